This design comes from an exercise in tuning for small area on the open sky130 flow, not from production work. Function was checked by simulation only, so behaviour that the tests miss may differ from the original. Order is by start time. A run may have started before the one above it ended, and the first run may already hold edits. Some runs may be left out. An edit can pass the tests and still lose a function that they never use. The clock cells of runs 11 to 16 come from the design's own scripts or RTL, not from TritonCTS. The flow treats the clock pin as an ideal source. Dropping or thinning the clock tree relies on that and would not hold on a real chip. Power and IR drop assume default switching activity.

### design/flow/config.mk
export PLATFORM = sky130hd
export DESIGN_NAME = spimaster_top
export DESIGN_NICKNAME = spimaster_top
export VERILOG_FILES = /design/flow/design.v
export SDC_FILE = /design/flow/constraint.sdc
export NUM_CORES = 4
export LEC_CHECK = 0
export CAP_MARGIN = 20
export CORE_MARGIN = 2
export CORE_UTILIZATION = 40
export SLEW_MARGIN = 20
### design/flow/constraint.sdc
create_clock -name core_clock -period 10.0 [get_ports {clk}]
set_input_delay 2.0000 -clock core_clock [delete_from_list [all_inputs] [get_ports {clk}]]
set_output_delay 2.0000 -clock core_clock [all_outputs]
set_load 0.01 [all_outputs]
### design/flow/design.v
module spimaster (
    input wire clk,
    input wire rst_n,
    input wire start,
    input wire [15:0] data_in,
    input wire [7:0] clk_div,
    output reg busy,
    output reg spi_cs_n,
    output reg spi_sclk,
    output reg spi_mosi
);
    localparam IDLE       = 2'b00;
    localparam TRANSFER   = 2'b01;
    localparam FINISH     = 2'b10;
    reg [1:0] state;
    reg [1:0] next_state;
    reg [15:0] shift_reg;
    reg [4:0] bit_count;       
    reg [7:0] clk_count;
    reg sclk_enable;
    reg sclk_internal;
    reg sclk_prev;             
    always @(posedge clk or negedge rst_n) begin
        if (!rst_n) begin
            clk_count <= 8'h0;
            sclk_internal <= 1'b0;
        end else if (sclk_enable) begin
            if (clk_count >= clk_div) begin
                clk_count <= 8'h0;
                sclk_internal <= ~sclk_internal;
            end else begin
                clk_count <= clk_count + 1'b1;
            end
        end else begin
            clk_count <= 8'h0;
            sclk_internal <= 1'b0;
        end
    end
    always @(posedge clk or negedge rst_n) begin
        if (!rst_n) begin
            state <= IDLE;
        end else begin
            state <= next_state;
        end
    end
    always @(*) begin
        next_state = state;
        case (state)
            IDLE: begin
                if (start) begin
                    next_state = TRANSFER;
                end
            end
            TRANSFER: begin
                if (bit_count == 5'd16 && sclk_internal == 1'b0 && clk_count == 8'h0) begin
                    next_state = FINISH;
                end
            end
            FINISH: begin
                next_state = IDLE;
            end
            default: begin
                next_state = IDLE;
            end
        endcase
    end
    always @(posedge clk or negedge rst_n) begin
        if (!rst_n) begin
            shift_reg <= 16'h0;
            bit_count <= 5'd0;
            busy <= 1'b0;
            spi_cs_n <= 1'b1;
            spi_sclk <= 1'b0;
            spi_mosi <= 1'b0;
            sclk_enable <= 1'b0;
            sclk_prev <= 1'b0;
        end else begin
            sclk_prev <= sclk_internal;
            case (state)
                IDLE: begin
                    busy <= 1'b0;
                    spi_cs_n <= 1'b1;
                    spi_sclk <= 1'b0;
                    spi_mosi <= 1'b0;
                    sclk_enable <= 1'b0;
                    bit_count <= 5'd0;
                    sclk_prev <= 1'b0;
                    if (start) begin
                        shift_reg <= data_in;
                        busy <= 1'b1;
                        spi_cs_n <= 1'b0;   
                    end
                end
                TRANSFER: begin
                    busy <= 1'b1;
                    spi_cs_n <= 1'b0;
                    sclk_enable <= 1'b1;
                    spi_sclk <= sclk_internal;
                    if (bit_count == 5'd0) begin
                        spi_mosi <= shift_reg[15];
                        shift_reg <= {shift_reg[14:0], 1'b0};
                        bit_count <= bit_count + 1'b1;
                    end
                    else if (sclk_prev == 1'b1 && sclk_internal == 1'b0) begin
                        if (bit_count < 5'd16) begin
                            spi_mosi <= shift_reg[15];
                            shift_reg <= {shift_reg[14:0], 1'b0};
                            bit_count <= bit_count + 1'b1;
                        end
                    end
                end
                FINISH: begin
                    busy <= 1'b0;
                    spi_cs_n <= 1'b1;   
                    spi_sclk <= 1'b0;
                    spi_mosi <= 1'b0;
                    sclk_enable <= 1'b0;
                    bit_count <= 5'd0;
                end
                default: begin
                    busy <= 1'b0;
                    spi_cs_n <= 1'b1;
                    spi_sclk <= 1'b0;
                    spi_mosi <= 1'b0;
                    sclk_enable <= 1'b0;
                    bit_count <= 5'd0;
                end
            endcase
        end
    end
endmodule
module spimaster_top (
    input wire clk,               
    input wire rst_btn,           
    input wire [1:0] mode_sw,     
    input wire start_btn,         
    input wire [3:0] clk_div_sw,  
    input wire [7:0] data_sw,     
    output wire led_busy,         
    output wire [1:0] led_mode,   
    output wire spi_cs_n,         
    output wire spi_sclk,         
    output wire spi_mosi          
);
    reg [19:0] debounce_counter;
    reg start_btn_sync, start_btn_prev;
    reg rst_btn_sync;
    wire start_pulse;
    wire rst_n;
    reg spi_start;
    reg [15:0] spi_data;
    wire spi_busy;
    reg [15:0] pattern_data;
    reg [23:0] auto_counter;      
    reg [11:0] ramp_value;        
    reg [7:0] sine_index;         
    always @(posedge clk) begin
        rst_btn_sync <= rst_btn;
    end
    assign rst_n = rst_btn_sync;
    always @(posedge clk or negedge rst_n) begin
        if (!rst_n) begin
            start_btn_sync <= 1'b0;
            start_btn_prev <= 1'b0;
            debounce_counter <= 20'd0;
        end else begin
            start_btn_prev <= start_btn_sync;
            if (start_btn != start_btn_sync) begin
                if (debounce_counter < 20'd999999) begin   
                    debounce_counter <= debounce_counter + 1'b1;
                end else begin
                    start_btn_sync <= start_btn;
                    debounce_counter <= 20'd0;
                end
            end else begin
                debounce_counter <= 20'd0;
            end
        end
    end
    assign start_pulse = (start_btn_sync && !start_btn_prev);
    always @(posedge clk or negedge rst_n) begin
        if (!rst_n) begin
            auto_counter <= 24'd0;
        end else if (mode_sw != 2'b00) begin   
            if (auto_counter >= 24'd8388607) begin   
                auto_counter <= 24'd0;
            end else begin
                auto_counter <= auto_counter + 1'b1;
            end
        end else begin
            auto_counter <= 24'd0;
        end
    end
    always @(posedge clk or negedge rst_n) begin
        if (!rst_n) begin
            ramp_value <= 12'd0;
        end else if (mode_sw == 2'b10 && auto_counter == 24'd0 && !spi_busy) begin
            ramp_value <= ramp_value + 12'd64;   
        end
    end
    always @(posedge clk or negedge rst_n) begin
        if (!rst_n) begin
            sine_index <= 8'd0;
        end else if (mode_sw == 2'b11 && auto_counter == 24'd0 && !spi_busy) begin
            sine_index <= sine_index + 8'd4;   
        end
    end
    function [11:0] sine_lookup;
        input [7:0] index;
        reg [5:0] table_index;
        begin
            table_index = index[7:2];   
            case (table_index)
                6'd0:  sine_lookup = 12'd2048;   
                6'd1:  sine_lookup = 12'd2448;
                6'd2:  sine_lookup = 12'd2831;
                6'd3:  sine_lookup = 12'd3185;
                6'd4:  sine_lookup = 12'd3495;
                6'd5:  sine_lookup = 12'd3750;
                6'd6:  sine_lookup = 12'd3939;
                6'd7:  sine_lookup = 12'd4056;
                6'd8:  sine_lookup = 12'd4095;   
                6'd9:  sine_lookup = 12'd4056;
                6'd10: sine_lookup = 12'd3939;
                6'd11: sine_lookup = 12'd3750;
                6'd12: sine_lookup = 12'd3495;
                6'd13: sine_lookup = 12'd3185;
                6'd14: sine_lookup = 12'd2831;
                6'd15: sine_lookup = 12'd2448;
                6'd16: sine_lookup = 12'd2048;   
                6'd17: sine_lookup = 12'd1648;
                6'd18: sine_lookup = 12'd1265;
                6'd19: sine_lookup = 12'd911;
                6'd20: sine_lookup = 12'd601;
                6'd21: sine_lookup = 12'd346;
                6'd22: sine_lookup = 12'd157;
                6'd23: sine_lookup = 12'd40;
                6'd24: sine_lookup = 12'd0;      
                6'd25: sine_lookup = 12'd40;
                6'd26: sine_lookup = 12'd157;
                6'd27: sine_lookup = 12'd346;
                6'd28: sine_lookup = 12'd601;
                6'd29: sine_lookup = 12'd911;
                6'd30: sine_lookup = 12'd1265;
                6'd31: sine_lookup = 12'd1648;
                default: sine_lookup = 12'd2048;   
            endcase
        end
    endfunction
    always @(*) begin
        case (mode_sw)
            2'b00: begin
                pattern_data = {8'h30, data_sw};   
            end
            2'b01: begin
                case (auto_counter[23:21])
                    3'd0: pattern_data = 16'h3000;   
                    3'd1: pattern_data = 16'h37FF;   
                    3'd2: pattern_data = 16'h3FFF;   
                    3'd3: pattern_data = 16'h3AAA;   
                    3'd4: pattern_data = 16'h3555;   
                    3'd5: pattern_data = 16'h3F0F;   
                    3'd6: pattern_data = 16'h30F0;   
                    3'd7: pattern_data = 16'h3FFF;   
                endcase
            end
            2'b10: begin
                pattern_data = {4'h3, ramp_value};   
            end
            2'b11: begin
                pattern_data = {4'h3, sine_lookup(sine_index)};
            end
            default: begin
                pattern_data = 16'h0000;
            end
        endcase
    end
    localparam CTRL_IDLE = 2'b00;
    localparam CTRL_START = 2'b01;
    localparam CTRL_WAIT = 2'b10;
    reg [1:0] ctrl_state;
    always @(posedge clk or negedge rst_n) begin
        if (!rst_n) begin
            ctrl_state <= CTRL_IDLE;
            spi_start <= 1'b0;
            spi_data <= 16'h0000;
        end else begin
            case (ctrl_state)
                CTRL_IDLE: begin
                    spi_start <= 1'b0;
                    if ((mode_sw == 2'b00 && start_pulse) ||
                        (mode_sw != 2'b00 && auto_counter == 24'd0 && !spi_busy)) begin
                        spi_data <= pattern_data;
                        ctrl_state <= CTRL_START;
                    end
                end
                CTRL_START: begin
                    spi_start <= 1'b1;
                    ctrl_state <= CTRL_WAIT;
                end
                CTRL_WAIT: begin
                    spi_start <= 1'b0;
                    if (!spi_busy) begin
                        ctrl_state <= CTRL_IDLE;
                    end
                end
                default: begin
                    ctrl_state <= CTRL_IDLE;
                    spi_start <= 1'b0;
                end
            endcase
        end
    end
    spimaster spi_inst (
        .clk(clk),
        .rst_n(rst_n),
        .start(spi_start),
        .data_in(spi_data),
        .clk_div({4'b0000, clk_div_sw}),   
        .busy(spi_busy),
        .spi_cs_n(spi_cs_n),
        .spi_sclk(spi_sclk),
        .spi_mosi(spi_mosi)
    );
    assign led_busy = spi_busy;
    assign led_mode = mode_sw;
endmodule
### design/flow/run.sh
#!/bin/bash
# synth_recipe.tcl (not shown) runs the flow's synth.tcl, then flattens the netlist and writes it again
# the make line also repeats each setting of config.mk as NAME=value (left out here)
make -C /OpenROAD-flow-scripts/flow DESIGN_CONFIG=/design/flow/config.mk WORK_HOME=/design/flow/orfs CLKGATE_MAP_FILE= SYNTH_SCRIPT=/design/flow/synth_recipe.tcl finish
==> reports/qor.csv, run 1 <==
metric,value,unit
status,finished clean,
critical-path-slowest-cell,sky130_fd_sc_hd__clkdlybuf4s50_1,
cts_buffers,17,
slew_headroom,29.6,%
grt_antenna_before_repair,0,
vias_in_the_first_global_route,4445,
port_bufs,22,
remaining_drc_errors,0,
post_synthesis_sequential_element_count,113,
drt_pre_antenna_iters,5,
synth-warning-count,2,
wl_per_cell,14.6,um
slowest_delay,870,ps
synth_enable_flop_cells,0,
track_usage,16.5,%
synthTopCellsByCount,"sky130_fd_sc_hd__dfrtp_1, sky130_fd_sc_hd__nor2_1, sky130_fd_sc_hd__nand2_1",
finish.net_count,706,
r2r_cells,4,
final.fill_count,1419,
cts_hold_buf,0,
largest_register_ff_count,24,
drive_above_1_share,8.86,%
drt.antenna.violating_nets,0,
cts.repair_timing.setup_buffer_count,0,
clock_sinks,113,
report.final.setup_viol,0,
chipWidth,129,um
path_max_fanout,17,
worstPathCellList,clkdlybuf4s50_1 > clkdlybuf4s50_1,
routed_via_density,5.28,
synthCells,649,
critical_path.reg2reg.startpoint,spi_inst.state[1],
total_instance_count_after_detailed_placement,855,
diodes,0,
unrepaired_setup_endpoints_after_global_routing,no,
final_cell_count_no_fill,888,
die-area,16700,um^2
postSynth.topFlopCell,sky130_fd_sc_hd__dfrtp_1,
timing_worst_setup_path_type,primary input to output pin,
dr_total_vias,4686,
p_leak,3.19,nW
cts_tree,done,
fin_crit,5540,ps
synth.cell_area,6270,um^2
clock.fmax,181,MHz
flow.area_growth_from_synthesis,16.2,%
dpl.hpwl,8720,um
pin_count_of_the_biggest_net_entering_global_routing,79,
rr_endpoint,spi_inst.shift_reg[15],
cts.root.buffer_cell,sky130_fd_sc_hd__clkbuf_16,
core.rowCount,45,
number_of_gates_resized_after_cts,0,
clock_latency_of_the_later_clocked_register_in_the_worst_skew_pair,410,ps
clk_pin_slew_worst_paths,50,ps
finClkSkew,6.57,ps
crit_arrival,3540,ps
synth_top_area_cell,sky130_fd_sc_hd__dfrtp_1,
critical_path.endpoint_type,output pin,
cp_data_required_time,8000,ps
synth.lib_cells_used.distinct,79,
cts-root-to-sink-buffers,2,
cap_violations,0,
initial_core_utilization,41.1,%
register_area_share_after_synthesis,45.0,%
critical_path.n_buffers_inverters,2,
gp_routability_congestion,0.869,
synthMostInstantiatedCell,sky130_fd_sc_hd__dfrtp_1,
hold_class,register to asynchronous set/reset pin,
startpoint_type,primary input,
drt_first_iter_violations,385,
grt_overflow,0,
dieHeight,129,um
post_synth_main_area_contributors,"sky130_fd_sc_hd__dfrtp_1, sky130_fd_sc_hd__nor2_1, sky130_fd_sc_hd__ha_1, sky130_fd_sc_hd__xor2_1, sky130_fd_sc_hd__xnor2_1",
drv_slew,0,
crit_family,buffers and inverters,
grt_pass1_wl,21800,um
synthArstFlopShare,99.1,%
per_instance_average_area_after_synthesis,9.66,um^2
min_period_over_period,55.4,%
detail_route.wirelength,12900,um
crit_path_frequent_cell,sky130_fd_sc_hd__clkdlybuf4s50_1,
cell_pwr_density,211,nW/um^2
setup_tns_final,0,ps
minimum_hold_slack,207,ps
worst_pin_slew,1060,ps
hold_viol_final,0,
irDropWorstVdd,148,uV
core,15300,um^2
clock_tree.htree_level_count,4,
layout.core_utilization,47.7,%
num_io_pins,23,
yosys.area.top_type_share,44.3,%
r2r_slack,6960,ps
-- layer usage --
metal | part of all wire [%] | routed length (um) | vias to the layer above | global-route usage [%]
met4 | 1.3 | 173 | 0 | 6.46
met1 | 49 | 6340 | 2277 | 23.2
met5 | 0 | 0 | - | 0
met3 | 3.9 | 501 | 15 | 4.46
li1 | - | - | 2296 | -
met2 | 46 | 5930 | 98 | 24.4
-- cells by family after synthesis --
kind of cell / after synthesis / synth area share [%]
AND/OR/NAND/NOR: 254 / 21.6
AO/OA/AOI/OAI: 121 / 13.6
flip-flops: 113 / 45.0
buffers and inverters: 68 / 4.63
multiplexers: 12 / 2.37
adder cells (fa/ha/maj): 25 / 4.99
XOR/XNOR: 55 / 7.68
other: 1 / 0.0598
-- power breakdown --
group / switching (mW) / internal (mW) / leakage (nW)
Clock: 0.212 / 0.413 / 0.296
Combinational: 0.163 / 0.134 / 1.47
Sequential: 0.0751 / 0.539 / 1.42
-- worst reg2reg max path, stage by stage, from the launching register on --
cell,delay [ps]
sky130_fd_sc_hd__dfrtp_1,410
sky130_fd_sc_hd__nand2b_1,600
sky130_fd_sc_hd__clkinv_1,640
sky130_fd_sc_hd__a21oi_2,1010
sky130_fd_sc_hd__o32ai_1,210
-- worst max-delay path by stage --
| stage | from | end | slack (ps) | cells after the start |
|---|---|---|---|---|
| 2_1_floorplan | mode_sw[0] | led_mode[0] | 5880 | 1 |
| 5_1_grt | mode_sw[0] | led_mode[0] | 4380 | 2 |
| 3_5_place_dp | mode_sw[0] | led_mode[0] | 4470 | 2 |
| 6_report | mode_sw[0] | led_mode[0] | 4460 | 2 |
| 4_1_cts | mode_sw[0] | led_mode[0] | 4460 | 2 |
| 3_3_place_gp | mode_sw[0] | led_mode[0] | 4520 | 2 |
-- area by class of cell --
| cell class | instances | area [um^2] | share of cell area, % |
|---|---|---|---|
| flip-flops and latches | 113 | 2830 | 38.8 |
| clock buffers | 21 | 470 | 6.46 |
| multi-input cells | 470 | 3160 | 43.4 |
| repair buffers | 26 | 270 | 3.71 |
| inverters | 36 | 135 | 1.85 |
| clock inverters | 11 | 153 | 2.10 |
| well taps | 211 | 264 | 3.62 |
-- metrics by stage --
stage / power [mW] / cell area (um^2) / setup WS, ps
2_1_floorplan: 0.836 / 6280 / 5880
3_3_place_gp: 0.903 / 6630 / 4520
3_5_place_dp: 0.917 / 6630 / 4470
4_1_cts: 1.55 / 7260 / 4460
5_1_grt: 1.62 / 7290 / 4380
6_report: 1.54 / 7290 / 4460
-- placed cells by master, fill, tap and decap left out, types with 4 or more instances in the layout --
cell type / instances
sky130_fd_sc_hd__nor2_1: 87
sky130_fd_sc_hd__a21oi_1: 21
sky130_fd_sc_hd__o2bb2ai_1: 4
sky130_fd_sc_hd__nor2b_1: 7
sky130_fd_sc_hd__a31oi_1: 14
sky130_fd_sc_hd__nand2b_1: 13
sky130_fd_sc_hd__a211oi_1: 5
sky130_fd_sc_hd__nor4_4: 5
sky130_fd_sc_hd__nor3_1: 9
sky130_fd_sc_hd__nor4_1: 5
sky130_fd_sc_hd__a21o_1: 8
sky130_fd_sc_hd__o21ai_0: 19
sky130_fd_sc_hd__dfrtp_1: 110
sky130_fd_sc_hd__clkdlybuf4s50_1: 22
sky130_fd_sc_hd__a211o_1: 4
sky130_fd_sc_hd__nand3_1: 23
sky130_fd_sc_hd__and2_1: 5
sky130_fd_sc_hd__clkbuf_16: 17
sky130_fd_sc_hd__nand2_1: 54
sky130_fd_sc_hd__nand4_1: 16
sky130_fd_sc_hd__ha_1: 25
sky130_fd_sc_hd__a32o_1: 5
sky130_fd_sc_hd__and3_1: 9
sky130_fd_sc_hd__xor2_1: 30
sky130_fd_sc_hd__mux2i_1: 7
sky130_fd_sc_hd__xnor2_1: 25
sky130_fd_sc_hd__o211ai_1: 4
sky130_fd_sc_hd__inv_1: 34
==> run 2, diff against run 1 <==
==> design/flow/design.v (replaced) <==
module spimaster (
    input  wire        clk,
    input  wire        rst_n,
    input  wire        start,
    input  wire        load,
    input  wire [11:0] data_in,
    input  wire [3:0]  clk_div,
    output wire        busy,
    output wire        spi_cs_n,
    output reg         spi_sclk,
    output reg         spi_mosi
);
    localparam [4:0] P_IDLE = 5'd0;
    localparam [4:0] P_T0 = 5'd1;
    localparam [4:0] P_T1A = 5'd2;
    localparam [4:0] P_T1B = 5'd3;
    localparam [4:0] P_T2 = 5'd4;
    localparam [4:0] P_T3 = 5'd5;
    localparam [4:0] P_T4 = 5'd6;
    localparam [4:0] P_T5 = 5'd7;
    localparam [4:0] P_T6 = 5'd8;
    localparam [4:0] P_T7 = 5'd9;
    localparam [4:0] P_T8 = 5'd10;
    localparam [4:0] P_T9 = 5'd11;
    localparam [4:0] P_T10 = 5'd12;
    localparam [4:0] P_T11 = 5'd13;
    localparam [4:0] P_T12 = 5'd14;
    localparam [4:0] P_T13 = 5'd15;
    localparam [4:0] P_T14 = 5'd16;
    localparam [4:0] P_T15 = 5'd17;
    localparam [4:0] P_T16 = 5'd18;
    localparam [4:0] P_FIN = 5'd19;
    reg  [4:0]  P;
    reg  [3:0]  cnt;
    reg  [11:0] sr;
    wire zc   = (cnt == 4'd0);
    wire fall = zc & spi_sclk;
    always @(posedge clk or negedge rst_n) begin
        if (!rst_n) begin
            P <= P_IDLE;
        end else begin
            case (P)
            P_IDLE: if (start) P <= P_T0;
            P_T0:   P <= P_T1A;
            P_T1A:  P <= P_T1B;
            P_T1B: if (fall) P <= P_T2;
            P_T2: if (fall) P <= P_T3;
            P_T3: if (fall) P <= P_T4;
            P_T4: if (fall) P <= P_T5;
            P_T5: if (fall) P <= P_T6;
            P_T6: if (fall) P <= P_T7;
            P_T7: if (fall) P <= P_T8;
            P_T8: if (fall) P <= P_T9;
            P_T9: if (fall) P <= P_T10;
            P_T10: if (fall) P <= P_T11;
            P_T11: if (fall) P <= P_T12;
            P_T12: if (fall) P <= P_T13;
            P_T13: if (fall) P <= P_T14;
            P_T14: if (fall) P <= P_T15;
            P_T15: if (fall) P <= P_T16;
            P_T16: if (fall) P <= P_FIN;
            default: P <= P_IDLE;
            endcase
        end
    end
    assign busy     = (P != P_IDLE);
    assign spi_cs_n = ~busy;
    always @(posedge clk)
        cnt <= ((P == P_T0) || (cnt >= clk_div)) ? 4'd0 : cnt + 4'd1;
    always @(posedge clk or negedge rst_n) begin
        if (!rst_n) begin
            spi_sclk <= 1'b0;
            spi_mosi <= 1'b0;
        end else begin
            spi_sclk <= ((P == P_T1B) | (P == P_T2) | (P == P_T3) | (P == P_T4) | (P == P_T5) | (P == P_T6) | (P == P_T7) | (P == P_T8) | (P == P_T9) | (P == P_T10) | (P == P_T11) | (P == P_T12) | (P == P_T13) | (P == P_T14) | (P == P_T15) | (P == P_T16)) & (spi_sclk ^ zc);
            if (((P == P_IDLE) | (P == P_T0) | (P == P_FIN)))
                spi_mosi <= 1'b0;
            else if (fall && ((P == P_T2) | (P == P_T3) | (P == P_T4) | (P == P_T5) | (P == P_T6) | (P == P_T7) | (P == P_T8) | (P == P_T9) | (P == P_T10) | (P == P_T11) | (P == P_T12) | (P == P_T13) | (P == P_T14) | (P == P_T15)))
                spi_mosi <= ((P == P_T2) | (P == P_T3)) | sr[11];
        end
    end
    always @(posedge clk) begin
        if (load && ((P == P_IDLE) | (P == P_T16) | (P == P_FIN)))
            sr <= data_in;
        else if (fall && ((P == P_T4) | (P == P_T5) | (P == P_T6) | (P == P_T7) | (P == P_T8) | (P == P_T9) | (P == P_T10) | (P == P_T11) | (P == P_T12) | (P == P_T13) | (P == P_T14) | (P == P_T15)))
            sr <= {sr[10:0], 1'b0};
    end
endmodule
module spimaster_top (
    input  wire       clk,
    input  wire       rst_btn,
    input  wire [1:0] mode_sw,
    input  wire       start_btn,
    input  wire [3:0] clk_div_sw,
    input  wire [7:0] data_sw,
    output wire       led_busy,
    output wire [1:0] led_mode,
    output wire       spi_cs_n,
    output wire       spi_sclk,
    output wire       spi_mosi
);
    reg rst_btn_sync;
    always @(posedge clk) rst_btn_sync <= rst_btn;
    wire rst_n = rst_btn_sync;
    localparam [20-1:0] DINV = 20'd699050;
    localparam [20-1:0] DEND = 20'd801525;
    reg  [20-1:0] deb_q;
    reg             start_btn_sync;
    reg             start_pulse;
    wire [20-1:0] deb_s   = deb_q ^ DINV;
    wire            differ  = start_btn ^ start_btn_sync;
    wire            deb_end = (deb_s == DEND);
    wire            accept  = differ & deb_end;
    wire            deb_clr = ~rst_n | ~differ | deb_end;
    wire [20-1:0] deb_nx  = {deb_s[20-2:0], ~(deb_s[19] ^ deb_s[16])};
    always @(posedge clk) begin
        deb_q          <= deb_clr ? DINV : (deb_nx ^ DINV);
        start_btn_sync <= rst_n & (start_btn_sync ^ accept);
        start_pulse    <= rst_n & accept & start_btn;
    end
    localparam [23-1:0] AINV = 23'd2796202;
    reg  [23-1:0] auto_q;
    wire [23-1:0] auto_s  = auto_q ^ AINV;
    wire            auto_lo = (auto_s[23-2:0] == {(23-1){1'b0}});
    wire            auto_z  = auto_lo & ~auto_s[23-1];
    wire            auto_clr = ~rst_n | (mode_sw == 2'b00);
    wire [23-1:0] auto_nx = {auto_s[23-2:0], auto_s[22] ^ auto_s[17] ^ auto_lo};
    always @(posedge clk)
        auto_q <= auto_clr ? AINV : (auto_nx ^ AINV);
    wire spi_busy;
    wire auto_go = auto_z & ~spi_busy;
    reg [5:0] ramp;
    reg [5:0] sidx;
    always @(posedge clk or negedge rst_n) begin
        if (!rst_n) begin
            ramp <= 6'd0;
            sidx <= 6'd0;
        end else begin
            if (mode_sw == 2'b10 && auto_go) ramp <= ramp + 6'd1;
            if (mode_sw == 2'b11 && auto_go) sidx <= sidx + 6'd1;
        end
    end
    reg [11:0] sine;
    always @(*) begin
        case (sidx)
            6'd0:  sine = 12'd2048;
            6'd1:  sine = 12'd2448;
            6'd2:  sine = 12'd2831;
            6'd3:  sine = 12'd3185;
            6'd4:  sine = 12'd3495;
            6'd5:  sine = 12'd3750;
            6'd6:  sine = 12'd3939;
            6'd7:  sine = 12'd4056;
            6'd8:  sine = 12'd4095;
            6'd9:  sine = 12'd4056;
            6'd10: sine = 12'd3939;
            6'd11: sine = 12'd3750;
            6'd12: sine = 12'd3495;
            6'd13: sine = 12'd3185;
            6'd14: sine = 12'd2831;
            6'd15: sine = 12'd2448;
            6'd16: sine = 12'd2048;
            6'd17: sine = 12'd1648;
            6'd18: sine = 12'd1265;
            6'd19: sine = 12'd911;
            6'd20: sine = 12'd601;
            6'd21: sine = 12'd346;
            6'd22: sine = 12'd157;
            6'd23: sine = 12'd40;
            6'd24: sine = 12'd0;
            6'd25: sine = 12'd40;
            6'd26: sine = 12'd157;
            6'd27: sine = 12'd346;
            6'd28: sine = 12'd601;
            6'd29: sine = 12'd911;
            6'd30: sine = 12'd1265;
            6'd31: sine = 12'd1648;
            default: sine = 12'd2048;
        endcase
    end
    reg [11:0] pattern;
    always @(*) begin
        case (mode_sw)
            2'b00:   pattern = {4'h0, data_sw};
            2'b01:   pattern = 12'h000;
            2'b10:   pattern = {ramp, 6'd0};
            default: pattern = sine;
        endcase
    end
    reg [1:0] ctrl;
    wire trig = (ctrl == 2'b00) &
                ((mode_sw == 2'b00) ? start_pulse : auto_go);
    always @(posedge clk or negedge rst_n) begin
        if (!rst_n)
            ctrl <= 2'b00;
        else case (ctrl)
            2'b00:   if (trig) ctrl <= 2'b01;
            2'b01:   ctrl <= 2'b11;
            default: ctrl <= spi_busy ? 2'b10 : 2'b00;
        endcase
    end
    spimaster spi_inst (
        .clk(clk),
        .rst_n(rst_n),
        .start(ctrl == 2'b11),
        .load(trig),
        .data_in(pattern),
        .clk_div(clk_div_sw),
        .busy(spi_busy),
        .spi_cs_n(spi_cs_n),
        .spi_sclk(spi_sclk),
        .spi_mosi(spi_mosi)
    );
    assign led_busy = spi_busy;
    assign led_mode = mode_sw;
endmodule
==> run 2 against run 1 <==
Compared with the run above: routed wire length down 38%; final cell count down 36%; non-clock buffer count down 2; critical endpoint is now led_mode[1]; area after synthesis down 36%; largest cell class unchanged; via count down 36%.
==> reports/qor.csv, run 2 <==
metric,value,unit,change
diodes,0,,unchanged
power_report.internal_total,601,uW,was 1.09 mW
share_comb_of_total_power,24.0,%,was 19.3%
critical_path.endpoint_type,output pin,,unchanged
grt_pass1_wl,13900,um,"was 21,800 um"
cts.root.buffer_cell,sky130_fd_sc_hd__clkbuf_8,,was sky130_fd_sc_hd__clkbuf_16
worst_pin_slew,924,ps,was 1060 ps
crit_arrival,3260,ps,was 3540 ps
synth_enable_flop_cells,12,,was 0
track_usage,15.8,%,was 16.5%
cp_data_required_time,8000,ps,about the same
synth-warning-count,2,,unchanged
switching_power,277,uW,was 450 uW
synth.cell_area,4000,um^2,was 6270 um^2
unrepaired_setup_endpoints_after_global_routing,no,,unchanged
clock.fmax,190,MHz,was 181 MHz
flow.area_growth_from_synthesis,12.1,%,was 16.2%
irDropWorstVdd,101,uV,was 148 uV
post_synth_main_area_contributors,"sky130_fd_sc_hd__dfxtp_1, sky130_fd_sc_hd__dfrtp_1, sky130_fd_sc_hd__edfxtp_1, sky130_fd_sc_hd__ha_1, sky130_fd_sc_hd__nand2_1",,"was sky130_fd_sc_hd__dfrtp_1, sky130_fd_sc_hd__nor2_1, sky130_fd_sc_hd__ha_1, sky130_fd_sc_hd__xor2_1, sky130_fd_sc_hd__xnor2_1"
power.total,878,uW,was 1.54 mW
placedInstanceArea,4290,um^2,was 6630 um^2
register_name_with_the_most_flops,auto_q,,
die-area,10800,um^2,"was 16,700 um^2"
finish.net_count,468,,was 706
per_instance_average_area_after_synthesis,9.47,um^2,was 9.66 um^2
rr_endpoint,spi_inst.sr[0],,was spi_inst.shift_reg[15]
grt_overflow,0,,unchanged
startpoint_type,primary input,,unchanged
grt_antenna_before_repair,0,,unchanged
critical-path-slowest-cell,sky130_fd_sc_hd__clkdlybuf4s50_1,,unchanged
dr_total_vias,3003,,"was 4,686"
seq_power_share,49.2,%,was 40.0%
pre_cts_ws,4720,ps,was 4470 ps
synthMostInstantiatedCell,sky130_fd_sc_hd__nand2_1,,was sky130_fd_sc_hd__dfrtp_1
finClkSkew,5.05,ps,was 6.57 ps
startpoint,mode_sw[1],,was mode_sw[0]
gp_routability_congestion,0.881,,was 0.869
path_max_fanout,10,,was 17
detail_route.wirelength,8030,um,"was 12,900 um"
critical_path.n_buffers_inverters,2,,unchanged
cts_tree,done,,unchanged
pin_count_of_the_biggest_net_entering_global_routing,32,,was 79
minimum_hold_slack,224,ps,was 207 ps
drive_above_1_share,7.97,%,was 8.86%
core,9730,um^2,"was 15,300 um^2"
port_bufs,22,,unchanged
slowest_delay,660,ps,was 870 ps
drt_first_iter_violations,260,,was 385
setup_tns_final,0,ps,unchanged
register_area_share_after_synthesis,47.2,%,was 45.0%
worst_slack,4740,ps,was 4460 ps
r2r_cells,5,,was 4
post_synthesis_sequential_element_count,83,,was 113
num_io_pins,23,,unchanged
crit_path_frequent_cell,sky130_fd_sc_hd__clkdlybuf4s50_1,,unchanged
synth_top_area_cell,sky130_fd_sc_hd__dfxtp_1,,was sky130_fd_sc_hd__dfrtp_1
cell_pwr_density,196,nW/um^2,was 211 nW/um^2
largest_register_ff_count,23,,was 24
r2r_slack,6810,ps,was 6960 ps
wl_per_cell,14.0,um,was 14.6 um
initial_core_utilization,41.1,%,about the same
clock_latency_of_the_later_clocked_register_in_the_worst_skew_pair,350,ps,was 410 ps
clock_sinks,83,,was 113
synthArstFlopShare,25.3,%,was 99.1%
fin_crit,5260,ps,was 5540 ps
hold_class,register to asynchronous set/reset pin,,unchanged
vias_in_the_first_global_route,2914,,"was 4,445"
yosys.area.top_type_share,25.0,%,was 44.3%
synthTopCellsByCount,"sky130_fd_sc_hd__nand2_1, sky130_fd_sc_hd__dfxtp_1, sky130_fd_sc_hd__nor2_1",,"was sky130_fd_sc_hd__dfrtp_1, sky130_fd_sc_hd__nor2_1, sky130_fd_sc_hd__nand2_1"
final.fill_count,984,,"was 1,419"
p_leak,1.79,nW,was 3.19 nW
remaining_drc_errors,0,,unchanged
report.final.setup_viol,0,,unchanged
number_of_gates_resized_after_cts,0,,unchanged
pwr-share-clk,26.7,%,was 40.7%
core.rowCount,36,,was 45
cts-root-to-sink-buffers,2,,unchanged
layout.area.seq,1890,um^2,was 2830 um^2
clk_pin_slew_worst_paths,80,ps,was 50 ps
worstPathCellList,clkdlybuf4s50_1 > clkdlybuf4s50_1,,unchanged
crit_family,buffers and inverters,,unchanged
cts.repair_timing.setup_buffer_count,0,,unchanged
design_area,4480,um^2,was 7290 um^2
cts_buffers,9,,was 17
timing_worst_setup_path_type,primary input to output pin,,unchanged
drt.antenna.violating_nets,0,,unchanged
status,finished clean,,unchanged
most_frequent_cells_in_the_layout,"sky130_fd_sc_hd__nand2_1, sky130_fd_sc_hd__dfxtp_1, sky130_fd_sc_hd__nor2_1",,"was sky130_fd_sc_hd__dfrtp_1, sky130_fd_sc_hd__nor2_1, sky130_fd_sc_hd__nand2_1"
min_period_over_period,52.6,%,was 55.4%
hold_viol_final,0,,unchanged
slew_headroom,38.4,%,was 29.6%
postSynth.topFlopCell,sky130_fd_sc_hd__dfxtp_1,,was sky130_fd_sc_hd__dfrtp_1
drv_slew,0,,unchanged
most_common_cell_after_layout_fill_and_taps_aside,sky130_fd_sc_hd__nand2_1,,was sky130_fd_sc_hd__dfrtp_1
dpl.hpwl,5780,um,was 8720 um
sw_frac_of_total,31.6,%,was 29.3%
multi_input_area,1910,um^2,was 3160 um^2
synth.lib_cells_used.distinct,54,,was 79
critical_path.reg2reg.startpoint,spi_inst.P[3],,was spi_inst.state[1]
clock_tree.htree_level_count,3,,was 4
synthCells,422,,was 649
drt_pre_antenna_iters,4,,was 5
cap_violations,0,,unchanged
chipWidth,104,um,was 129 um
dieHeight,104,um,was 129 um
cts_hold_buf,0,,unchanged
routed_via_density,5.25,,was 5.28
## run 2: cell types whose count changed in the layout (fill, tap and decap cells not counted), sizes merged, moves of 9 or more
cell,delta
edfxtp,+12
inv,-13
xor2,-26
dfrtp,-90
dfxtp,+49
xnor2,-12
nand3,-12
nor2,-41
clkbuf,-10
and3,-9
## run 2: cell families (layout without fill, tap and decap cells)
kind of cell	Yosys count	after routing	share of synthesized area [%]
flip-flops	83	83	47.2
AO/OA/AOI/OAI	78	78	13.4
adder cells (fa/ha/maj)	17	17	5.32
XOR/XNOR	17	17	3.73
multiplexers	20	20	5.89
buffers and inverters	46	63	4.95
AND/OR/NAND/NOR	161	161	19.5
## run 2: worst max-delay path by stage
| stage | to | cells after the start |
|---|---|---|
| after detailed placement | led_mode[1] | 2 |
| after floorplan | led_mode[0] | 1 |
| after global placement | led_mode[1] | 2 |
| after global routing | led_mode[0] | 2 |
| final | led_mode[1] | 2 |
| after CTS | led_mode[1] | 2 |
## run 2: per-layer routing
| layer | routed length (um) | vias to the layer above | track usage [%] |
|---|---|---|---|
| li1 | - | 1505 | - |
| met2 | 3700 | 68 | 24.1 |
| met1 | 3790 | 1422 | 21.7 |
| met3 | 439 | 8 | 4.89 |
| met4 | 99 | 0 | 4.73 |
| met5 | 0 | - | 0 |
## run 2: layout make-up
cell class	instances	share of cell area (%)
clock buffers	11	3.16
clock inverters	5	1.15
inverters	23	1.93
multi-input cells	293	42.7
flip-flops and latches	83	42.1
well taps	133	3.72
repair buffers	24	5.25
## run 2: through the flow
step	utilization [%]	instances
floorplan	-	422
global placement	44.1	556
detailed placement	44.1	556
CTS	46.0	572
global route	46.0	572
finish	46.0	572
## run 2: power groups by stage
| stage | clock network [mW] | registers (mW) | logic (mW) |
|---|---|---|---|
| 2_1_floorplan | 0 | 0.413 | 0.178 |
| 3_3_place_gp | 0 | 0.438 | 0.207 |
| 3_5_place_dp | 0 | 0.439 | 0.212 |
| 4_1_cts | 0.244 | 0.432 | 0.213 |
| 5_1_grt | 0.258 | 0.440 | 0.241 |
| 6_report | 0.235 | 0.432 | 0.211 |
==> run 3, diff against run 2 <==
--- a/design/flow/config.mk
+++ b/design/flow/config.mk
@@ -7,5 +7,9 @@
 export LEC_CHECK = 0
 export CAP_MARGIN = 20
 export CORE_MARGIN = 2
-export CORE_UTILIZATION = 40
+export CORE_UTILIZATION = 70
+export CTS_BUF_LIST = sky130_fd_sc_hd__clkbuf_4 sky130_fd_sc_hd__clkbuf_8
+export CTS_CLUSTER_DIAMETER = 60
+export CTS_CLUSTER_SIZE = 20
+export PLACE_DENSITY = 0.8
 export SLEW_MARGIN = 20
==> run 3 against run 2 <==
Compared with the run above: clock power rose by 6%; worst setup slack got worse by 4.9 ps; largest cell class unchanged; flip-flop and latch count did not move; critical endpoint unchanged; sequential power barely moved; die area fell by 41%; routed wire length rose by 3.2%; power rose by 2.3%; clock-buffer cell count fell by 2; via count rose by 3.6%.
==> reports/qor.csv, run 3 <==
metric,value,unit,change
drt_pre_antenna_iters,6,,was 4
placedInstanceArea,4210,um^2,was 4290 um^2
startpoint_type,primary input,,unchanged
register_name_with_the_most_flops,auto_q,,unchanged
pin_count_of_the_biggest_net_entering_global_routing,32,,unchanged
rr_endpoint,spi_inst.sr[9],,was spi_inst.sr[0]
power.total,898,uW,was 878 uW
grt_pass1_wl,13500,um,"was 13,900 um"
grt_overflow,0,,unchanged
clock_latency_of_the_later_clocked_register_in_the_worst_skew_pair,350,ps,about the same
cts.repair_timing.setup_buffer_count,0,,unchanged
cts_buffers,9,,unchanged
track_usage,27.8,%,was 15.8%
clock.fmax,190,MHz,about the same
synth.cell_area,4000,um^2,unchanged
cts_hold_buf,0,,unchanged
most_frequent_cells_in_the_layout,"sky130_fd_sc_hd__nand2_1, sky130_fd_sc_hd__dfxtp_1, sky130_fd_sc_hd__nor2_1",,unchanged
core,5510,um^2,was 9730 um^2
post_synth_main_area_contributors,"sky130_fd_sc_hd__dfxtp_1, sky130_fd_sc_hd__dfrtp_1, sky130_fd_sc_hd__edfxtp_1, sky130_fd_sc_hd__ha_1, sky130_fd_sc_hd__nand2_1",,unchanged
irDropWorstVdd,176,uV,was 101 uV
detail_route.wirelength,8280,um,was 8030 um
clk_pin_slew_worst_paths,90,ps,was 80 ps
synthArstFlopShare,25.3,%,unchanged
hold_class,register to asynchronous set/reset pin,,unchanged
drt.antenna.violating_nets,0,,unchanged
num_io_pins,23,,unchanged
core.rowCount,27,,was 36
minimum_hold_slack,261,ps,was 224 ps
per_instance_average_area_after_synthesis,9.47,um^2,unchanged
synth_enable_flop_cells,12,,unchanged
postSynth.topFlopCell,sky130_fd_sc_hd__dfxtp_1,,unchanged
crit_family,buffers and inverters,,unchanged
routed_via_density,6.09,,was 5.25
worstPathCellList,clkdlybuf4s50_1 > clkdlybuf4s50_1,,unchanged
vias_in_the_first_global_route,2871,,"was 2,914"
pre_cts_ws,4740,ps,was 4720 ps
port_bufs,22,,unchanged
diodes,0,,unchanged
cp_data_required_time,8000,ps,about the same
critical_path.n_buffers_inverters,2,,unchanged
cell_pwr_density,203,nW/um^2,was 196 nW/um^2
finClkSkew,12.1,ps,was 5.05 ps
gp_routability_congestion,0.911,,was 0.881
remaining_drc_errors,0,,unchanged
chipWidth,79.6,um,was 104 um
final_cell_count_no_fill,511,,was 572
synthTopCellsByCount,"sky130_fd_sc_hd__nand2_1, sky130_fd_sc_hd__dfxtp_1, sky130_fd_sc_hd__nor2_1",,unchanged
dpl.hpwl,5670,um,was 5780 um
worst_pin_slew,931,ps,was 924 ps
worst_slack,4730,ps,was 4740 ps
report.final.setup_viol,0,,unchanged
fin_crit,5270,ps,was 5260 ps
total_instance_count_after_detailed_placement,495,,was 556
drive_above_1_share,8.20,%,was 7.97%
critical-path-slowest-cell,sky130_fd_sc_hd__clkdlybuf4s50_1,,unchanged
drt_first_iter_violations,454,,was 260
path_max_fanout,10,,unchanged
cts_tree,done,,unchanged
setup_tns_final,0,ps,unchanged
register_area_share_after_synthesis,47.2,%,unchanged
r2r_cells,5,,unchanged
critical_path.reg2reg.startpoint,spi_inst.P[1],,was spi_inst.P[3]
synthCells,422,,unchanged
initial_core_utilization,72.6,%,was 41.1%
most_common_cell_after_layout_fill_and_taps_aside,sky130_fd_sc_hd__nand2_1,,unchanged
flow.area_growth_from_synthesis,10.6,%,was 12.1%
clock_tree.htree_level_count,3,,unchanged
clock_sinks,83,,unchanged
unrepaired_setup_endpoints_after_global_routing,no,,unchanged
largest_register_ff_count,23,,unchanged
slowest_delay,660,ps,about the same
design_area,4420,um^2,was 4480 um^2
wl_per_cell,16.2,um,was 14.0 um
drv_slew,0,,unchanged
crit_path_frequent_cell,sky130_fd_sc_hd__clkdlybuf4s50_1,,unchanged
slew_headroom,37.9,%,was 38.4%
synth-warning-count,2,,unchanged
cts.root.buffer_cell,sky130_fd_sc_hd__clkbuf_8,,unchanged
yosys.area.top_type_share,25.0,%,unchanged
r2r_slack,6780,ps,was 6810 ps
critical_path.endpoint_type,output pin,,unchanged
synth_top_area_cell,sky130_fd_sc_hd__dfxtp_1,,unchanged
min_period_over_period,52.7,%,was 52.6%
post_synthesis_sequential_element_count,83,,unchanged
dr_total_vias,3112,,"was 3,003"
grt_antenna_before_repair,0,,unchanged
synthMostInstantiatedCell,sky130_fd_sc_hd__nand2_1,,unchanged
timing_worst_setup_path_type,primary input to output pin,,unchanged
synth.lib_cells_used.distinct,54,,unchanged
hold_viol_final,0,,unchanged
finish.net_count,468,,unchanged
number_of_gates_resized_after_cts,0,,unchanged
dieHeight,79.6,um,was 104 um
crit_arrival,3270,ps,was 3260 ps
layout.core_utilization,80.2,%,was 46.0%
p_leak,1.79,nW,about the same
cts-root-to-sink-buffers,2,,unchanged
cap_violations,0,,unchanged
status,finished clean,,unchanged
die-area,6330,um^2,"was 10,800 um^2"
run 3: cell count changes in the layout (fill, tap and decap cells not counted), sizes merged:
cell / before / now
clkinv: 3 / 2
clkbuf: 11 / 9
inv: 24 / 27
run 3: worst max path at each step:
stage                    start           to  slack [ps]  cells past startpoint
floorplan           mode_sw[0]  led_mode[0]        5880                      1
global placement    mode_sw[1]  led_mode[1]        4760                      2
detailed placement  mode_sw[1]  led_mode[1]        4740                      2
CTS                 mode_sw[0]  led_mode[0]        4730                      2
global route        mode_sw[1]  led_mode[1]        4640                      2
finish              mode_sw[1]  led_mode[1]        4730                      2
run 3: where the power goes:
part           switching [mW]  internal (mW)  leakage [nW]
Combinational           0.118         0.0984         0.913
Clock                   0.129          0.120         0.108
Sequential             0.0516          0.382         0.774
run 3: kinds of logic (layout without fill, tap and decap cells):
kind of cell	count (synthesis)	count (layout)	share of synthesized area, %
buf+inv	46	63	4.95
simple gates	161	161	19.5
compound gates	78	78	13.4
flops	83	83	47.2
xor+xnor	17	17	3.73
fa+ha+maj	17	17	5.32
mux	20	20	5.89
run 3: layout make-up:
| type | instances | area, um^2 |
|---|---|---|
| multi-input combinational | 293 | 1910 |
| clock buffer | 9 | 124 |
| inverter | 23 | 86.3 |
| sequential | 83 | 1890 |
| timing repair buffer | 24 | 235 |
| clock inverter | 7 | 83.8 |
| tap | 72 | 90.1 |
| fill | 354 | 1090 |
run 3: layer usage:
metal  GRT usage (%)  vias up  share of wire, %
li1                -     1505                 -
met1            38.0     1480                46
met2            45.2      109                47
met3            5.32       18               5.1
met4            7.76        0               1.7
met5               0        -                 0
==> run 4, diff against run 3 <==
==> design/flow/flow/run.sh (new file) <==
#!/bin/bash
# Own layout flow: the standard layout (standard.sh) with these changes:
#  - clock tree: large sink clusters and no dummy loads (flow/cts_args.txt).
# Each tool's output is in orfs/logs/; make's own output in standard_make.log.
set -euo pipefail
W=$(pwd)
export MY_ABC_SCRIPT="$W/flow/area.abc"
export CTS_ARGS="$(cat "$W/flow/cts_args.txt")"
if [[ -f "$W/flow/port_args.txt" ]]; then
  export BUFFER_PORTS_ARGS="$(cat "$W/flow/port_args.txt")"
fi
bash standard.sh SYNTH_SCRIPT="$W/flow/area_synth.tcl" finish > "$W/standard_make.log" 2>&1
==> design/flow/flow/area.abc (new file) <==
strash
&get -n
&deepsyn -I 4 -J 50
&put
dch -f
amap
topo
==> design/flow/flow/area_synth.tcl (new file) <==
# synth_recipe.tcl, with ABC run on flow/area.abc (no delay target) instead of
# the script and -D ORFS's synth.tcl passes it.
proc abc {args} {
  set new {}
  set skip 0
  foreach a $args {
    if {$skip} { set skip 0; continue }
    if {$a eq "-script" || $a eq "-D"} { set skip 1; continue }
    lappend new $a
  }
  yosys abc -script $::env(MY_ABC_SCRIPT) {*}$new
}
source [file join [file dirname [file normalize [info script]]] .. synth_recipe.tcl]
==> design/flow/flow/cts_args.txt (new file) <==
-sink_clustering_enable -repair_clock_nets -dont_use_dummy_load -sink_clustering_size 100 -sink_clustering_max_diameter 500 -buf_list {sky130_fd_sc_hd__clkbuf_8 sky130_fd_sc_hd__clkbuf_16}
==> design/flow/standard.sh (new file) <==
#!/bin/bash
# synth_recipe.tcl (not shown) runs the flow's synth.tcl, then flattens the netlist and writes it again
# the make line also repeats each setting of config.mk as NAME=value (left out here)
make -C /OpenROAD-flow-scripts/flow DESIGN_CONFIG=/design/flow/config.mk WORK_HOME=/design/flow/orfs CLKGATE_MAP_FILE= SYNTH_SCRIPT=/design/flow/synth_recipe.tcl "${@:-finish}"
==> design/flow/config.mk (replaced) <==
export PLATFORM = sky130hd
export DESIGN_NAME = spimaster_top
export DESIGN_NICKNAME = spimaster_top
export VERILOG_FILES = /design/flow/design.v
export SDC_FILE = /design/flow/constraint.sdc
export NUM_CORES = 4
export LEC_CHECK = 0
export CAP_MARGIN = 20
export CORE_MARGIN = 2
export CORE_UTILIZATION = 40
export SLEW_MARGIN = 20
removed: design/flow/run.sh
==> run 4 against run 3 <==
Compared with the run above: still clean; die area grew 56%; worst setup slack gained 140 ps; power grew 2.0%; area after synthesis shrank 9.2%; clock skew grew 22 ps; design area shrank 7.2%; final cell count grew 7.0%.
==> reports/qor.csv, run 4 <==
metric,value,unit,change
status,finished clean,,unchanged
finish.net_count,475,,was 468
synthMostInstantiatedCell,sky130_fd_sc_hd__nor2_1,,was sky130_fd_sc_hd__nand2_1
hold_class,register to asynchronous set/reset pin,,unchanged
slew_headroom,52.1,%,was 37.9%
crit_arrival,3130,ps,was 3270 ps
grt_pass1_wl,13000,um,"was 13,500 um"
unrepaired_setup_endpoints_after_global_routing,no,,unchanged
chipWidth,99.3,um,was 79.6 um
synthCells,409,,was 422
clock_latency_of_the_later_clocked_register_in_the_worst_skew_pair,350,ps,about the same
num_io_pins,23,,unchanged
irDropWorstVdd,115,uV,was 176 uV
worst_pin_slew,716,ps,was 931 ps
slowest_delay,570,ps,was 660 ps
vias_in_the_first_global_route,2821,,"was 2,871"
clock_sinks,83,,unchanged
yosys.area.top_type_share,27.6,%,was 25.0%
per_instance_average_area_after_synthesis,8.87,um^2,was 9.47 um^2
cts_hold_buf,0,,unchanged
clk_pin_slew_worst_paths,80,ps,was 90 ps
cts.root.buffer_cell,sky130_fd_sc_hd__clkbuf_8,,unchanged
cts.repair_timing.setup_buffer_count,0,,unchanged
most_frequent_cells_in_the_layout,"sky130_fd_sc_hd__nor2_1, sky130_fd_sc_hd__dfxtp_1, sky130_fd_sc_hd__clkinv_1",,"was sky130_fd_sc_hd__nand2_1, sky130_fd_sc_hd__dfxtp_1, sky130_fd_sc_hd__nor2_1"
dr_total_vias,2884,,"was 3,112"
cts_tree,done,,unchanged
synthSimpleGateAreaFrac,22.7,%,was 19.5%
synthTopCellsByCount,"sky130_fd_sc_hd__nor2_1, sky130_fd_sc_hd__dfxtp_1, sky130_fd_sc_hd__clkinv_1",,"was sky130_fd_sc_hd__nand2_1, sky130_fd_sc_hd__dfxtp_1, sky130_fd_sc_hd__nor2_1"
cap_violations,0,,unchanged
total_instance_count_after_detailed_placement,538,,was 495
setup_tns_final,0,ps,unchanged
remaining_drc_errors,0,,unchanged
combinational_family_with_the_most_area_after_synthesis,simple AND/OR/NAND/NOR gates,,unchanged
r2r_cells,12,,was 5
startpoint_type,primary input,,unchanged
cts_buffers,9,,unchanged
p_leak,1.55,nW,was 1.79 nW
synth.lib_cells_used.distinct,41,,was 54
cell_pwr_density,223,nW/um^2,was 203 nW/um^2
synth_top_area_cell,sky130_fd_sc_hd__dfxtp_1,,unchanged
drive_above_1_share,2.28,%,was 8.20%
post_synth_main_area_contributors,"sky130_fd_sc_hd__dfxtp_1, sky130_fd_sc_hd__dfrtp_1, sky130_fd_sc_hd__edfxtp_1, sky130_fd_sc_hd__nor2_1, sky130_fd_sc_hd__ha_1",,"was sky130_fd_sc_hd__dfxtp_1, sky130_fd_sc_hd__dfrtp_1, sky130_fd_sc_hd__edfxtp_1, sky130_fd_sc_hd__ha_1, sky130_fd_sc_hd__nand2_1"
pin_count_of_the_biggest_net_entering_global_routing,36,,was 32
core,8760,um^2,was 5510 um^2
fin_crit,5130,ps,was 5270 ps
critical_path.endpoint_type,output pin,,unchanged
rr_endpoint,spi_inst.sr[3],,was spi_inst.sr[9]
postSynth.topFlopCell,sky130_fd_sc_hd__dfxtp_1,,unchanged
r2r_slack,5960,ps,was 6780 ps
initial_core_utilization,41.4,%,was 72.6%
drt.antenna.violating_nets,0,,unchanged
synthMuxAreaShare,0,%,was 5.89%
gp_routability_congestion,0.897,,was 0.911
dieHeight,99.3,um,was 79.6 um
post_synthesis_sequential_element_count,83,,unchanged
grt_overflow,0,,unchanged
drv_slew,0,,unchanged
synth-warning-count,2,,unchanged
routed_via_density,5.27,,was 6.09
number_of_gates_resized_after_cts,0,,unchanged
core.rowCount,34,,was 27
path_max_fanout,6,,was 10
synth-xor-area-share,0,%,was 3.73%
clock_tree.htree_level_count,3,,unchanged
report.final.setup_viol,0,,unchanged
largest_register_ff_count,23,,unchanged
register_name_with_the_most_flops,auto_q,,unchanged
crit_family,buffers and inverters,,unchanged
synth_enable_flop_cells,12,,unchanged
detail_route.wirelength,7590,um,was 8280 um
cts-root-to-sink-buffers,2,,unchanged
synthArstFlopShare,25.3,%,unchanged
port_bufs,22,,unchanged
hold_viol_final,0,,unchanged
final_cell_count_no_fill,547,,was 511
diodes,0,,unchanged
dpl.hpwl,5730,um,was 5670 um
synth.cell_area,3630,um^2,was 4000 um^2
die-area,9850,um^2,was 6330 um^2
drt_pre_antenna_iters,4,,was 6
worstPathCellList,clkdlybuf4s50_1 > clkdlybuf4s50_1,,unchanged
wl_per_cell,13.9,um,was 16.2 um
critical_path.reg2reg.startpoint,spi_inst.P[3],,was spi_inst.P[1]
worst_slack,4870,ps,was 4730 ps
flow.area_growth_from_synthesis,13.0,%,was 10.6%
layout.core_utilization,46.8,%,was 80.2%
clock.fmax,195,MHz,was 190 MHz
most_common_cell_after_layout_fill_and_taps_aside,sky130_fd_sc_hd__nor2_1,,was sky130_fd_sc_hd__nand2_1
synthesized_area_fraction_occupied_by_ao_oa_aoi_and_oai_cells,14.2,%,was 13.4%
register_area_share_after_synthesis,52.0,%,was 47.2%
min_period_over_period,51.3,%,was 52.7%
critical-path-slowest-cell,sky130_fd_sc_hd__clkdlybuf4s50_1,,unchanged
power.total,916,uW,was 898 uW
cp_data_required_time,8000,ps,about the same
critical_path.n_buffers_inverters,2,,unchanged
finClkSkew,34.6,ps,was 12.1 ps
crit_path_frequent_cell,sky130_fd_sc_hd__clkdlybuf4s50_1,,unchanged
drt_first_iter_violations,89,,was 454
track_usage,16.4,%,was 27.8%
final.fill_count,842,,was 354
grt_antenna_before_repair,0,,unchanged
pre_cts_ws,4870,ps,was 4740 ps
timing_worst_setup_path_type,primary input to output pin,,unchanged
adder_and_majority_gate_portion_of_the_synthesized_area,5.86,%,was 5.32%
[run 4: cell count changes in the layout (fill, tap and decap cells not counted), sizes merged, moves of 9 or more]
cell / previous run / this run
clkinv: 2 / 47
inv: 27 / 0
mux2: 10 / 0
mux2i: 10 / 0
nand2: 53 / 36
nand2b: 10 / 1
nor2: 46 / 85
xnor2: 13 / 0
[run 4: final cells by class]
| type | count | area (um^2) | share of cell area [%] |
|---|---|---|---|
| inverter | 47 | 176 | 4.30 |
| clock buffer | 9 | 124 | 3.02 |
| sequential | 83 | 1890 | 46.0 |
| tap | 108 | 135 | 3.29 |
| timing repair buffer | 23 | 228 | 5.55 |
| multi-input combinational | 277 | 1550 | 37.8 |
[run 4: through the flow]
stage | instance area (um^2) | hold slack, ps
3_5_place_dp | 3980 | 270
2_1_floorplan | 3630 | 353
4_1_cts | 4100 | 293
6_report | 4100 | 277
5_1_grt | 4100 | 346
3_3_place_gp | 3980 | 271
[run 4: logic make-up after synthesis]
| kind of cell | count (synthesis) |
|---|---|
| buffers and inverters | 49 |
| AO/OA/AOI/OAI | 76 |
| AND/OR/NAND/NOR | 184 |
| flip-flops | 83 |
| adder cells (fa/ha/maj) | 17 |
[run 4: worst max-delay path by stage]
| stage | start | depth (start not counted) | slack, ps | to |
|---|---|---|---|---|
| 5_1_grt | mode_sw[1] | 2 | 4850 | led_mode[1] |
| 3_5_place_dp | mode_sw[1] | 2 | 4870 | led_mode[1] |
| 6_report | mode_sw[1] | 2 | 4870 | led_mode[1] |
| 3_3_place_gp | mode_sw[1] | 2 | 4890 | led_mode[1] |
| 4_1_cts | mode_sw[1] | 2 | 4870 | led_mode[1] |
| 2_1_floorplan | mode_sw[0] | 1 | 5880 | led_mode[0] |
[run 4: routing by layer]
| metal | GRT usage [%] | wire, um |
|---|---|---|
| met5 | 0 | 0 |
| met4 | 5.90 | 96 |
| met3 | 3.23 | 276 |
| met2 | 26.3 | 3500 |
| met1 | 22.2 | 3710 |
[run 4: power breakdown]
group          internal, mW  switching (mW)
clock network        0.0806           0.100
registers             0.389          0.0492
logic                 0.115           0.182
total                 0.584           0.332
==> run 5, diff against run 4 <==
==> design/flow/flow/port_args.txt (new file) <==
-buffer_cell sky130_fd_sc_hd__buf_1
==> run 5 against run 4 <==
Compared with the run above: die area unchanged; utilization is 1.6 points lower; still clean on timing, DRC and antenna; final cell count stayed put; global-route usage is 0.16 points higher; critical endpoint unchanged; worst setup slack improved by 770 ps; design area fell by 3.4%.
==> reports/qor.csv, run 5 <==
metric,value,unit,change
status,finished clean,,unchanged
clock_sinks,83,,unchanged
p_leak,1.49,nW,was 1.55 nW
dr_total_vias,2940,,"was 2,884"
cts_buffers,9,,unchanged
flow.area_growth_from_synthesis,9.20,%,was 13.0%
design_area,3960,um^2,was 4100 um^2
dieHeight,99.3,um,unchanged
synthesized_area_fraction_occupied_by_ao_oa_aoi_and_oai_cells,14.2,%,unchanged
finish.net_count,475,,unchanged
cts-root-to-sink-buffers,2,,unchanged
report.final.setup_viol,0,,unchanged
cts.root.buffer_cell,sky130_fd_sc_hd__clkbuf_8,,unchanged
drive_above_1_share,2.28,%,unchanged
largest_register_ff_count,23,,unchanged
synth_top_area_cell,sky130_fd_sc_hd__dfxtp_1,,unchanged
synthMostInstantiatedCell,sky130_fd_sc_hd__nor2_1,,unchanged
gp_routability_congestion,0.908,,was 0.897
cap_violations,0,,unchanged
slowest_delay,180,ps,was 570 ps
remaining_drc_errors,0,,unchanged
routed_via_density,5.37,,was 5.27
postSynth.topFlopCell,sky130_fd_sc_hd__dfxtp_1,,unchanged
wl_per_cell,13.9,um,about the same
clock.fmax,229,MHz,was 195 MHz
die-area,9850,um^2,unchanged
most_common_cell_after_layout_fill_and_taps_aside,sky130_fd_sc_hd__nor2_1,,unchanged
dpl.hpwl,5890,um,was 5730 um
yosys.area.top_type_share,27.6,%,unchanged
grt_pass1_wl,13100,um,"was 13,000 um"
post_synth_main_area_contributors,"sky130_fd_sc_hd__dfxtp_1, sky130_fd_sc_hd__dfrtp_1, sky130_fd_sc_hd__edfxtp_1, sky130_fd_sc_hd__nor2_1, sky130_fd_sc_hd__ha_1",,unchanged
chipWidth,99.3,um,unchanged
setup_tns_final,0,ps,unchanged
register_name_with_the_most_flops,auto_q,,unchanged
min_period_over_period,43.6,%,was 51.3%
clock_latency_of_the_later_clocked_register_in_the_worst_skew_pair,350,ps,about the same
initial_core_utilization,41.4,%,unchanged
worst_slack,5640,ps,was 4870 ps
num_io_pins,23,,unchanged
grt.busiest_layer,met2,,unchanged
diodes,0,,unchanged
per_instance_average_area_after_synthesis,8.87,um^2,unchanged
critical_path.endpoint_type,output pin,,unchanged
worst_pin_slew,677,ps,was 716 ps
crit_path_frequent_cell,sky130_fd_sc_hd__buf_1,,was sky130_fd_sc_hd__clkdlybuf4s50_1
track_usage,16.6,%,was 16.4%
most_frequent_cells_in_the_layout,"sky130_fd_sc_hd__nor2_1, sky130_fd_sc_hd__dfxtp_1, sky130_fd_sc_hd__clkinv_1",,unchanged
clock_tree.htree_level_count,3,,unchanged
cts_hold_buf,0,,unchanged
placedInstanceArea,3840,um^2,was 3980 um^2
grt_antenna_before_repair,0,,unchanged
core,8760,um^2,unchanged
slew_headroom,54.7,%,was 52.1%
synthTopCellsByCount,"sky130_fd_sc_hd__nor2_1, sky130_fd_sc_hd__dfxtp_1, sky130_fd_sc_hd__clkinv_1",,unchanged
startpoint_type,primary input,,unchanged
path_max_fanout,6,,unchanged
worstPathCellList,buf_1 > buf_1,,was clkdlybuf4s50_1 > clkdlybuf4s50_1
layout.core_utilization,45.2,%,was 46.8%
synthCells,409,,unchanged
hold_viol_final,0,,unchanged
grt.met3_usage,3.37,%,was 3.23%
groute.layer.met1.usage,22.7,%,was 22.2%
irDropWorstVdd,90.3,uV,was 115 uV
pre_cts_ws,5640,ps,was 4870 ps
cell_pwr_density,228,nW/um^2,was 223 nW/um^2
finClkSkew,26.6,ps,was 34.6 ps
synth-warning-count,2,,unchanged
synth.cell_area,3630,um^2,unchanged
synth_enable_flop_cells,12,,unchanged
synthMuxAreaShare,0,%,unchanged
critical-path-slowest-cell,sky130_fd_sc_hd__buf_1,,was sky130_fd_sc_hd__clkdlybuf4s50_1
drt_first_iter_violations,110,,was 89
fin_crit,4360,ps,was 5130 ps
synthSimpleGateAreaFrac,22.7,%,unchanged
number_of_gates_resized_after_cts,0,,unchanged
detail_route.wirelength,7600,um,was 7590 um
register_area_share_after_synthesis,52.0,%,unchanged
drv_slew,0,,unchanged
adder_and_majority_gate_portion_of_the_synthesized_area,5.86,%,unchanged
vias_in_the_first_global_route,2829,,"was 2,821"
cts_tree,done,,unchanged
m2_gr_usage,26.5,%,was 26.3%
pin_count_of_the_biggest_net_entering_global_routing,36,,unchanged
synthArstFlopShare,25.3,%,unchanged
port_bufs,22,,unchanged
drt_pre_antenna_iters,4,,unchanged
grt_overflow,0,,unchanged
unrepaired_setup_endpoints_after_global_routing,no,,unchanged
hold_class,register to asynchronous set/reset pin,,unchanged
post_synthesis_sequential_element_count,83,,unchanged
cp_data_required_time,8000,ps,about the same
crit_arrival,2360,ps,was 3130 ps
core.rowCount,34,,unchanged
crit_family,buffers and inverters,,unchanged
synth.lib_cells_used.distinct,41,,unchanged
drt.antenna.violating_nets,0,,unchanged
synth-xor-area-share,0,%,unchanged
cts.repair_timing.setup_buffer_count,0,,unchanged
clk_pin_slew_worst_paths,70,ps,was 80 ps
combinational_family_with_the_most_area_after_synthesis,simple AND/OR/NAND/NOR gates,,unchanged
critical_path.n_buffers_inverters,2,,unchanged
timing_worst_setup_path_type,primary input to output pin,,unchanged
==> run 5: worst paths after layout <==
path | startpoint | to | slack, ps | cells after the start
worst min-delay path | rst_btn_sync | spi_inst.P[2] | 260 | 1
worst min register to register | rst_btn_sync | spi_inst.P[2] | 260 | 1
worst max-delay path | mode_sw[1] | led_mode[1] | 5640 | 2
min in group core_clock | deb_q[10] | deb_q[11] | 380 | 1
max in group asynchronous | rst_btn_sync | sidx[4] | 9430 | 1
worst max register to register | spi_inst.P[3] | spi_inst.sr[4] | 5960 | 12
==> run 5: final cells by class <==
| class | instances | area (um^2) |
|---|---|---|
| clock buffer | 9 | 124 |
| fill | 889 | 4800 |
| inverter | 47 | 176 |
| multi-input combinational | 277 | 1550 |
| sequential | 83 | 1890 |
| tap | 108 | 135 |
| timing repair buffer | 23 | 90.1 |
==> run 5: per-stage QoR <==
step	instances	hold WS, ps	power [mW]
after global placement	538	258	0.731
after floorplan	409	353	0.650
after global routing	547	325	0.979
after CTS	547	273	0.912
final	547	258	0.905
after detailed placement	538	264	0.731
==> run 5: cell families (layout without fill, tap and decap cells) <==
logic type,after synthesis,after routing
and+or+nand+nor,184,184
adders and majority gates,17,17
DFF,83,83
AOI/OAI and AO/OA,76,76
buffers and inverters,49,79
==> run 5: per-layer routing <==
metal | vias up | part of all wire, %
met5 | - | 0
met4 | 0 | 1.6
met3 | 12 | 3.8
met2 | 59 | 47
met1 | 1393 | 47
li1 | 1476 | -
==> run 5: power breakdown <==
| group | internal, mW | leakage, nW | total [mW] | switching (mW) |
|---|---|---|---|---|
| clock network | 0.0805 | 0.0647 | 0.180 | 0.0994 |
| registers | 0.389 | 0.756 | 0.437 | 0.0488 |
| logic | 0.105 | 0.671 | 0.288 | 0.182 |
| total | 0.574 | 1.49 | 0.905 | 0.330 |
==> run 6, diff against run 5 <==
==> design/flow/flow/cts_args.txt (replaced) <==
-repair_clock_nets -dont_use_dummy_load -buf_list {sky130_fd_sc_hd__clkbuf_4 sky130_fd_sc_hd__clkbuf_8 sky130_fd_sc_hd__clkbuf_16}
==> run 6 against run 5 <==
Compared with the run above: non-clock buffer count unchanged; synthesized cell count unchanged; routed wire length unchanged; critical path depth unchanged; first-iteration DRC count unchanged; largest cell class unchanged.
==> reports/qor.csv, run 6 <==
metric,value,unit,change
grt_pass1_wl,13100,um,unchanged
cts_tree,done,,unchanged
worstPathCellList,buf_1 > buf_1,,unchanged
r2r_slack,5960,ps,about the same
dr_total_vias,2940,,unchanged
clock_sinks,83,,unchanged
p_leak,1.49,nW,unchanged
report.final.setup_viol,0,,unchanged
flow.area_growth_from_synthesis,9.20,%,unchanged
synth.lib_cells_used.distinct,41,,unchanged
path_max_fanout,6,,unchanged
drv_slew,0,,unchanged
minimum_hold_slack,258,ps,unchanged
timing_worst_setup_path_type,primary input to output pin,,unchanged
synth_enable_flop_cells,12,,unchanged
synth-warning-count,2,,unchanged
min_period_over_period,43.6,%,unchanged
pin_count_of_the_biggest_net_entering_global_routing,36,,unchanged
most_common_cell_after_layout_fill_and_taps_aside,sky130_fd_sc_hd__nor2_1,,unchanged
die-area,9850,um^2,unchanged
post_synthesis_sequential_element_count,83,,unchanged
core.rowCount,34,,unchanged
register_area_share_after_synthesis,52.0,%,unchanged
post_synth_main_area_contributors,"sky130_fd_sc_hd__dfxtp_1, sky130_fd_sc_hd__dfrtp_1, sky130_fd_sc_hd__edfxtp_1, sky130_fd_sc_hd__nor2_1, sky130_fd_sc_hd__ha_1",,unchanged
diodes,0,,unchanged
cap_violations,0,,unchanged
gp_routability_congestion,0.908,,unchanged
grt_overflow,0,,unchanged
remaining_drc_errors,0,,unchanged
fin_crit,4360,ps,unchanged
detail_route.wirelength,7600,um,unchanged
synthMostInstantiatedCell,sky130_fd_sc_hd__nor2_1,,unchanged
finish.net_count,475,,unchanged
status,finished clean,,unchanged
synth_top_area_cell,sky130_fd_sc_hd__dfxtp_1,,unchanged
crit_family,buffers and inverters,,unchanged
startpoint_type,primary input,,unchanged
hold_viol_final,0,,unchanged
synthCells,409,,unchanged
crit_path_frequent_cell,sky130_fd_sc_hd__buf_1,,unchanged
core,8760,um^2,unchanged
rr_endpoint,spi_inst.sr[4],,unchanged
hold_class,register to asynchronous set/reset pin,,unchanged
chipWidth,99.3,um,unchanged
cts-root-to-sink-buffers,2,,unchanged
layout.core_utilization,45.2,%,unchanged
clock_latency_of_the_later_clocked_register_in_the_worst_skew_pair,350,ps,about the same
number_of_gates_resized_after_cts,0,,unchanged
clock_tree.htree_level_count,3,,unchanged
wl_met1,3600,um,unchanged
largest_register_ff_count,23,,unchanged
vias_in_the_first_global_route,2829,,unchanged
synthArstFlopShare,25.3,%,unchanged
dieHeight,99.3,um,unchanged
synthTopCellsByCount,"sky130_fd_sc_hd__nor2_1, sky130_fd_sc_hd__dfxtp_1, sky130_fd_sc_hd__clkinv_1",,unchanged
drt_pre_antenna_iters,4,,unchanged
final_cell_count_no_fill,547,,unchanged
cts_buffers,9,,unchanged
route.met2.wl,3590,um,unchanged
slew_headroom,54.7,%,unchanged
port_bufs,22,,unchanged
initial_core_utilization,41.4,%,unchanged
slowest_delay,180,ps,about the same
cell_pwr_density,228,nW/um^2,unchanged
cts.repair_timing.setup_buffer_count,0,,unchanged
drt.antenna.violating_nets,0,,unchanged
setup_tns_final,0,ps,unchanged
drive_above_1_share,2.28,%,unchanged
yosys.area.top_type_share,27.6,%,unchanged
clk_pin_slew_worst_paths,70,ps,about the same
track_usage,16.6,%,unchanged
critical_path.reg2reg.startpoint,spi_inst.P[3],,unchanged
irDropWorstVdd,90.3,uV,unchanged
critical_path.endpoint_type,output pin,,unchanged
worst_pin_slew,677,ps,unchanged
route.met3.wl,289,um,unchanged
wl_per_cell,13.9,um,unchanged
per_instance_average_area_after_synthesis,8.87,um^2,unchanged
critical_path.n_buffers_inverters,2,,unchanged
synth.cell_area,3630,um^2,unchanged
r2r_cells,12,,unchanged
register_name_with_the_most_flops,auto_q,,unchanged
unrepaired_setup_endpoints_after_global_routing,no,,unchanged
cp_data_required_time,8000,ps,about the same
most_frequent_cells_in_the_layout,"sky130_fd_sc_hd__nor2_1, sky130_fd_sc_hd__dfxtp_1, sky130_fd_sc_hd__clkinv_1",,unchanged
finClkSkew,26.6,ps,unchanged
postSynth.topFlopCell,sky130_fd_sc_hd__dfxtp_1,,unchanged
dpl.hpwl,5890,um,unchanged
clock.fmax,229,MHz,unchanged
route.top_layer_used,met4,,unchanged
num_io_pins,23,,unchanged
critical-path-slowest-cell,sky130_fd_sc_hd__buf_1,,unchanged
cts_hold_buf,0,,unchanged
grt_antenna_before_repair,0,,unchanged
routed_via_density,5.37,,unchanged
cts.root.buffer_cell,sky130_fd_sc_hd__clkbuf_8,,unchanged
total_instance_count_after_detailed_placement,538,,unchanged
crit_arrival,2360,ps,about the same
drt_first_iter_violations,110,,unchanged
-- run 6: cell type report --
type,instances,area (um^2)
tap,108,135
multi-input combinational,277,1550
inverter,47,176
sequential,83,1890
clock buffer,9,124
timing repair buffer,23,90.1
fill,889,4800
-- run 6: per-stage QoR --
stage	setup WS [ps]	total power [mW]	instance area (um^2)
floorplan	5880	0.650	3630
global placement	5650	0.731	3840
detailed placement	5640	0.731	3840
CTS	5640	0.912	3960
global route	5540	0.979	3960
finish	5640	0.905	3960
-- run 6: metal layers --
| layer | vias to the layer above | GRT usage, % |
|---|---|---|
| li1 | 1476 | - |
| met1 | 1393 | 22.7 |
| met2 | 59 | 26.5 |
| met3 | 12 | 3.37 |
| met4 | 0 | 5.37 |
| met5 | - | 0 |
-- run 6: logic make-up after synthesis --
group,Yosys count,synth area share (%)
AOI/OAI and AO/OA,76,14.2
DFF,83,52.0
adders and majority gates,17,5.86
and+or+nand+nor,184,22.7
buffers and inverters,49,5.27
-- run 6: power by group --
group / internal (mW) / switching [mW] / leakage [nW]
logic: 0.105 / 0.182 / 0.671
registers: 0.389 / 0.0488 / 0.756
clock network: 0.0805 / 0.0994 / 0.0647
-- run 6: worst max-delay path by stage --
stage,startpoint,end,slack [ps],cells after the start
detailed placement,mode_sw[1],led_mode[1],5640,2
global route,spi_inst.P[3],spi_inst.sr[4],5540,12
floorplan,mode_sw[0],led_mode[0],5880,1
CTS,mode_sw[1],led_mode[1],5640,2
global placement,mode_sw[1],led_mode[1],5650,2
finish,mode_sw[1],led_mode[1],5640,2
-- run 6: worst register-to-register path, stage by stage, from the launching register on --
cell                       delay, ps
sky130_fd_sc_hd__dfrtp_1         440
sky130_fd_sc_hd__or3_1           420
sky130_fd_sc_hd__nor2_1          160
sky130_fd_sc_hd__clkinv_1        110
sky130_fd_sc_hd__nor2_1          250
sky130_fd_sc_hd__clkinv_1        200
sky130_fd_sc_hd__or4_1           650
sky130_fd_sc_hd__o21ai_0         270
sky130_fd_sc_hd__nand3_1         480
sky130_fd_sc_hd__clkinv_1        330
sky130_fd_sc_hd__o21ai_0         180
sky130_fd_sc_hd__o22ai_1         140
sky130_fd_sc_hd__o21ai_0         130
==> run 7, diff against run 6 <==
==> design/flow/flow/cts_args.txt (replaced) <==
-sink_clustering_enable -repair_clock_nets -dont_use_dummy_load -sink_clustering_size 100 -sink_clustering_max_diameter 500 -buf_list {sky130_fd_sc_hd__clkbuf_16}
==> run 7 against run 6 <==
Compared with the run above: utilization is 1.2 points higher; routed wire length is 2.2% higher; die area stayed put; via count is 0.37% lower; still clean; critical path type unchanged; synthesized cell count stayed put; clock-buffer cell count stayed put; first-iteration DRC count is 25% higher; largest power group unchanged; worst hold slack better by 5.7 ps; sequential power hardly changed; area after synthesis stayed put.
==> reports/qor.csv, run 7 <==
metric,value,unit,change
status,finished clean,,unchanged
synthTopCellsByCount,"sky130_fd_sc_hd__nor2_1, sky130_fd_sc_hd__dfxtp_1, sky130_fd_sc_hd__clkinv_1",,unchanged
cts_tree,done,,unchanged
number_of_gates_resized_after_cts,0,,unchanged
diodes,0,,unchanged
yosys.area.top_type_share,27.6,%,unchanged
final.fill_count,875,,was 889
grt_antenna_before_repair,0,,unchanged
synthMostInstantiatedCell,sky130_fd_sc_hd__nor2_1,,unchanged
most_frequent_cells_in_the_layout,"sky130_fd_sc_hd__nor2_1, sky130_fd_sc_hd__dfxtp_1, sky130_fd_sc_hd__clkinv_1",,unchanged
most_common_cell_after_layout_fill_and_taps_aside,sky130_fd_sc_hd__nor2_1,,unchanged
chipWidth,99.3,um,unchanged
power_report.internal_total,652,uW,was 574 uW
num_io_pins,23,,unchanged
clock_latency_of_the_later_clocked_register_in_the_worst_skew_pair,340,ps,was 350 ps
vias_in_the_first_global_route,2841,,"was 2,829"
synth-warning-count,2,,unchanged
critical_path.n_buffers_inverters,2,,unchanged
pin_count_of_the_biggest_net_entering_global_routing,36,,unchanged
clock_tree.htree_level_count,3,,unchanged
setup_tns_final,0,ps,unchanged
pwr-share-clk,27.1,%,was 19.9%
finClkSkew,22.8,ps,was 26.6 ps
track_usage,16.6,%,unchanged
synth_enable_flop_cells,12,,unchanged
flow.area_growth_from_synthesis,12.0,%,was 9.20%
register_name_with_the_most_flops,auto_q,,unchanged
grt_overflow,0,,unchanged
critical-path-slowest-cell,sky130_fd_sc_hd__buf_1,,unchanged
drive_above_1_share,2.28,%,unchanged
critical_path.endpoint_type,output pin,,unchanged
cts.repair_timing.setup_buffer_count,0,,unchanged
drt_first_iter_violations,138,,was 110
drv_slew,0,,unchanged
drt.antenna.violating_nets,0,,unchanged
initial_core_utilization,41.4,%,unchanged
hold_class,register to asynchronous set/reset pin,,unchanged
dieHeight,99.3,um,unchanged
port_bufs,22,,unchanged
worstPathCellList,buf_1 > buf_1,,unchanged
total_instance_count_after_detailed_placement,538,,unchanged
path_max_fanout,6,,unchanged
crit_arrival,2360,ps,about the same
cts_buffers,9,,unchanged
multi_input_area,1550,um^2,unchanged
dr_total_vias,2929,,"was 2,940"
final_cell_count_no_fill,547,,unchanged
clock.fmax,229,MHz,about the same
grt_pass1_wl,13200,um,"was 13,100 um"
detail_route.wirelength,7770,um,was 7600 um
synth.lib_cells_used.distinct,41,,unchanged
sw_frac_of_total,34.6,%,was 36.5%
synthCells,409,,unchanged
core.rowCount,34,,unchanged
largest_register_ff_count,23,,unchanged
slew_headroom,54.7,%,about the same
per_instance_average_area_after_synthesis,8.87,um^2,unchanged
seq_power_share,44.0,%,was 48.3%
irDropWorstVdd,108,uV,was 90.3 uV
core,8760,um^2,unchanged
unrepaired_setup_endpoints_after_global_routing,no,,unchanged
gp_routability_congestion,0.908,,unchanged
worst_pin_slew,676,ps,was 677 ps
report.final.setup_viol,0,,unchanged
clock_sinks,83,,unchanged
crit_family,buffers and inverters,,unchanged
cts_hold_buf,0,,unchanged
timing_worst_setup_path_type,primary input to output pin,,unchanged
synthArstFlopShare,25.3,%,unchanged
hold_viol_final,0,,unchanged
cts-root-to-sink-buffers,2,,unchanged
die-area,9850,um^2,unchanged
post_synth_main_area_contributors,"sky130_fd_sc_hd__dfxtp_1, sky130_fd_sc_hd__dfrtp_1, sky130_fd_sc_hd__edfxtp_1, sky130_fd_sc_hd__nor2_1, sky130_fd_sc_hd__ha_1",,unchanged
slowest_delay,180,ps,about the same
remaining_drc_errors,0,,unchanged
synth_top_area_cell,sky130_fd_sc_hd__dfxtp_1,,unchanged
cts.root.buffer_cell,sky130_fd_sc_hd__clkbuf_16,,was sky130_fd_sc_hd__clkbuf_8
startpoint_type,primary input,,unchanged
min_period_over_period,43.6,%,about the same
r2r_slack,6010,ps,was 5960 ps
routed_via_density,5.35,,was 5.37
switching_power,345,uW,was 330 uW
wl_per_cell,14.2,um,was 13.9 um
register_area_share_after_synthesis,52.0,%,unchanged
dpl.hpwl,5890,um,unchanged
clk_pin_slew_worst_paths,60,ps,was 70 ps
fin_crit,4360,ps,about the same
share_comb_of_total_power,29.0,%,was 31.8%
postSynth.topFlopCell,sky130_fd_sc_hd__dfxtp_1,,unchanged
p_leak,1.54,nW,was 1.49 nW
synth.cell_area,3630,um^2,unchanged
layout.area.seq,1890,um^2,unchanged
crit_path_frequent_cell,sky130_fd_sc_hd__buf_1,,unchanged
cell_pwr_density,245,nW/um^2,was 228 nW/um^2
post_synthesis_sequential_element_count,83,,unchanged
cp_data_required_time,8000,ps,about the same
drt_pre_antenna_iters,4,,unchanged
finish.net_count,475,,unchanged
cap_violations,0,,unchanged
## run 7: changes by cell type in the layout (fill, tap and decap cells not counted)
| cell | delta |
|---|---|
| sky130_fd_sc_hd__clkbuf_8 | -9 |
| sky130_fd_sc_hd__clkbuf_16 | +9 |
## run 7: logic make-up (layout without fill, tap and decap cells)
group	count (synthesis)	in the layout	share of synthesized area [%]
fa+ha+maj	17	17	5.86
compound gates	76	76	14.2
flops	83	83	52.0
simple gates	184	184	22.7
buf+inv	49	79	5.27
## run 7: power by group through the flow
stage | Clock (mW) | Sequential [mW] | Combinational, mW
global route | 0.287 | 0.447 | 0.334
global placement | 0 | 0.442 | 0.289
floorplan | 0 | 0.434 | 0.217
finish | 0.270 | 0.438 | 0.289
CTS | 0.275 | 0.437 | 0.288
detailed placement | 0 | 0.444 | 0.287
## run 7: area by class of cell
cell class,count,area share (%)
Tap cell,108,3.32
Inverter,47,4.34
Clock buffer,9,5.54
Multi-Input combinational cell,277,38.2
Timing Repair Buffer,23,2.22
Sequential cell,83,46.4
## run 7: stage by stage
| step | worst slack, ps | cell area (um^2) | power (mW) | utilization [%] | hold slack [ps] |
|---|---|---|---|---|---|
| 6_report | 5640 | 4070 | 0.997 | 46.4 | 264 |
| 4_1_cts | 5640 | 4070 | 1.00 | 46.4 | 270 |
| 3_5_place_dp | 5640 | 3840 | 0.731 | 43.8 | 264 |
| 5_1_grt | 5570 | 4070 | 1.07 | 46.4 | 323 |
| 3_3_place_gp | 5650 | 3840 | 0.731 | 43.8 | 258 |
| 2_1_floorplan | 5880 | 3630 | 0.650 | - | 353 |
## run 7: path summary, 6_finish.rpt
| path | endpoint | cells after the start | startpoint |
|---|---|---|---|
| hold / removal | sidx[5] | 1 | rst_btn_sync |
| setup / recovery | led_mode[1] | 2 | mode_sw[1] |
| hold reg to reg | sidx[5] | 1 | rst_btn_sync |
| min in group core_clock | deb_q[11] | 1 | deb_q[10] |
| setup reg to reg | spi_inst.sr[4] | 12 | spi_inst.P[3] |
| max in group asynchronous | sidx[0] | 1 | rst_btn_sync |
## run 7: routing by layer
| metal | vias up | part of all wire, % | track usage, % |
|---|---|---|---|
| met2 | 43 | 47 | 27.0 |
| met4 | 0 | 1.2 | 4.43 |
| met5 | - | 0 | 0 |
| met3 | 11 | 3.0 | 3.37 |
| met1 | 1399 | 48 | 22.6 |
| li1 | 1476 | - | - |
==> run 8, diff against run 7 <==
--- a/design/flow/design.v
+++ b/design/flow/design.v
@@ -140,44 +140,188 @@
             if (mode_sw == 2'b11 && auto_go) sidx <= sidx + 6'd1;
         end
     end
-    reg [11:0] sine;
-    always @(*) begin
-        case (sidx)
-            6'd0:  sine = 12'd2048;
-            6'd1:  sine = 12'd2448;
-            6'd2:  sine = 12'd2831;
-            6'd3:  sine = 12'd3185;
-            6'd4:  sine = 12'd3495;
-            6'd5:  sine = 12'd3750;
-            6'd6:  sine = 12'd3939;
-            6'd7:  sine = 12'd4056;
-            6'd8:  sine = 12'd4095;
-            6'd9:  sine = 12'd4056;
-            6'd10: sine = 12'd3939;
-            6'd11: sine = 12'd3750;
-            6'd12: sine = 12'd3495;
-            6'd13: sine = 12'd3185;
-            6'd14: sine = 12'd2831;
-            6'd15: sine = 12'd2448;
-            6'd16: sine = 12'd2048;
-            6'd17: sine = 12'd1648;
-            6'd18: sine = 12'd1265;
-            6'd19: sine = 12'd911;
-            6'd20: sine = 12'd601;
-            6'd21: sine = 12'd346;
-            6'd22: sine = 12'd157;
-            6'd23: sine = 12'd40;
-            6'd24: sine = 12'd0;
-            6'd25: sine = 12'd40;
-            6'd26: sine = 12'd157;
-            6'd27: sine = 12'd346;
-            6'd28: sine = 12'd601;
-            6'd29: sine = 12'd911;
-            6'd30: sine = 12'd1265;
-            6'd31: sine = 12'd1648;
-            default: sine = 12'd2048;
-        endcase
-    end
+    wire [11:0] sine;
+    assign sine[0] = (sidx == 6'd2)
+        | (sidx == 6'd3)
+        | (sidx == 6'd4)
+        | (sidx == 6'd6)
+        | (sidx == 6'd8)
+        | (sidx == 6'd10)
+        | (sidx == 6'd12)
+        | (sidx == 6'd13)
+        | (sidx == 6'd14)
+        | (sidx == 6'd18)
+        | (sidx == 6'd19)
+        | (sidx == 6'd20)
+        | (sidx == 6'd22)
+        | (sidx == 6'd26)
+        | (sidx == 6'd28)
+        | (sidx == 6'd29)
+        | (sidx == 6'd30);
+    assign sine[1] = (sidx == 6'd2)
+        | (sidx == 6'd4)
+        | (sidx == 6'd5)
+        | (sidx == 6'd6)
+        | (sidx == 6'd8)
+        | (sidx == 6'd10)
+        | (sidx == 6'd11)
+        | (sidx == 6'd12)
+        | (sidx == 6'd14)
+        | (sidx == 6'd19)
+        | (sidx == 6'd21)
+        | (sidx == 6'd27)
+        | (sidx == 6'd29);
+    assign sine[2] = (sidx == 6'd2)
+        | (sidx == 6'd4)
+        | (sidx == 6'd5)
+        | (sidx == 6'd8)
+        | (sidx == 6'd11)
+        | (sidx == 6'd12)
+        | (sidx == 6'd14)
+        | (sidx == 6'd19)
+        | (sidx == 6'd22)
+        | (sidx == 6'd26)
+        | (sidx == 6'd29);
+    assign sine[3] = (sidx == 6'd2)
+        | (sidx == 6'd7)
+        | (sidx == 6'd8)
+        | (sidx == 6'd9)
+        | (sidx == 6'd14)
+        | (sidx == 6'd19)
+        | (sidx == 6'd20)
+        | (sidx == 6'd21)
+        | (sidx == 6'd22)
+        | (sidx == 6'd23)
+        | (sidx == 6'd25)
+        | (sidx == 6'd26)
+        | (sidx == 6'd27)
+        | (sidx == 6'd28)
+        | (sidx == 6'd29);
+    assign sine[4] = (sidx == 6'd1)
+        | (sidx == 6'd3)
+        | (sidx == 6'd7)
+        | (sidx == 6'd8)
+        | (sidx == 6'd9)
+        | (sidx == 6'd13)
+        | (sidx == 6'd15)
+        | (sidx == 6'd17)
+        | (sidx == 6'd18)
+        | (sidx == 6'd20)
+        | (sidx == 6'd21)
+        | (sidx == 6'd22)
+        | (sidx == 6'd26)
+        | (sidx == 6'd27)
+        | (sidx == 6'd28)
+        | (sidx == 6'd30)
+        | (sidx == 6'd31);
+    assign sine[5] = (sidx == 6'd3)
+        | (sidx == 6'd4)
+        | (sidx == 6'd5)
+        | (sidx == 6'd6)
+        | (sidx == 6'd8)
+        | (sidx == 6'd10)
+        | (sidx == 6'd11)
+        | (sidx == 6'd12)
+        | (sidx == 6'd13)
+        | (sidx == 6'd17)
+        | (sidx == 6'd18)
+        | (sidx == 6'd23)
+        | (sidx == 6'd25)
+        | (sidx == 6'd30)
+        | (sidx == 6'd31);
+    assign sine[6] = (sidx == 6'd3)
+        | (sidx == 6'd6)
+        | (sidx == 6'd7)
+        | (sidx == 6'd8)
+        | (sidx == 6'd9)
+        | (sidx == 6'd10)
+        | (sidx == 6'd13)
+        | (sidx == 6'd17)
+        | (sidx == 6'd18)
+        | (sidx == 6'd20)
+        | (sidx == 6'd21)
+        | (sidx == 6'd27)
+        | (sidx == 6'd28)
+        | (sidx == 6'd30)
+        | (sidx == 6'd31);
+    assign sine[7] = (sidx == 6'd1)
+        | (sidx == 6'd4)
+        | (sidx == 6'd5)
+        | (sidx == 6'd7)
+        | (sidx == 6'd8)
+        | (sidx == 6'd9)
+        | (sidx == 6'd11)
+        | (sidx == 6'd12)
+        | (sidx == 6'd15)
+        | (sidx == 6'd18)
+        | (sidx == 6'd19)
+        | (sidx == 6'd22)
+        | (sidx == 6'd26)
+        | (sidx == 6'd29)
+        | (sidx == 6'd30);
+    assign sine[8] = (sidx == 6'd1)
+        | (sidx == 6'd2)
+        | (sidx == 6'd4)
+        | (sidx == 6'd6)
+        | (sidx == 6'd7)
+        | (sidx == 6'd8)
+        | (sidx == 6'd9)
+        | (sidx == 6'd10)
+        | (sidx == 6'd12)
+        | (sidx == 6'd14)
+        | (sidx == 6'd15)
+        | (sidx == 6'd19)
+        | (sidx == 6'd21)
+        | (sidx == 6'd27)
+        | (sidx == 6'd29);
+    assign sine[9] = (sidx == 6'd2)
+        | (sidx == 6'd5)
+        | (sidx == 6'd6)
+        | (sidx == 6'd7)
+        | (sidx == 6'd8)
+        | (sidx == 6'd9)
+        | (sidx == 6'd10)
+        | (sidx == 6'd11)
+        | (sidx == 6'd14)
+        | (sidx == 6'd17)
+        | (sidx == 6'd19)
+        | (sidx == 6'd20)
+        | (sidx == 6'd28)
+        | (sidx == 6'd29)
+        | (sidx == 6'd31);
+    assign sine[10] = (sidx == 6'd3)
+        | (sidx == 6'd4)
+        | (sidx == 6'd5)
+        | (sidx == 6'd6)
+        | (sidx == 6'd7)
+        | (sidx == 6'd8)
+        | (sidx == 6'd9)
+        | (sidx == 6'd10)
+        | (sidx == 6'd11)
+        | (sidx == 6'd12)
+        | (sidx == 6'd13)
+        | (sidx == 6'd17)
+        | (sidx == 6'd18)
+        | (sidx == 6'd30)
+        | (sidx == 6'd31);
+    assign sine[11] = sidx[5]
+        | (sidx == 6'd0)
+        | (sidx == 6'd1)
+        | (sidx == 6'd2)
+        | (sidx == 6'd3)
+        | (sidx == 6'd4)
+        | (sidx == 6'd5)
+        | (sidx == 6'd6)
+        | (sidx == 6'd7)
+        | (sidx == 6'd8)
+        | (sidx == 6'd9)
+        | (sidx == 6'd10)
+        | (sidx == 6'd11)
+        | (sidx == 6'd12)
+        | (sidx == 6'd13)
+        | (sidx == 6'd14)
+        | (sidx == 6'd15)
+        | (sidx == 6'd16);
     reg [11:0] pattern;
     always @(*) begin
         case (mode_sw)
==> design/flow/flow/cts_args.txt (replaced) <==
-sink_clustering_enable -repair_clock_nets -dont_use_dummy_load -sink_clustering_size 100 -sink_clustering_max_diameter 500 -buf_list {sky130_fd_sc_hd__clkbuf_8 sky130_fd_sc_hd__clkbuf_16}
==> run 8 against run 7 <==
Compared with the run above: still clean; worst setup slack worse by 140 ps; sequential power about the same; final cell count is 6.2% lower; register-to-register slack better by 110 ps; design area fell by 6.7%; synthesized cell count is 7.8% lower; global-route usage fell by 2.0 points; routed wire length is 19% lower; sequential share of layout area increased by 3.3 points; utilization decreased by 0.69 points; critical path type unchanged; largest power group unchanged; highest routed layer unchanged.
==> reports/qor.csv, run 8 <==
metric,value,unit,change
clock_tree.htree_level_count,3,,unchanged
hold_viol_final,0,,unchanged
dpl.hpwl,4700,um,was 5890 um
synthCells,377,,was 409
crit_family,buffers and inverters,,unchanged
gp_routability_congestion,0.836,,was 0.908
critical_path.endpoint_type,output pin,,unchanged
register_name_with_the_most_flops,auto_q,,unchanged
synthTopCellsByCount,"sky130_fd_sc_hd__nor2_1, sky130_fd_sc_hd__clkinv_1, sky130_fd_sc_hd__dfxtp_1",,"was sky130_fd_sc_hd__nor2_1, sky130_fd_sc_hd__dfxtp_1, sky130_fd_sc_hd__clkinv_1"
most_frequent_cells_in_the_layout,"sky130_fd_sc_hd__nor2_1, sky130_fd_sc_hd__clkinv_1, sky130_fd_sc_hd__dfxtp_1",,"was sky130_fd_sc_hd__nor2_1, sky130_fd_sc_hd__dfxtp_1, sky130_fd_sc_hd__clkinv_1"
r2r_cells,15,,was 12
core,8300,um^2,was 8760 um^2
register_area_share_after_synthesis,54.6,%,was 52.0%
die-area,9400,um^2,was 9850 um^2
yosys.area.top_type_share,29.0,%,was 27.6%
pre_cts_ws,5490,ps,was 5640 ps
routed_via_density,4.97,,was 5.35
rr_endpoint,spi_inst.sr[4],,unchanged
minimum_hold_slack,220,ps,was 264 ps
timing_worst_setup_path_type,primary input to output pin,,unchanged
finClkSkew,21.1,ps,was 22.8 ps
detail_route.wirelength,6270,um,was 7770 um
track_usage,14.6,%,was 16.6%
synth.cell_area,3450,um^2,was 3630 um^2
clock.fmax,222,MHz,was 229 MHz
post_synth_main_area_contributors,"sky130_fd_sc_hd__dfxtp_1, sky130_fd_sc_hd__dfrtp_1, sky130_fd_sc_hd__edfxtp_1, sky130_fd_sc_hd__nor2_1, sky130_fd_sc_hd__clkinv_1",,"was sky130_fd_sc_hd__dfxtp_1, sky130_fd_sc_hd__dfrtp_1, sky130_fd_sc_hd__edfxtp_1, sky130_fd_sc_hd__nor2_1, sky130_fd_sc_hd__ha_1"
setup_tns_final,0,ps,unchanged
crit_arrival,2500,ps,was 2360 ps
largest_register_ff_count,23,,unchanged
fin_crit,4500,ps,was 4360 ps
path_max_fanout,7,,was 6
worst_pin_slew,715,ps,was 676 ps
clk_pin_slew_worst_paths,80,ps,was 60 ps
flow.area_growth_from_synthesis,9.78,%,was 12.0%
wl_per_cell,12.2,um,was 14.2 um
cap_violations,0,,unchanged
cts.root.buffer_cell,sky130_fd_sc_hd__clkbuf_8,,was sky130_fd_sc_hd__clkbuf_16
design_area,3790,um^2,was 4070 um^2
final_cell_count_no_fill,513,,was 547
synth_enable_flop_cells,12,,unchanged
slew_headroom,52.1,%,was 54.7%
cts_hold_buf,0,,unchanged
startpoint_type,primary input,,unchanged
layout.core_utilization,45.7,%,was 46.4%
total_instance_count_after_detailed_placement,504,,was 538
report.final.setup_viol,0,,unchanged
cell_pwr_density,220,nW/um^2,was 245 nW/um^2
p_leak,1.40,nW,was 1.54 nW
initial_core_utilization,41.6,%,was 41.4%
worst_slack,5500,ps,was 5640 ps
hold_class,register to asynchronous set/reset pin,,unchanged
crit_path_frequent_cell,sky130_fd_sc_hd__buf_1,,unchanged
postSynth.topFlopCell,sky130_fd_sc_hd__dfxtp_1,,unchanged
cts-root-to-sink-buffers,2,,unchanged
clock_sinks,83,,unchanged
core.rowCount,33,,was 34
critical_path.reg2reg.startpoint,spi_inst.P[3],,unchanged
remaining_drc_errors,0,,unchanged
cts.repair_timing.setup_buffer_count,0,,unchanged
unrepaired_setup_endpoints_after_global_routing,no,,unchanged
chipWidth,96.9,um,was 99.3 um
synthArstFlopShare,25.3,%,unchanged
vias_in_the_first_global_route,2469,,"was 2,841"
grt_overflow,0,,unchanged
status,finished clean,,unchanged
most_common_cell_after_layout_fill_and_taps_aside,sky130_fd_sc_hd__nor2_1,,unchanged
pin_count_of_the_biggest_net_entering_global_routing,26,,was 36
drt_pre_antenna_iters,4,,unchanged
drv_slew,0,,unchanged
synth.lib_cells_used.distinct,39,,was 41
finish.net_count,439,,was 475
dr_total_vias,2551,,"was 2,929"
slowest_delay,310,ps,was 180 ps
cp_data_required_time,8000,ps,about the same
grt_pass1_wl,11100,um,"was 13,200 um"
power.total,836,uW,was 997 uW
diodes,0,,unchanged
worstPathCellList,buf_1 > buf_1,,unchanged
drt.antenna.violating_nets,0,,unchanged
critical-path-slowest-cell,sky130_fd_sc_hd__buf_1,,unchanged
synth-warning-count,2,,unchanged
port_bufs,22,,unchanged
r2r_slack,6120,ps,was 6010 ps
clock_latency_of_the_later_clocked_register_in_the_worst_skew_pair,340,ps,about the same
cts_tree,done,,unchanged
critical_path.n_buffers_inverters,2,,unchanged
cts_buffers,9,,unchanged
dieHeight,96.9,um,was 99.3 um
synthMostInstantiatedCell,sky130_fd_sc_hd__nor2_1,,unchanged
min_period_over_period,45.0,%,was 43.6%
synth_top_area_cell,sky130_fd_sc_hd__dfxtp_1,,unchanged
drt_first_iter_violations,112,,was 138
post_synthesis_sequential_element_count,83,,unchanged
placedInstanceArea,3670,um^2,was 3840 um^2
number_of_gates_resized_after_cts,0,,unchanged
per_instance_average_area_after_synthesis,9.16,um^2,was 8.87 um^2
drive_above_1_share,2.70,%,was 2.28%
grt_antenna_before_repair,0,,unchanged
num_io_pins,23,,unchanged
irDropWorstVdd,89.6,uV,was 108 uV
[run 8: cell count changes in the layout (fill, tap and decap cells not counted), moves of 5 or more]
cell / change
sky130_fd_sc_hd__clkinv_1: +8
sky130_fd_sc_hd__nand2_1: -6
sky130_fd_sc_hd__o32a_1: -5
sky130_fd_sc_hd__o21ai_0: -6
sky130_fd_sc_hd__a22oi_1: +8
sky130_fd_sc_hd__clkbuf_8: +9
sky130_fd_sc_hd__or2_0: +11
sky130_fd_sc_hd__nor2_1: -16
sky130_fd_sc_hd__nand3_1: -15
sky130_fd_sc_hd__ha_1: -5
sky130_fd_sc_hd__clkbuf_16: -9
[run 8: layout make-up]
| class | instances | area (um^2) |
|---|---|---|
| timing repair buffer | 24 | 97.6 |
| fill | 803 | 4510 |
| multi-input combinational | 237 | 1350 |
| inverter | 55 | 206 |
| clock buffer | 9 | 124 |
| tap | 105 | 131 |
| sequential | 83 | 1890 |
[run 8: worst max path at each step]
stage               startpoint           to  slack [ps]  cells past startpoint
floorplan           mode_sw[0]  led_mode[0]        5880                      1
CTS                 mode_sw[0]  led_mode[0]        5490                      2
detailed placement  mode_sw[0]  led_mode[0]        5490                      2
global route        mode_sw[0]  led_mode[0]        5450                      2
finish              mode_sw[0]  led_mode[0]        5500                      2
global placement    mode_sw[0]  led_mode[0]        5490                      2
[run 8: power breakdown]
group	switching [mW]	internal (mW)	leakage, nW
combinational	0.132	0.0850	0.582
sequential	0.0421	0.396	0.751
clock	0.101	0.0805	0.0647
[run 8: metal layers]
metal,track usage (%),up-vias,part of all wire [%]
met2,22.8,33,45
met5,0,-,0
met4,7.80,0,2.2
met1,19.0,1154,50
met3,2.89,12,2.8
li1,-,1352,-
[run 8: kinds of logic (layout without fill, tap and decap cells)]
kind of cell    Yosys count  in the layout  share of synthesized area (%)
simple gates            154            154                           20.5
fa+ha+maj                12             12                           4.35
compound gates           70             70                           13.9
buf+inv                  57             88                           6.41
flops                    83             83                           54.6
xor+xnor                  1              1                          0.254
==> run 9, diff against run 8 <==
==> design/flow/flow/area.abc (replaced) <==
strash
&get -n
&deepsyn -I 20 -J 100
&put
dch -f
amap
topo
==> run 9 against run 8 <==
Compared with the run above: global-route usage grew 0.46 points; worst hold slack lost 10 ps; sequential share of layout area grew 1.1 points; largest power group unchanged; flip-flop and latch count is the same.
==> reports/qor.csv, run 9 <==
metric,value,unit,change
num_io_pins,23,,unchanged
critical_path.reg2reg.startpoint,spi_inst.P[3],,unchanged
rr_endpoint,spi_inst.sr[10],,was spi_inst.sr[4]
synthArstFlopShare,25.3,%,unchanged
chipWidth,95.7,um,was 96.9 um
post_synth_main_area_contributors,"sky130_fd_sc_hd__dfxtp_1, sky130_fd_sc_hd__dfrtp_1, sky130_fd_sc_hd__edfxtp_1, sky130_fd_sc_hd__nor2_1, sky130_fd_sc_hd__clkinv_1",,unchanged
core.rowCount,33,,unchanged
wl_per_cell,12.1,um,was 12.2 um
cp_data_required_time,8000,ps,about the same
drv_slew,0,,unchanged
clock_latency_of_the_later_clocked_register_in_the_worst_skew_pair,340,ps,about the same
drt_pre_antenna_iters,4,,unchanged
drt_first_iter_violations,80,,was 112
r2r_cells,15,,unchanged
startpoint_type,primary input,,unchanged
crit_path_frequent_cell,sky130_fd_sc_hd__buf_1,,unchanged
pin_count_of_the_biggest_net_entering_global_routing,25,,was 26
clock.fmax,225,MHz,was 222 MHz
cts-root-to-sink-buffers,2,,unchanged
slowest_delay,220,ps,was 310 ps
share_comb_of_total_power,29.0,%,was 25.9%
grt_antenna_before_repair,0,,unchanged
drive_above_1_share,3.04,%,was 2.70%
synth-warning-count,2,,unchanged
final_cell_count_no_fill,500,,was 513
layout.area.seq,1890,um^2,unchanged
hold_viol_final,0,,unchanged
hold_class,register to asynchronous set/reset pin,,unchanged
grt_overflow,0,,unchanged
cts_hold_buf,0,,unchanged
slew_headroom,47.6,%,was 52.1%
irDropWorstVdd,85.5,uV,was 89.6 uV
unrepaired_setup_endpoints_after_global_routing,no,,unchanged
register_name_with_the_most_flops,auto_q,,unchanged
core,8180,um^2,was 8300 um^2
critical-path-slowest-cell,sky130_fd_sc_hd__buf_1,,unchanged
dr_total_vias,2488,,"was 2,551"
timing_worst_setup_path_type,primary input to output pin,,unchanged
cts.root.buffer_cell,sky130_fd_sc_hd__clkbuf_8,,unchanged
grt_pass1_wl,10400,um,"was 11,100 um"
track_usage,15.0,%,was 14.6%
seq_power_share,49.9,%,was 52.4%
worst_slack,5560,ps,was 5500 ps
critical_path.n_buffers_inverters,2,,unchanged
drt.antenna.violating_nets,0,,unchanged
critical_path.endpoint_type,output pin,,unchanged
worstPathCellList,buf_1 > buf_1,,unchanged
dpl.hpwl,4510,um,was 4700 um
cts_buffers,9,,unchanged
diodes,0,,unchanged
postSynth.topFlopCell,sky130_fd_sc_hd__dfxtp_1,,unchanged
status,finished clean,,unchanged
pwr-share-clk,21.1,%,was 21.7%
min_period_over_period,44.4,%,was 45.0%
finClkSkew,14.4,ps,was 21.1 ps
final.fill_count,800,,was 803
routed_via_density,4.98,,was 4.97
synth.cell_area,3360,um^2,was 3450 um^2
vias_in_the_first_global_route,2368,,"was 2,469"
cts_tree,done,,unchanged
crit_arrival,2440,ps,was 2500 ps
cts.repair_timing.setup_buffer_count,0,,unchanged
die-area,9160,um^2,was 9400 um^2
power_report.internal_total,564,uW,was 561 uW
p_leak,1.38,nW,was 1.40 nW
port_bufs,22,,unchanged
synthMostInstantiatedCell,sky130_fd_sc_hd__nor2_1,,unchanged
pre_cts_ws,5570,ps,was 5490 ps
cap_violations,0,,unchanged
synthCells,363,,was 377
synth.lib_cells_used.distinct,32,,was 39
number_of_gates_resized_after_cts,0,,unchanged
setup_tns_final,0,ps,unchanged
dieHeight,95.7,um,was 96.9 um
yosys.area.top_type_share,29.8,%,was 29.0%
synth_top_area_cell,sky130_fd_sc_hd__dfxtp_1,,unchanged
report.final.setup_viol,0,,unchanged
register_area_share_after_synthesis,56.1,%,was 54.6%
largest_register_ff_count,23,,unchanged
initial_core_utilization,41.2,%,was 41.6%
post_synthesis_sequential_element_count,83,,unchanged
gp_routability_congestion,0.867,,was 0.836
crit_family,buffers and inverters,,unchanged
detail_route.wirelength,6050,um,was 6270 um
total_instance_count_after_detailed_placement,491,,was 504
finish.net_count,426,,was 439
worst_pin_slew,783,ps,was 715 ps
remaining_drc_errors,0,,unchanged
most_frequent_cells_in_the_layout,"sky130_fd_sc_hd__nor2_1, sky130_fd_sc_hd__dfxtp_1, sky130_fd_sc_hd__clkinv_1",,"was sky130_fd_sc_hd__nor2_1, sky130_fd_sc_hd__clkinv_1, sky130_fd_sc_hd__dfxtp_1"
clk_pin_slew_worst_paths,70,ps,was 80 ps
most_common_cell_after_layout_fill_and_taps_aside,sky130_fd_sc_hd__nor2_1,,unchanged
per_instance_average_area_after_synthesis,9.27,um^2,was 9.16 um^2
switching_power,292,uW,was 275 uW
sw_frac_of_total,34.1,%,was 32.9%
cell_pwr_density,231,nW/um^2,was 220 nW/um^2
flow.area_growth_from_synthesis,10.3,%,was 9.78%
clock_tree.htree_level_count,3,,unchanged
multi_input_area,1290,um^2,was 1350 um^2
synth_enable_flop_cells,12,,unchanged
clock_sinks,83,,unchanged
path_max_fanout,5,,was 7
r2r_slack,5770,ps,was 6120 ps
fin_crit,4440,ps,was 4500 ps
synthTopCellsByCount,"sky130_fd_sc_hd__nor2_1, sky130_fd_sc_hd__dfxtp_1, sky130_fd_sc_hd__clkinv_1",,"was sky130_fd_sc_hd__nor2_1, sky130_fd_sc_hd__clkinv_1, sky130_fd_sc_hd__dfxtp_1"
[run 9: cell types whose count changed in the layout (fill, tap and decap cells not counted), moves of 3 or more]
cell	delta
sky130_fd_sc_hd__nor2_1	+4
sky130_fd_sc_hd__o21ai_0	+11
sky130_fd_sc_hd__o221ai_1	+7
sky130_fd_sc_hd__nand2_1	-3
sky130_fd_sc_hd__o21a_1	-4
sky130_fd_sc_hd__clkinv_1	-9
[run 9: layer usage]
layer  track usage, %  up-vias  share of wire, %
met2             22.6       44                45
met5                0        -                 0
li1                 -     1312                 -
met4             8.93        0               2.3
met1             19.7     1120                49
met3             3.45       12               3.9
[run 9: layout make-up]
class / instances / share of cell area (%)
well taps: 105 / 3.54
clock buffers: 9 / 3.34
multi-input cells: 232 / 34.8
flip-flops and latches: 83 / 50.9
repair buffers: 25 / 2.83
inverters: 46 / 4.65
[run 9: through the flow]
stage	utilization [%]	hold slack, ps	area [um^2]	power (mW)
floorplan	-	289	3360	0.618
global placement	43.9	224	3590	0.679
detailed placement	43.9	225	3590	0.683
CTS	45.4	228	3710	0.867
global route	45.4	269	3710	0.928
finish	45.4	210	3710	0.856
[run 9: power by group through the flow]
| stage | registers (mW) | logic (mW) | clock network (mW) |
|---|---|---|---|
| 6_report | 0.427 | 0.249 | 0.180 |
| 5_1_grt | 0.435 | 0.290 | 0.204 |
| 4_1_cts | 0.427 | 0.250 | 0.190 |
| 3_5_place_dp | 0.435 | 0.249 | 0 |
| 3_3_place_gp | 0.433 | 0.246 | 0 |
| 2_1_floorplan | 0.429 | 0.189 | 0 |
[run 9: cells by family (layout without fill, tap and decap cells)]
logic type      Yosys count  in the layout  synth area share [%]
buf+inv                  48             80                  5.58
simple gates            147            147                  19.7
flops                    83             83                  56.1
fa+ha+maj                12             12                  4.46
compound gates           73             73                  14.2
[run 9: how the worst max path moves through the flow]
stage	endpoint	cells past startpoint	startpoint
floorplan	led_mode[0]	1	mode_sw[0]
global placement	led_mode[1]	2	mode_sw[1]
detailed placement	led_mode[1]	2	mode_sw[1]
CTS	led_mode[1]	2	mode_sw[1]
global route	spi_inst.sr[7]	15	spi_inst.P[3]
finish	led_mode[1]	2	mode_sw[1]
==> run 10, diff against run 9 <==
==> design/flow/flow/run.sh (replaced) <==
#!/bin/bash
# Own layout flow: the standard layout (standard.sh) with these changes:
#  - synthesis: no adder cells (ADDER_MAP_FILE empty), so ABC also maps the
#    adders and comparators;
#  - clock tree: no dummy loads (flow/cts_args.txt);
#  - port buffers: sky130_fd_sc_hd__buf_1 (flow/port_args.txt).
# Each tool's output is in orfs/logs/; make's own output in standard_make.log.
set -euo pipefail
W=$(pwd)
export MY_ABC_SCRIPT="$W/flow/area.abc"
export CTS_ARGS="$(cat "$W/flow/cts_args.txt")"
if [[ -f "$W/flow/port_args.txt" ]]; then
  export BUFFER_PORTS_ARGS="$(cat "$W/flow/port_args.txt")"
fi
bash standard.sh SYNTH_SCRIPT="$W/flow/area_synth.tcl" ADDER_MAP_FILE= finish > "$W/standard_make.log" 2>&1
==> run 10 against run 9 <==
Compared with the run above: maximum frequency shrank 6.6%; critical path depth is 6 higher; synthesized cell count fell by 3.3%; flip-flop and latch count did not move; sequential share of layout area grew 3.1 points; sequential power barely moved; final cell count fell by 3.4%; combinational power is 28% lower; clock-buffer cell count did not move; routed wire length rose by 4.1%; die area decreased by 5.5%; power is 7.8% lower; largest cell class unchanged.
==> reports/qor.csv, run 10 <==
metric,value,unit,change
groute.layer.met1.usage,20.0,%,was 19.7%
grt_pass1_wl,11000,um,"was 10,400 um"
yosys.area.top_type_share,31.6,%,was 29.8%
critical-path-slowest-cell,sky130_fd_sc_hd__nor2_1,,was sky130_fd_sc_hd__buf_1
drt_first_iter_violations,110,,was 80
cts_hold_buf,0,,unchanged
r2r_slack,6180,ps,was 5770 ps
register_name_with_the_most_flops,auto_q,,unchanged
drt_pre_antenna_iters,5,,was 4
clock_tree.htree_level_count,3,,unchanged
irDropWorstVdd,89.4,uV,was 85.5 uV
slew_headroom,44.7,%,was 47.6%
power_report.internal_total,536,uW,was 564 uW
synth_top_area_cell,sky130_fd_sc_hd__dfxtp_1,,unchanged
synth.lib_cells_used.distinct,34,,was 32
cts.repair_timing.setup_buffer_count,0,,unchanged
critical_path.endpoint_type,register,,was output pin
drive_above_1_share,2.62,%,was 3.04%
grt.busiest_layer,met2,,unchanged
rr_endpoint,spi_inst.sr[7],,was spi_inst.sr[10]
dpl.hpwl,4770,um,was 4510 um
synth.cell_area,3170,um^2,was 3360 um^2
unrepaired_setup_endpoints_after_global_routing,no,,unchanged
cell_pwr_density,226,nW/um^2,was 231 nW/um^2
synthCells,351,,was 363
clock_sinks,83,,unchanged
placedInstanceArea,3370,um^2,was 3590 um^2
timing_worst_setup_path_type,primary input to register,,was primary input to output pin
pin_count_of_the_biggest_net_entering_global_routing,24,,was 25
combinational_family_with_the_most_area_after_synthesis,simple AND/OR/NAND/NOR gates,,unchanged
core.rowCount,32,,was 33
clk_pin_slew_worst_paths,80,ps,was 70 ps
slowest_delay,670,ps,was 220 ps
detail_route.wirelength,6300,um,was 6050 um
share_comb_of_total_power,22.9,%,was 29.0%
critical_path.reg2reg.startpoint,auto_q[10],,was spi_inst.P[3]
cts_buffers,9,,unchanged
chipWidth,93.0,um,was 95.7 um
worstPathCellList,buf_1 > nor2_1 > o32ai_1 > nor2_1 > clkinv_1 > a31oi_1 > o21ai_0 > o32a_1,,was buf_1 > buf_1
cts.root.buffer_cell,sky130_fd_sc_hd__clkbuf_8,,unchanged
die-area,8660,um^2,was 9160 um^2
diodes,0,,unchanged
status,finished clean,,unchanged
per_instance_average_area_after_synthesis,9.04,um^2,was 9.27 um^2
clock_latency_of_the_later_clocked_register_in_the_worst_skew_pair,340,ps,about the same
cts_tree,done,,unchanged
cts-root-to-sink-buffers,2,,unchanged
crit_arrival,4840,ps,was 2440 ps
post_synthesis_sequential_element_count,83,,unchanged
grt.met3_usage,5.00,%,was 3.45%
cap_violations,0,,unchanged
drt.antenna.violating_nets,0,,unchanged
synthesized_area_fraction_occupied_by_ao_oa_aoi_and_oai_cells,14.2,%,about the same
r2r_cells,12,,was 15
finClkSkew,23.2,ps,was 14.4 ps
setup_tns_final,0,ps,unchanged
layout.core_utilization,45.5,%,was 45.4%
most_common_cell_after_layout_fill_and_taps_aside,sky130_fd_sc_hd__nor2_1,,unchanged
grt_overflow,0,,unchanged
synthTopCellsByCount,"sky130_fd_sc_hd__nor2_1, sky130_fd_sc_hd__dfxtp_1, sky130_fd_sc_hd__nand2_1",,"was sky130_fd_sc_hd__nor2_1, sky130_fd_sc_hd__dfxtp_1, sky130_fd_sc_hd__clkinv_1"
hold_viol_final,0,,unchanged
synth_enable_flop_cells,12,,unchanged
routed_via_density,5.14,,was 4.98
dr_total_vias,2482,,"was 2,488"
number_of_gates_resized_after_cts,0,,unchanged
core,7690,um^2,was 8180 um^2
final.fill_count,785,,was 800
design_area,3500,um^2,was 3710 um^2
drv_slew,0,,unchanged
postSynth.topFlopCell,sky130_fd_sc_hd__dfxtp_1,,unchanged
crit_path_frequent_cell,sky130_fd_sc_hd__nor2_1,,was sky130_fd_sc_hd__buf_1
vias_in_the_first_global_route,2465,,"was 2,368"
pwr-share-clk,22.7,%,was 21.1%
grt_antenna_before_repair,0,,unchanged
gp_routability_congestion,0.867,,unchanged
cp_data_required_time,10090,ps,was 8000 ps
seq_power_share,54.5,%,was 49.9%
pre_cts_ws,4900,ps,was 5570 ps
sw_frac_of_total,32.1,%,was 34.1%
hold_class,register to asynchronous set/reset pin,,unchanged
startpoint_type,primary input,,unchanged
register_area_share_after_synthesis,59.5,%,was 56.1%
m2_gr_usage,26.6,%,was 22.6%
flow.area_growth_from_synthesis,10.3,%,about the same
clock.fmax,211,MHz,was 225 MHz
wl_per_cell,13.0,um,was 12.1 um
synthMostInstantiatedCell,sky130_fd_sc_hd__nor2_1,,unchanged
remaining_drc_errors,0,,unchanged
dieHeight,93.0,um,was 95.7 um
largest_register_ff_count,23,,unchanged
worst_pin_slew,826,ps,was 783 ps
synthSimpleGateAreaFrac,21.2,%,was 19.7%
min_period_over_period,47.5,%,was 44.4%
report.final.setup_viol,0,,unchanged
track_usage,16.3,%,was 15.0%
port_bufs,22,,unchanged
switching_power,253,uW,was 292 uW
post_synth_main_area_contributors,"sky130_fd_sc_hd__dfxtp_1, sky130_fd_sc_hd__dfrtp_1, sky130_fd_sc_hd__edfxtp_1, sky130_fd_sc_hd__nor2_1, sky130_fd_sc_hd__nand2_1",,"was sky130_fd_sc_hd__dfxtp_1, sky130_fd_sc_hd__dfrtp_1, sky130_fd_sc_hd__edfxtp_1, sky130_fd_sc_hd__nor2_1, sky130_fd_sc_hd__clkinv_1"
path_max_fanout,13,,was 5
adder_and_majority_gate_portion_of_the_synthesized_area,0,%,was 4.46%
most_frequent_cells_in_the_layout,"sky130_fd_sc_hd__nor2_1, sky130_fd_sc_hd__dfxtp_1, sky130_fd_sc_hd__nand2_1",,"was sky130_fd_sc_hd__nor2_1, sky130_fd_sc_hd__dfxtp_1, sky130_fd_sc_hd__clkinv_1"
num_io_pins,23,,unchanged
synth-warning-count,2,,unchanged
synth-xor-area-share,0,%,unchanged
initial_core_utilization,41.3,%,was 41.2%
synthMuxAreaShare,0,%,unchanged
fin_crit,4750,ps,was 4440 ps
synthArstFlopShare,25.3,%,unchanged
minimum_hold_slack,197,ps,was 210 ps
finish.net_count,400,,was 426
p_leak,1.29,nW,was 1.38 nW
worst_slack,5250,ps,was 5560 ps
-- run 10: cell count changes after synthesis, sizes merged, moves of 6 or more --
| cell | previous run | this run |
|---|---|---|
| o21ai | 26 | 15 |
| a21oi | 8 | 23 |
| clkinv | 46 | 39 |
| or2 | 12 | 4 |
| a22oi | 9 | 1 |
| o221ai | 8 | 2 |
| ha | 12 | 0 |
| nand2 | 27 | 41 |
-- run 10: final cells by class --
| cell class | count | area, um^2 | share of cell area (%) |
|---|---|---|---|
| Timing Repair Buffer | 23 | 90.1 | 2.58 |
| Sequential cell | 83 | 1890 | 53.9 |
| Multi-Input combinational cell | 227 | 1120 | 32.1 |
| Tap cell | 102 | 128 | 3.65 |
| Clock buffer | 9 | 124 | 3.54 |
| Inverter | 39 | 146 | 4.18 |
-- run 10: power groups by stage --
stage / sequential [mW] / combinational [mW] / clock, mW
2_1_floorplan: 0.429 / 0.136 / 0
3_3_place_gp: 0.436 / 0.177 / 0
3_5_place_dp: 0.437 / 0.181 / 0
4_1_cts: 0.430 / 0.182 / 0.188
5_1_grt: 0.437 / 0.209 / 0.202
6_report: 0.430 / 0.180 / 0.179
-- run 10: kinds of logic (layout without fill, tap and decap cells) --
kind of cell | count (synthesis) | in the layout
buffers and inverters | 41 | 71
flip-flops | 83 | 83
AO/OA/AOI/OAI | 71 | 71
AND/OR/NAND/NOR | 156 | 156
-- run 10: routing by layer --
layer | vias to the layer above | wire length, um
met5 | - | 0
met4 | 0 | 144
met3 | 14 | 270
met2 | 49 | 2970
met1 | 1153 | 2920
li1 | 1266 | -
-- run 10: worst max-delay path, delay by kind of cell --
family | cells | cell delay, ps
buffers and inverters | 2 | 550
AO/OA/AOI/OAI | 4 | 1000
AND/OR/NAND/NOR | 2 | 1290
-- run 10: how the worst max path moves through the flow --
stage | start | to
2_1_floorplan | mode_sw[1] | spi_inst.sr[7]
3_3_place_gp | mode_sw[1] | spi_inst.sr[7]
3_5_place_dp | mode_sw[1] | spi_inst.sr[7]
4_1_cts | mode_sw[1] | spi_inst.sr[7]
5_1_grt | mode_sw[1] | spi_inst.sr[1]
6_report | mode_sw[1] | spi_inst.sr[7]
-- run 10: per-stage QoR --
step                power [mW]  instances
floorplan                0.565        351
global placement         0.613        474
detailed placement       0.618        474
CTS                      0.799        483
global route             0.847        483
finish                   0.789        483
==> run 11, diff against run 10 <==
--- a/design/flow/design.v
+++ b/design/flow/design.v
@@ -65,8 +65,12 @@
     end
     assign busy     = (P != P_IDLE);
     assign spi_cs_n = ~busy;
+    wire [3:0] gt_b = cnt & ~clk_div;
+    wire [3:0] eq_b = ~(cnt ^ clk_div);
+    wire cnt_ge = gt_b[3] | (eq_b[3] & (gt_b[2] | (eq_b[2] & (gt_b[1] | (eq_b[1] & (gt_b[0] | eq_b[0]))))));
+    wire [3:0] cnt_t = {&cnt[2:0], &cnt[1:0], cnt[0], 1'b1};
     always @(posedge clk)
-        cnt <= ((P == P_T0) || (cnt >= clk_div)) ? 4'd0 : cnt + 4'd1;
+        cnt <= ((P == P_T0) || cnt_ge) ? 4'd0 : cnt ^ cnt_t;
     always @(posedge clk or negedge rst_n) begin
         if (!rst_n) begin
             spi_sclk <= 1'b0;
@@ -131,13 +135,15 @@
     wire auto_go = auto_z & ~spi_busy;
     reg [5:0] ramp;
     reg [5:0] sidx;
-    always @(posedge clk or negedge rst_n) begin
+    wire [5:0] ramp_t = {&ramp[4:0], &ramp[3:0], &ramp[2:0], &ramp[1:0], ramp[0], 1'b1};
+    wire [5:0] sidx_t = {&sidx[4:0], &sidx[3:0], &sidx[2:0], &sidx[1:0], sidx[0], 1'b1};
+    always @(posedge clk) begin
         if (!rst_n) begin
             ramp <= 6'd0;
             sidx <= 6'd0;
         end else begin
-            if (mode_sw == 2'b10 && auto_go) ramp <= ramp + 6'd1;
-            if (mode_sw == 2'b11 && auto_go) sidx <= sidx + 6'd1;
+            if (mode_sw == 2'b10 && auto_go) ramp <= ramp ^ ramp_t;
+            if (mode_sw == 2'b11 && auto_go) sidx <= sidx ^ sidx_t;
         end
     end
     wire [11:0] sine;
@@ -334,7 +340,7 @@
     reg [1:0] ctrl;
     wire trig = (ctrl == 2'b00) &
                 ((mode_sw == 2'b00) ? start_pulse : auto_go);
-    always @(posedge clk or negedge rst_n) begin
+    always @(posedge clk) begin
         if (!rst_n)
             ctrl <= 2'b00;
         else case (ctrl)
==> design/flow/flow/run.sh (replaced) <==
#!/bin/bash
# Own layout flow: the standard layout (standard.sh) with these changes:
#  - clock tree: built by flow/pre_cts.tcl (the clock port drives a few
#    clkbuf_8, each feeding a group of nearby flip-flops) in place of
#    TritonCTS; the rest of ORFS's CTS step (legalisation, timing repair)
#    runs unchanged;
#  - port buffers: sky130_fd_sc_hd__buf_1 (flow/port_args.txt).
# Each tool's output is in orfs/logs/; make's own output in standard_make.log.
set -euo pipefail
W=$(pwd)
export MY_ABC_SCRIPT="$W/flow/area.abc"
export PRE_CTS_TCL="$W/flow/pre_cts.tcl"
export BUFFER_PORTS_ARGS="$(cat "$W/flow/port_args.txt")"
bash standard.sh SYNTH_SCRIPT="$W/flow/area_synth.tcl" ADDER_MAP_FILE= finish > "$W/standard_make.log" 2>&1
==> design/flow/flow/area.abc (replaced) <==
strash
&get -n
&deepsyn -I 4 -J 50
&dch -f
&nf -a -R 1000 -C 32 -F 8 -A 8
&put
topo
==> design/flow/flow/pre_cts.tcl (new file) <==
# PRE_CTS hook: build the clock tree by hand and make the CTS call in ORFS's
# cts.tcl a no-op; the rest of cts.tcl (legalisation, timing repair) runs as
# usual. The clock port drives one root buffer (clkbuf_4), which drives K
# leaf buffers (clkbuf_8), one per group of about 14 flip-flops; the groups
# come from recursive bisection of the flip-flops' positions, and each leaf
# buffer starts at its group's centroid, the root at the leaves' centroid.

proc manual_cts_bisect {pts k} {
  if {$k <= 1} { return [list $pts] }
  set xs [lsort -integer -index 1 $pts]
  set ys [lsort -integer -index 2 $pts]
  set w [expr {[lindex $xs end 1] - [lindex $xs 0 1]}]
  set h [expr {[lindex $ys end 2] - [lindex $ys 0 2]}]
  set s [expr {$w >= $h ? $xs : $ys}]
  set k1 [expr {$k / 2}]
  set k2 [expr {$k - $k1}]
  set n [llength $s]
  set m [expr {($n * $k1) / $k}]
  return [concat [manual_cts_bisect [lrange $s 0 [expr {$m - 1}]] $k1] \
                 [manual_cts_bisect [lrange $s $m end] $k2]]
}

proc manual_cts {rootmaster bufmaster per_buf} {
  set block [ord::get_db_block]
  set clknet [$block findNet clk]
  set sinks {}
  foreach it [$clknet getITerms] {
    if {[$it isInputSignal]} {
      set bb [[$it getInst] getBBox]
      lappend sinks [list $it [expr {([$bb xMin] + [$bb xMax]) / 2}] [expr {([$bb yMin] + [$bb yMax]) / 2}]]
    }
  }
  set n [llength $sinks]
  set k [expr {($n + $per_buf - 1) / $per_buf}]
  if {$k > 4 * 64} { error "manual_cts: too many sinks" }
  set master [[ord::get_db] findMaster $bufmaster]
  # root buffer: the clock port drives only this one cell
  set root [odb::dbInst_create $block [[ord::get_db] findMaster $rootmaster] "clkbuf_manual_root"]
  set rootnet [odb::dbNet_create $block "clknet_manual_root"]
  $rootnet setSigType CLOCK
  [$root findITerm A] connect $clknet
  [$root findITerm X] connect $rootnet
  set rx 0
  set ry 0
  set gi 0
  foreach grp [manual_cts_bisect $sinks $k] {
    set sx 0
    set sy 0
    foreach s $grp {
      incr sx [lindex $s 1]
      incr sy [lindex $s 2]
    }
    set inst [odb::dbInst_create $block $master "clkbuf_manual_$gi"]
    set net [odb::dbNet_create $block "clknet_manual_$gi"]
    $net setSigType CLOCK
    set cx [expr {$sx / [llength $grp]}]
    set cy [expr {$sy / [llength $grp]}]
    incr rx $cx
    incr ry $cy
    $inst setLocation $cx $cy
    $inst setPlacementStatus PLACED
    [$inst findITerm A] connect $rootnet
    [$inst findITerm X] connect $net
    foreach s $grp {
      set it [lindex $s 0]
      $it disconnect
      $it connect $net
    }
    puts "manual_cts: clkbuf_manual_$gi drives [llength $grp] clock pins"
    incr gi
  }
  $root setLocation [expr {$rx / $gi}] [expr {$ry / $gi}]
  $root setPlacementStatus PLACED
}

manual_cts sky130_fd_sc_hd__clkbuf_4 sky130_fd_sc_hd__clkbuf_8 14
proc clock_tree_synthesis {args} { puts "clock_tree_synthesis skipped: clock tree built by pre_cts.tcl" }
set_propagated_clock [all_clocks]
removed: design/flow/flow/cts_args.txt
==> run 11 against run 10 <==
Compared with the run above: critical path type is now primary input to output pin; critical endpoint is now led_mode[1]; clock skew shrank 8.6 ps; critical path depth down 6; die area is 0.87% lower; utilization shrank 0.72 points; clock power shrank 14%.
==> reports/qor.csv, run 11 <==
metric,value,unit,change
per_instance_average_area_after_synthesis,9.47,um^2,was 9.04 um^2
r2r_cells,13,,was 12
critical-path-slowest-cell,sky130_fd_sc_hd__buf_1,,was sky130_fd_sc_hd__nor2_1
yosys.area.top_type_share,40.8,%,was 31.6%
multi_input_area,1280,um^2,was 1120 um^2
wl_per_cell,13.2,um,was 13.0 um
setup_tns_final,0,ps,unchanged
report.final.setup_viol,0,,unchanged
port_bufs,22,,unchanged
crit_arrival,2440,ps,was 4840 ps
placedInstanceArea,3350,um^2,was 3370 um^2
num_io_pins,23,,unchanged
layout.area.seq,1820,um^2,was 1890 um^2
status,finished clean,,unchanged
critical_path.n_buffers_inverters,2,,unchanged
synth_top_area_cell,sky130_fd_sc_hd__dfxtp_1,,unchanged
clock_latency_of_the_later_clocked_register_in_the_worst_skew_pair,400,ps,was 340 ps
drt_first_iter_violations,109,,was 110
grt_pass1_wl,10300,um,"was 11,000 um"
synthTopCellsByCount,"sky130_fd_sc_hd__dfxtp_1, sky130_fd_sc_hd__nand2_1, sky130_fd_sc_hd__nor2_1",,"was sky130_fd_sc_hd__nor2_1, sky130_fd_sc_hd__dfxtp_1, sky130_fd_sc_hd__nand2_1"
synth.cell_area,3140,um^2,was 3170 um^2
total_instance_count_after_detailed_placement,456,,was 474
final.fill_count,793,,was 785
cts_hold_buf,0,,unchanged
clock.fmax,225,MHz,was 211 MHz
initial_core_utilization,40.9,%,was 41.3%
synthMostInstantiatedCell,sky130_fd_sc_hd__dfxtp_1,,was sky130_fd_sc_hd__nor2_1
cap_violations,0,,unchanged
irDropWorstVdd,75.0,uV,was 89.4 uV
dieHeight,92.6,um,was 93.0 um
synth_enable_flop_cells,12,,unchanged
crit_path_frequent_cell,sky130_fd_sc_hd__buf_1,,was sky130_fd_sc_hd__nor2_1
dr_total_vias,2448,,"was 2,482"
post_synthesis_sequential_element_count,83,,unchanged
most_frequent_cells_in_the_layout,"sky130_fd_sc_hd__dfxtp_1, sky130_fd_sc_hd__nand2_1, sky130_fd_sc_hd__nor2_1",,"was sky130_fd_sc_hd__nor2_1, sky130_fd_sc_hd__dfxtp_1, sky130_fd_sc_hd__nand2_1"
seq_power_share,60.6,%,was 54.5%
drt.antenna.violating_nets,0,,unchanged
critical_path_depth,2,,was 8
final_cell_count_no_fill,463,,was 483
synthCells,332,,was 351
finish.net_count,380,,was 400
slowest_delay,250,ps,was 670 ps
cell_pwr_density,197,nW/um^2,was 226 nW/um^2
sw_frac_of_total,28.4,%,was 32.1%
clk_pin_slew_worst_paths,90,ps,was 80 ps
core,7690,um^2,unchanged
grt_antenna_before_repair,0,,unchanged
groute.layer.met1.usage,20.9,%,was 20.0%
dpl.hpwl,4380,um,was 4770 um
remaining_drc_errors,0,,unchanged
switching_power,192,uW,was 253 uW
core.rowCount,32,,unchanged
synthArstFlopShare,8.43,%,was 25.3%
routed_via_density,5.29,,was 5.14
grt.met3_usage,1.46,%,was 5.00%
fin_crit,4440,ps,was 4750 ps
slew_headroom,39.0,%,was 44.7%
startpoint_type,primary input,,unchanged
most_common_cell_after_layout_fill_and_taps_aside,sky130_fd_sc_hd__dfxtp_1,,was sky130_fd_sc_hd__nor2_1
worst_pin_slew,913,ps,was 826 ps
vias_in_the_first_global_route,2237,,"was 2,465"
grt.busiest_layer,met2,,unchanged
post_synth_main_area_contributors,"sky130_fd_sc_hd__dfxtp_1, sky130_fd_sc_hd__edfxtp_1, sky130_fd_sc_hd__nand2_1, sky130_fd_sc_hd__nor2_1, sky130_fd_sc_hd__dfrtp_1",,"was sky130_fd_sc_hd__dfxtp_1, sky130_fd_sc_hd__dfrtp_1, sky130_fd_sc_hd__edfxtp_1, sky130_fd_sc_hd__nor2_1, sky130_fd_sc_hd__nand2_1"
synth.lib_cells_used.distinct,40,,was 34
postSynth.topFlopCell,sky130_fd_sc_hd__dfxtp_1,,unchanged
drive_above_1_share,2.49,%,was 2.62%
chipWidth,92.6,um,was 93.0 um
diodes,0,,unchanged
drv_slew,0,,unchanged
synth-warning-count,2,,unchanged
register_name_with_the_most_flops,auto_q,,unchanged
grt_overflow,0,,unchanged
hold_class,register to asynchronous set/reset pin,,unchanged
m2_gr_usage,22.6,%,was 26.6%
cp_data_required_time,8000,ps,"was 10,090 ps"
finClkSkew,14.5,ps,was 23.2 ps
detail_route.wirelength,6130,um,was 6300 um
pwr-share-clk,22.7,%,about the same
largest_register_ff_count,23,,unchanged
number_of_gates_resized_after_cts,0,,unchanged
share_comb_of_total_power,16.7,%,was 22.9%
min_period_over_period,44.4,%,was 47.5%
design_area,3440,um^2,was 3500 um^2
gp_routability_congestion,0.939,,was 0.867
track_usage,14.1,%,was 16.3%
crit_family,buffers and inverters,,was simple AND/OR/NAND/NOR gates
cts.repair_timing.setup_buffer_count,0,,unchanged
register_area_share_after_synthesis,57.8,%,was 59.5%
power_report.internal_total,486,uW,was 536 uW
die-area,8580,um^2,was 8660 um^2
p_leak,1.24,nW,was 1.29 nW
flow.area_growth_from_synthesis,9.55,%,was 10.3%
drt_pre_antenna_iters,5,,unchanged
critical_path.endpoint_type,output pin,,was register
path_max_fanout,8,,was 13
timing_worst_setup_path_type,primary input to output pin,,was primary input to register
worstPathCellList,buf_1 > buf_1,,was buf_1 > nor2_1 > o32ai_1 > nor2_1 > clkinv_1 > a31oi_1 > o21ai_0 > o32a_1
hold_viol_final,0,,unchanged
unrepaired_setup_endpoints_after_global_routing,no,,unchanged
pin_count_of_the_biggest_net_entering_global_routing,28,,was 24
==> run 11: cell types whose count changed in the layout (fill, tap and decap cells not counted), moves of 5 or more <==
cell and change:
sky130_fd_sc_hd__dfxtp_1 +14, sky130_fd_sc_hd__nor2_1 -28, sky130_fd_sc_hd__and3_1 +5, sky130_fd_sc_hd__nand2_1 +17, sky130_fd_sc_hd__dfrtp_1 -14, sky130_fd_sc_hd__a222oi_1 +5, sky130_fd_sc_hd__nor3b_1 +9, sky130_fd_sc_hd__clkinv_1 -31
sky130_fd_sc_hd__a21oi_1 -5, sky130_fd_sc_hd__o22ai_1 -6
==> run 11: worst paths after layout <==
kind	slack (ps)	end	startpoint
setup / recovery	5560	led_mode[1]	mode_sw[1]
hold reg to reg	370	spi_inst.spi_mosi	rst_btn_sync
max in group asynchronous	9080	spi_inst.P[0]	rst_btn_sync
hold / removal	370	spi_inst.spi_mosi	rst_btn_sync
setup reg to reg	5870	spi_inst.sr[6]	spi_inst.P[4]
min in group core_clock	380	auto_q[17]	auto_q[16]
==> run 11: layout make-up <==
cell class                      count  share of cell area (%)
Inverter                            8                   0.872
Multi-Input combinational cell    239                    37.2
Buffer                              7                    2.62
Timing Repair Buffer               24                    2.83
Tap cell                          102                    3.71
Sequential cell                    83                    52.8
==> run 11: logic make-up (layout without fill, tap and decap cells) <==
group	after synthesis	in the layout	synth area share (%)
flip-flops	83	83	57.8
AND/OR/NAND/NOR	169	169	25.2
XOR/XNOR	7	7	1.95
multiplexers	2	2	0.637
AO/OA/AOI/OAI	61	61	13.0
buffers and inverters	10	39	1.43
==> run 11: layer usage <==
layer	routed length [um]	up-vias
li1	-	1237
met3	310	14
met4	137	0
met5	0	-
met2	2660	56
met1	3020	1141
==> run 11: power groups by stage <==
stage               Sequential (mW)  Combinational, mW  Clock [mW]
detailed placement            0.418              0.114           0
global placement              0.418              0.113           0
CTS                           0.411              0.115       0.161
global route                  0.417              0.130       0.174
finish                        0.411              0.113       0.154
floorplan                     0.412             0.0869           0
==> run 11: metrics by stage <==
stage	setup WS [ps]	total power, mW	utilization (%)	hold WS (ps)
floorplan	5880	0.499	-	216
global placement	5570	0.531	43.6	362
detailed placement	5500	0.532	43.6	366
CTS	5560	0.687	44.8	381
global route	5470	0.721	44.8	396
finish	5560	0.678	44.8	366
==> run 12, diff against run 11 <==
==> design/flow/flow/area.abc (replaced) <==
strash
&get -n
&deepsyn -I 20 -J 100
&dch -f
&nf -a -R 1000 -C 32 -F 8 -A 8
&put
topo
==> run 12 against run 11 <==
Compared with the run above: still clean; first-iteration DRC count is 45% higher; clock power about the same; synthesized cell count increased by 2.4%; final cell count increased by 1.9%.
==> reports/qor.csv, run 12 <==
metric,value,unit,change
status,finished clean,,unchanged
clk_pin_slew_worst_paths,90,ps,about the same
per_instance_average_area_after_synthesis,9.24,um^2,was 9.47 um^2
clock.fmax,218,MHz,was 225 MHz
largest_register_ff_count,23,,unchanged
hold_class,register to asynchronous set/reset pin,,unchanged
cell_pwr_density,196,nW/um^2,was 197 nW/um^2
critical-path-slowest-cell,sky130_fd_sc_hd__or2_0,,was sky130_fd_sc_hd__buf_1
hold_viol_final,0,,unchanged
cp_data_required_time,10170,ps,was 8000 ps
post_synthesis_sequential_element_count,83,,unchanged
core,7650,um^2,was 7690 um^2
clock_latency_of_the_later_clocked_register_in_the_worst_skew_pair,410,ps,was 400 ps
synth.lib_cells_used.distinct,40,,unchanged
chipWidth,92.6,um,about the same
wl_per_cell,12.6,um,was 13.2 um
synth_top_area_cell,sky130_fd_sc_hd__dfxtp_1,,unchanged
finClkSkew,17.2,ps,was 14.5 ps
slew_headroom,44.5,%,was 39.0%
die-area,8580,um^2,about the same
startpoint,mode_sw[0],,was mode_sw[1]
detail_route.wirelength,5970,um,was 6130 um
most_frequent_cells_in_the_layout,"sky130_fd_sc_hd__dfxtp_1, sky130_fd_sc_hd__nand2_1, sky130_fd_sc_hd__nor2_1",,unchanged
total_instance_count_after_detailed_placement,465,,was 456
adder_and_majority_gate_portion_of_the_synthesized_area,0.637,%,was 0%
drv_slew,0,,unchanged
path_max_fanout,14,,was 8
timing_worst_setup_path_type,primary input to register,,was primary input to output pin
synthMuxAreaShare,0.637,%,about the same
remaining_drc_errors,0,,unchanged
final.fill_count,751,,was 793
synth_enable_flop_cells,12,,unchanged
track_usage,13.9,%,was 14.1%
drive_above_1_share,2.70,%,was 2.49%
dpl.hpwl,4280,um,was 4380 um
routed_via_density,5.08,,was 5.29
gp_routability_congestion,0.953,,was 0.939
irDropWorstVdd,124,uV,was 75.0 uV
cts_hold_buf,0,,unchanged
critical_path.reg2reg.startpoint,spi_inst.P[4],,unchanged
synth-xor-area-share,2.23,%,was 1.95%
synthSimpleGateAreaFrac,24.1,%,was 25.2%
synthTopCellsByCount,"sky130_fd_sc_hd__dfxtp_1, sky130_fd_sc_hd__nand2_1, sky130_fd_sc_hd__nor2_1",,unchanged
num_io_pins,23,,unchanged
slowest_delay,620,ps,was 250 ps
worstPathCellList,buf_1 > nor2_1 > mux2i_1 > or2_0 > clkinv_1 > nand4b_1 > or2_0 > nor2_1 > mux2i_1 > xor2_1 > a221o_1,,was buf_1 > buf_1
worst_slack,5400,ps,was 5560 ps
synthMostInstantiatedCell,sky130_fd_sc_hd__dfxtp_1,,unchanged
synthesized_area_fraction_occupied_by_ao_oa_aoi_and_oai_cells,12.5,%,was 13.0%
postSynth.topFlopCell,sky130_fd_sc_hd__dfxtp_1,,unchanged
vias_in_the_first_global_route,2210,,"was 2,237"
register_area_share_after_synthesis,57.8,%,about the same
grt_overflow,0,,unchanged
fin_crit,4600,ps,was 4440 ps
flow.area_growth_from_synthesis,9.80,%,was 9.55%
diodes,0,,unchanged
initial_core_utilization,41.1,%,was 40.9%
unrepaired_setup_endpoints_after_global_routing,no,,unchanged
cap_violations,0,,unchanged
synth.cell_area,3140,um^2,about the same
register_name_with_the_most_flops,auto_q,,unchanged
synthArstFlopShare,8.43,%,unchanged
critical_path.endpoint_type,register,,was output pin
finish.net_count,389,,was 380
final_cell_count_no_fill,472,,was 463
minimum_hold_slack,196,ps,was 366 ps
p_leak,1.26,nW,was 1.24 nW
port_bufs,22,,unchanged
setup_tns_final,0,ps,unchanged
min_period_over_period,46.0,%,was 44.4%
number_of_gates_resized_after_cts,0,,unchanged
pin_count_of_the_biggest_net_entering_global_routing,27,,was 28
synthCells,340,,was 332
core.rowCount,32,,unchanged
post_synth_main_area_contributors,"sky130_fd_sc_hd__dfxtp_1, sky130_fd_sc_hd__edfxtp_1, sky130_fd_sc_hd__nand2_1, sky130_fd_sc_hd__nor2_1, sky130_fd_sc_hd__dfrtp_1",,unchanged
combinational_family_with_the_most_area_after_synthesis,simple AND/OR/NAND/NOR gates,,unchanged
cts.repair_timing.setup_buffer_count,0,,unchanged
startpoint_type,primary input,,unchanged
worst_pin_slew,831,ps,was 913 ps
pre_cts_ws,4970,ps,was 5500 ps
crit_arrival,4770,ps,was 2440 ps
most_common_cell_after_layout_fill_and_taps_aside,sky130_fd_sc_hd__dfxtp_1,,unchanged
grt_pass1_wl,10200,um,"was 10,300 um"
drt_first_iter_violations,158,,was 109
drt.antenna.violating_nets,0,,unchanged
grt_antenna_before_repair,0,,unchanged
synth-warning-count,2,,unchanged
dr_total_vias,2399,,"was 2,448"
dieHeight,92.6,um,about the same
drt_pre_antenna_iters,5,,unchanged
yosys.area.top_type_share,40.8,%,about the same
report.final.setup_viol,0,,unchanged
run 12: worst paths after layout:
kind | cells after the start | slack, ps | end
worst max-delay path | 11 | 5400 | spi_inst.sr[9]
worst min-delay path | 1 | 200 | spi_inst.P[0]
worst max register to register | 12 | 5600 | spi_inst.sr[9]
worst min register to register | 1 | 200 | spi_inst.P[0]
max in group asynchronous | 1 | 9600 | spi_inst.spi_mosi
min in group core_clock | 1 | 380 | auto_q[1]
run 12: final cells by class:
type	instances	area, um^2	area share [%]
timing repair buffer	25	105	3.05
sequential	83	1820	52.7
multi-input combinational	242	1260	36.5
inverter	13	48.8	1.42
buffer	7	90.1	2.61
tap	102	128	3.70
run 12: worst max-delay path, delay by kind of cell:
| family | cells | cell delay [ps] |
|---|---|---|
| buffers and inverters | 2 | 380 |
| AOI/OAI and AO/OA | 1 | 260 |
| muxes | 2 | 540 |
| and+or+nand+nor | 5 | 1500 |
| xor gates and xnor gates | 1 | 100 |
run 12: logic make-up (layout without fill, tap and decap cells):
| kind of cell | after synthesis | after routing |
|---|---|---|
| adder cells (fa/ha/maj) | 2 | 2 |
| AO/OA/AOI/OAI | 63 | 63 |
| buffers and inverters | 15 | 45 |
| XOR/XNOR | 8 | 8 |
| multiplexers | 2 | 2 |
| flip-flops | 83 | 83 |
| AND/OR/NAND/NOR | 167 | 167 |
run 12: through the flow:
stage | power (mW) | utilization, % | area, um^2
floorplan | 0.498 | - | 3140
global placement | 0.530 | 43.9 | 3360
detailed placement | 0.532 | 43.9 | 3360
CTS | 0.686 | 45.1 | 3450
global route | 0.720 | 45.1 | 3450
finish | 0.677 | 45.1 | 3450
run 12: per-layer routing:
layer / vias to the layer above / global-route usage [%] / wire length [um]
li1: 1244 / - / -
met2: 35 / 22.4 / 2680
met4: 0 / 1.87 / 82
met3: 9 / 2.36 / 263
met1: 1111 / 20.3 / 2940
met5: - / 0 / 0
run 12: report_power, final:
group	total (mW)	internal, mW	switching, mW	leakage, nW
Clock	0.153	0.0583	0.0945	0.0477
Sequential	0.404	0.377	0.0277	0.710
Combinational	0.120	0.0527	0.0670	0.503
Total	0.677	0.487	0.189	1.26
==> run 13, diff against run 12 <==
==> design/flow/flow/area.abc (replaced) <==
strash
&get -n
&deepsyn -I 4 -J 50
&dch -f
&nf -a -R 1000 -C 32 -F 8 -A 8
&put
topo
--- a/design/flow/flow/pre_cts.tcl
+++ b/design/flow/flow/pre_cts.tcl
@@ -73,6 +73,6 @@
   $root setPlacementStatus PLACED
 }
 
-manual_cts sky130_fd_sc_hd__clkbuf_4 sky130_fd_sc_hd__clkbuf_8 14
+manual_cts sky130_fd_sc_hd__clkbuf_2 sky130_fd_sc_hd__clkbuf_8 17
 proc clock_tree_synthesis {args} { puts "clock_tree_synthesis skipped: clock tree built by pre_cts.tcl" }
 set_propagated_clock [all_clocks]
--- a/design/flow/config.mk
+++ b/design/flow/config.mk
@@ -7,5 +7,5 @@
 export LEC_CHECK = 0
 export CAP_MARGIN = 20
 export CORE_MARGIN = 2
-export CORE_UTILIZATION = 40
+export CORE_UTILIZATION = 60
 export SLEW_MARGIN = 20
==> run 13 against run 12 <==
Compared with the run above: clock power fell by 9%; worst hold slack improved by 140 ps; area after synthesis barely moved.
==> reports/qor.csv, run 13 <==
metric,value,unit,change
status,finished clean,,unchanged
dpl.hpwl,4130,um,was 4280 um
most_frequent_cells_in_the_layout,"sky130_fd_sc_hd__dfxtp_1, sky130_fd_sc_hd__nand2_1, sky130_fd_sc_hd__nor2_1",,unchanged
chipWidth,76.4,um,was 92.6 um
register_name_with_the_most_flops,auto_q,,unchanged
r2r_cells,12,,unchanged
initial_core_utilization,61.9,%,was 41.1%
synth.lib_cells_used.distinct,40,,unchanged
register_area_share_after_synthesis,57.8,%,about the same
critical_path.n_buffers_inverters,2,,unchanged
dieHeight,76.4,um,was 92.6 um
synth_top_area_cell,sky130_fd_sc_hd__dfxtp_1,,unchanged
report.final.setup_viol,0,,unchanged
post_synthesis_sequential_element_count,83,,unchanged
synthMostInstantiatedCell,sky130_fd_sc_hd__dfxtp_1,,unchanged
synth.cell_area,3140,um^2,about the same
crit_arrival,2450,ps,was 4770 ps
cts_hold_buf,0,,unchanged
synthArstFlopShare,8.43,%,unchanged
irDropWorstVdd,151,uV,was 124 uV
cap_violations,0,,unchanged
r2r_slack,5670,ps,was 5600 ps
grt_pass1_wl,9790,um,"was 10,200 um"
power.total,662,uW,was 677 uW
startpoint,mode_sw[0],,unchanged
dr_total_vias,2397,,"was 2,399"
wl_per_cell,13.2,um,was 12.6 um
synthMuxAreaShare,0.637,%,about the same
adder_and_majority_gate_portion_of_the_synthesized_area,0,%,was 0.637%
drt_pre_antenna_iters,4,,was 5
cell_pwr_density,196,nW/um^2,about the same
vias_in_the_first_global_route,2252,,"was 2,210"
num_io_pins,23,,unchanged
grt_overflow,0,,unchanged
clock.fmax,225,MHz,was 218 MHz
grt_antenna_before_repair,0,,unchanged
track_usage,19.5,%,was 13.9%
drive_above_1_share,1.95,%,was 2.70%
timing_worst_setup_path_type,primary input to output pin,,was primary input to register
remaining_drc_errors,0,,unchanged
hold_class,register to asynchronous set/reset pin,,unchanged
cp_data_required_time,8000,ps,"was 10,170 ps"
worstPathCellList,buf_1 > buf_1,,was buf_1 > nor2_1 > mux2i_1 > or2_0 > clkinv_1 > nand4b_1 > or2_0 > nor2_1 > mux2i_1 > xor2_1 > a221o_1
clock_latency_of_the_later_clocked_register_in_the_worst_skew_pair,470,ps,was 410 ps
drv_slew,0,,unchanged
routed_via_density,5.59,,was 5.08
synth-xor-area-share,1.95,%,was 2.23%
postSynth.topFlopCell,sky130_fd_sc_hd__dfxtp_1,,unchanged
critical_path.endpoint_type,output pin,,was register
min_period_over_period,44.5,%,was 46.0%
diodes,0,,unchanged
synthSimpleGateAreaFrac,25.2,%,was 24.1%
rr_endpoint,spi_inst.sr[6],,was spi_inst.sr[9]
worst_pin_slew,875,ps,was 831 ps
per_instance_average_area_after_synthesis,9.47,um^2,was 9.24 um^2
combinational_family_with_the_most_area_after_synthesis,simple AND/OR/NAND/NOR gates,,unchanged
hold_viol_final,0,,unchanged
cts.repair_timing.setup_buffer_count,0,,unchanged
critical-path-slowest-cell,sky130_fd_sc_hd__buf_1,,was sky130_fd_sc_hd__or2_0
gp_routability_congestion,0.832,,was 0.953
die-area,5830,um^2,was 8580 um^2
drt_first_iter_violations,186,,was 158
p_leak,1.23,nW,was 1.26 nW
post_synth_main_area_contributors,"sky130_fd_sc_hd__dfxtp_1, sky130_fd_sc_hd__edfxtp_1, sky130_fd_sc_hd__nand2_1, sky130_fd_sc_hd__nor2_1, sky130_fd_sc_hd__dfrtp_1",,unchanged
crit_family,buffers and inverters,,was simple AND/OR/NAND/NOR gates
synthesized_area_fraction_occupied_by_ao_oa_aoi_and_oai_cells,13.0,%,was 12.5%
critical_path.reg2reg.startpoint,spi_inst.P[4],,unchanged
clk_pin_slew_worst_paths,100,ps,was 90 ps
core.rowCount,26,,was 32
synthTopCellsByCount,"sky130_fd_sc_hd__dfxtp_1, sky130_fd_sc_hd__nand2_1, sky130_fd_sc_hd__nor2_1",,unchanged
yosys.area.top_type_share,40.8,%,about the same
largest_register_ff_count,23,,unchanged
flow.area_growth_from_synthesis,7.52,%,was 9.80%
final.fill_count,436,,was 751
unrepaired_setup_endpoints_after_global_routing,no,,unchanged
synthCells,332,,was 340
most_common_cell_after_layout_fill_and_taps_aside,sky130_fd_sc_hd__dfxtp_1,,unchanged
fin_crit,4450,ps,was 4600 ps
detail_route.wirelength,5660,um,was 5970 um
path_max_fanout,8,,was 14
pin_count_of_the_biggest_net_entering_global_routing,28,,was 27
setup_tns_final,0,ps,unchanged
finClkSkew,18.0,ps,was 17.2 ps
drt.antenna.violating_nets,0,,unchanged
slowest_delay,230,ps,was 620 ps
crit_path_frequent_cell,sky130_fd_sc_hd__buf_1,,
number_of_gates_resized_after_cts,0,,unchanged
synth_enable_flop_cells,12,,unchanged
synth-warning-count,2,,unchanged
core,5070,um^2,was 7650 um^2
port_bufs,22,,unchanged
slew_headroom,41.6,%,was 44.5%
finish.net_count,378,,was 389
startpoint_type,primary input,,unchanged
==> run 13: cell types whose count changed in the layout (fill, tap and decap cells not counted), sizes merged, moves of 3 or more <==
cell / previous run / this run
nor2: 55 / 47
a22oi: 5 / 2
nand3b: 0 / 3
o21ai: 19 / 13
nand3: 10 / 6
a222oi: 3 / 6
nor3b: 5 / 9
clkinv: 13 / 8
==> run 13: worst max path at each step <==
| stage | slack, ps | depth (start not counted) | end |
|---|---|---|---|
| floorplan | 5880 | 1 | led_mode[0] |
| global placement | 5390 | 10 | spi_inst.sr[5] |
| detailed placement | 5190 | 11 | spi_inst.sr[6] |
| CTS | 5540 | 2 | led_mode[0] |
| global route | 5230 | 12 | spi_inst.sr[6] |
| finish | 5550 | 2 | led_mode[0] |
==> run 13: logic make-up after synthesis <==
group / after synthesis
buf+inv: 10
flops: 83
simple gates: 169
xor+xnor: 7
compound gates: 61
mux: 2
==> run 13: layout make-up <==
class	count	area, um^2	area share [%]
well taps	70	87.6	2.59
repair buffers	23	90.1	2.67
flip-flops and latches	83	1820	53.8
multi-input cells	239	1280	37.9
inverters	8	30.0	0.889
plain buffers	6	73.8	2.18
==> run 13: worst register-to-register path: cells and delay by family, from the launching register on <==
kind	cells	cell delay, ps
multiplexers	1	180
AND/OR/NAND/NOR	9	3150
flip-flops	1	470
AO/OA/AOI/OAI	2	350
==> run 13: through the flow <==
| stage | instance area [um^2] | hold slack (ps) | util (%) | instances | setup WS (ps) |
|---|---|---|---|---|---|
| after global routing | 3380 | 393 | 66.6 | 429 | 5230 |
| after CTS | 3380 | 361 | 66.6 | 429 | 5540 |
| after detailed placement | 3310 | 367 | 65.1 | 423 | 5190 |
| after global placement | 3310 | 357 | 65.1 | 423 | 5390 |
| after floorplan | 3140 | 216 | - | 332 | 5880 |
| final | 3380 | 332 | 66.6 | 429 | 5550 |
==> run 13: per-layer routing <==
metal	vias up	GRT usage [%]	part of all wire (%)
li1	1236	-	-
met3	6	1.90	4.1
met5	-	0	0
met2	44	34.0	47
met1	1111	27.1	48
met4	0	3.09	1.3
==> run 13: where the power goes <==
| part | total, mW | internal (mW) | switching (mW) | leakage (nW) |
|---|---|---|---|---|
| logic | 0.112 | 0.0489 | 0.0631 | 0.476 |
| registers | 0.411 | 0.379 | 0.0324 | 0.712 |
| clock network | 0.139 | 0.0471 | 0.0916 | 0.0401 |
==> run 14, diff against run 13 <==
==> design/flow/flow/area.abc (replaced) <==
strash
&get -n
&deepsyn -I 20 -J 100
&dch -f
&nf -a -R 1000 -C 32 -F 8 -A 8
&put
topo
--- a/design/flow/flow/pre_cts.tcl
+++ b/design/flow/flow/pre_cts.tcl
@@ -1,7 +1,7 @@
 # PRE_CTS hook: build the clock tree by hand and make the CTS call in ORFS's
 # cts.tcl a no-op; the rest of cts.tcl (legalisation, timing repair) runs as
-# usual. The clock port drives one root buffer (clkbuf_4), which drives K
-# leaf buffers (clkbuf_8), one per group of about 14 flip-flops; the groups
+# usual. The clock port drives one root buffer (clkbuf_2), which drives K
+# leaf buffers (clkbuf_8), one per group of about 17 flip-flops; the groups
 # come from recursive bisection of the flip-flops' positions, and each leaf
 # buffer starts at its group's centroid, the root at the leaves' centroid.
 
==> run 14 against run 13 <==
Compared with the run above: largest power group unchanged; clock power barely moved; register-to-register slack barely moved; area after synthesis barely moved; critical path depth rose by 9; synthesized cell count rose by 2.4%; flip-flop and latch count did not move; combinational power rose by 4%.
==> reports/qor.csv, run 14 <==
metric,value,unit,change
status,finished clean,,unchanged
slowest_delay,630,ps,was 230 ps
yosys.area.top_type_share,40.8,%,about the same
slew_headroom,43.4,%,was 41.6%
unrepaired_setup_endpoints_after_global_routing,no,,unchanged
chipWidth,76.3,um,was 76.4 um
synthMostInstantiatedCell,sky130_fd_sc_hd__dfxtp_1,,unchanged
synthArstFlopShare,8.43,%,unchanged
synthMuxAreaShare,0.637,%,about the same
worst_pin_slew,849,ps,was 875 ps
power_report.internal_total,476,uW,was 475 uW
synthesized_area_fraction_occupied_by_ao_oa_aoi_and_oai_cells,12.5,%,was 13.0%
setup_tns_final,0,ps,unchanged
worstPathCellList,buf_1 > nor2_1 > mux2i_1 > or2_0 > clkinv_1 > nand4b_1 > or2_0 > nor2_1 > mux2i_1 > xor2_1 > a221o_1,,was buf_1 > buf_1
grt_pass1_wl,10000,um,was 9790 um
layout.area.seq,1820,um^2,unchanged
most_frequent_cells_in_the_layout,"sky130_fd_sc_hd__dfxtp_1, sky130_fd_sc_hd__nand2_1, sky130_fd_sc_hd__nor2_1",,unchanged
final.fill_count,433,,was 436
pin_count_of_the_biggest_net_entering_global_routing,27,,was 28
synth.cell_area,3140,um^2,about the same
finish.net_count,387,,was 378
synth-xor-area-share,2.23,%,was 1.95%
synthCells,340,,was 332
grt_antenna_before_repair,0,,unchanged
cp_data_required_time,10220,ps,was 8000 ps
port_bufs,22,,unchanged
per_instance_average_area_after_synthesis,9.24,um^2,was 9.47 um^2
largest_register_ff_count,23,,unchanged
post_synth_main_area_contributors,"sky130_fd_sc_hd__dfxtp_1, sky130_fd_sc_hd__edfxtp_1, sky130_fd_sc_hd__nand2_1, sky130_fd_sc_hd__nor2_1, sky130_fd_sc_hd__dfrtp_1",,unchanged
hold_class,register to asynchronous set/reset pin,,unchanged
register_name_with_the_most_flops,auto_q,,unchanged
synthTopCellsByCount,"sky130_fd_sc_hd__dfxtp_1, sky130_fd_sc_hd__nand2_1, sky130_fd_sc_hd__nor2_1",,unchanged
fin_crit,4560,ps,was 4450 ps
critical-path-slowest-cell,sky130_fd_sc_hd__or2_0,,was sky130_fd_sc_hd__buf_1
dr_total_vias,2429,,"was 2,397"
share_comb_of_total_power,17.7,%,was 16.9%
critical_path.endpoint_type,register,,was output pin
dpl.hpwl,4140,um,was 4130 um
postSynth.topFlopCell,sky130_fd_sc_hd__dfxtp_1,,unchanged
num_io_pins,23,,unchanged
routed_via_density,5.55,,was 5.59
detail_route.wirelength,5700,um,was 5660 um
startpoint_type,primary input,,unchanged
adder_and_majority_gate_portion_of_the_synthesized_area,0.637,%,was 0%
irDropWorstVdd,141,uV,was 151 uV
sw_frac_of_total,28.1,%,was 28.3%
synth.lib_cells_used.distinct,40,,unchanged
design_area,3380,um^2,about the same
grt_overflow,0,,unchanged
remaining_drc_errors,0,,unchanged
cell_pwr_density,196,nW/um^2,about the same
cap_violations,0,,unchanged
cts.repair_timing.setup_buffer_count,0,,unchanged
multi_input_area,1260,um^2,was 1280 um^2
flow.area_growth_from_synthesis,7.77,%,was 7.52%
crit_arrival,4780,ps,was 2450 ps
switching_power,186,uW,was 187 uW
clock_latency_of_the_later_clocked_register_in_the_worst_skew_pair,460,ps,was 470 ps
placedInstanceArea,3310,um^2,about the same
synth_top_area_cell,sky130_fd_sc_hd__dfxtp_1,,unchanged
initial_core_utilization,61.9,%,about the same
p_leak,1.25,nW,was 1.23 nW
drive_above_1_share,2.17,%,was 1.95%
register_area_share_after_synthesis,57.8,%,about the same
clk_pin_slew_worst_paths,100,ps,about the same
path_max_fanout,14,,was 8
pwr-share-clk,20.9,%,was 21.0%
post_synthesis_sequential_element_count,83,,unchanged
most_common_cell_after_layout_fill_and_taps_aside,sky130_fd_sc_hd__dfxtp_1,,unchanged
cts_hold_buf,0,,unchanged
power.total,662,uW,about the same
report.final.setup_viol,0,,unchanged
diodes,0,,unchanged
drt_first_iter_violations,236,,was 186
dieHeight,76.3,um,was 76.4 um
number_of_gates_resized_after_cts,0,,unchanged
vias_in_the_first_global_route,2251,,"was 2,252"
synth_enable_flop_cells,12,,unchanged
wl_per_cell,13.0,um,was 13.2 um
core,5070,um^2,unchanged
synthSimpleGateAreaFrac,24.1,%,was 25.2%
clock.fmax,219,MHz,was 225 MHz
min_period_over_period,45.6,%,was 44.5%
hold_viol_final,0,,unchanged
core.rowCount,26,,unchanged
drv_slew,0,,unchanged
die-area,5830,um^2,about the same
synth-warning-count,2,,unchanged
timing_worst_setup_path_type,primary input to register,,was primary input to output pin
finClkSkew,12.4,ps,was 18.0 ps
drt.antenna.violating_nets,0,,unchanged
combinational_family_with_the_most_area_after_synthesis,simple AND/OR/NAND/NOR gates,,unchanged
gp_routability_congestion,0.892,,was 0.832
track_usage,19.8,%,was 19.5%
seq_power_share,61.4,%,was 62.1%
drt_pre_antenna_iters,5,,was 4
## run 14: cell count changes after synthesis, moves of 3 or more
| cell | change |
|---|---|
| sky130_fd_sc_hd__nor2_1 | +8 |
| sky130_fd_sc_hd__nand3_1 | +4 |
| sky130_fd_sc_hd__nor3b_1 | -4 |
| sky130_fd_sc_hd__o21ai_0 | +6 |
| sky130_fd_sc_hd__nand3b_1 | -3 |
| sky130_fd_sc_hd__a222oi_1 | -3 |
| sky130_fd_sc_hd__clkinv_1 | +5 |
| sky130_fd_sc_hd__a22oi_1 | +3 |
## run 14: power by group through the flow
| stage | sequential, mW | clock [mW] | combinational [mW] |
|---|---|---|---|
| final | 0.407 | 0.138 | 0.117 |
| after global placement | 0.413 | 0 | 0.116 |
| after floorplan | 0.409 | 0 | 0.0895 |
| after CTS | 0.407 | 0.144 | 0.118 |
| after detailed placement | 0.414 | 0 | 0.117 |
| after global routing | 0.412 | 0.155 | 0.133 |
## run 14: final cells by class
cell class                 instances  share of cell area, %
sequential                        83                   53.7
multi-input combinational        242                   37.2
timing repair buffer              24                   2.88
tap                               70                   2.59
buffer                             6                   2.18
inverter                          13                   1.44
## run 14: critical path: cells and delay by family
| kind | cells | cell delay, ps |
|---|---|---|
| compound gates | 1 | 270 |
| xor+xnor | 1 | 130 |
| buf+inv | 2 | 390 |
| mux | 2 | 520 |
| simple gates | 5 | 1470 |
## run 14: cells by family (layout without fill, tap and decap cells)
| family | count (synthesis) | count (layout) |
|---|---|---|
| AOI/OAI and AO/OA | 63 | 63 |
| and+or+nand+nor | 167 | 167 |
| xor gates and xnor gates | 8 | 8 |
| muxes | 2 | 2 |
| buffers and inverters | 15 | 43 |
| adders and majority gates | 2 | 2 |
| DFF | 83 | 83 |
## run 14: layer usage
layer,wire length [um],vias to the layer above,track usage [%]
met2,2610,62,33.2
met4,95,0,3.45
met1,2730,1110,28.3
met5,0,-,0
met3,263,10,2.37
li1,-,1247,-
## run 14: through the flow
step / setup slack [ps] / std cells / hold WS [ps] / util [%]
global route: 5050 / 438 / 402 / 66.7
floorplan: 5670 / 340 / 206 / -
global placement: 5120 / 432 / 333 / 65.2
CTS: 5460 / 438 / 335 / 66.7
detailed placement: 4970 / 432 / 341 / 65.2
finish: 5440 / 438 / 323 / 66.7
## run 14: worst paths after layout
path | startpoint | slack, ps | cells past startpoint | end
worst min register to register | rst_btn_sync | 320 | 0 | spi_inst.P[0]
worst min-delay path | rst_btn_sync | 320 | 0 | spi_inst.P[0]
min in group core_clock | deb_q[8] | 380 | 1 | deb_q[9]
worst max register to register | spi_inst.P[4] | 5660 | 12 | spi_inst.sr[9]
max in group asynchronous | rst_btn_sync | 9160 | 0 | spi_inst.P[4]
worst max-delay path | mode_sw[0] | 5440 | 11 | spi_inst.sr[9]
==> run 15, diff against run 14 <==
==> design/flow/flow/run.sh (replaced) <==
#!/bin/bash
# Own layout flow: the standard layout (standard.sh) with these changes:
#  - clock tree: built by flow/pre_cts.tcl in place of TritonCTS: the clock
#    port drives one root clkbuf_2, which drives a few clkbuf_8, each feeding
#    a group of nearby flip-flops (a balanced two-level tree); the rest of
#    ORFS's CTS step (legalisation, timing repair) runs unchanged;
#  - port buffers: sky130_fd_sc_hd__buf_1 (flow/port_args.txt).
# Each tool's output is in orfs/logs/; make's own output in standard_make.log.
set -euo pipefail
W=$(pwd)
export MY_ABC_SCRIPT="$W/flow/area.abc"
export PRE_CTS_TCL="$W/flow/pre_cts.tcl"
export BUFFER_PORTS_ARGS="$(cat "$W/flow/port_args.txt")"
bash standard.sh SYNTH_SCRIPT="$W/flow/area_synth.tcl" ADDER_MAP_FILE= finish > "$W/standard_make.log" 2>&1
==> design/flow/flow/area.abc (replaced) <==
strash
&get -n
&deepsyn -I 4 -J 50
&dch -f
&nf -a -R 1000 -C 32 -F 8 -A 8
&put
topo
==> run 15 against run 14 <==
Compared with the run above: still clean; register-to-register slack hardly changed; synthesized cell count is 2.4% lower; clock power about the same; first-iteration DRC count is 21% lower; critical path depth is 9 lower; maximum frequency is 2.6% higher; flip-flop and latch count unchanged; sequential power grew 1%; routed wire length shrank 0.79%; critical endpoint is now led_mode[0]; largest cell class unchanged.
==> reports/qor.csv, run 15 <==
metric,value,unit,change
synth_top_area_cell,sky130_fd_sc_hd__dfxtp_1,,unchanged
core,5070,um^2,unchanged
worstPathCellList,buf_1 > buf_1,,was buf_1 > nor2_1 > mux2i_1 > or2_0 > clkinv_1 > nand4b_1 > or2_0 > nor2_1 > mux2i_1 > xor2_1 > a221o_1
critical-path-slowest-cell,sky130_fd_sc_hd__buf_1,,was sky130_fd_sc_hd__or2_0
placedInstanceArea,3310,um^2,about the same
gp_routability_congestion,0.832,,was 0.892
number_of_gates_resized_after_cts,0,,unchanged
postSynth.topFlopCell,sky130_fd_sc_hd__dfxtp_1,,unchanged
per_instance_average_area_after_synthesis,9.47,um^2,was 9.24 um^2
clock_latency_of_the_later_clocked_register_in_the_worst_skew_pair,470,ps,was 460 ps
die-area,5830,um^2,about the same
crit_path_frequent_cell,sky130_fd_sc_hd__buf_1,,
wl_per_cell,13.2,um,was 13.0 um
core.rowCount,26,,unchanged
synthCells,332,,was 340
post_synthesis_sequential_element_count,83,,unchanged
detail_route.wirelength,5660,um,was 5700 um
synth-warning-count,2,,unchanged
cts_hold_buf,0,,unchanged
diodes,0,,unchanged
design_area,3380,um^2,about the same
timing_worst_setup_path_type,primary input to output pin,,was primary input to register
most_common_cell_after_layout_fill_and_taps_aside,sky130_fd_sc_hd__dfxtp_1,,unchanged
critical_path.n_buffers_inverters,2,,unchanged
hold_viol_final,0,,unchanged
slew_headroom,41.6,%,was 43.4%
irDropWorstVdd,151,uV,was 141 uV
pre_cts_ws,5190,ps,was 4970 ps
path_max_fanout,8,,was 14
cp_data_required_time,8000,ps,"was 10,220 ps"
largest_register_ff_count,23,,unchanged
dpl.hpwl,4130,um,was 4140 um
register_name_with_the_most_flops,auto_q,,unchanged
status,finished clean,,unchanged
flow.area_growth_from_synthesis,7.52,%,was 7.77%
drive_above_1_share,1.95,%,was 2.17%
worst_slack,5550,ps,was 5440 ps
setup_tns_final,0,ps,unchanged
synth.lib_cells_used.distinct,40,,unchanged
worst_pin_slew,875,ps,was 849 ps
synthArstFlopShare,8.43,%,unchanged
report.final.setup_viol,0,,unchanged
num_io_pins,23,,unchanged
pin_count_of_the_biggest_net_entering_global_routing,28,,was 27
chipWidth,76.4,um,was 76.3 um
minimum_hold_slack,332,ps,was 323 ps
grt_pass1_wl,9790,um,"was 10,000 um"
clock.fmax,225,MHz,was 219 MHz
post_synth_main_area_contributors,"sky130_fd_sc_hd__dfxtp_1, sky130_fd_sc_hd__edfxtp_1, sky130_fd_sc_hd__nand2_1, sky130_fd_sc_hd__nor2_1, sky130_fd_sc_hd__dfrtp_1",,unchanged
hold_class,register to asynchronous set/reset pin,,unchanged
dieHeight,76.4,um,was 76.3 um
most_frequent_cells_in_the_layout,"sky130_fd_sc_hd__dfxtp_1, sky130_fd_sc_hd__nand2_1, sky130_fd_sc_hd__nor2_1",,unchanged
yosys.area.top_type_share,40.8,%,about the same
total_instance_count_after_detailed_placement,423,,was 432
port_bufs,22,,unchanged
synth.cell_area,3140,um^2,about the same
remaining_drc_errors,0,,unchanged
p_leak,1.23,nW,was 1.25 nW
vias_in_the_first_global_route,2252,,"was 2,251"
final_cell_count_no_fill,429,,was 438
clk_pin_slew_worst_paths,100,ps,about the same
track_usage,19.5,%,was 19.8%
dr_total_vias,2397,,"was 2,429"
cap_violations,0,,unchanged
routed_via_density,5.59,,was 5.55
critical_path.endpoint_type,output pin,,was register
cell_pwr_density,196,nW/um^2,about the same
grt_antenna_before_repair,0,,unchanged
grt_overflow,0,,unchanged
crit_arrival,2450,ps,was 4780 ps
register_area_share_after_synthesis,57.8,%,about the same
fin_crit,4450,ps,was 4560 ps
drt_pre_antenna_iters,4,,was 5
synthTopCellsByCount,"sky130_fd_sc_hd__dfxtp_1, sky130_fd_sc_hd__nand2_1, sky130_fd_sc_hd__nor2_1",,unchanged
initial_core_utilization,61.9,%,about the same
finish.net_count,378,,was 387
slowest_delay,230,ps,was 630 ps
min_period_over_period,44.5,%,was 45.6%
finClkSkew,18.0,ps,was 12.4 ps
drt_first_iter_violations,186,,was 236
cts.repair_timing.setup_buffer_count,0,,unchanged
crit_family,buffers and inverters,,was simple AND/OR/NAND/NOR gates
unrepaired_setup_endpoints_after_global_routing,no,,unchanged
startpoint_type,primary input,,unchanged
drv_slew,0,,unchanged
synth_enable_flop_cells,12,,unchanged
synthMostInstantiatedCell,sky130_fd_sc_hd__dfxtp_1,,unchanged
drt.antenna.violating_nets,0,,unchanged
final.fill_count,436,,was 433
-- run 15: cells by family after synthesis --
family          share of synthesized area, %
xor+xnor                                1.95
mux                                    0.637
buf+inv                                 1.43
compound gates                          13.0
simple gates                            25.2
flops                                   57.8
-- run 15: final cells by class --
cell class	count	area (um^2)	area share [%]
Buffer	6	73.8	2.18
Timing Repair Buffer	23	90.1	2.67
Sequential cell	83	1820	53.8
Multi-Input combinational cell	239	1280	37.9
Tap cell	70	87.6	2.59
Inverter	8	30.0	0.889
-- run 15: metrics by stage --
stage / util [%] / power, mW
floorplan: - / 0.499
global placement: 65.1 / 0.528
detailed placement: 65.1 / 0.532
CTS: 66.6 / 0.668
global route: 66.6 / 0.701
finish: 66.6 / 0.662
-- run 15: path summary, 6_finish.rpt --
path / slack, ps / cells past startpoint / to / from
setup / recovery: 5550 / 2 / led_mode[0] / mode_sw[0]
hold / removal: 330 / 0 / spi_inst.P[2] / rst_btn_sync
setup reg to reg: 5670 / 12 / spi_inst.sr[6] / spi_inst.P[4]
hold reg to reg: 330 / 0 / spi_inst.P[2] / rst_btn_sync
max in group asynchronous: 9140 / 0 / spi_inst.spi_sclk / rst_btn_sync
min in group core_clock: 360 / 1 / auto_q[3] / auto_q[2]
-- run 15: per-layer routing --
| metal | wire (um) | vias to the layer above | track usage, % |
|---|---|---|---|
| li1 | - | 1236 | - |
| met1 | 2690 | 1111 | 27.1 |
| met2 | 2660 | 44 | 34.0 |
| met3 | 232 | 6 | 1.90 |
| met4 | 74 | 0 | 3.09 |
| met5 | 0 | - | 0 |
-- run 15: report_power, final --
| group | total [mW] | switching [mW] | internal (mW) |
|---|---|---|---|
| Combinational | 0.112 | 0.0631 | 0.0489 |
| Sequential | 0.411 | 0.0324 | 0.379 |
| Clock | 0.139 | 0.0916 | 0.0471 |
==> run 16, diff against run 15 <==
==> design/flow/flow/run.sh (replaced) <==
#!/bin/bash
# Own layout flow: the standard layout (standard.sh) with these changes:
#  - clock tree: built by flow/pre_cts.tcl in place of TritonCTS: the clock
#    port drives one root clkbuf_2, which drives a few clkbuf_8, each feeding
#    a group of nearby flip-flops (a balanced two-level tree); the rest of
#    ORFS's CTS step (legalisation, timing repair) runs unchanged;
set -euo pipefail
W=$(pwd)
export MY_ABC_SCRIPT="$W/flow/area.abc"
export PRE_CTS_TCL="$W/flow/pre_cts.tcl"
bash standard.sh SYNTH_SCRIPT="$W/flow/area_synth.tcl" ADDER_MAP_FILE= finish > "$W/standard_make.log" 2>&1
removed: design/flow/flow/port_args.txt
==> run 16 against run 15 <==
Compared with the run above: flip-flop and latch count unchanged; critical path type unchanged; still clean on timing, DRC and antenna; combinational power up 11%; power up 1.9%; largest power group unchanged.
==> reports/qor.csv, run 16 <==
metric,value,unit,change
adder_and_majority_gate_portion_of_the_synthesized_area,0,%,unchanged
routed_via_density,5.72,,was 5.59
post_synthesis_sequential_element_count,83,,unchanged
dr_total_vias,2455,,"was 2,397"
crit_path_frequent_cell,sky130_fd_sc_hd__clkdlybuf4s50_1,,was sky130_fd_sc_hd__buf_1
synthesized_area_fraction_occupied_by_ao_oa_aoi_and_oai_cells,13.0,%,unchanged
seq_power_share,61.0,%,was 62.1%
clock.fmax,192,MHz,was 225 MHz
clock_latency_of_the_later_clocked_register_in_the_worst_skew_pair,470,ps,about the same
synthCells,332,,unchanged
detail_route.wirelength,5820,um,was 5660 um
clk_pin_slew_worst_paths,110,ps,was 100 ps
cp_data_required_time,8000,ps,about the same
most_frequent_cells_in_the_layout,"sky130_fd_sc_hd__dfxtp_1, sky130_fd_sc_hd__nand2_1, sky130_fd_sc_hd__nor2_1",,unchanged
setup_tns_final,0,ps,unchanged
synthSimpleGateAreaFrac,25.2,%,unchanged
minimum_hold_slack,332,ps,about the same
path_max_fanout,8,,unchanged
flow.area_growth_from_synthesis,11.9,%,was 7.52%
pwr-share-clk,20.6,%,was 21.0%
worstPathCellList,clkdlybuf4s50_1 > clkdlybuf4s50_1,,was buf_1 > buf_1
power_report.internal_total,486,uW,was 475 uW
hold_class,register to asynchronous set/reset pin,,unchanged
grt.busiest_layer,met2,,unchanged
multi_input_area,1280,um^2,unchanged
drv_slew,0,,unchanged
startpoint_type,primary input,,unchanged
irDropWorstVdd,170,uV,was 151 uV
hold_viol_final,0,,unchanged
finClkSkew,16.9,ps,was 18.0 ps
groute.layer.met1.usage,27.3,%,was 27.1%
synth_enable_flop_cells,12,,unchanged
core.rowCount,26,,unchanged
dieHeight,76.4,um,unchanged
port_bufs,22,,unchanged
post_synth_main_area_contributors,"sky130_fd_sc_hd__dfxtp_1, sky130_fd_sc_hd__edfxtp_1, sky130_fd_sc_hd__nand2_1, sky130_fd_sc_hd__nor2_1, sky130_fd_sc_hd__dfrtp_1",,unchanged
remaining_drc_errors,0,,unchanged
synth.lib_cells_used.distinct,40,,unchanged
p_leak,1.29,nW,was 1.23 nW
share_comb_of_total_power,18.5,%,was 16.9%
cts_hold_buf,0,,unchanged
synthArstFlopShare,8.43,%,unchanged
initial_core_utilization,61.9,%,unchanged
final_cell_count_no_fill,429,,unchanged
dpl.hpwl,4290,um,was 4130 um
num_io_pins,23,,unchanged
cts.repair_timing.setup_buffer_count,0,,unchanged
slew_headroom,41.0,%,was 41.6%
crit_family,buffers and inverters,,unchanged
critical_path_depth,2,,unchanged
most_common_cell_after_layout_fill_and_taps_aside,sky130_fd_sc_hd__dfxtp_1,,unchanged
yosys.area.top_type_share,40.8,%,unchanged
status,finished clean,,unchanged
track_usage,20.0,%,was 19.5%
r2r_cells,12,,unchanged
synth.cell_area,3140,um^2,unchanged
layout.core_utilization,69.3,%,was 66.6%
drt_first_iter_violations,127,,was 186
gp_routability_congestion,0.881,,was 0.832
drt_pre_antenna_iters,4,,unchanged
layout.area.seq,1820,um^2,unchanged
grt.met3_usage,2.49,%,was 1.90%
pre_cts_ws,4800,ps,was 5190 ps
critical_path.n_buffers_inverters,2,,unchanged
synthMostInstantiatedCell,sky130_fd_sc_hd__dfxtp_1,,unchanged
synth_top_area_cell,sky130_fd_sc_hd__dfxtp_1,,unchanged
final.fill_count,432,,was 436
switching_power,188,uW,was 187 uW
finish.net_count,378,,unchanged
critical-path-slowest-cell,sky130_fd_sc_hd__clkdlybuf4s50_1,,was sky130_fd_sc_hd__buf_1
synth-warning-count,2,,unchanged
postSynth.topFlopCell,sky130_fd_sc_hd__dfxtp_1,,unchanged
largest_register_ff_count,23,,unchanged
combinational_family_with_the_most_area_after_synthesis,simple AND/OR/NAND/NOR gates,,unchanged
grt_overflow,0,,unchanged
pin_count_of_the_biggest_net_entering_global_routing,28,,unchanged
core,5070,um^2,unchanged
power.total,674,uW,was 662 uW
number_of_gates_resized_after_cts,0,,unchanged
register_area_share_after_synthesis,57.8,%,unchanged
report.final.setup_viol,0,,unchanged
per_instance_average_area_after_synthesis,9.47,um^2,unchanged
min_period_over_period,52.0,%,was 44.5%
unrepaired_setup_endpoints_after_global_routing,no,,unchanged
die-area,5830,um^2,unchanged
diodes,0,,unchanged
m2_gr_usage,34.4,%,was 34.0%
fin_crit,5200,ps,was 4450 ps
drive_above_1_share,1.95,%,unchanged
slowest_delay,600,ps,was 230 ps
design_area,3520,um^2,was 3380 um^2
worst_slack,4800,ps,was 5550 ps
wl_per_cell,13.6,um,was 13.2 um
synthTopCellsByCount,"sky130_fd_sc_hd__dfxtp_1, sky130_fd_sc_hd__nand2_1, sky130_fd_sc_hd__nor2_1",,unchanged
chipWidth,76.4,um,unchanged
total_instance_count_after_detailed_placement,423,,unchanged
synthMuxAreaShare,0.637,%,unchanged
register_name_with_the_most_flops,auto_q,,unchanged
placedInstanceArea,3440,um^2,was 3310 um^2
vias_in_the_first_global_route,2264,,"was 2,252"
timing_worst_setup_path_type,primary input to output pin,,unchanged
cell_pwr_density,192,nW/um^2,was 196 nW/um^2
synth-xor-area-share,1.95,%,unchanged
cap_violations,0,,unchanged
worst_pin_slew,883,ps,was 875 ps
grt_antenna_before_repair,0,,unchanged
critical_path.endpoint_type,output pin,,unchanged
grt_pass1_wl,10100,um,was 9790 um
drt.antenna.violating_nets,0,,unchanged
sw_frac_of_total,27.9,%,was 28.3%
crit_arrival,3200,ps,was 2450 ps
## run 16: cell types whose count changed in the layout (fill, tap and decap cells not counted)
cell,previous run,this run
sky130_fd_sc_hd__clkdlybuf4s50_1,0,22
sky130_fd_sc_hd__buf_1,22,0
## run 16: power groups by stage
stage,Clock (mW),Sequential [mW],Combinational (mW)
global route,0.157,0.417,0.139
floorplan,0,0.412,0.0869
detailed placement,0,0.419,0.125
global placement,0,0.418,0.121
finish,0.139,0.411,0.124
CTS,0.144,0.411,0.126
## run 16: path summary, 6_finish.rpt
path                       slack, ps          start                end
setup / recovery                4800     mode_sw[0]        led_mode[0]
hold / removal                   330   rst_btn_sync  spi_inst.spi_mosi
setup reg to reg                5730  spi_inst.P[4]     spi_inst.sr[6]
hold reg to reg                  330   rst_btn_sync  spi_inst.spi_mosi
max in group asynchronous       9130   rst_btn_sync      spi_inst.P[0]
min in group core_clock          370      auto_q[2]          auto_q[3]
## run 16: layout make-up
class	count	share of cell area, %
plain buffers	6	2.10
inverters	8	0.854
multi-input cells	239	36.4
flip-flops and latches	83	51.7
well taps	70	2.49
repair buffers	23	6.47
## run 16: per-layer routing
layer | routed length [um] | vias up | share of wire, %
met5 | 0 | - | 0
met4 | 111 | 0 | 1.9
met3 | 245 | 9 | 4.2
met2 | 2750 | 55 | 47
met1 | 2710 | 1148 | 47
li1 | - | 1243 | -
## run 16: cells by family after synthesis
| kind of cell | after synthesis |
|---|---|
| xor+xnor | 7 |
| flops | 83 |
| compound gates | 61 |
| mux | 2 |
| buf+inv | 10 |
| simple gates | 169 |

-- port drivers added, routing unchanged --
In the flow no input, the clock included, has a driving cell. The finished layouts below were timed again as built, in two steps. Step 1, drivers: a clkbuf_16 drives clk and a buf_2 each remaining input, both assumed. Step 2 times the ports against the registers' clock, not the clock port: input delays grow and output delays shrink by t, the midpoint of the rising clock arrivals with the driver on. Slacks: no drivers / after step 1 / after step 2; pairs: no drivers / after step 1.
| run | shift t [ns] | slack for setup (ns) | hold WS [ns] | cell pins on the clock port's net |
|---|---|---|---|---|
| run 1 | 0.450 | 4.463 / 4.439 / 4.439 | 0.207 / 0.207 / 0.207 | 1 |
| run 2 | 0.374 | 4.736 / 4.707 / 4.707 | 0.224 / 0.224 / 0.224 | 1 |
| run 3 | 0.376 | 4.731 / 4.709 / 4.709 | 0.261 / 0.261 / 0.261 | 1 |
| run 4 | 0.364 | 4.868 / 4.844 / 4.844 | 0.277 / 0.277 / 0.277 | 1 |
| run 5 | 0.366 | 5.637 / 5.615 / 5.615 | 0.258 / 0.258 / 0.258 | 1 |
| run 6 | 0.366 | 5.637 / 5.615 / 5.615 | 0.258 / 0.258 / 0.258 | 1 |
| run 7 | 0.359 | 5.640 / 5.618 / 5.618 | 0.264 / 0.264 / 0.264 | 1 |
| run 8 | 0.367 | 5.498 / 5.476 / 5.476 | 0.220 / 0.220 / 0.220 | 1 |
| run 9 | 0.368 | 5.565 / 5.540 / 5.540 | 0.210 / 0.210 / 0.210 | 1 |
| run 10 | 0.357 | 5.253 / 5.260 / 4.902 | 0.197 / 0.197 / 0.197 | 1 |
| run 11 | 0.417 | 5.565 / 5.522 / 5.458 | 0.366 / 0.366 / 0.366 | 1 |
| run 12 | 0.428 | 5.404 / 5.400 / 4.971 | 0.196 / 0.196 / 0.196 | 1 |
| run 13 | 0.483 | 5.553 / 5.514 / 5.142 | 0.332 / 0.332 / 0.332 | 1 |
| run 14 | 0.475 | 5.437 / 5.440 / 4.965 | 0.323 / 0.323 / 0.323 | 1 |
| run 15 | 0.483 | 5.553 / 5.514 / 5.142 | 0.332 / 0.332 / 0.332 | 1 |
| run 16 | 0.483 | 4.805 / 4.763 / 4.763 | 0.332 / 0.332 / 0.332 | 1 |
After both steps setup and hold are still met in every run listed. The setup slack of run 14, which loses most, moves by +0.003 ns with the drivers and by -0.472 ns with both steps.
